Context: an optimization exercise on an open-source flow, tuned for small area, a short achievable clock period and few clock cycles per item. The choices shown serve that exercise and are no tape-out recipe.
RTL that was checked went through simulation tests only; none was proved equivalent to the original.
Order is by start time. A run may have started before the one above it ended, and the first run may already hold edits.
Some runs may be left out. An edit can pass the tests and still lose a function that they never use.
No functional check of the RTL was part of runs 2, 4 to 6, 13 and 15 to 17.

**design/flow/config.mk**
```make
export PLATFORM = sky130hd
export DESIGN_NAME = invsqrt
export DESIGN_NICKNAME = invsqrt
export VERILOG_FILES = /design/flow/design.v
export SDC_FILE = /design/flow/constraint.sdc
export NUM_CORES = 4
export LEC_CHECK = 0
export CAP_MARGIN = 20
export CORE_MARGIN = 2
export CORE_UTILIZATION = 40
export SLEW_MARGIN = 20
```
**design/flow/constraint.sdc**
```tcl
create_clock -name core_clock -period 11.0 [get_ports {clk}]
set_input_delay 2.2000 -clock core_clock [delete_from_list [all_inputs] [get_ports {clk}]]
set_output_delay 2.2000 -clock core_clock [all_outputs]
set_load 0.01 [all_outputs]
```
**design/flow/design.v**
```verilog
`timescale 1ns / 1ps
module float_sq_mul (clk, rst, start, float_in_sq, float_in_mul, float_out, ready);
input wire start;
input wire clk;
input wire rst;
input wire [31:0] float_in_sq;
input wire [31:0] float_in_mul;
output reg [31:0] float_out;
output reg ready;
wire signed [7:0] E_sq, E_mul;
wire signed [7:0] E_sq2;
reg signed [7:0] E;
wire [22:0] M_in_sq, M_in_mul, M_sq_trunc, M_mul_trunc;
reg [22:0] M_sq_done, M;
reg [47:0] M_mul, M_sq, M_sq_of;
reg [2:0] state;
localparam IDLE_SQ = 3'b000,
           OVERLOWSQ = 3'b001,
           ROUNDSQ = 3'b010,
           MUL = 3'b011,
           OVERFLOWMUL = 3'b100,
           ROUNDMUL = 3'b101,
           FINISH = 3'b110;
assign E_sq = float_in_sq[30:23] - 127;
assign E_mul = float_in_mul[30:23] - 127;
assign E_sq2 = E_sq << 1;
assign M_in_sq = float_in_sq[22:0];
assign M_in_mul = float_in_mul[22:0];
assign M_sq_trunc = M_sq[22:0];
assign M_mul_trunc = M_mul[22:0];
always @(posedge clk)
    if(rst == 1'b1) begin
        float_out <= 32'b0;
        E <= 8'b0;
        M_sq_done <= 23'b0;
        M <= 23'b0;
        M_mul <= 48'b0;
        M_sq <= 48'b0;
        M_sq_of <= 48'b0;
        ready <= 1'b0;
        state <= IDLE_SQ;
    end else begin
        case(state)
            IDLE_SQ: begin
                ready <= 1'b0;
                if (start == 1'b1) begin
                    M_sq <= ({1'b1, M_in_sq} * {1'b1, M_in_sq});
                    state <= OVERLOWSQ;
                end else
                    state <= IDLE_SQ;
            end
            OVERLOWSQ: begin
                if (M_sq[47] == 1'b1) begin
                    M_sq_of <= (M_sq >> 1);
                    E <= E_sq2 + E_mul + 1;
                end else begin
                    M_sq_of <= M_sq;
                    E <= E_sq2 + E_mul;
                end
                state <= ROUNDSQ;
            end
            ROUNDSQ: begin
                if(M_sq_trunc[22] == 1'b1)
                    M_sq_done <= M_sq_of[45:23] + 1;
                else
                    M_sq_done <= M_sq_of[45:23];
                state <= MUL;
            end
            MUL: begin
                M_mul <= ({1'b1, M_sq_done} * {1'b1, M_in_mul});
                state <= OVERFLOWMUL;
            end
            OVERFLOWMUL: begin
                if (M_mul[47] == 1'b1) begin
                    M_mul <= (M_mul >> 1);
                    E <= E + 1;
                end else begin
                    M_mul <= M_mul;
                    E <= E;
                end
                state <= ROUNDMUL;
            end
            ROUNDMUL: begin
                if(M_mul_trunc[22] == 1'b1)
                    M <= M_mul[45:23] + 1;
                else
                    M <= M_mul[45:23];
                state <= FINISH;
            end
            FINISH: begin
                float_out[30:0] <= {(E + 127), M};
                float_out[31] <= 0;
                ready <= 1'b1;
                state <= IDLE_SQ;
            end
        endcase
    end
endmodule
`timescale 1ns / 1ps
module float_sub_1d5 (clk, rst, start, float_in, float_out, ready);
input wire start;
input wire clk;
input wire rst;
input wire [31:0] float_in;
output reg [31:0] float_out;
output reg ready;
wire [1:0] E_in;
wire [7:0] E;
reg [23 +3:0] M_in, M_sub, M_ov;
reg [23:0] M_rd;
wire E_ov;
reg [2:0] state;
wire [22:0] M;
localparam IDLE = 3'b000,
           SUBTRACTION = 3'b001,
           OVERFLOW = 3'b010,
           ROUNDING = 3'b011,
           FINISH = 3'b100;
assign E_in = float_in[24:23];
assign M = float_in[22:0];
assign E_ov = (M_sub[23+3] == 1'b0) ? 1'b0 : 1'b1;
assign E = {7'b011_1111, E_ov};
always @(posedge clk)
    if(rst == 1'b1) begin
        float_out <= 32'b0;
        M_in <= 27'b0;
        M_sub <= 27'b0;
        M_ov <= 27'b0;
        M_rd <= 24'b0;
        ready <= 1'b0;
        state <= IDLE;
    end else begin
        case(state)
            IDLE: begin
                ready <= 0;
                if (start == 1'b1) begin
                    if (E_in == 2'b10)
                        M_in <= (({1'b1, M, 3'b000}) >> 1);
                    else if (E_in == 2'b01)
                        M_in <= (({1'b1, M, 3'b000}) >> 2);
                    else
                        M_in <= {1'b1, M, 3'b000};
                    state <= SUBTRACTION;
                end else begin
                    state <= IDLE;
                end
            end
            SUBTRACTION: begin
                M_sub <= ({1'b1, 23'h40_0000, 3'b000}) - M_in;
                state <= OVERFLOW;
            end
            OVERFLOW: begin
                if (M_sub[23+3] == 1'b0)
                    M_ov <= M_sub << 1;
                else
                    M_ov <= M_sub;
                state <= ROUNDING;
            end
            ROUNDING: begin
                if (M_ov[3-1] == 1'b1)
                    M_rd <= M_ov[23+3:3] + 1;
                else
                    M_rd <= M_ov[23+3:3];
                state <= FINISH;
            end
            FINISH: begin
                float_out[30:0] <= {E, M_rd[22:0]};
                float_out[31] <= 0;
                ready <= 1'b1;
                state <= IDLE;
            end
        endcase
    end
endmodule
`timescale 1ns / 1ps
module float_mul (clk, rst, start, float_in_1, float_in_2, float_out, ready);
input wire start;
input wire clk;
input wire rst;
input wire [31:0] float_in_1;
input wire [31:0] float_in_2;
output reg [31:0] float_out;
output reg ready;
wire signed [7:0] E1, E2;
reg signed [7:0] E;
wire [22:0] M1, M2, M_trunc;
reg [22:0] M;
reg [47:0] M_mul;
reg [1:0] state;
localparam IDLE_MUL = 2'b00,
           OVERFLOW = 2'b01,
           ROUNDING = 2'b10,
           FINISH = 2'b11;
assign E1 = float_in_1[30:23] - 127;
assign E2 = float_in_2[30:23] - 127;
assign M1 = float_in_1[22:0];
assign M2 = float_in_2[22:0];
assign M_trunc = M_mul[22:0];
always @ (posedge clk)
    if(rst == 1'b1) begin
        float_out <= 32'b0;
        ready <= 1'b0;
        state <= IDLE_MUL;
        E <= 8'b0;
        M <= 23'b0;
        M_mul <= 48'b0;
    end else begin
        case(state)
            IDLE_MUL: begin
                E <= E1 + E2;
                ready <= 1'b0;
                if (start == 1'b1) begin
                    M_mul <= ({1'b1, M1} * {1'b1, M2});
                    state <= OVERFLOW;
                end else begin
                    state <= IDLE_MUL;
                end
            end
            OVERFLOW: begin
                if (M_mul[47] == 1) begin
                    M_mul <= M_mul >> 1;
                    E <= E + 1;
                end else begin
                    M_mul <= M_mul;
                    E <= E;
                end
                state <= ROUNDING;
            end
            ROUNDING: begin
                if(M_trunc[22] == 1) begin
                    M <= M_mul[45:23] + 1;
                end else begin
                    M <= M_mul[45:23];
                end
                state <= FINISH;
            end
            FINISH: begin
                float_out[30:0] <= {(E + 127), M};
                float_out[31] <= 0;
                ready <= 1'b1;
                state <= IDLE_MUL;
            end
        endcase
    end
endmodule
`timescale 1ns / 1ps
module invsqrt (clk, rst, start, float_in, float_out, ready);
input wire start;
input wire clk;
input wire rst;
input wire [31:0] float_in;
output wire [31:0] float_out;
output reg ready;
wire [31:0] x2, y, mul_yyx2, sub_1d5_yyx2, fp;
wire [22:0] M_in;
wire [7:0] E_in_x2;
wire rdy_1, rdy_2, rdy_3;
wire [31:0] float_out_invsq;
wire error;
assign M_in = float_in[22:0];
assign E_in_x2 = float_in[30:23] - 1;
assign x2 = {1'b0, E_in_x2, M_in};
assign y = 32'h5f3759df - (float_in >> 1);
assign error = ((float_in == 32'b0) || (float_in[30:23] == 8'hFF) || (float_in[31] == 1'b1)) ? 1'b1 : 1'b0;
assign float_out = (error == 1'b0) ? float_out_invsq : 32'h7FFFFFFF;
float_sq_mul  multiply_yyx2     (clk, rst, start, y,        x2, mul_yyx2,                  rdy_1);
float_sub_1d5 subtract_1d5_yyx2 (clk, rst, rdy_1, mul_yyx2, sub_1d5_yyx2,                  rdy_2);
float_mul     multiply_y_sub    (clk, rst, rdy_2, y,        sub_1d5_yyx2, float_out_invsq, rdy_3);
always @(posedge clk)
    if(rst == 1'b1) begin
        ready <= 0;
    end else begin
        if (start == 1'b1) begin
            ready <= 0;
        end else if (rdy_3 == 1'b1) begin
            ready <= 1;
        end else begin
            ready <= ready;
        end
    end
endmodule
```
**design/flow/run.sh**
```bash
#!/bin/bash
# synth_recipe.tcl (not shown) runs the flow's synth.tcl, then flattens the netlist and writes it again
# the make line also repeats each setting of config.mk as NAME=value (left out here)
make -C /OpenROAD-flow-scripts/flow DESIGN_CONFIG=/design/flow/config.mk WORK_HOME=/design/flow/orfs CLKGATE_MAP_FILE= SYNTH_SCRIPT=/design/flow/synth_recipe.tcl finish
```
==> flow_summary.yaml, run 1 <==
floorplan:
  dieArea_um2: 173000
  row_count: 151
  fp.dieW_um: 415
  design.portCount: 68
  coreArea_um2: 169000
  start_util_pct: 40.1
  die_h_um: 415
clock_network:
  cts_sinks: 372
  clockBufferDepth: 3
  clk_pin_slew_ns: 0.06
  hold_buffers: 0
  insertion_delay_ns: 0.62
  clockRootBuffer: "clkbuf_16"
  cts_made_buffers: 44
  cts_setup_buffers: 0
  htreeDepth: 2
  cts_repair_resize_count: 0
  cts_tree: "built"
detailed_routing:
  vias: 51600
  drt_iter0_drc: 3001
  viasPerCell: 5.09
  drtAntennaViolNets: 0
  dr.pass1.iters: 5
  wl_per_cell_um: 18.5
  wl_um: 187000
  drc: 0
finish:
  multi_input_area_um2: 52900
  nFillCells: 16500
  final_area_um2: 74900
  nets: 9837
  final_util_pct: 44.4
  finalNonFillerCells: 10100
  seqCellArea_um2: 7450
  area_growth_syn_to_layout_pct: 10.6
  drive_gt1_share_pct: 7.93
worst_setup_path:
  crit_required_ns: 11.44
  arrival_ns: 11.09
  crit_path_max_incr_delay_ns: 0.55
  cp_slowest_cell: "clkdlybuf4s50_1"
  cp_max_fo: 6
  end_kind: "register"
  critPathLaunchType: "input port"
  worst-setup-path-type: "in -> reg"
grt:
  grt_max_degree: 129
  grt_pass1_vias: 55400
  overflow: 0
  antenna_found_initial: 6
  grt_use_total_pct: 22.4
  grt.busiest_layer: "met2"
  grt_pass1_wl_um: 307000
  grt_use_met3_pct: 3.10
  grt_util_met1_pct: 29.6
  grt_use_met2_pct: 37.7
timing:
  hold_viol_final: 0
  period_needed_ns: 10.65
  skew_ns: 0.0724
  slew_violations: 0
  worst_slew_pin_slew_ns: 1.14
  slew_headroom_pct: 23.7
  rsz0062_at_grt: "no"
  max_freq_ghz: 0.0939
  min_period_over_period_pct: 96.8
  setup_viol: 0
synthesis:
  yosysTopAreaCell: "fa_1"
  async_flop_share_pct: 0
  synth_cells: 7726
  synth_warnings: 4
  synth_edf_count: 0
  synth-main-ff-cell: "dfxtp_1"
  seq_area_frac_synth_pct: 11.0
  synth.avg_cell_area_um2: 8.76
  netlist_area_um2: 67700
  synth_top_area_share_pct: 41.0
  yosysUniqueCellTypes: 75
  ys_ff_latch: 372
  synth_commonest_cells: "inv_1 (1597), fa_1 (1386), nand2_1 (1154)"
  synthTopCellsByArea: "fa_1 (41%), dfxtp_1 (11%), ha_1 (9.8%)"
  yosysMostFrequentCell: "inv_1"
run:
  drv_cap: 0
placement:
  placed_cell_area_um2: 73500
  hpwl_um: 151000
  dp.cells: 10100
  numPortBuffers: 66
  gp_congestion: 0.931
min_path:
  hold_path.class: "reg -> reg"
run_status:
  outcome: "timing/DRC/antenna clean"
## per-stage QoR
| step | setup TNS, ns | worst slack, ns | hold WS (ns) |
|---|---|---|---|
| 6_report | 0 | 0.347 | 0.409 |
| 5_1_grt | 0 | 0.00196 | 0.443 |
| 4_1_cts | 0 | 0.466 | 0.418 |
| 3_5_place_dp | -0.0887 | -0.0887 | 0.445 |
| 3_3_place_gp | -0.00135 | -0.00135 | 0.441 |
| 2_1_floorplan | 0 | 0.687 | 0.432 |
## final cells by class
cell class,instances,share of cell area (%)
sequential,372,9.94
inverter,1600,8.02
clock inverter,14,0.227
clock buffer,61,1.62
timing repair buffer,532,5.78
multi-input combinational,5338,70.7
tap,2218,3.71
antenna,4,0.0134
## metal layers
layer | share of wire (%) | routed length [um]
met1 | 43 | 79900
met2 | 48 | 90100
met3 | 5.8 | 10800
met4 | 3.6 | 6690
met5 | 0.0085 | 16
## cell usage in the layout, fill, tap and decap left out, drive strengths merged, types with 57 or more instances in the layout
master / n
a211oi: 155
a21o: 58
a21oi: 243
and2: 312
buf: 473
clkbuf: 61
clkdlybuf4s50: 59
dfxtp: 372
fa: 1386
ha: 528
inv: 1600
mux2i: 105
nand2: 1154
nand2b: 65
nand3: 66
nor2: 477
nor2b: 57
o21ai: 140
xnor2: 92
xor2: 114
## worst max-delay path: cells and delay by family
kind,cells,cell delay (ns)
fa+ha+maj,8,3.75
buf+inv,13,2.06
compound gates,8,1.48
simple gates,8,1.30
xor+xnor,1,0.29
## flip-flops by register name, indices dropped and copies added, names as in the netlist, 2 cells and up
| signal | cells |
|---|---|
| multiply_y_sub.E | 8 |
| multiply_y_sub.M | 23 |
| multiply_y_sub.M_mul | 26 |
| multiply_y_sub.float_out | 31 |
| multiply_y_sub.state | 2 |
| multiply_yyx2.E | 2 |
| multiply_yyx2.M | 23 |
| multiply_yyx2.M_mul | 26 |
| multiply_yyx2.M_sq | 26 |
| multiply_yyx2.M_sq_done | 23 |
| multiply_yyx2.M_sq_of | 23 |
| multiply_yyx2.float_out | 25 |
| multiply_yyx2.state | 3 |
| subtract_1d5_yyx2.M_in | 26 |
| subtract_1d5_yyx2.M_ov | 24 |
| subtract_1d5_yyx2.M_rd | 23 |
| subtract_1d5_yyx2.M_sub | 26 |
| subtract_1d5_yyx2.float_out | 25 |
| subtract_1d5_yyx2.state | 3 |
## cell families after synthesis
kind of cell | synth area share [%]
AO/OA/AOI/OAI | 7.02
XOR/XNOR | 2.66
adder cells (fa/ha/maj) | 50.7
buffers and inverters | 11.2
flip-flops | 11.0
multiplexers | 1.60
other | 0.00554
AND/OR/NAND/NOR | 15.8
## worst paths after layout
path / slack, ns / cells past startpoint / from / to
setup / recovery: 0.35 / 38 / float_in[11] / multiply_yyx2.M_sq[47]
hold / removal: 0.41 / 2 / subtract_1d5_yyx2.M_rd[20] / subtract_1d5_yyx2.float_out[20]
setup reg to reg: 2.76 / 23 / multiply_yyx2.M_sq_done[17] / multiply_yyx2.M_mul[34]
hold reg to reg: 0.41 / 2 / subtract_1d5_yyx2.M_rd[20] / subtract_1d5_yyx2.float_out[20]
Testbench counts, summed over its fixed seeds: cycles 57,600, items 3,200.
Power of run 1 is not shown: the default activity estimate is doubtful for this run.
==> run 2: changes to the inputs <==
==> design/flow/design.v (replaced) <==
`timescale 1ns / 1ps
module invsqrt (clk, rst, start, float_in, float_out, ready);
input wire start;
input wire clk;
input wire rst;
input wire [31:0] float_in;
output wire [31:0] float_out;
output wire ready;
localparam IDLE = 2'd0,
           S1   = 2'd1,
           S2   = 2'd2,
           DONE = 2'd3;
reg  [1:0]  state;
reg  [47:22] P;
reg         n1;        
reg         e_ov;      
wire [31:0] y  = 32'h5f3759df - (float_in >> 1);
wire [7:0]  ye = y[30:23];
wire [7:0]  xe = float_in[30:23];
wire [22:0] sq_done = (P[47] ? P[46:24] : P[45:23]) + {22'd0, P[22]};
wire [22:0] m_rnd   = (P[47] ? P[46:24] : P[45:23]) + {22'd0, (P[47] ? P[23] : P[22])};
wire [7:0]  te = {ye - 8'd127, 1'b0} + (xe - 8'd128) + {7'd0, n1} + {7'd0, P[47]} + 8'd127;
wire [26:0] m_t = {1'b1, m_rnd, 3'b000};
wire [26:0] m_in = (te[1:0] == 2'b10) ? (m_t >> 1) :
                   (te[1:0] == 2'b01) ? (m_t >> 2) : m_t;
wire [26:0] m_sub = 27'h6000000 - m_in;
wire [26:0] m_ov  = m_sub[26] ? m_sub : (m_sub << 1);
wire [22:0] rd    = m_ov[25:3] + {22'd0, m_ov[2]};
wire [23:0] opa = (state == S1) ? {1'b1, sq_done} : {1'b1, y[22:0]};
wire [23:0] opb = (state == S1) ? {1'b1, float_in[22:0]} :
                  (state == S2) ? {1'b1, rd} : {1'b1, y[22:0]};
wire [47:0] prod = opa * opb;
always @(posedge clk) begin
    if (rst) begin
        state <= IDLE;
    end else if (start) begin
        state <= S1;
    end else begin
        case (state)
            S1:      state <= S2;
            S2:      state <= DONE;
            default: state <= state;
        endcase
    end
end
always @(posedge clk) begin
    if (start || state == S1 || state == S2)
        P <= prod[47:22];
    if (state == S1)
        n1 <= P[47];
    if (state == S2)
        e_ov <= m_sub[26];
end
assign ready = (state == DONE);
wire [7:0] oe = ye + {7'd0, e_ov} - 8'd1 + {7'd0, P[47]};
wire error = (float_in == 32'b0) || (float_in[30:23] == 8'hFF) || float_in[31];
assign float_out = error ? 32'h7FFFFFFF : {1'b0, oe, m_rnd};
endmodule
==> run 2 against run 1 <==
  * Now fails the layout checks on negative setup slack
  * Synthesized cell count shrank 62%
  * Utilization grew 8.5 points
  * Flip-flop and latch count shrank 342
  * Wire length shrank 55%
  * Final cell count shrank 58%
  * First-iteration DRC count shrank 43%
  * Non-clock buffer count grew 159
  * Register-to-register slack lost 4.2 ns
==> flow_summary.yaml, run 2 <==
placement:
  dp.cells: 4182
  numPortBuffers: 66
  hpwl_um: 72200
  pre_cts_slack_ns: -4.41
  gp_congestion: 0.958
worst_setup_path:
  r2r_slack_ns: -1.47
  path_common_cell: "fa_1"
  cp_max_fo: 6
  end_kind: "register"
  critPathLaunchType: "input port"
  reg2regPathDepth: 52
  worst-setup-path-type: "in -> reg"
  r2r-end: "P[47]"
  crit_path_max_incr_delay_ns: 0.56
  arrival_ns: 14.28
  crit_required_ns: 11.05
  regToRegStartpoint: "P[47]"
  cp_slowest_cell: "fa_2"
floorplan:
  row_count: 89
  die_h_um: 249
  start_util_pct: 40.6
  design.portCount: 68
  dieArea_um2: 62100
  coreArea_um2: 59200
  fp.dieW_um: 249
timing:
  setup_viol: 26
  worst_slack_ns: -3.23
  min_period_over_period_pct: 129
  max_freq_ghz: 0.0703
  worst_slew_pin_slew_ns: 0.869
  hold_ws_ns: 0.511
  skew_ns: 0.0112
  hold_viol_final: 0
  period_needed_ns: 14.23
  rsz0062_at_grt: "yes"
  slew_violations: 0
  slew_headroom_pct: 42.0
clock_network:
  htreeDepth: 2
  cts_made_buffers: 5
  clockBufferDepth: 2
  clockRootBuffer: "clkbuf_16"
  clk_pin_slew_ns: 0.07
  insertion_delay_ns: 0.30
  cts_tree: "built"
  cts_sinks: 30
synthesis:
  synth_cells: 2904
  synth_edf_count: 28
  synth.avg_cell_area_um2: 8.29
  async_flop_share_pct: 0
  seq_area_frac_synth_pct: 3.66
  synth_top_area_share_pct: 40.1
  yosysMostFrequentCell: "inv_1"
  ys_ff_latch: 30
  netlist_area_um2: 24100
  synth_warnings: 1
  synth_commonest_cells: "inv_1 (573), fa_1 (482), nand2_1 (455)"
  synth-main-ff-cell: "edfxtp_1"
  yosysTopAreaCell: "fa_1"
  synthTopCellsByArea: "fa_1 (40%), ha_1 (10%), inv_1 (8.9%)"
  yosysUniqueCellTypes: 103
grt:
  overflow: 0
  grt_pass1_wl_um: 133000
  grt_pass1_vias: 24100
  grt_use_total_pct: 27.5
  grt_max_degree: 72
  antenna_found_initial: 0
min_path:
  hold_depth: 2
  hp-start: "state[0]"
  hold_path.class: "reg -> reg"
  min_to: "state[0]"
finish:
  largest_register_ffs: 26
  nFillCells: 5479
  final_util_pct: 52.9
  area_growth_syn_to_layout_pct: 30.3
  drive_gt1_share_pct: 25.1
  multi_input_area_um2: 21500
  nets: 4181
  layout_common_cells: "buf_4 (584), inv_1 (564), fa_1 (467), nand2_1 (441), nor2_1 (223)"
  largest-register: "P"
  seqCellArea_um2: 881
  antenna_cells: 0
  final_common_cell: "buf_4"
  finalNonFillerCells: 4245
  top_regs: "P x26, state x2"
detailed_routing:
  vias: 22600
  viasPerCell: 5.33
  drc: 0
  drtAntennaViolNets: 0
  drt_iter0_drc: 1705
  dr.pass1.iters: 5
  wl_per_cell_um: 19.8
  wl_um: 84200
run_status:
  failed_checks: "negative setup slack"
  outcome: "complete, but fails checks"
run:
  drv_cap: 0
==> run 2: layer usage <==
layer	vias up	GRT usage (%)	wire, um
met3	183	4.40	6190
met1	11300	36.2	35000
met2	914	46.1	39500
met5	-	0	0
met4	0	9.14	3550
li1	10200	-	-
==> run 2: how the worst max path moves through the flow <==
stage | from | endpoint | slack (ns) | cells after the start
2_1_floorplan | float_in[6] | P[47] | -3.69 | 64
3_3_place_gp | float_in[6] | P[47] | -4.16 | 62
3_5_place_dp | float_in[6] | P[47] | -4.41 | 62
4_1_cts | float_in[6] | P[40] | -3.24 | 63
5_1_grt | float_in[7] | P[40] | -3.75 | 62
6_report | float_in[6] | P[47] | -3.23 | 60
==> run 2: area by class of cell <==
| cell class | instances | area share [%] |
|---|---|---|
| multi-input combinational | 2156 | 68.4 |
| timing repair buffer | 691 | 18.2 |
| inverter | 587 | 7.07 |
| tap | 773 | 3.08 |
| sequential | 30 | 2.81 |
| clock buffer | 5 | 0.399 |
| clock inverter | 3 | 0.0519 |
==> run 2: stage by stage <==
step,TNS [ns],cell area [um2]
after global routing,-86.85,31400
after floorplan,-78.91,24500
after CTS,-74.14,30800
final,-75.38,31400
after global placement,-96.00,30000
after detailed placement,-102.45,30000
==> run 2: cells by family (layout without fill, tap and decap cells) <==
| logic type | count (synthesis) | in the layout | share of synthesized area, % |
|---|---|---|---|
| adders and majority gates | 675 | 675 | 50.1 |
| and+or+nand+nor | 983 | 983 | 18.6 |
| buffers and inverters | 718 | 1286 | 11.6 |
| muxes | 45 | 45 | 2.08 |
| other | 1 | 1 | 0.0156 |
| DFF | 30 | 30 | 3.66 |
| xor gates and xnor gates | 121 | 121 | 4.47 |
| AOI/OAI and AO/OA | 331 | 331 | 9.49 |
==> run 2: critical path: cells and delay by family <==
kind            cells  cell delay (ns)
fa+ha+maj          11             4.29
simple gates       18             3.16
compound gates     15             2.80
buf+inv            12             1.10
xor+xnor            3             0.46
mux                 1             0.25
==> run 2: timing repair <==
item                                    CTS  global route
pin swaps                                65            60
endpoints found under the setup margin   26            26
gates resized for setup                  94           101
buffers inserted                         36            27
hold buffers                              0             0
Power of run 2 is not shown: default switching activity piles up to over one toggle a cycle in this logic, so the estimate is an artifact.
==> run 3: changes to the inputs <==
==> design/flow/design.v (replaced) <==
`timescale 1ns / 1ps
module booth_mul (a, b, cin, p);
input  wire [23:0] a;
input  wire [23:0] b;
input  wire        cin;
output wire [47:0] p;
wire one0 = b[0] ^ cin;
wire two0 = (b[1] & ~b[0] & ~cin) | (~b[1] & b[0] & cin);
wire neg0 = b[1];
wire pp0_0 = ((one0 & a[0])) ^ neg0;
wire pp0_1 = ((one0 & a[1]) | (two0 & a[0])) ^ neg0;
wire pp0_2 = ((one0 & a[2]) | (two0 & a[1])) ^ neg0;
wire pp0_3 = ((one0 & a[3]) | (two0 & a[2])) ^ neg0;
wire pp0_4 = ((one0 & a[4]) | (two0 & a[3])) ^ neg0;
wire pp0_5 = ((one0 & a[5]) | (two0 & a[4])) ^ neg0;
wire pp0_6 = ((one0 & a[6]) | (two0 & a[5])) ^ neg0;
wire pp0_7 = ((one0 & a[7]) | (two0 & a[6])) ^ neg0;
wire pp0_8 = ((one0 & a[8]) | (two0 & a[7])) ^ neg0;
wire pp0_9 = ((one0 & a[9]) | (two0 & a[8])) ^ neg0;
wire pp0_10 = ((one0 & a[10]) | (two0 & a[9])) ^ neg0;
wire pp0_11 = ((one0 & a[11]) | (two0 & a[10])) ^ neg0;
wire pp0_12 = ((one0 & a[12]) | (two0 & a[11])) ^ neg0;
wire pp0_13 = ((one0 & a[13]) | (two0 & a[12])) ^ neg0;
wire pp0_14 = ((one0 & a[14]) | (two0 & a[13])) ^ neg0;
wire pp0_15 = ((one0 & a[15]) | (two0 & a[14])) ^ neg0;
wire pp0_16 = ((one0 & a[16]) | (two0 & a[15])) ^ neg0;
wire pp0_17 = ((one0 & a[17]) | (two0 & a[16])) ^ neg0;
wire pp0_18 = ((one0 & a[18]) | (two0 & a[17])) ^ neg0;
wire pp0_19 = ((one0 & a[19]) | (two0 & a[18])) ^ neg0;
wire pp0_20 = ((one0 & a[20]) | (two0 & a[19])) ^ neg0;
wire pp0_21 = ((one0 & a[21]) | (two0 & a[20])) ^ neg0;
wire pp0_22 = ((one0 & a[22]) | (two0 & a[21])) ^ neg0;
wire pp0_23 = ((one0 & a[23]) | (two0 & a[22])) ^ neg0;
wire pp0_24 = ((two0 & a[23])) ^ neg0;
wire nn0 = ~neg0;
wire one1 = b[2] ^ b[1];
wire two1 = (b[3] & ~b[2] & ~b[1]) | (~b[3] & b[2] & b[1]);
wire neg1 = b[3];
wire pp1_0 = ((one1 & a[0])) ^ neg1;
wire pp1_1 = ((one1 & a[1]) | (two1 & a[0])) ^ neg1;
wire pp1_2 = ((one1 & a[2]) | (two1 & a[1])) ^ neg1;
wire pp1_3 = ((one1 & a[3]) | (two1 & a[2])) ^ neg1;
wire pp1_4 = ((one1 & a[4]) | (two1 & a[3])) ^ neg1;
wire pp1_5 = ((one1 & a[5]) | (two1 & a[4])) ^ neg1;
wire pp1_6 = ((one1 & a[6]) | (two1 & a[5])) ^ neg1;
wire pp1_7 = ((one1 & a[7]) | (two1 & a[6])) ^ neg1;
wire pp1_8 = ((one1 & a[8]) | (two1 & a[7])) ^ neg1;
wire pp1_9 = ((one1 & a[9]) | (two1 & a[8])) ^ neg1;
wire pp1_10 = ((one1 & a[10]) | (two1 & a[9])) ^ neg1;
wire pp1_11 = ((one1 & a[11]) | (two1 & a[10])) ^ neg1;
wire pp1_12 = ((one1 & a[12]) | (two1 & a[11])) ^ neg1;
wire pp1_13 = ((one1 & a[13]) | (two1 & a[12])) ^ neg1;
wire pp1_14 = ((one1 & a[14]) | (two1 & a[13])) ^ neg1;
wire pp1_15 = ((one1 & a[15]) | (two1 & a[14])) ^ neg1;
wire pp1_16 = ((one1 & a[16]) | (two1 & a[15])) ^ neg1;
wire pp1_17 = ((one1 & a[17]) | (two1 & a[16])) ^ neg1;
wire pp1_18 = ((one1 & a[18]) | (two1 & a[17])) ^ neg1;
wire pp1_19 = ((one1 & a[19]) | (two1 & a[18])) ^ neg1;
wire pp1_20 = ((one1 & a[20]) | (two1 & a[19])) ^ neg1;
wire pp1_21 = ((one1 & a[21]) | (two1 & a[20])) ^ neg1;
wire pp1_22 = ((one1 & a[22]) | (two1 & a[21])) ^ neg1;
wire pp1_23 = ((one1 & a[23]) | (two1 & a[22])) ^ neg1;
wire pp1_24 = ((two1 & a[23])) ^ neg1;
wire nn1 = ~neg1;
wire one2 = b[4] ^ b[3];
wire two2 = (b[5] & ~b[4] & ~b[3]) | (~b[5] & b[4] & b[3]);
wire neg2 = b[5];
wire pp2_0 = ((one2 & a[0])) ^ neg2;
wire pp2_1 = ((one2 & a[1]) | (two2 & a[0])) ^ neg2;
wire pp2_2 = ((one2 & a[2]) | (two2 & a[1])) ^ neg2;
wire pp2_3 = ((one2 & a[3]) | (two2 & a[2])) ^ neg2;
wire pp2_4 = ((one2 & a[4]) | (two2 & a[3])) ^ neg2;
wire pp2_5 = ((one2 & a[5]) | (two2 & a[4])) ^ neg2;
wire pp2_6 = ((one2 & a[6]) | (two2 & a[5])) ^ neg2;
wire pp2_7 = ((one2 & a[7]) | (two2 & a[6])) ^ neg2;
wire pp2_8 = ((one2 & a[8]) | (two2 & a[7])) ^ neg2;
wire pp2_9 = ((one2 & a[9]) | (two2 & a[8])) ^ neg2;
wire pp2_10 = ((one2 & a[10]) | (two2 & a[9])) ^ neg2;
wire pp2_11 = ((one2 & a[11]) | (two2 & a[10])) ^ neg2;
wire pp2_12 = ((one2 & a[12]) | (two2 & a[11])) ^ neg2;
wire pp2_13 = ((one2 & a[13]) | (two2 & a[12])) ^ neg2;
wire pp2_14 = ((one2 & a[14]) | (two2 & a[13])) ^ neg2;
wire pp2_15 = ((one2 & a[15]) | (two2 & a[14])) ^ neg2;
wire pp2_16 = ((one2 & a[16]) | (two2 & a[15])) ^ neg2;
wire pp2_17 = ((one2 & a[17]) | (two2 & a[16])) ^ neg2;
wire pp2_18 = ((one2 & a[18]) | (two2 & a[17])) ^ neg2;
wire pp2_19 = ((one2 & a[19]) | (two2 & a[18])) ^ neg2;
wire pp2_20 = ((one2 & a[20]) | (two2 & a[19])) ^ neg2;
wire pp2_21 = ((one2 & a[21]) | (two2 & a[20])) ^ neg2;
wire pp2_22 = ((one2 & a[22]) | (two2 & a[21])) ^ neg2;
wire pp2_23 = ((one2 & a[23]) | (two2 & a[22])) ^ neg2;
wire pp2_24 = ((two2 & a[23])) ^ neg2;
wire nn2 = ~neg2;
wire one3 = b[6] ^ b[5];
wire two3 = (b[7] & ~b[6] & ~b[5]) | (~b[7] & b[6] & b[5]);
wire neg3 = b[7];
wire pp3_0 = ((one3 & a[0])) ^ neg3;
wire pp3_1 = ((one3 & a[1]) | (two3 & a[0])) ^ neg3;
wire pp3_2 = ((one3 & a[2]) | (two3 & a[1])) ^ neg3;
wire pp3_3 = ((one3 & a[3]) | (two3 & a[2])) ^ neg3;
wire pp3_4 = ((one3 & a[4]) | (two3 & a[3])) ^ neg3;
wire pp3_5 = ((one3 & a[5]) | (two3 & a[4])) ^ neg3;
wire pp3_6 = ((one3 & a[6]) | (two3 & a[5])) ^ neg3;
wire pp3_7 = ((one3 & a[7]) | (two3 & a[6])) ^ neg3;
wire pp3_8 = ((one3 & a[8]) | (two3 & a[7])) ^ neg3;
wire pp3_9 = ((one3 & a[9]) | (two3 & a[8])) ^ neg3;
wire pp3_10 = ((one3 & a[10]) | (two3 & a[9])) ^ neg3;
wire pp3_11 = ((one3 & a[11]) | (two3 & a[10])) ^ neg3;
wire pp3_12 = ((one3 & a[12]) | (two3 & a[11])) ^ neg3;
wire pp3_13 = ((one3 & a[13]) | (two3 & a[12])) ^ neg3;
wire pp3_14 = ((one3 & a[14]) | (two3 & a[13])) ^ neg3;
wire pp3_15 = ((one3 & a[15]) | (two3 & a[14])) ^ neg3;
wire pp3_16 = ((one3 & a[16]) | (two3 & a[15])) ^ neg3;
wire pp3_17 = ((one3 & a[17]) | (two3 & a[16])) ^ neg3;
wire pp3_18 = ((one3 & a[18]) | (two3 & a[17])) ^ neg3;
wire pp3_19 = ((one3 & a[19]) | (two3 & a[18])) ^ neg3;
wire pp3_20 = ((one3 & a[20]) | (two3 & a[19])) ^ neg3;
wire pp3_21 = ((one3 & a[21]) | (two3 & a[20])) ^ neg3;
wire pp3_22 = ((one3 & a[22]) | (two3 & a[21])) ^ neg3;
wire pp3_23 = ((one3 & a[23]) | (two3 & a[22])) ^ neg3;
wire pp3_24 = ((two3 & a[23])) ^ neg3;
wire nn3 = ~neg3;
wire one4 = b[8] ^ b[7];
wire two4 = (b[9] & ~b[8] & ~b[7]) | (~b[9] & b[8] & b[7]);
wire neg4 = b[9];
wire pp4_0 = ((one4 & a[0])) ^ neg4;
wire pp4_1 = ((one4 & a[1]) | (two4 & a[0])) ^ neg4;
wire pp4_2 = ((one4 & a[2]) | (two4 & a[1])) ^ neg4;
wire pp4_3 = ((one4 & a[3]) | (two4 & a[2])) ^ neg4;
wire pp4_4 = ((one4 & a[4]) | (two4 & a[3])) ^ neg4;
wire pp4_5 = ((one4 & a[5]) | (two4 & a[4])) ^ neg4;
wire pp4_6 = ((one4 & a[6]) | (two4 & a[5])) ^ neg4;
wire pp4_7 = ((one4 & a[7]) | (two4 & a[6])) ^ neg4;
wire pp4_8 = ((one4 & a[8]) | (two4 & a[7])) ^ neg4;
wire pp4_9 = ((one4 & a[9]) | (two4 & a[8])) ^ neg4;
wire pp4_10 = ((one4 & a[10]) | (two4 & a[9])) ^ neg4;
wire pp4_11 = ((one4 & a[11]) | (two4 & a[10])) ^ neg4;
wire pp4_12 = ((one4 & a[12]) | (two4 & a[11])) ^ neg4;
wire pp4_13 = ((one4 & a[13]) | (two4 & a[12])) ^ neg4;
wire pp4_14 = ((one4 & a[14]) | (two4 & a[13])) ^ neg4;
wire pp4_15 = ((one4 & a[15]) | (two4 & a[14])) ^ neg4;
wire pp4_16 = ((one4 & a[16]) | (two4 & a[15])) ^ neg4;
wire pp4_17 = ((one4 & a[17]) | (two4 & a[16])) ^ neg4;
wire pp4_18 = ((one4 & a[18]) | (two4 & a[17])) ^ neg4;
wire pp4_19 = ((one4 & a[19]) | (two4 & a[18])) ^ neg4;
wire pp4_20 = ((one4 & a[20]) | (two4 & a[19])) ^ neg4;
wire pp4_21 = ((one4 & a[21]) | (two4 & a[20])) ^ neg4;
wire pp4_22 = ((one4 & a[22]) | (two4 & a[21])) ^ neg4;
wire pp4_23 = ((one4 & a[23]) | (two4 & a[22])) ^ neg4;
wire pp4_24 = ((two4 & a[23])) ^ neg4;
wire nn4 = ~neg4;
wire one5 = b[10] ^ b[9];
wire two5 = (b[11] & ~b[10] & ~b[9]) | (~b[11] & b[10] & b[9]);
wire neg5 = b[11];
wire pp5_0 = ((one5 & a[0])) ^ neg5;
wire pp5_1 = ((one5 & a[1]) | (two5 & a[0])) ^ neg5;
wire pp5_2 = ((one5 & a[2]) | (two5 & a[1])) ^ neg5;
wire pp5_3 = ((one5 & a[3]) | (two5 & a[2])) ^ neg5;
wire pp5_4 = ((one5 & a[4]) | (two5 & a[3])) ^ neg5;
wire pp5_5 = ((one5 & a[5]) | (two5 & a[4])) ^ neg5;
wire pp5_6 = ((one5 & a[6]) | (two5 & a[5])) ^ neg5;
wire pp5_7 = ((one5 & a[7]) | (two5 & a[6])) ^ neg5;
wire pp5_8 = ((one5 & a[8]) | (two5 & a[7])) ^ neg5;
wire pp5_9 = ((one5 & a[9]) | (two5 & a[8])) ^ neg5;
wire pp5_10 = ((one5 & a[10]) | (two5 & a[9])) ^ neg5;
wire pp5_11 = ((one5 & a[11]) | (two5 & a[10])) ^ neg5;
wire pp5_12 = ((one5 & a[12]) | (two5 & a[11])) ^ neg5;
wire pp5_13 = ((one5 & a[13]) | (two5 & a[12])) ^ neg5;
wire pp5_14 = ((one5 & a[14]) | (two5 & a[13])) ^ neg5;
wire pp5_15 = ((one5 & a[15]) | (two5 & a[14])) ^ neg5;
wire pp5_16 = ((one5 & a[16]) | (two5 & a[15])) ^ neg5;
wire pp5_17 = ((one5 & a[17]) | (two5 & a[16])) ^ neg5;
wire pp5_18 = ((one5 & a[18]) | (two5 & a[17])) ^ neg5;
wire pp5_19 = ((one5 & a[19]) | (two5 & a[18])) ^ neg5;
wire pp5_20 = ((one5 & a[20]) | (two5 & a[19])) ^ neg5;
wire pp5_21 = ((one5 & a[21]) | (two5 & a[20])) ^ neg5;
wire pp5_22 = ((one5 & a[22]) | (two5 & a[21])) ^ neg5;
wire pp5_23 = ((one5 & a[23]) | (two5 & a[22])) ^ neg5;
wire pp5_24 = ((two5 & a[23])) ^ neg5;
wire nn5 = ~neg5;
wire one6 = b[12] ^ b[11];
wire two6 = (b[13] & ~b[12] & ~b[11]) | (~b[13] & b[12] & b[11]);
wire neg6 = b[13];
wire pp6_0 = ((one6 & a[0])) ^ neg6;
wire pp6_1 = ((one6 & a[1]) | (two6 & a[0])) ^ neg6;
wire pp6_2 = ((one6 & a[2]) | (two6 & a[1])) ^ neg6;
wire pp6_3 = ((one6 & a[3]) | (two6 & a[2])) ^ neg6;
wire pp6_4 = ((one6 & a[4]) | (two6 & a[3])) ^ neg6;
wire pp6_5 = ((one6 & a[5]) | (two6 & a[4])) ^ neg6;
wire pp6_6 = ((one6 & a[6]) | (two6 & a[5])) ^ neg6;
wire pp6_7 = ((one6 & a[7]) | (two6 & a[6])) ^ neg6;
wire pp6_8 = ((one6 & a[8]) | (two6 & a[7])) ^ neg6;
wire pp6_9 = ((one6 & a[9]) | (two6 & a[8])) ^ neg6;
wire pp6_10 = ((one6 & a[10]) | (two6 & a[9])) ^ neg6;
wire pp6_11 = ((one6 & a[11]) | (two6 & a[10])) ^ neg6;
wire pp6_12 = ((one6 & a[12]) | (two6 & a[11])) ^ neg6;
wire pp6_13 = ((one6 & a[13]) | (two6 & a[12])) ^ neg6;
wire pp6_14 = ((one6 & a[14]) | (two6 & a[13])) ^ neg6;
wire pp6_15 = ((one6 & a[15]) | (two6 & a[14])) ^ neg6;
wire pp6_16 = ((one6 & a[16]) | (two6 & a[15])) ^ neg6;
wire pp6_17 = ((one6 & a[17]) | (two6 & a[16])) ^ neg6;
wire pp6_18 = ((one6 & a[18]) | (two6 & a[17])) ^ neg6;
wire pp6_19 = ((one6 & a[19]) | (two6 & a[18])) ^ neg6;
wire pp6_20 = ((one6 & a[20]) | (two6 & a[19])) ^ neg6;
wire pp6_21 = ((one6 & a[21]) | (two6 & a[20])) ^ neg6;
wire pp6_22 = ((one6 & a[22]) | (two6 & a[21])) ^ neg6;
wire pp6_23 = ((one6 & a[23]) | (two6 & a[22])) ^ neg6;
wire pp6_24 = ((two6 & a[23])) ^ neg6;
wire nn6 = ~neg6;
wire one7 = b[14] ^ b[13];
wire two7 = (b[15] & ~b[14] & ~b[13]) | (~b[15] & b[14] & b[13]);
wire neg7 = b[15];
wire pp7_0 = ((one7 & a[0])) ^ neg7;
wire pp7_1 = ((one7 & a[1]) | (two7 & a[0])) ^ neg7;
wire pp7_2 = ((one7 & a[2]) | (two7 & a[1])) ^ neg7;
wire pp7_3 = ((one7 & a[3]) | (two7 & a[2])) ^ neg7;
wire pp7_4 = ((one7 & a[4]) | (two7 & a[3])) ^ neg7;
wire pp7_5 = ((one7 & a[5]) | (two7 & a[4])) ^ neg7;
wire pp7_6 = ((one7 & a[6]) | (two7 & a[5])) ^ neg7;
wire pp7_7 = ((one7 & a[7]) | (two7 & a[6])) ^ neg7;
wire pp7_8 = ((one7 & a[8]) | (two7 & a[7])) ^ neg7;
wire pp7_9 = ((one7 & a[9]) | (two7 & a[8])) ^ neg7;
wire pp7_10 = ((one7 & a[10]) | (two7 & a[9])) ^ neg7;
wire pp7_11 = ((one7 & a[11]) | (two7 & a[10])) ^ neg7;
wire pp7_12 = ((one7 & a[12]) | (two7 & a[11])) ^ neg7;
wire pp7_13 = ((one7 & a[13]) | (two7 & a[12])) ^ neg7;
wire pp7_14 = ((one7 & a[14]) | (two7 & a[13])) ^ neg7;
wire pp7_15 = ((one7 & a[15]) | (two7 & a[14])) ^ neg7;
wire pp7_16 = ((one7 & a[16]) | (two7 & a[15])) ^ neg7;
wire pp7_17 = ((one7 & a[17]) | (two7 & a[16])) ^ neg7;
wire pp7_18 = ((one7 & a[18]) | (two7 & a[17])) ^ neg7;
wire pp7_19 = ((one7 & a[19]) | (two7 & a[18])) ^ neg7;
wire pp7_20 = ((one7 & a[20]) | (two7 & a[19])) ^ neg7;
wire pp7_21 = ((one7 & a[21]) | (two7 & a[20])) ^ neg7;
wire pp7_22 = ((one7 & a[22]) | (two7 & a[21])) ^ neg7;
wire pp7_23 = ((one7 & a[23]) | (two7 & a[22])) ^ neg7;
wire pp7_24 = ((two7 & a[23])) ^ neg7;
wire nn7 = ~neg7;
wire one8 = b[16] ^ b[15];
wire two8 = (b[17] & ~b[16] & ~b[15]) | (~b[17] & b[16] & b[15]);
wire neg8 = b[17];
wire pp8_0 = ((one8 & a[0])) ^ neg8;
wire pp8_1 = ((one8 & a[1]) | (two8 & a[0])) ^ neg8;
wire pp8_2 = ((one8 & a[2]) | (two8 & a[1])) ^ neg8;
wire pp8_3 = ((one8 & a[3]) | (two8 & a[2])) ^ neg8;
wire pp8_4 = ((one8 & a[4]) | (two8 & a[3])) ^ neg8;
wire pp8_5 = ((one8 & a[5]) | (two8 & a[4])) ^ neg8;
wire pp8_6 = ((one8 & a[6]) | (two8 & a[5])) ^ neg8;
wire pp8_7 = ((one8 & a[7]) | (two8 & a[6])) ^ neg8;
wire pp8_8 = ((one8 & a[8]) | (two8 & a[7])) ^ neg8;
wire pp8_9 = ((one8 & a[9]) | (two8 & a[8])) ^ neg8;
wire pp8_10 = ((one8 & a[10]) | (two8 & a[9])) ^ neg8;
wire pp8_11 = ((one8 & a[11]) | (two8 & a[10])) ^ neg8;
wire pp8_12 = ((one8 & a[12]) | (two8 & a[11])) ^ neg8;
wire pp8_13 = ((one8 & a[13]) | (two8 & a[12])) ^ neg8;
wire pp8_14 = ((one8 & a[14]) | (two8 & a[13])) ^ neg8;
wire pp8_15 = ((one8 & a[15]) | (two8 & a[14])) ^ neg8;
wire pp8_16 = ((one8 & a[16]) | (two8 & a[15])) ^ neg8;
wire pp8_17 = ((one8 & a[17]) | (two8 & a[16])) ^ neg8;
wire pp8_18 = ((one8 & a[18]) | (two8 & a[17])) ^ neg8;
wire pp8_19 = ((one8 & a[19]) | (two8 & a[18])) ^ neg8;
wire pp8_20 = ((one8 & a[20]) | (two8 & a[19])) ^ neg8;
wire pp8_21 = ((one8 & a[21]) | (two8 & a[20])) ^ neg8;
wire pp8_22 = ((one8 & a[22]) | (two8 & a[21])) ^ neg8;
wire pp8_23 = ((one8 & a[23]) | (two8 & a[22])) ^ neg8;
wire pp8_24 = ((two8 & a[23])) ^ neg8;
wire nn8 = ~neg8;
wire one9 = b[18] ^ b[17];
wire two9 = (b[19] & ~b[18] & ~b[17]) | (~b[19] & b[18] & b[17]);
wire neg9 = b[19];
wire pp9_0 = ((one9 & a[0])) ^ neg9;
wire pp9_1 = ((one9 & a[1]) | (two9 & a[0])) ^ neg9;
wire pp9_2 = ((one9 & a[2]) | (two9 & a[1])) ^ neg9;
wire pp9_3 = ((one9 & a[3]) | (two9 & a[2])) ^ neg9;
wire pp9_4 = ((one9 & a[4]) | (two9 & a[3])) ^ neg9;
wire pp9_5 = ((one9 & a[5]) | (two9 & a[4])) ^ neg9;
wire pp9_6 = ((one9 & a[6]) | (two9 & a[5])) ^ neg9;
wire pp9_7 = ((one9 & a[7]) | (two9 & a[6])) ^ neg9;
wire pp9_8 = ((one9 & a[8]) | (two9 & a[7])) ^ neg9;
wire pp9_9 = ((one9 & a[9]) | (two9 & a[8])) ^ neg9;
wire pp9_10 = ((one9 & a[10]) | (two9 & a[9])) ^ neg9;
wire pp9_11 = ((one9 & a[11]) | (two9 & a[10])) ^ neg9;
wire pp9_12 = ((one9 & a[12]) | (two9 & a[11])) ^ neg9;
wire pp9_13 = ((one9 & a[13]) | (two9 & a[12])) ^ neg9;
wire pp9_14 = ((one9 & a[14]) | (two9 & a[13])) ^ neg9;
wire pp9_15 = ((one9 & a[15]) | (two9 & a[14])) ^ neg9;
wire pp9_16 = ((one9 & a[16]) | (two9 & a[15])) ^ neg9;
wire pp9_17 = ((one9 & a[17]) | (two9 & a[16])) ^ neg9;
wire pp9_18 = ((one9 & a[18]) | (two9 & a[17])) ^ neg9;
wire pp9_19 = ((one9 & a[19]) | (two9 & a[18])) ^ neg9;
wire pp9_20 = ((one9 & a[20]) | (two9 & a[19])) ^ neg9;
wire pp9_21 = ((one9 & a[21]) | (two9 & a[20])) ^ neg9;
wire pp9_22 = ((one9 & a[22]) | (two9 & a[21])) ^ neg9;
wire pp9_23 = ((one9 & a[23]) | (two9 & a[22])) ^ neg9;
wire pp9_24 = ((two9 & a[23])) ^ neg9;
wire nn9 = ~neg9;
wire one10 = b[20] ^ b[19];
wire two10 = (b[21] & ~b[20] & ~b[19]) | (~b[21] & b[20] & b[19]);
wire neg10 = b[21];
wire pp10_0 = ((one10 & a[0])) ^ neg10;
wire pp10_1 = ((one10 & a[1]) | (two10 & a[0])) ^ neg10;
wire pp10_2 = ((one10 & a[2]) | (two10 & a[1])) ^ neg10;
wire pp10_3 = ((one10 & a[3]) | (two10 & a[2])) ^ neg10;
wire pp10_4 = ((one10 & a[4]) | (two10 & a[3])) ^ neg10;
wire pp10_5 = ((one10 & a[5]) | (two10 & a[4])) ^ neg10;
wire pp10_6 = ((one10 & a[6]) | (two10 & a[5])) ^ neg10;
wire pp10_7 = ((one10 & a[7]) | (two10 & a[6])) ^ neg10;
wire pp10_8 = ((one10 & a[8]) | (two10 & a[7])) ^ neg10;
wire pp10_9 = ((one10 & a[9]) | (two10 & a[8])) ^ neg10;
wire pp10_10 = ((one10 & a[10]) | (two10 & a[9])) ^ neg10;
wire pp10_11 = ((one10 & a[11]) | (two10 & a[10])) ^ neg10;
wire pp10_12 = ((one10 & a[12]) | (two10 & a[11])) ^ neg10;
wire pp10_13 = ((one10 & a[13]) | (two10 & a[12])) ^ neg10;
wire pp10_14 = ((one10 & a[14]) | (two10 & a[13])) ^ neg10;
wire pp10_15 = ((one10 & a[15]) | (two10 & a[14])) ^ neg10;
wire pp10_16 = ((one10 & a[16]) | (two10 & a[15])) ^ neg10;
wire pp10_17 = ((one10 & a[17]) | (two10 & a[16])) ^ neg10;
wire pp10_18 = ((one10 & a[18]) | (two10 & a[17])) ^ neg10;
wire pp10_19 = ((one10 & a[19]) | (two10 & a[18])) ^ neg10;
wire pp10_20 = ((one10 & a[20]) | (two10 & a[19])) ^ neg10;
wire pp10_21 = ((one10 & a[21]) | (two10 & a[20])) ^ neg10;
wire pp10_22 = ((one10 & a[22]) | (two10 & a[21])) ^ neg10;
wire pp10_23 = ((one10 & a[23]) | (two10 & a[22])) ^ neg10;
wire pp10_24 = ((two10 & a[23])) ^ neg10;
wire nn10 = ~neg10;
wire one11 = b[22] ^ b[21];
wire two11 = (b[23] & ~b[22] & ~b[21]) | (~b[23] & b[22] & b[21]);
wire neg11 = b[23];
wire pp11_0 = ((one11 & a[0])) ^ neg11;
wire pp11_1 = ((one11 & a[1]) | (two11 & a[0])) ^ neg11;
wire pp11_2 = ((one11 & a[2]) | (two11 & a[1])) ^ neg11;
wire pp11_3 = ((one11 & a[3]) | (two11 & a[2])) ^ neg11;
wire pp11_4 = ((one11 & a[4]) | (two11 & a[3])) ^ neg11;
wire pp11_5 = ((one11 & a[5]) | (two11 & a[4])) ^ neg11;
wire pp11_6 = ((one11 & a[6]) | (two11 & a[5])) ^ neg11;
wire pp11_7 = ((one11 & a[7]) | (two11 & a[6])) ^ neg11;
wire pp11_8 = ((one11 & a[8]) | (two11 & a[7])) ^ neg11;
wire pp11_9 = ((one11 & a[9]) | (two11 & a[8])) ^ neg11;
wire pp11_10 = ((one11 & a[10]) | (two11 & a[9])) ^ neg11;
wire pp11_11 = ((one11 & a[11]) | (two11 & a[10])) ^ neg11;
wire pp11_12 = ((one11 & a[12]) | (two11 & a[11])) ^ neg11;
wire pp11_13 = ((one11 & a[13]) | (two11 & a[12])) ^ neg11;
wire pp11_14 = ((one11 & a[14]) | (two11 & a[13])) ^ neg11;
wire pp11_15 = ((one11 & a[15]) | (two11 & a[14])) ^ neg11;
wire pp11_16 = ((one11 & a[16]) | (two11 & a[15])) ^ neg11;
wire pp11_17 = ((one11 & a[17]) | (two11 & a[16])) ^ neg11;
wire pp11_18 = ((one11 & a[18]) | (two11 & a[17])) ^ neg11;
wire pp11_19 = ((one11 & a[19]) | (two11 & a[18])) ^ neg11;
wire pp11_20 = ((one11 & a[20]) | (two11 & a[19])) ^ neg11;
wire pp11_21 = ((one11 & a[21]) | (two11 & a[20])) ^ neg11;
wire pp11_22 = ((one11 & a[22]) | (two11 & a[21])) ^ neg11;
wire pp11_23 = ((one11 & a[23]) | (two11 & a[22])) ^ neg11;
wire pp11_24 = ((two11 & a[23])) ^ neg11;
wire nn11 = ~neg11;
wire s1 = pp0_2 ^ pp1_0;
wire c2 = pp0_2 & pp1_0;
wire s3 = pp0_3 ^ pp1_1;
wire c4 = pp0_3 & pp1_1;
wire s5 = pp0_4 ^ pp1_2 ^ pp2_0;
wire c6 = (pp0_4 & pp1_2) | (pp0_4 & pp2_0) | (pp1_2 & pp2_0);
wire s7 = neg2 ^ c4;
wire c8 = neg2 & c4;
wire s9 = pp0_5 ^ pp1_3 ^ pp2_1;
wire c10 = (pp0_5 & pp1_3) | (pp0_5 & pp2_1) | (pp1_3 & pp2_1);
wire s11 = c6 ^ c8;
wire c12 = c6 & c8;
wire s13 = pp0_6 ^ pp1_4 ^ pp2_2;
wire c14 = (pp0_6 & pp1_4) | (pp0_6 & pp2_2) | (pp1_4 & pp2_2);
wire s15 = pp3_0 ^ neg3 ^ c10;
wire c16 = (pp3_0 & neg3) | (pp3_0 & c10) | (neg3 & c10);
wire s17 = s13 ^ c12;
wire c18 = s13 & c12;
wire s19 = pp0_7 ^ pp1_5 ^ pp2_3;
wire c20 = (pp0_7 & pp1_5) | (pp0_7 & pp2_3) | (pp1_5 & pp2_3);
wire s21 = pp3_1 ^ c14 ^ s19;
wire c22 = (pp3_1 & c14) | (pp3_1 & s19) | (c14 & s19);
wire s23 = c16 ^ c18;
wire c24 = c16 & c18;
wire s25 = pp0_8 ^ pp1_6 ^ pp2_4;
wire c26 = (pp0_8 & pp1_6) | (pp0_8 & pp2_4) | (pp1_6 & pp2_4);
wire s27 = pp3_2 ^ pp4_0 ^ neg4;
wire c28 = (pp3_2 & pp4_0) | (pp3_2 & neg4) | (pp4_0 & neg4);
wire s29 = c20 ^ s25 ^ s27;
wire c30 = (c20 & s25) | (c20 & s27) | (s25 & s27);
wire s31 = c22 ^ s29;
wire c32 = c22 & s29;
wire s33 = pp0_9 ^ pp1_7 ^ pp2_5;
wire c34 = (pp0_9 & pp1_7) | (pp0_9 & pp2_5) | (pp1_7 & pp2_5);
wire s35 = pp3_3 ^ pp4_1 ^ c26;
wire c36 = (pp3_3 & pp4_1) | (pp3_3 & c26) | (pp4_1 & c26);
wire s37 = c28 ^ s33 ^ c30;
wire c38 = (c28 & s33) | (c28 & c30) | (s33 & c30);
wire s39 = s35 ^ c32;
wire c40 = s35 & c32;
wire s41 = pp0_10 ^ pp1_8 ^ pp2_6;
wire c42 = (pp0_10 & pp1_8) | (pp0_10 & pp2_6) | (pp1_8 & pp2_6);
wire s43 = pp3_4 ^ pp4_2 ^ pp5_0;
wire c44 = (pp3_4 & pp4_2) | (pp3_4 & pp5_0) | (pp4_2 & pp5_0);
wire s45 = neg5 ^ c34 ^ s41;
wire c46 = (neg5 & c34) | (neg5 & s41) | (c34 & s41);
wire s47 = s43 ^ c36 ^ s45;
wire c48 = (s43 & c36) | (s43 & s45) | (c36 & s45);
wire s49 = c38 ^ c40;
wire c50 = c38 & c40;
wire s51 = pp0_11 ^ pp1_9 ^ pp2_7;
wire c52 = (pp0_11 & pp1_9) | (pp0_11 & pp2_7) | (pp1_9 & pp2_7);
wire s53 = pp3_5 ^ pp4_3 ^ pp5_1;
wire c54 = (pp3_5 & pp4_3) | (pp3_5 & pp5_1) | (pp4_3 & pp5_1);
wire s55 = c42 ^ c44 ^ s51;
wire c56 = (c42 & c44) | (c42 & s51) | (c44 & s51);
wire s57 = s53 ^ c46 ^ s55;
wire c58 = (s53 & c46) | (s53 & s55) | (c46 & s55);
wire s59 = c48 ^ s57;
wire c60 = c48 & s57;
wire s61 = pp0_12 ^ pp1_10 ^ pp2_8;
wire c62 = (pp0_12 & pp1_10) | (pp0_12 & pp2_8) | (pp1_10 & pp2_8);
wire s63 = pp3_6 ^ pp4_4 ^ pp5_2;
wire c64 = (pp3_6 & pp4_4) | (pp3_6 & pp5_2) | (pp4_4 & pp5_2);
wire s65 = pp6_0 ^ neg6 ^ c52;
wire c66 = (pp6_0 & neg6) | (pp6_0 & c52) | (neg6 & c52);
wire s67 = c54 ^ s61 ^ s63;
wire c68 = (c54 & s61) | (c54 & s63) | (s61 & s63);
wire s69 = c56 ^ s65 ^ s67;
wire c70 = (c56 & s65) | (c56 & s67) | (s65 & s67);
wire s71 = c58 ^ s69;
wire c72 = c58 & s69;
wire s73 = pp0_13 ^ pp1_11 ^ pp2_9;
wire c74 = (pp0_13 & pp1_11) | (pp0_13 & pp2_9) | (pp1_11 & pp2_9);
wire s75 = pp3_7 ^ pp4_5 ^ pp5_3;
wire c76 = (pp3_7 & pp4_5) | (pp3_7 & pp5_3) | (pp4_5 & pp5_3);
wire s77 = pp6_1 ^ c62 ^ c64;
wire c78 = (pp6_1 & c62) | (pp6_1 & c64) | (c62 & c64);
wire s79 = s73 ^ s75 ^ c66;
wire c80 = (s73 & s75) | (s73 & c66) | (s75 & c66);
wire s81 = c68 ^ s77 ^ s79;
wire c82 = (c68 & s77) | (c68 & s79) | (s77 & s79);
wire s83 = c70 ^ c72;
wire c84 = c70 & c72;
wire s85 = pp0_14 ^ pp1_12 ^ pp2_10;
wire c86 = (pp0_14 & pp1_12) | (pp0_14 & pp2_10) | (pp1_12 & pp2_10);
wire s87 = pp3_8 ^ pp4_6 ^ pp5_4;
wire c88 = (pp3_8 & pp4_6) | (pp3_8 & pp5_4) | (pp4_6 & pp5_4);
wire s89 = pp6_2 ^ pp7_0 ^ neg7;
wire c90 = (pp6_2 & pp7_0) | (pp6_2 & neg7) | (pp7_0 & neg7);
wire s91 = c74 ^ c76 ^ s85;
wire c92 = (c74 & c76) | (c74 & s85) | (c76 & s85);
wire s93 = s87 ^ s89 ^ c78;
wire c94 = (s87 & s89) | (s87 & c78) | (s89 & c78);
wire s95 = s91 ^ c80 ^ s93;
wire c96 = (s91 & c80) | (s91 & s93) | (c80 & s93);
wire s97 = c82 ^ s95;
wire c98 = c82 & s95;
wire s99 = pp0_15 ^ pp1_13 ^ pp2_11;
wire c100 = (pp0_15 & pp1_13) | (pp0_15 & pp2_11) | (pp1_13 & pp2_11);
wire s101 = pp3_9 ^ pp4_7 ^ pp5_5;
wire c102 = (pp3_9 & pp4_7) | (pp3_9 & pp5_5) | (pp4_7 & pp5_5);
wire s103 = pp6_3 ^ pp7_1 ^ c86;
wire c104 = (pp6_3 & pp7_1) | (pp6_3 & c86) | (pp7_1 & c86);
wire s105 = c88 ^ c90 ^ s99;
wire c106 = (c88 & c90) | (c88 & s99) | (c90 & s99);
wire s107 = s101 ^ c92 ^ s103;
wire c108 = (s101 & c92) | (s101 & s103) | (c92 & s103);
wire s109 = s105 ^ c94 ^ s107;
wire c110 = (s105 & c94) | (s105 & s107) | (c94 & s107);
wire s111 = c96 ^ s109;
wire c112 = c96 & s109;
wire s113 = pp0_16 ^ pp1_14 ^ pp2_12;
wire c114 = (pp0_16 & pp1_14) | (pp0_16 & pp2_12) | (pp1_14 & pp2_12);
wire s115 = pp3_10 ^ pp4_8 ^ pp5_6;
wire c116 = (pp3_10 & pp4_8) | (pp3_10 & pp5_6) | (pp4_8 & pp5_6);
wire s117 = pp6_4 ^ pp7_2 ^ pp8_0;
wire c118 = (pp6_4 & pp7_2) | (pp6_4 & pp8_0) | (pp7_2 & pp8_0);
wire s119 = neg8 ^ c100 ^ c102;
wire c120 = (neg8 & c100) | (neg8 & c102) | (c100 & c102);
wire s121 = s113 ^ s115 ^ s117;
wire c122 = (s113 & s115) | (s113 & s117) | (s115 & s117);
wire s123 = c104 ^ c106 ^ s119;
wire c124 = (c104 & c106) | (c104 & s119) | (c106 & s119);
wire s125 = s121 ^ c108 ^ s123;
wire c126 = (s121 & c108) | (s121 & s123) | (c108 & s123);
wire s127 = c110 ^ s125;
wire c128 = c110 & s125;
wire s129 = pp0_17 ^ pp1_15 ^ pp2_13;
wire c130 = (pp0_17 & pp1_15) | (pp0_17 & pp2_13) | (pp1_15 & pp2_13);
wire s131 = pp3_11 ^ pp4_9 ^ pp5_7;
wire c132 = (pp3_11 & pp4_9) | (pp3_11 & pp5_7) | (pp4_9 & pp5_7);
wire s133 = pp6_5 ^ pp7_3 ^ pp8_1;
wire c134 = (pp6_5 & pp7_3) | (pp6_5 & pp8_1) | (pp7_3 & pp8_1);
wire s135 = c114 ^ c116 ^ c118;
wire c136 = (c114 & c116) | (c114 & c118) | (c116 & c118);
wire s137 = s129 ^ s131 ^ s133;
wire c138 = (s129 & s131) | (s129 & s133) | (s131 & s133);
wire s139 = c120 ^ c122 ^ s135;
wire c140 = (c120 & c122) | (c120 & s135) | (c122 & s135);
wire s141 = s137 ^ c124 ^ s139;
wire c142 = (s137 & c124) | (s137 & s139) | (c124 & s139);
wire s143 = c126 ^ s141;
wire c144 = c126 & s141;
wire s145 = pp0_18 ^ pp1_16 ^ pp2_14;
wire c146 = (pp0_18 & pp1_16) | (pp0_18 & pp2_14) | (pp1_16 & pp2_14);
wire s147 = pp3_12 ^ pp4_10 ^ pp5_8;
wire c148 = (pp3_12 & pp4_10) | (pp3_12 & pp5_8) | (pp4_10 & pp5_8);
wire s149 = pp6_6 ^ pp7_4 ^ pp8_2;
wire c150 = (pp6_6 & pp7_4) | (pp6_6 & pp8_2) | (pp7_4 & pp8_2);
wire s151 = pp9_0 ^ neg9 ^ c130;
wire c152 = (pp9_0 & neg9) | (pp9_0 & c130) | (neg9 & c130);
wire s153 = c132 ^ c134 ^ s145;
wire c154 = (c132 & c134) | (c132 & s145) | (c134 & s145);
wire s155 = s147 ^ s149 ^ c136;
wire c156 = (s147 & s149) | (s147 & c136) | (s149 & c136);
wire s157 = c138 ^ s151 ^ s153;
wire c158 = (c138 & s151) | (c138 & s153) | (s151 & s153);
wire s159 = c140 ^ s155 ^ s157;
wire c160 = (c140 & s155) | (c140 & s157) | (s155 & s157);
wire s161 = c142 ^ s159;
wire c162 = c142 & s159;
wire s163 = pp0_19 ^ pp1_17 ^ pp2_15;
wire c164 = (pp0_19 & pp1_17) | (pp0_19 & pp2_15) | (pp1_17 & pp2_15);
wire s165 = pp3_13 ^ pp4_11 ^ pp5_9;
wire c166 = (pp3_13 & pp4_11) | (pp3_13 & pp5_9) | (pp4_11 & pp5_9);
wire s167 = pp6_7 ^ pp7_5 ^ pp8_3;
wire c168 = (pp6_7 & pp7_5) | (pp6_7 & pp8_3) | (pp7_5 & pp8_3);
wire s169 = pp9_1 ^ c146 ^ c148;
wire c170 = (pp9_1 & c146) | (pp9_1 & c148) | (c146 & c148);
wire s171 = c150 ^ s163 ^ s165;
wire c172 = (c150 & s163) | (c150 & s165) | (s163 & s165);
wire s173 = s167 ^ c152 ^ c154;
wire c174 = (s167 & c152) | (s167 & c154) | (c152 & c154);
wire s175 = s169 ^ s171 ^ c156;
wire c176 = (s169 & s171) | (s169 & c156) | (s171 & c156);
wire s177 = c158 ^ s173 ^ s175;
wire c178 = (c158 & s173) | (c158 & s175) | (s173 & s175);
wire s179 = c160 ^ s177;
wire c180 = c160 & s177;
wire s181 = pp0_20 ^ pp1_18 ^ pp2_16;
wire c182 = (pp0_20 & pp1_18) | (pp0_20 & pp2_16) | (pp1_18 & pp2_16);
wire s183 = pp3_14 ^ pp4_12 ^ pp5_10;
wire c184 = (pp3_14 & pp4_12) | (pp3_14 & pp5_10) | (pp4_12 & pp5_10);
wire s185 = pp6_8 ^ pp7_6 ^ pp8_4;
wire c186 = (pp6_8 & pp7_6) | (pp6_8 & pp8_4) | (pp7_6 & pp8_4);
wire s187 = pp9_2 ^ pp10_0 ^ neg10;
wire c188 = (pp9_2 & pp10_0) | (pp9_2 & neg10) | (pp10_0 & neg10);
wire s189 = c164 ^ c166 ^ c168;
wire c190 = (c164 & c166) | (c164 & c168) | (c166 & c168);
wire s191 = s181 ^ s183 ^ s185;
wire c192 = (s181 & s183) | (s181 & s185) | (s183 & s185);
wire s193 = s187 ^ c170 ^ c172;
wire c194 = (s187 & c170) | (s187 & c172) | (c170 & c172);
wire s195 = s189 ^ s191 ^ c174;
wire c196 = (s189 & s191) | (s189 & c174) | (s191 & c174);
wire s197 = s193 ^ c176 ^ s195;
wire c198 = (s193 & c176) | (s193 & s195) | (c176 & s195);
wire s199 = c178 ^ s197;
wire c200 = c178 & s197;
wire s201 = pp0_21 ^ pp1_19 ^ pp2_17;
wire c202 = (pp0_21 & pp1_19) | (pp0_21 & pp2_17) | (pp1_19 & pp2_17);
wire s203 = pp3_15 ^ pp4_13 ^ pp5_11;
wire c204 = (pp3_15 & pp4_13) | (pp3_15 & pp5_11) | (pp4_13 & pp5_11);
wire s205 = pp6_9 ^ pp7_7 ^ pp8_5;
wire c206 = (pp6_9 & pp7_7) | (pp6_9 & pp8_5) | (pp7_7 & pp8_5);
wire s207 = pp9_3 ^ pp10_1 ^ c182;
wire c208 = (pp9_3 & pp10_1) | (pp9_3 & c182) | (pp10_1 & c182);
wire s209 = c184 ^ c186 ^ c188;
wire c210 = (c184 & c186) | (c184 & c188) | (c186 & c188);
wire s211 = s201 ^ s203 ^ s205;
wire c212 = (s201 & s203) | (s201 & s205) | (s203 & s205);
wire s213 = c190 ^ c192 ^ s207;
wire c214 = (c190 & c192) | (c190 & s207) | (c192 & s207);
wire s215 = s209 ^ s211 ^ c194;
wire c216 = (s209 & s211) | (s209 & c194) | (s211 & c194);
wire s217 = s213 ^ c196 ^ s215;
wire c218 = (s213 & c196) | (s213 & s215) | (c196 & s215);
wire s219 = c198 ^ s217;
wire c220 = c198 & s217;
wire s221 = pp0_22 ^ pp1_20 ^ pp2_18;
wire c222 = (pp0_22 & pp1_20) | (pp0_22 & pp2_18) | (pp1_20 & pp2_18);
wire s223 = pp3_16 ^ pp4_14 ^ pp5_12;
wire c224 = (pp3_16 & pp4_14) | (pp3_16 & pp5_12) | (pp4_14 & pp5_12);
wire s225 = pp6_10 ^ pp7_8 ^ pp8_6;
wire c226 = (pp6_10 & pp7_8) | (pp6_10 & pp8_6) | (pp7_8 & pp8_6);
wire s227 = pp9_4 ^ pp10_2 ^ pp11_0;
wire c228 = (pp9_4 & pp10_2) | (pp9_4 & pp11_0) | (pp10_2 & pp11_0);
wire s229 = neg11 ^ c202 ^ c204;
wire c230 = (neg11 & c202) | (neg11 & c204) | (c202 & c204);
wire s231 = c206 ^ s221 ^ s223;
wire c232 = (c206 & s221) | (c206 & s223) | (s221 & s223);
wire s233 = s225 ^ s227 ^ c208;
wire c234 = (s225 & s227) | (s225 & c208) | (s227 & c208);
wire s235 = c210 ^ c212 ^ s229;
wire c236 = (c210 & c212) | (c210 & s229) | (c212 & s229);
wire s237 = s231 ^ c214 ^ s233;
wire c238 = (s231 & c214) | (s231 & s233) | (c214 & s233);
wire s239 = s235 ^ c216 ^ s237;
wire c240 = (s235 & c216) | (s235 & s237) | (c216 & s237);
wire s241 = c218 ^ s239;
wire c242 = c218 & s239;
wire s243 = pp0_23 ^ pp1_21 ^ pp2_19;
wire c244 = (pp0_23 & pp1_21) | (pp0_23 & pp2_19) | (pp1_21 & pp2_19);
wire s245 = pp3_17 ^ pp4_15 ^ pp5_13;
wire c246 = (pp3_17 & pp4_15) | (pp3_17 & pp5_13) | (pp4_15 & pp5_13);
wire s247 = pp6_11 ^ pp7_9 ^ pp8_7;
wire c248 = (pp6_11 & pp7_9) | (pp6_11 & pp8_7) | (pp7_9 & pp8_7);
wire s249 = pp9_5 ^ pp10_3 ^ pp11_1;
wire c250 = (pp9_5 & pp10_3) | (pp9_5 & pp11_1) | (pp10_3 & pp11_1);
wire s251 = c222 ^ c224 ^ c226;
wire c252 = (c222 & c224) | (c222 & c226) | (c224 & c226);
wire s253 = c228 ^ s243 ^ s245;
wire c254 = (c228 & s243) | (c228 & s245) | (s243 & s245);
wire s255 = s247 ^ s249 ^ c230;
wire c256 = (s247 & s249) | (s247 & c230) | (s249 & c230);
wire s257 = c232 ^ s251 ^ s253;
wire c258 = (c232 & s251) | (c232 & s253) | (s251 & s253);
wire s259 = c234 ^ c236 ^ s255;
wire c260 = (c234 & c236) | (c234 & s255) | (c236 & s255);
wire s261 = s257 ^ c238 ^ s259;
wire c262 = (s257 & c238) | (s257 & s259) | (c238 & s259);
wire s263 = c240 ^ s261;
wire c264 = c240 & s261;
wire s265 = pp0_24 ^ pp1_22 ^ pp2_20;
wire c266 = (pp0_24 & pp1_22) | (pp0_24 & pp2_20) | (pp1_22 & pp2_20);
wire s267 = pp3_18 ^ pp4_16 ^ pp5_14;
wire c268 = (pp3_18 & pp4_16) | (pp3_18 & pp5_14) | (pp4_16 & pp5_14);
wire s269 = pp6_12 ^ pp7_10 ^ pp8_8;
wire c270 = (pp6_12 & pp7_10) | (pp6_12 & pp8_8) | (pp7_10 & pp8_8);
wire s271 = pp9_6 ^ pp10_4 ^ pp11_2;
wire c272 = (pp9_6 & pp10_4) | (pp9_6 & pp11_2) | (pp10_4 & pp11_2);
wire s273 = a[0] ^ c244 ^ c246;
wire c274 = (a[0] & c244) | (a[0] & c246) | (c244 & c246);
wire s275 = c248 ^ c250 ^ s265;
wire c276 = (c248 & c250) | (c248 & s265) | (c250 & s265);
wire s277 = s267 ^ s269 ^ s271;
wire c278 = (s267 & s269) | (s267 & s271) | (s269 & s271);
wire s279 = c252 ^ c254 ^ s273;
wire c280 = (c252 & c254) | (c252 & s273) | (c254 & s273);
wire s281 = s275 ^ s277 ^ c256;
wire c282 = (s275 & s277) | (s275 & c256) | (s277 & c256);
wire s283 = c258 ^ s279 ^ s281;
wire c284 = (c258 & s279) | (c258 & s281) | (s279 & s281);
wire s285 = c260 ^ c262 ^ s283;
wire c286 = (c260 & c262) | (c260 & s283) | (c262 & s283);
wire s287 = nn0 ^ pp1_23 ^ pp2_21;
wire c288 = (nn0 & pp1_23) | (nn0 & pp2_21) | (pp1_23 & pp2_21);
wire s289 = pp3_19 ^ pp4_17 ^ pp5_15;
wire c290 = (pp3_19 & pp4_17) | (pp3_19 & pp5_15) | (pp4_17 & pp5_15);
wire s291 = pp6_13 ^ pp7_11 ^ pp8_9;
wire c292 = (pp6_13 & pp7_11) | (pp6_13 & pp8_9) | (pp7_11 & pp8_9);
wire s293 = pp9_7 ^ pp10_5 ^ pp11_3;
wire c294 = (pp9_7 & pp10_5) | (pp9_7 & pp11_3) | (pp10_5 & pp11_3);
wire s295 = a[1] ^ 1'b1 ^ c266;
wire c296 = (a[1] & 1'b1) | (a[1] & c266) | (1'b1 & c266);
wire s297 = c268 ^ c270 ^ c272;
wire c298 = (c268 & c270) | (c268 & c272) | (c270 & c272);
wire s299 = s287 ^ s289 ^ s291;
wire c300 = (s287 & s289) | (s287 & s291) | (s289 & s291);
wire s301 = s293 ^ c274 ^ c276;
wire c302 = (s293 & c274) | (s293 & c276) | (c274 & c276);
wire s303 = c278 ^ s295 ^ s297;
wire c304 = (c278 & s295) | (c278 & s297) | (s295 & s297);
wire s305 = s299 ^ c280 ^ s301;
wire c306 = (s299 & c280) | (s299 & s301) | (c280 & s301);
wire s307 = s303 ^ c282 ^ s305;
wire c308 = (s303 & c282) | (s303 & s305) | (c282 & s305);
wire s309 = c284 ^ s307;
wire c310 = c284 & s307;
wire s311 = pp1_24 ^ pp2_22 ^ pp3_20;
wire c312 = (pp1_24 & pp2_22) | (pp1_24 & pp3_20) | (pp2_22 & pp3_20);
wire s313 = pp4_18 ^ pp5_16 ^ pp6_14;
wire c314 = (pp4_18 & pp5_16) | (pp4_18 & pp6_14) | (pp5_16 & pp6_14);
wire s315 = pp7_12 ^ pp8_10 ^ pp9_8;
wire c316 = (pp7_12 & pp8_10) | (pp7_12 & pp9_8) | (pp8_10 & pp9_8);
wire s317 = pp10_6 ^ pp11_4 ^ a[2];
wire c318 = (pp10_6 & pp11_4) | (pp10_6 & a[2]) | (pp11_4 & a[2]);
wire s319 = 1'b1 ^ c288 ^ c290;
wire c320 = (1'b1 & c288) | (1'b1 & c290) | (c288 & c290);
wire s321 = c292 ^ c294 ^ s311;
wire c322 = (c292 & c294) | (c292 & s311) | (c294 & s311);
wire s323 = s313 ^ s315 ^ s317;
wire c324 = (s313 & s315) | (s313 & s317) | (s315 & s317);
wire s325 = c296 ^ c298 ^ c300;
wire c326 = (c296 & c298) | (c296 & c300) | (c298 & c300);
wire s327 = s319 ^ s321 ^ s323;
wire c328 = (s319 & s321) | (s319 & s323) | (s321 & s323);
wire s329 = c302 ^ c304 ^ s325;
wire c330 = (c302 & c304) | (c302 & s325) | (c304 & s325);
wire s331 = s327 ^ c306 ^ s329;
wire c332 = (s327 & c306) | (s327 & s329) | (c306 & s329);
wire s333 = c308 ^ s331;
wire c334 = c308 & s331;
wire s335 = nn1 ^ pp2_23 ^ pp3_21;
wire c336 = (nn1 & pp2_23) | (nn1 & pp3_21) | (pp2_23 & pp3_21);
wire s337 = pp4_19 ^ pp5_17 ^ pp6_15;
wire c338 = (pp4_19 & pp5_17) | (pp4_19 & pp6_15) | (pp5_17 & pp6_15);
wire s339 = pp7_13 ^ pp8_11 ^ pp9_9;
wire c340 = (pp7_13 & pp8_11) | (pp7_13 & pp9_9) | (pp8_11 & pp9_9);
wire s341 = pp10_7 ^ pp11_5 ^ a[3];
wire c342 = (pp10_7 & pp11_5) | (pp10_7 & a[3]) | (pp11_5 & a[3]);
wire s343 = c312 ^ c314 ^ c316;
wire c344 = (c312 & c314) | (c312 & c316) | (c314 & c316);
wire s345 = c318 ^ s335 ^ s337;
wire c346 = (c318 & s335) | (c318 & s337) | (s335 & s337);
wire s347 = s339 ^ s341 ^ c320;
wire c348 = (s339 & s341) | (s339 & c320) | (s341 & c320);
wire s349 = c322 ^ c324 ^ s343;
wire c350 = (c322 & c324) | (c322 & s343) | (c324 & s343);
wire s351 = s345 ^ c326 ^ s347;
wire c352 = (s345 & c326) | (s345 & s347) | (c326 & s347);
wire s353 = c328 ^ s349 ^ s351;
wire c354 = (c328 & s349) | (c328 & s351) | (s349 & s351);
wire s355 = c330 ^ c332 ^ s353;
wire c356 = (c330 & c332) | (c330 & s353) | (c332 & s353);
wire s357 = pp2_24 ^ pp3_22 ^ pp4_20;
wire c358 = (pp2_24 & pp3_22) | (pp2_24 & pp4_20) | (pp3_22 & pp4_20);
wire s359 = pp5_18 ^ pp6_16 ^ pp7_14;
wire c360 = (pp5_18 & pp6_16) | (pp5_18 & pp7_14) | (pp6_16 & pp7_14);
wire s361 = pp8_12 ^ pp9_10 ^ pp10_8;
wire c362 = (pp8_12 & pp9_10) | (pp8_12 & pp10_8) | (pp9_10 & pp10_8);
wire s363 = pp11_6 ^ a[4] ^ 1'b1;
wire c364 = (pp11_6 & a[4]) | (pp11_6 & 1'b1) | (a[4] & 1'b1);
wire s365 = c336 ^ c338 ^ c340;
wire c366 = (c336 & c338) | (c336 & c340) | (c338 & c340);
wire s367 = c342 ^ s357 ^ s359;
wire c368 = (c342 & s357) | (c342 & s359) | (s357 & s359);
wire s369 = s361 ^ s363 ^ c344;
wire c370 = (s361 & s363) | (s361 & c344) | (s363 & c344);
wire s371 = c346 ^ s365 ^ s367;
wire c372 = (c346 & s365) | (c346 & s367) | (s365 & s367);
wire s373 = c348 ^ c350 ^ s369;
wire c374 = (c348 & c350) | (c348 & s369) | (c350 & s369);
wire s375 = s371 ^ c352 ^ s373;
wire c376 = (s371 & c352) | (s371 & s373) | (c352 & s373);
wire s377 = c354 ^ s375;
wire c378 = c354 & s375;
wire s379 = nn2 ^ pp3_23 ^ pp4_21;
wire c380 = (nn2 & pp3_23) | (nn2 & pp4_21) | (pp3_23 & pp4_21);
wire s381 = pp5_19 ^ pp6_17 ^ pp7_15;
wire c382 = (pp5_19 & pp6_17) | (pp5_19 & pp7_15) | (pp6_17 & pp7_15);
wire s383 = pp8_13 ^ pp9_11 ^ pp10_9;
wire c384 = (pp8_13 & pp9_11) | (pp8_13 & pp10_9) | (pp9_11 & pp10_9);
wire s385 = pp11_7 ^ a[5] ^ c358;
wire c386 = (pp11_7 & a[5]) | (pp11_7 & c358) | (a[5] & c358);
wire s387 = c360 ^ c362 ^ c364;
wire c388 = (c360 & c362) | (c360 & c364) | (c362 & c364);
wire s389 = s379 ^ s381 ^ s383;
wire c390 = (s379 & s381) | (s379 & s383) | (s381 & s383);
wire s391 = c366 ^ c368 ^ s385;
wire c392 = (c366 & c368) | (c366 & s385) | (c368 & s385);
wire s393 = s387 ^ s389 ^ c370;
wire c394 = (s387 & s389) | (s387 & c370) | (s389 & c370);
wire s395 = c372 ^ s391 ^ s393;
wire c396 = (c372 & s391) | (c372 & s393) | (s391 & s393);
wire s397 = c374 ^ c376 ^ s395;
wire c398 = (c374 & c376) | (c374 & s395) | (c376 & s395);
wire s399 = pp3_24 ^ pp4_22 ^ pp5_20;
wire c400 = (pp3_24 & pp4_22) | (pp3_24 & pp5_20) | (pp4_22 & pp5_20);
wire s401 = pp6_18 ^ pp7_16 ^ pp8_14;
wire c402 = (pp6_18 & pp7_16) | (pp6_18 & pp8_14) | (pp7_16 & pp8_14);
wire s403 = pp9_12 ^ pp10_10 ^ pp11_8;
wire c404 = (pp9_12 & pp10_10) | (pp9_12 & pp11_8) | (pp10_10 & pp11_8);
wire s405 = a[6] ^ 1'b1 ^ c380;
wire c406 = (a[6] & 1'b1) | (a[6] & c380) | (1'b1 & c380);
wire s407 = c382 ^ c384 ^ s399;
wire c408 = (c382 & c384) | (c382 & s399) | (c384 & s399);
wire s409 = s401 ^ s403 ^ c386;
wire c410 = (s401 & s403) | (s401 & c386) | (s403 & c386);
wire s411 = c388 ^ c390 ^ s405;
wire c412 = (c388 & c390) | (c388 & s405) | (c390 & s405);
wire s413 = s407 ^ c392 ^ s409;
wire c414 = (s407 & c392) | (s407 & s409) | (c392 & s409);
wire s415 = s411 ^ c394 ^ s413;
wire c416 = (s411 & c394) | (s411 & s413) | (c394 & s413);
wire s417 = c396 ^ s415;
wire c418 = c396 & s415;
wire s419 = nn3 ^ pp4_23 ^ pp5_21;
wire c420 = (nn3 & pp4_23) | (nn3 & pp5_21) | (pp4_23 & pp5_21);
wire s421 = pp6_19 ^ pp7_17 ^ pp8_15;
wire c422 = (pp6_19 & pp7_17) | (pp6_19 & pp8_15) | (pp7_17 & pp8_15);
wire s423 = pp9_13 ^ pp10_11 ^ pp11_9;
wire c424 = (pp9_13 & pp10_11) | (pp9_13 & pp11_9) | (pp10_11 & pp11_9);
wire s425 = a[7] ^ c400 ^ c402;
wire c426 = (a[7] & c400) | (a[7] & c402) | (c400 & c402);
wire s427 = c404 ^ s419 ^ s421;
wire c428 = (c404 & s419) | (c404 & s421) | (s419 & s421);
wire s429 = s423 ^ c406 ^ c408;
wire c430 = (s423 & c406) | (s423 & c408) | (c406 & c408);
wire s431 = s425 ^ s427 ^ c410;
wire c432 = (s425 & s427) | (s425 & c410) | (s427 & c410);
wire s433 = c412 ^ s429 ^ s431;
wire c434 = (c412 & s429) | (c412 & s431) | (s429 & s431);
wire s435 = c414 ^ c416 ^ s433;
wire c436 = (c414 & c416) | (c414 & s433) | (c416 & s433);
wire s437 = pp4_24 ^ pp5_22 ^ pp6_20;
wire c438 = (pp4_24 & pp5_22) | (pp4_24 & pp6_20) | (pp5_22 & pp6_20);
wire s439 = pp7_18 ^ pp8_16 ^ pp9_14;
wire c440 = (pp7_18 & pp8_16) | (pp7_18 & pp9_14) | (pp8_16 & pp9_14);
wire s441 = pp10_12 ^ pp11_10 ^ a[8];
wire c442 = (pp10_12 & pp11_10) | (pp10_12 & a[8]) | (pp11_10 & a[8]);
wire s443 = 1'b1 ^ c420 ^ c422;
wire c444 = (1'b1 & c420) | (1'b1 & c422) | (c420 & c422);
wire s445 = c424 ^ s437 ^ s439;
wire c446 = (c424 & s437) | (c424 & s439) | (s437 & s439);
wire s447 = s441 ^ c426 ^ c428;
wire c448 = (s441 & c426) | (s441 & c428) | (c426 & c428);
wire s449 = s443 ^ s445 ^ c430;
wire c450 = (s443 & s445) | (s443 & c430) | (s445 & c430);
wire s451 = s447 ^ c432 ^ s449;
wire c452 = (s447 & c432) | (s447 & s449) | (c432 & s449);
wire s453 = c434 ^ s451;
wire c454 = c434 & s451;
wire s455 = nn4 ^ pp5_23 ^ pp6_21;
wire c456 = (nn4 & pp5_23) | (nn4 & pp6_21) | (pp5_23 & pp6_21);
wire s457 = pp7_19 ^ pp8_17 ^ pp9_15;
wire c458 = (pp7_19 & pp8_17) | (pp7_19 & pp9_15) | (pp8_17 & pp9_15);
wire s459 = pp10_13 ^ pp11_11 ^ a[9];
wire c460 = (pp10_13 & pp11_11) | (pp10_13 & a[9]) | (pp11_11 & a[9]);
wire s461 = c438 ^ c440 ^ c442;
wire c462 = (c438 & c440) | (c438 & c442) | (c440 & c442);
wire s463 = s455 ^ s457 ^ s459;
wire c464 = (s455 & s457) | (s455 & s459) | (s457 & s459);
wire s465 = c444 ^ c446 ^ s461;
wire c466 = (c444 & c446) | (c444 & s461) | (c446 & s461);
wire s467 = s463 ^ c448 ^ s465;
wire c468 = (s463 & c448) | (s463 & s465) | (c448 & s465);
wire s469 = c450 ^ s467 ^ c452;
wire c470 = (c450 & s467) | (c450 & c452) | (s467 & c452);
wire s471 = pp5_24 ^ pp6_22 ^ pp7_20;
wire c472 = (pp5_24 & pp6_22) | (pp5_24 & pp7_20) | (pp6_22 & pp7_20);
wire s473 = pp8_18 ^ pp9_16 ^ pp10_14;
wire c474 = (pp8_18 & pp9_16) | (pp8_18 & pp10_14) | (pp9_16 & pp10_14);
wire s475 = pp11_12 ^ a[10] ^ 1'b1;
wire c476 = (pp11_12 & a[10]) | (pp11_12 & 1'b1) | (a[10] & 1'b1);
wire s477 = c456 ^ c458 ^ c460;
wire c478 = (c456 & c458) | (c456 & c460) | (c458 & c460);
wire s479 = s471 ^ s473 ^ s475;
wire c480 = (s471 & s473) | (s471 & s475) | (s473 & s475);
wire s481 = c462 ^ c464 ^ s477;
wire c482 = (c462 & c464) | (c462 & s477) | (c464 & s477);
wire s483 = s479 ^ c466 ^ s481;
wire c484 = (s479 & c466) | (s479 & s481) | (c466 & s481);
wire s485 = c468 ^ s483;
wire c486 = c468 & s483;
wire s487 = nn5 ^ pp6_23 ^ pp7_21;
wire c488 = (nn5 & pp6_23) | (nn5 & pp7_21) | (pp6_23 & pp7_21);
wire s489 = pp8_19 ^ pp9_17 ^ pp10_15;
wire c490 = (pp8_19 & pp9_17) | (pp8_19 & pp10_15) | (pp9_17 & pp10_15);
wire s491 = pp11_13 ^ a[11] ^ c472;
wire c492 = (pp11_13 & a[11]) | (pp11_13 & c472) | (a[11] & c472);
wire s493 = c474 ^ c476 ^ s487;
wire c494 = (c474 & c476) | (c474 & s487) | (c476 & s487);
wire s495 = s489 ^ c478 ^ c480;
wire c496 = (s489 & c478) | (s489 & c480) | (c478 & c480);
wire s497 = s491 ^ s493 ^ c482;
wire c498 = (s491 & s493) | (s491 & c482) | (s493 & c482);
wire s499 = s495 ^ s497 ^ c484;
wire c500 = (s495 & s497) | (s495 & c484) | (s497 & c484);
wire s501 = pp6_24 ^ pp7_22 ^ pp8_20;
wire c502 = (pp6_24 & pp7_22) | (pp6_24 & pp8_20) | (pp7_22 & pp8_20);
wire s503 = pp9_18 ^ pp10_16 ^ pp11_14;
wire c504 = (pp9_18 & pp10_16) | (pp9_18 & pp11_14) | (pp10_16 & pp11_14);
wire s505 = a[12] ^ 1'b1 ^ c488;
wire c506 = (a[12] & 1'b1) | (a[12] & c488) | (1'b1 & c488);
wire s507 = c490 ^ s501 ^ s503;
wire c508 = (c490 & s501) | (c490 & s503) | (s501 & s503);
wire s509 = c492 ^ c494 ^ s505;
wire c510 = (c492 & c494) | (c492 & s505) | (c494 & s505);
wire s511 = s507 ^ c496 ^ s509;
wire c512 = (s507 & c496) | (s507 & s509) | (c496 & s509);
wire s513 = c498 ^ s511;
wire c514 = c498 & s511;
wire s515 = nn6 ^ pp7_23 ^ pp8_21;
wire c516 = (nn6 & pp7_23) | (nn6 & pp8_21) | (pp7_23 & pp8_21);
wire s517 = pp9_19 ^ pp10_17 ^ pp11_15;
wire c518 = (pp9_19 & pp10_17) | (pp9_19 & pp11_15) | (pp10_17 & pp11_15);
wire s519 = a[13] ^ c502 ^ c504;
wire c520 = (a[13] & c502) | (a[13] & c504) | (c502 & c504);
wire s521 = s515 ^ s517 ^ c506;
wire c522 = (s515 & s517) | (s515 & c506) | (s517 & c506);
wire s523 = c508 ^ s519 ^ c510;
wire c524 = (c508 & s519) | (c508 & c510) | (s519 & c510);
wire s525 = s521 ^ s523 ^ c512;
wire c526 = (s521 & s523) | (s521 & c512) | (s523 & c512);
wire s527 = pp7_24 ^ pp8_22 ^ pp9_20;
wire c528 = (pp7_24 & pp8_22) | (pp7_24 & pp9_20) | (pp8_22 & pp9_20);
wire s529 = pp10_18 ^ pp11_16 ^ a[14];
wire c530 = (pp10_18 & pp11_16) | (pp10_18 & a[14]) | (pp11_16 & a[14]);
wire s531 = 1'b1 ^ c516 ^ c518;
wire c532 = (1'b1 & c516) | (1'b1 & c518) | (c516 & c518);
wire s533 = s527 ^ s529 ^ c520;
wire c534 = (s527 & s529) | (s527 & c520) | (s529 & c520);
wire s535 = s531 ^ c522 ^ s533;
wire c536 = (s531 & c522) | (s531 & s533) | (c522 & s533);
wire s537 = c524 ^ s535;
wire c538 = c524 & s535;
wire s539 = nn7 ^ pp8_23 ^ pp9_21;
wire c540 = (nn7 & pp8_23) | (nn7 & pp9_21) | (pp8_23 & pp9_21);
wire s541 = pp10_19 ^ pp11_17 ^ a[15];
wire c542 = (pp10_19 & pp11_17) | (pp10_19 & a[15]) | (pp11_17 & a[15]);
wire s543 = c528 ^ c530 ^ s539;
wire c544 = (c528 & c530) | (c528 & s539) | (c530 & s539);
wire s545 = s541 ^ c532 ^ s543;
wire c546 = (s541 & c532) | (s541 & s543) | (c532 & s543);
wire s547 = c534 ^ s545 ^ c536;
wire c548 = (c534 & s545) | (c534 & c536) | (s545 & c536);
wire s549 = pp8_24 ^ pp9_22 ^ pp10_20;
wire c550 = (pp8_24 & pp9_22) | (pp8_24 & pp10_20) | (pp9_22 & pp10_20);
wire s551 = pp11_18 ^ a[16] ^ 1'b1;
wire c552 = (pp11_18 & a[16]) | (pp11_18 & 1'b1) | (a[16] & 1'b1);
wire s553 = c540 ^ c542 ^ s549;
wire c554 = (c540 & c542) | (c540 & s549) | (c542 & s549);
wire s555 = s551 ^ c544 ^ s553;
wire c556 = (s551 & c544) | (s551 & s553) | (c544 & s553);
wire s557 = c546 ^ s555;
wire c558 = c546 & s555;
wire s559 = nn8 ^ pp9_23 ^ pp10_21;
wire c560 = (nn8 & pp9_23) | (nn8 & pp10_21) | (pp9_23 & pp10_21);
wire s561 = pp11_19 ^ a[17] ^ c550;
wire c562 = (pp11_19 & a[17]) | (pp11_19 & c550) | (a[17] & c550);
wire s563 = c552 ^ s559 ^ c554;
wire c564 = (c552 & s559) | (c552 & c554) | (s559 & c554);
wire s565 = s561 ^ c556 ^ s563;
wire c566 = (s561 & c556) | (s561 & s563) | (c556 & s563);
wire s567 = pp9_24 ^ pp10_22 ^ pp11_20;
wire c568 = (pp9_24 & pp10_22) | (pp9_24 & pp11_20) | (pp10_22 & pp11_20);
wire s569 = a[18] ^ 1'b1 ^ c560;
wire c570 = (a[18] & 1'b1) | (a[18] & c560) | (1'b1 & c560);
wire s571 = s567 ^ c562 ^ s569;
wire c572 = (s567 & c562) | (s567 & s569) | (c562 & s569);
wire s573 = c564 ^ s571;
wire c574 = c564 & s571;
wire s575 = nn9 ^ pp10_23 ^ pp11_21;
wire c576 = (nn9 & pp10_23) | (nn9 & pp11_21) | (pp10_23 & pp11_21);
wire s577 = a[19] ^ c568 ^ s575;
wire c578 = (a[19] & c568) | (a[19] & s575) | (c568 & s575);
wire s579 = c570 ^ s577 ^ c572;
wire c580 = (c570 & s577) | (c570 & c572) | (s577 & c572);
wire s581 = pp10_24 ^ pp11_22 ^ a[20];
wire c582 = (pp10_24 & pp11_22) | (pp10_24 & a[20]) | (pp11_22 & a[20]);
wire s583 = 1'b1 ^ c576 ^ s581;
wire c584 = (1'b1 & c576) | (1'b1 & s581) | (c576 & s581);
wire s585 = c578 ^ s583;
wire c586 = c578 & s583;
wire s587 = nn10 ^ pp11_23 ^ a[21];
wire c588 = (nn10 & pp11_23) | (nn10 & a[21]) | (pp11_23 & a[21]);
wire s589 = c582 ^ s587 ^ c584;
wire c590 = (c582 & s587) | (c582 & c584) | (s587 & c584);
wire s591 = pp11_24 ^ a[22] ^ 1'b1;
wire c592 = (pp11_24 & a[22]) | (pp11_24 & 1'b1) | (a[22] & 1'b1);
wire s593 = c588 ^ s591;
wire c594 = c588 & s591;
wire s595 = nn11 ^ a[23] ^ c592;
wire c596 = (nn11 & a[23]) | (nn11 & c592) | (a[23] & c592);
wire [47:0] ps = {c594, s593, c586, s585, c574, s573, c558, s557, c538, s537, c514, c500, c486, s485, c454, c436, c418, c398, c378, s377, c334, c310, c286, c264, c242, c220, c200, c180, c162, c144, c128, c112, c98, c84, s81, c60, c50, s47, s37, c24, s21, s15, s9, s5, c2, neg1, pp0_1, neg0};
wire [47:0] pc = {s595, c590, s589, c580, s579, c566, s565, c548, s547, c526, s525, s513, s499, c470, s469, s453, s435, s417, s397, c356, s355, s333, s309, s285, s263, s241, s219, s199, s179, s161, s143, s127, s111, s97, s83, s71, s59, s49, s39, s31, s23, s17, s11, s7, s3, s1, 1'b0, pp0_0};
assign p = ps + pc;
endmodule
`timescale 1ns / 1ps
module invsqrt (clk, rst, start, float_in, float_out, ready);
input wire start;
input wire clk;
input wire rst;
input wire [31:0] float_in;
output wire [31:0] float_out;
output wire ready;
localparam IDLE = 2'd0,
           S1   = 2'd1,
           S2   = 2'd2,
           DONE = 2'd3;
reg  [1:0]   state;
reg  [47:22] R;
reg  [1:0]   K;       
reg          wrap1;   
reg          wrap3;   
reg          e_ov;    
wire [31:0] y  = 32'h5f3759df - (float_in >> 1);
wire [7:0]  ye = y[30:23];
wire [7:0]  xe = float_in[30:23];
wire [22:0] xm = float_in[22:0];
wire in_s1 = (state == S1);
wire in_s2 = (state == S2);
wire [22:0] hi1 = R[47] ? R[46:24] : R[45:23];
wire        r1  = R[22];
wire        n2   = R[47] & ~wrap1;
wire [22:0] hi2  = R[47] ? R[46:24] : R[45:23];
wire        r2   = R[47] ? R[23] : R[22];
wire [1:0]  te   = K + {1'b0, n2};
wire [1:0]  s    = (te == 2'b10) ? 2'd1 : (te == 2'b01) ? 2'd2 : 2'd0;
wire [25:0] ds   = (s == 2'd1) ? 26'h1800000 : (s == 2'd2) ? 26'h3000000 : 26'h0C00000;
wire        wrap2 = r2 & (&hi2);
wire [25:0] w    = wrap2 ? (ds - 26'h0800000) : (ds + {3'b110, ~hi2} + {25'd0, ~r2});
wire [26:0] m_sub = (s == 2'd1) ? {w[24:0], 2'b00} : (s == 2'd2) ? {w, 1'b0} : {w[23:0], 3'b000};
wire [26:0] m_ov  = m_sub[26] ? m_sub : (m_sub << 1);
wire [22:0] a3   = m_ov[25:3];
wire        r3   = m_ov[2];
wire [23:0] opa = in_s1 ? {1'b1, xm} : {1'b1, y[22:0]};
wire [23:0] opb = in_s1 ? {1'b1, hi1} : in_s2 ? {1'b1, a3} : {1'b1, y[22:0]};
wire        cin = in_s1 ? r1 : in_s2 ? r3 : 1'b0;
wire [47:0] P;
booth_mul mul (.a(opa), .b(opb), .cin(cin), .p(P));
wire        n3  = R[47] & ~wrap3;
wire [22:0] m3  = R[47] ? R[46:24] + {22'd0, R[23]} : R[45:23] + {22'd0, R[22]};
wire [7:0]  oe  = ye + {7'd0, e_ov} - 8'd1 + {7'd0, n3};
wire error = (float_in == 32'b0) || (float_in[30:23] == 8'hFF) || float_in[31];
assign float_out = error ? 32'h7FFFFFFF : {1'b0, oe, m3};
assign ready = (state == DONE);
always @(posedge clk) begin
    if (rst)
        state <= IDLE;
    else if (start)
        state <= S1;
    else if (in_s1)
        state <= S2;
    else if (in_s2)
        state <= DONE;
end
always @(posedge clk) begin
    if (start || in_s1 || in_s2)
        R <= P[47:22];
    if (start)
        K <= {ye[0], 1'b0} + xe[1:0] + 2'd1;
    if (in_s1) begin
        K <= K + {1'b0, R[47]};
        wrap1 <= r1 & (&hi1);
    end
    if (in_s2) begin
        e_ov <= m_sub[26];
        wrap3 <= r3 & (&a3);
    end
end
endmodule
==> run 3 against run 2 <==
  * Utilization down 7.7 points
  * First-iteration DRC count up 130%
  * Clock-buffer cell count unchanged
  * Final cell count down 5.4%
  * Clock skew down 0.0080 ns
  * Now clean on timing, DRC and antenna
  * Worst setup slack better by 3.6 ns
  * Wire length up 31%
  * Fmax up 34%
==> flow_summary.yaml, run 3 <==
clock_network:
  clockBufferDepth: 2
  insertion_delay_ns: 0.29
  cts_tree: "built"
  clk_pin_slew_ns: 0.06
  htreeDepth: 2
  cts_sinks: 33
  cts_made_buffers: 5
  clockRootBuffer: "clkbuf_16"
floorplan:
  row_count: 88
  design.portCount: 68
  dieArea_um2: 59700
  fp.dieW_um: 244
  coreArea_um2: 57400
  die_h_um: 244
  start_util_pct: 40.2
synthesis:
  seq_area_frac_synth_pct: 4.21
  yosysMostFrequentCell: "a21oi_1"
  yosysTopAreaCell: "fa_1"
  async_flop_share_pct: 0
  synth_cells: 3246
  synth-main-ff-cell: "edfxtp_1"
  netlist_area_um2: 23100
  synth_edf_count: 31
  synth.avg_cell_area_um2: 7.11
  ys_ff_latch: 33
  synth_warnings: 1
  synthTopCellsByArea: "fa_1 (21%), a21oi_1 (9.3%), o21ai_0 (8.0%)"
  yosysUniqueCellTypes: 101
  synth_commonest_cells: "a21oi_1 (428), o21ai_0 (370), inv_1 (322)"
  synth_top_area_share_pct: 20.7
finish:
  nets: 3642
  top_regs: "R x26, K x2, state x2"
  antenna_cells: 0
  final_area_um2: 25900
  layout_common_cells: "a21oi_1 (424), o21ai_0 (366), inv_1 (322), buf_4 (254), fa_1 (239)"
  finalNonFillerCells: 4014
  final_common_cell: "a21oi_1"
  drive_gt1_share_pct: 12.0
  area_growth_syn_to_layout_pct: 12.4
  final_util_pct: 45.2
  nFillCells: 5935
  largest_register_ffs: 26
  largest-register: "R"
detailed_routing:
  wl_um: 110000
  wl_per_cell_um: 27.5
  dr.pass1.iters: 8
  drc: 0
  drtAntennaViolNets: 0
  vias: 26700
  drt_iter0_drc: 3856
  viasPerCell: 6.64
worst_setup_path:
  crit_path_max_incr_delay_ns: 0.54
  critPathLaunchType: "register"
  setup.worst_path.start: "R[47]"
  cp_slowest_cell: "a222oi_1"
  end_kind: "register"
  arrival_ns: 10.63
  regToRegStartpoint: "R[47]"
  path_common_cell: "fa_1"
  cp_max_fo: 43
  crit_required_ns: 11.04
  reg2regPathDepth: 42
  worst-setup-path-type: "reg -> reg"
timing:
  slew_violations: 0
  max_freq_ghz: 0.0944
  hold_viol_final: 0
  slew_headroom_pct: 30.9
  skew_ns: 0.00318
  period_needed_ns: 10.59
  worst_slack_ns: 0.407
  worst_slew_pin_slew_ns: 1.04
  min_period_over_period_pct: 96.3
  setup_viol: 0
placement:
  gp_congestion: 0.973
  numPortBuffers: 66
  placed_cell_area_um2: 25600
  pre_cts_slack_ns: -0.0293
  hpwl_um: 85300
  dp.cells: 4003
run_status:
  outcome: "timing/DRC/antenna clean"
grt:
  grt_use_total_pct: 35.7
  antenna_found_initial: 1
  overflow: 0
  grt_pass1_vias: 24900
  grt_max_degree: 78
  grt_pass1_wl_um: 162000
min_path:
  hold_path.class: "reg -> reg"
  hp-start: "state[1]"
  hold_depth: 2
run:
  drv_cap: 0
## run 3: cell types whose count changed after synthesis, sizes merged, moves of 28 or more
cell / before / now
a21oi: 87 / 429
o21ai: 52 / 378
nand2: 455 / 189
inv: 577 / 325
fa: 482 / 239
clkbuf: 87 / 260
o22ai: 5 / 118
nor2: 243 / 159
ha: 193 / 120
o221ai: 2 / 71
a22oi: 5 / 65
buf: 44 / 80
a222oi: 1 / 30
a221oi: 6 / 34
## run 3: path summary, 6_finish.rpt
path | endpoint | slack, ns
setup / recovery | R[44] | 0.41
hold / removal | state[1] | 0.53
setup reg to reg | R[44] | 0.41
hold reg to reg | state[1] | 0.53
## run 3: routing by layer
metal | wire length, um | track usage (%) | part of all wire [%]
met2 | 47600 | 54.7 | 43
met3 | 12900 | 7.33 | 12
met1 | 44300 | 48.9 | 40
met4 | 5480 | 14.6 | 5.0
met5 | 0 | 0 | 0
## run 3: critical path, delay by kind of cell, from the launching register on
kind,cells,cell delay [ns]
flip-flops,1,0.36
adder cells (fa/ha/maj),10,3.75
XOR/XNOR,2,0.34
AO/OA/AOI/OAI,12,2.77
buffers and inverters,9,1.25
AND/OR/NAND/NOR,9,1.86
## run 3: stage by stage
step           setup TNS [ns]  hold slack, ns
6_report                    0           0.528
5_1_grt               -0.0254           0.541
4_1_cts                     0           0.522
3_5_place_dp          -0.0329           0.511
3_3_place_gp                0           0.490
2_1_floorplan               0           0.470
## run 3: area by class of cell
| class | instances | area [um2] | area share [%] |
|---|---|---|---|
| Sequential cell | 33 | 971 | 3.74 |
| Multi-Input combinational cell | 2542 | 19800 | 76.3 |
| Timing Repair Buffer | 335 | 2810 | 10.8 |
| Tap cell | 765 | 957 | 3.69 |
| Clock buffer | 5 | 125 | 0.482 |
| Inverter | 331 | 1240 | 4.79 |
| Clock inverter | 3 | 46.3 | 0.178 |
## run 3: logic make-up (layout without fill, tap and decap cells)
group	count (synthesis)	in the layout	share of synthesized area, %
buffers and inverters	671	674	11.3
AOI/OAI and AO/OA	1346	1346	36.4
DFF	33	33	4.21
and+or+nand+nor	669	669	14.2
muxes	38	38	1.70
adders and majority gates	370	370	27.7
other	1	1	0.0162
xor gates and xnor gates	118	118	4.48
## run 3: timing repair
action | CTS | global route
hold endpoints to repair | 0 | 0
setup buffers | 0 | 3
endpoints found under the setup margin | 0 | 16
hold buffers | 0 | 0
resized for setup | 0 | 47
Testbench counts for the RTL of run 3, summed over its fixed seeds: cycles 12,800, items 3,200.
Power of run 3 is left out for the same reason.
==> run 4: changes to the inputs <==
--- a/design/flow/design.v
+++ b/design/flow/design.v
@@ -1,2 +1,20 @@
 `timescale 1ns / 1ps
+module sub_1d5 (K, n, hi, r, m_ov, e_ov);
+input  wire [1:0]  K;
+input  wire        n;
+input  wire [22:0] hi;
+input  wire        r;
+output wire [23:0] m_ov;    
+output wire        e_ov;
+wire [1:0]  te = K + {1'b0, n};
+wire [1:0]  s  = (te == 2'b10) ? 2'd1 : (te == 2'b01) ? 2'd2 : 2'd0;
+wire [25:0] ds   = (s == 2'd1) ? 26'h1800000 : (s == 2'd2) ? 26'h3000000 : 26'h0C00000;
+wire        wrap = r & (&hi);
+wire [25:0] w    = wrap ? (ds - 26'h0800000) : (ds + {3'b110, ~hi} + {25'd0, ~r});
+wire [26:0] m_sub = (s == 2'd1) ? {w[24:0], 2'b00} : (s == 2'd2) ? {w, 1'b0} : {w[23:0], 3'b000};
+wire [26:0] mo    = m_sub[26] ? m_sub : (m_sub << 1);
+assign m_ov = mo[25:2];
+assign e_ov = m_sub[26];
+endmodule
+`timescale 1ns / 1ps
 module booth_mul (a, b, cin, p);
@@ -980,14 +998,9 @@
 wire        r1  = R[22];
-wire        n2   = R[47] & ~wrap1;
-wire [22:0] hi2  = R[47] ? R[46:24] : R[45:23];
-wire        r2   = R[47] ? R[23] : R[22];
-wire [1:0]  te   = K + {1'b0, n2};
-wire [1:0]  s    = (te == 2'b10) ? 2'd1 : (te == 2'b01) ? 2'd2 : 2'd0;
-wire [25:0] ds   = (s == 2'd1) ? 26'h1800000 : (s == 2'd2) ? 26'h3000000 : 26'h0C00000;
-wire        wrap2 = r2 & (&hi2);
-wire [25:0] w    = wrap2 ? (ds - 26'h0800000) : (ds + {3'b110, ~hi2} + {25'd0, ~r2});
-wire [26:0] m_sub = (s == 2'd1) ? {w[24:0], 2'b00} : (s == 2'd2) ? {w, 1'b0} : {w[23:0], 3'b000};
-wire [26:0] m_ov  = m_sub[26] ? m_sub : (m_sub << 1);
-wire [22:0] a3   = m_ov[25:3];
-wire        r3   = m_ov[2];
+wire [23:0] sub_lo, sub_hi;    
+wire        ov_lo, ov_hi;      
+sub_1d5 sub_n0 (.K(K), .n(1'b0),   .hi(R[45:23]), .r(R[22]), .m_ov(sub_lo), .e_ov(ov_lo));
+sub_1d5 sub_n1 (.K(K), .n(~wrap1), .hi(R[46:24]), .r(R[23]), .m_ov(sub_hi), .e_ov(ov_hi));
+wire [22:0] a3   = R[47] ? sub_hi[23:1] : sub_lo[23:1];
+wire        r3   = R[47] ? sub_hi[0] : sub_lo[0];
+wire        ov2  = R[47] ? ov_hi : ov_lo;
 wire [23:0] opa = in_s1 ? {1'b1, xm} : {1'b1, y[22:0]};
@@ -1023,3 +1036,3 @@
     if (in_s2) begin
-        e_ov <= m_sub[26];
+        e_ov <= ov2;
         wrap3 <= r3 & (&a3);
--- a/design/flow/config.mk
+++ b/design/flow/config.mk
@@ -7,2 +7,3 @@
 export LEC_CHECK = 0
+export ABC_AREA = 1
 export CAP_MARGIN = 20
==> run 4 against run 3 <==
  * Clock skew up 0.013 ns
  * Utilization decreased by 1.6 points
  * Synthesized area down 0.93%
  * Non-clock buffer count down 166
  * Wire length shrank 14%
  * Fmax is 1.8% higher
  * Critical endpoint is now R[37]
  * Highest routed layer unchanged
==> flow_summary.yaml, run 4 <==
finish:
  nets: 3930
  largest-register: "R"
  final_common_cell: "nand2_1"
  top_regs: "R x26, K x2, state x2"
  antenna_cells: 0
  largest_register_ffs: 26
  layout_common_cells: "nand2_1 (771), inv_1 (565), xor2_1 (281), nor2_1 (279), fa_1 (239)"
  final_util_pct: 43.6
  finalNonFillerCells: 4287
  drive_gt1_share_pct: 5.55
  area_growth_syn_to_layout_pct: 7.66
synthesis:
  seq_area_frac_synth_pct: 4.25
  synth_top_area_share_pct: 20.9
  synth.avg_cell_area_um2: 6.47
  ys_ff_latch: 33
  yosysTopAreaCell: "fa_1"
  synthTopCellsByArea: "fa_1 (21%), nand2_1 (13%), xor2_1 (11%)"
  yosysUniqueCellTypes: 60
  synth-main-ff-cell: "edfxtp_1"
  synth_edf_count: 31
  yosysMostFrequentCell: "nand2_1"
  synth_commonest_cells: "nand2_1 (771), inv_1 (565), xor2_1 (281)"
  netlist_area_um2: 22900
  synth_cells: 3536
  synth_warnings: 1
  async_flop_share_pct: 0
worst_setup_path:
  crit_path_max_incr_delay_ns: 0.65
  cp_max_fo: 10
  crit_required_ns: 11.05
  r2r_slack_ns: 0.78
  worst-setup-path-type: "in -> reg"
  critPathLaunchType: "input port"
  cp_slowest_cell: "clkdlybuf4s50_1"
  r2r-end: "R[37]"
  reg2regPathDepth: 39
  path_buf_inv: 6
  regToRegStartpoint: "K[0]"
  arrival_ns: 10.45
  end_kind: "register"
  path_common_cell: "nand2_1"
  crit_family: "adder cells"
floorplan:
  die_h_um: 243
  design.portCount: 68
  dieArea_um2: 59100
  row_count: 87
  coreArea_um2: 56500
  start_util_pct: 40.5
  fp.dieW_um: 243
run_status:
  outcome: "timing/DRC/antenna clean"
min_path:
  hold_path.class: "reg -> reg"
  min_to: "state[1]"
  hp-start: "state[1]"
  hold_depth: 2
detailed_routing:
  drc: 0
  drtAntennaViolNets: 0
  wl_um: 95400
  vias: 24900
  drt_iter0_drc: 2641
  dr.pass1.iters: 5
  wl_per_cell_um: 22.2
  viasPerCell: 5.81
grt:
  grt_pass1_wl_um: 143000
  overflow: 0
  antenna_found_initial: 0
  grt_max_degree: 78
  grt_pass1_vias: 23300
  grt_use_total_pct: 31.6
timing:
  slew_violations: 0
  skew_ns: 0.0160
  worst_slew_pin_slew_ns: 1.05
  max_freq_ghz: 0.0961
  rsz0062_at_grt: "no"
  period_needed_ns: 10.41
  slew_headroom_pct: 29.0
  hold_viol_final: 0
  setup_tns_ns: 0
  min_period_over_period_pct: 94.6
  setup_viol: 0
clock_network:
  cts_repair_resize_count: 0
  clockRootBuffer: "clkbuf_16"
  cts_made_buffers: 5
  cts_setup_buffers: 0
  cts_tree: "built"
  insertion_delay_ns: 0.30
  htreeDepth: 2
  cts_sinks: 33
  hold_buffers: 0
  clk_pin_slew_ns: 0.07
  clockBufferDepth: 2
placement:
  dp.cells: 4279
  hpwl_um: 78200
  numPortBuffers: 66
  gp_congestion: 0.990
run:
  drv_cap: 0
run 4: cell count changes after synthesis, sizes merged, moves of 161 or more:
cell,previous run,this run
a21oi,429,132
o21ai,378,217
xor2,42,281
clkbuf,260,84
nand2,189,785
inv,325,581
run 4: worst max path at each step:
stage | start | end | slack, ns | cells after the start
2_1_floorplan | float_in[6] | R[37] | 1.58 | 41
3_3_place_gp | float_in[6] | R[37] | 0.45 | 31
3_5_place_dp | float_in[6] | R[37] | 0.43 | 37
4_1_cts | float_in[6] | R[37] | 0.73 | 37
5_1_grt | float_in[6] | R[37] | 0.01 | 44
6_report | float_in[6] | R[37] | 0.59 | 37
run 4: worst register-to-register path: cells and delay by family (launching register included):
family | cells | cell delay [ns]
compound gates | 9 | 2.21
xor+xnor | 3 | 0.61
fa+ha+maj | 10 | 4.12
buf+inv | 3 | 0.36
flops | 1 | 0.56
simple gates | 14 | 2.11
run 4: cell type report:
cell class	instances	area, um2
multi-input combinational	2731	18900
clock inverter	3	46.3
tap	756	946
fill	6076	31900
clock buffer	5	125
inverter	590	2210
sequential	33	971
timing repair buffer	169	1430
run 4: cell families after synthesis:
group	share of synthesized area, %
AOI/OAI and AO/OA	17.9
xor gates and xnor gates	11.2
adders and majority gates	27.9
buffers and inverters	13.5
DFF	4.25
other	0.0164
and+or+nand+nor	25.4
run 4: layer usage:
metal	track usage [%]	share of wire (%)
met5	0	0
met4	13.2	4.7
met3	3.77	8.5
met1	42.5	41
met2	51.2	46
run 4: through the flow:
stage	setup slack (ns)	area [um2]	hold slack (ns)
CTS	0.735	24600	0.526
finish	0.592	24600	0.530
floorplan	1.58	22900	0.470
global route	0.0132	24600	0.568
global placement	0.452	24500	0.515
detailed placement	0.431	24500	0.517
Power of run 4 is left out for the same reason.
==> run 5: changes to the inputs <==
==> design/flow/design.v (replaced) <==
`timescale 1ns / 1ps
module booth_mul (a, b, cin, p);
input  wire [23:0] a;
input  wire [23:0] b;
input  wire        cin;
output wire [47:0] p;
wire one0 = b[0] ^ cin;
wire two0 = (b[1] & ~b[0] & ~cin) | (~b[1] & b[0] & cin);
wire neg0 = b[1];
wire pp0_0 = ((one0 & a[0])) ^ neg0;
wire pp0_1 = ((one0 & a[1]) | (two0 & a[0])) ^ neg0;
wire pp0_2 = ((one0 & a[2]) | (two0 & a[1])) ^ neg0;
wire pp0_3 = ((one0 & a[3]) | (two0 & a[2])) ^ neg0;
wire pp0_4 = ((one0 & a[4]) | (two0 & a[3])) ^ neg0;
wire pp0_5 = ((one0 & a[5]) | (two0 & a[4])) ^ neg0;
wire pp0_6 = ((one0 & a[6]) | (two0 & a[5])) ^ neg0;
wire pp0_7 = ((one0 & a[7]) | (two0 & a[6])) ^ neg0;
wire pp0_8 = ((one0 & a[8]) | (two0 & a[7])) ^ neg0;
wire pp0_9 = ((one0 & a[9]) | (two0 & a[8])) ^ neg0;
wire pp0_10 = ((one0 & a[10]) | (two0 & a[9])) ^ neg0;
wire pp0_11 = ((one0 & a[11]) | (two0 & a[10])) ^ neg0;
wire pp0_12 = ((one0 & a[12]) | (two0 & a[11])) ^ neg0;
wire pp0_13 = ((one0 & a[13]) | (two0 & a[12])) ^ neg0;
wire pp0_14 = ((one0 & a[14]) | (two0 & a[13])) ^ neg0;
wire pp0_15 = ((one0 & a[15]) | (two0 & a[14])) ^ neg0;
wire pp0_16 = ((one0 & a[16]) | (two0 & a[15])) ^ neg0;
wire pp0_17 = ((one0 & a[17]) | (two0 & a[16])) ^ neg0;
wire pp0_18 = ((one0 & a[18]) | (two0 & a[17])) ^ neg0;
wire pp0_19 = ((one0 & a[19]) | (two0 & a[18])) ^ neg0;
wire pp0_20 = ((one0 & a[20]) | (two0 & a[19])) ^ neg0;
wire pp0_21 = ((one0 & a[21]) | (two0 & a[20])) ^ neg0;
wire pp0_22 = ((one0 & a[22]) | (two0 & a[21])) ^ neg0;
wire pp0_23 = ((one0 & a[23]) | (two0 & a[22])) ^ neg0;
wire pp0_24 = ((two0 & a[23])) ^ neg0;
wire nn0 = ~neg0;
wire one1 = b[2] ^ b[1];
wire two1 = (b[3] & ~b[2] & ~b[1]) | (~b[3] & b[2] & b[1]);
wire neg1 = b[3];
wire pp1_0 = ((one1 & a[0])) ^ neg1;
wire pp1_1 = ((one1 & a[1]) | (two1 & a[0])) ^ neg1;
wire pp1_2 = ((one1 & a[2]) | (two1 & a[1])) ^ neg1;
wire pp1_3 = ((one1 & a[3]) | (two1 & a[2])) ^ neg1;
wire pp1_4 = ((one1 & a[4]) | (two1 & a[3])) ^ neg1;
wire pp1_5 = ((one1 & a[5]) | (two1 & a[4])) ^ neg1;
wire pp1_6 = ((one1 & a[6]) | (two1 & a[5])) ^ neg1;
wire pp1_7 = ((one1 & a[7]) | (two1 & a[6])) ^ neg1;
wire pp1_8 = ((one1 & a[8]) | (two1 & a[7])) ^ neg1;
wire pp1_9 = ((one1 & a[9]) | (two1 & a[8])) ^ neg1;
wire pp1_10 = ((one1 & a[10]) | (two1 & a[9])) ^ neg1;
wire pp1_11 = ((one1 & a[11]) | (two1 & a[10])) ^ neg1;
wire pp1_12 = ((one1 & a[12]) | (two1 & a[11])) ^ neg1;
wire pp1_13 = ((one1 & a[13]) | (two1 & a[12])) ^ neg1;
wire pp1_14 = ((one1 & a[14]) | (two1 & a[13])) ^ neg1;
wire pp1_15 = ((one1 & a[15]) | (two1 & a[14])) ^ neg1;
wire pp1_16 = ((one1 & a[16]) | (two1 & a[15])) ^ neg1;
wire pp1_17 = ((one1 & a[17]) | (two1 & a[16])) ^ neg1;
wire pp1_18 = ((one1 & a[18]) | (two1 & a[17])) ^ neg1;
wire pp1_19 = ((one1 & a[19]) | (two1 & a[18])) ^ neg1;
wire pp1_20 = ((one1 & a[20]) | (two1 & a[19])) ^ neg1;
wire pp1_21 = ((one1 & a[21]) | (two1 & a[20])) ^ neg1;
wire pp1_22 = ((one1 & a[22]) | (two1 & a[21])) ^ neg1;
wire pp1_23 = ((one1 & a[23]) | (two1 & a[22])) ^ neg1;
wire pp1_24 = ((two1 & a[23])) ^ neg1;
wire nn1 = ~neg1;
wire one2 = b[4] ^ b[3];
wire two2 = (b[5] & ~b[4] & ~b[3]) | (~b[5] & b[4] & b[3]);
wire neg2 = b[5];
wire pp2_0 = ((one2 & a[0])) ^ neg2;
wire pp2_1 = ((one2 & a[1]) | (two2 & a[0])) ^ neg2;
wire pp2_2 = ((one2 & a[2]) | (two2 & a[1])) ^ neg2;
wire pp2_3 = ((one2 & a[3]) | (two2 & a[2])) ^ neg2;
wire pp2_4 = ((one2 & a[4]) | (two2 & a[3])) ^ neg2;
wire pp2_5 = ((one2 & a[5]) | (two2 & a[4])) ^ neg2;
wire pp2_6 = ((one2 & a[6]) | (two2 & a[5])) ^ neg2;
wire pp2_7 = ((one2 & a[7]) | (two2 & a[6])) ^ neg2;
wire pp2_8 = ((one2 & a[8]) | (two2 & a[7])) ^ neg2;
wire pp2_9 = ((one2 & a[9]) | (two2 & a[8])) ^ neg2;
wire pp2_10 = ((one2 & a[10]) | (two2 & a[9])) ^ neg2;
wire pp2_11 = ((one2 & a[11]) | (two2 & a[10])) ^ neg2;
wire pp2_12 = ((one2 & a[12]) | (two2 & a[11])) ^ neg2;
wire pp2_13 = ((one2 & a[13]) | (two2 & a[12])) ^ neg2;
wire pp2_14 = ((one2 & a[14]) | (two2 & a[13])) ^ neg2;
wire pp2_15 = ((one2 & a[15]) | (two2 & a[14])) ^ neg2;
wire pp2_16 = ((one2 & a[16]) | (two2 & a[15])) ^ neg2;
wire pp2_17 = ((one2 & a[17]) | (two2 & a[16])) ^ neg2;
wire pp2_18 = ((one2 & a[18]) | (two2 & a[17])) ^ neg2;
wire pp2_19 = ((one2 & a[19]) | (two2 & a[18])) ^ neg2;
wire pp2_20 = ((one2 & a[20]) | (two2 & a[19])) ^ neg2;
wire pp2_21 = ((one2 & a[21]) | (two2 & a[20])) ^ neg2;
wire pp2_22 = ((one2 & a[22]) | (two2 & a[21])) ^ neg2;
wire pp2_23 = ((one2 & a[23]) | (two2 & a[22])) ^ neg2;
wire pp2_24 = ((two2 & a[23])) ^ neg2;
wire nn2 = ~neg2;
wire one3 = b[6] ^ b[5];
wire two3 = (b[7] & ~b[6] & ~b[5]) | (~b[7] & b[6] & b[5]);
wire neg3 = b[7];
wire pp3_0 = ((one3 & a[0])) ^ neg3;
wire pp3_1 = ((one3 & a[1]) | (two3 & a[0])) ^ neg3;
wire pp3_2 = ((one3 & a[2]) | (two3 & a[1])) ^ neg3;
wire pp3_3 = ((one3 & a[3]) | (two3 & a[2])) ^ neg3;
wire pp3_4 = ((one3 & a[4]) | (two3 & a[3])) ^ neg3;
wire pp3_5 = ((one3 & a[5]) | (two3 & a[4])) ^ neg3;
wire pp3_6 = ((one3 & a[6]) | (two3 & a[5])) ^ neg3;
wire pp3_7 = ((one3 & a[7]) | (two3 & a[6])) ^ neg3;
wire pp3_8 = ((one3 & a[8]) | (two3 & a[7])) ^ neg3;
wire pp3_9 = ((one3 & a[9]) | (two3 & a[8])) ^ neg3;
wire pp3_10 = ((one3 & a[10]) | (two3 & a[9])) ^ neg3;
wire pp3_11 = ((one3 & a[11]) | (two3 & a[10])) ^ neg3;
wire pp3_12 = ((one3 & a[12]) | (two3 & a[11])) ^ neg3;
wire pp3_13 = ((one3 & a[13]) | (two3 & a[12])) ^ neg3;
wire pp3_14 = ((one3 & a[14]) | (two3 & a[13])) ^ neg3;
wire pp3_15 = ((one3 & a[15]) | (two3 & a[14])) ^ neg3;
wire pp3_16 = ((one3 & a[16]) | (two3 & a[15])) ^ neg3;
wire pp3_17 = ((one3 & a[17]) | (two3 & a[16])) ^ neg3;
wire pp3_18 = ((one3 & a[18]) | (two3 & a[17])) ^ neg3;
wire pp3_19 = ((one3 & a[19]) | (two3 & a[18])) ^ neg3;
wire pp3_20 = ((one3 & a[20]) | (two3 & a[19])) ^ neg3;
wire pp3_21 = ((one3 & a[21]) | (two3 & a[20])) ^ neg3;
wire pp3_22 = ((one3 & a[22]) | (two3 & a[21])) ^ neg3;
wire pp3_23 = ((one3 & a[23]) | (two3 & a[22])) ^ neg3;
wire pp3_24 = ((two3 & a[23])) ^ neg3;
wire nn3 = ~neg3;
wire one4 = b[8] ^ b[7];
wire two4 = (b[9] & ~b[8] & ~b[7]) | (~b[9] & b[8] & b[7]);
wire neg4 = b[9];
wire pp4_0 = ((one4 & a[0])) ^ neg4;
wire pp4_1 = ((one4 & a[1]) | (two4 & a[0])) ^ neg4;
wire pp4_2 = ((one4 & a[2]) | (two4 & a[1])) ^ neg4;
wire pp4_3 = ((one4 & a[3]) | (two4 & a[2])) ^ neg4;
wire pp4_4 = ((one4 & a[4]) | (two4 & a[3])) ^ neg4;
wire pp4_5 = ((one4 & a[5]) | (two4 & a[4])) ^ neg4;
wire pp4_6 = ((one4 & a[6]) | (two4 & a[5])) ^ neg4;
wire pp4_7 = ((one4 & a[7]) | (two4 & a[6])) ^ neg4;
wire pp4_8 = ((one4 & a[8]) | (two4 & a[7])) ^ neg4;
wire pp4_9 = ((one4 & a[9]) | (two4 & a[8])) ^ neg4;
wire pp4_10 = ((one4 & a[10]) | (two4 & a[9])) ^ neg4;
wire pp4_11 = ((one4 & a[11]) | (two4 & a[10])) ^ neg4;
wire pp4_12 = ((one4 & a[12]) | (two4 & a[11])) ^ neg4;
wire pp4_13 = ((one4 & a[13]) | (two4 & a[12])) ^ neg4;
wire pp4_14 = ((one4 & a[14]) | (two4 & a[13])) ^ neg4;
wire pp4_15 = ((one4 & a[15]) | (two4 & a[14])) ^ neg4;
wire pp4_16 = ((one4 & a[16]) | (two4 & a[15])) ^ neg4;
wire pp4_17 = ((one4 & a[17]) | (two4 & a[16])) ^ neg4;
wire pp4_18 = ((one4 & a[18]) | (two4 & a[17])) ^ neg4;
wire pp4_19 = ((one4 & a[19]) | (two4 & a[18])) ^ neg4;
wire pp4_20 = ((one4 & a[20]) | (two4 & a[19])) ^ neg4;
wire pp4_21 = ((one4 & a[21]) | (two4 & a[20])) ^ neg4;
wire pp4_22 = ((one4 & a[22]) | (two4 & a[21])) ^ neg4;
wire pp4_23 = ((one4 & a[23]) | (two4 & a[22])) ^ neg4;
wire pp4_24 = ((two4 & a[23])) ^ neg4;
wire nn4 = ~neg4;
wire one5 = b[10] ^ b[9];
wire two5 = (b[11] & ~b[10] & ~b[9]) | (~b[11] & b[10] & b[9]);
wire neg5 = b[11];
wire pp5_0 = ((one5 & a[0])) ^ neg5;
wire pp5_1 = ((one5 & a[1]) | (two5 & a[0])) ^ neg5;
wire pp5_2 = ((one5 & a[2]) | (two5 & a[1])) ^ neg5;
wire pp5_3 = ((one5 & a[3]) | (two5 & a[2])) ^ neg5;
wire pp5_4 = ((one5 & a[4]) | (two5 & a[3])) ^ neg5;
wire pp5_5 = ((one5 & a[5]) | (two5 & a[4])) ^ neg5;
wire pp5_6 = ((one5 & a[6]) | (two5 & a[5])) ^ neg5;
wire pp5_7 = ((one5 & a[7]) | (two5 & a[6])) ^ neg5;
wire pp5_8 = ((one5 & a[8]) | (two5 & a[7])) ^ neg5;
wire pp5_9 = ((one5 & a[9]) | (two5 & a[8])) ^ neg5;
wire pp5_10 = ((one5 & a[10]) | (two5 & a[9])) ^ neg5;
wire pp5_11 = ((one5 & a[11]) | (two5 & a[10])) ^ neg5;
wire pp5_12 = ((one5 & a[12]) | (two5 & a[11])) ^ neg5;
wire pp5_13 = ((one5 & a[13]) | (two5 & a[12])) ^ neg5;
wire pp5_14 = ((one5 & a[14]) | (two5 & a[13])) ^ neg5;
wire pp5_15 = ((one5 & a[15]) | (two5 & a[14])) ^ neg5;
wire pp5_16 = ((one5 & a[16]) | (two5 & a[15])) ^ neg5;
wire pp5_17 = ((one5 & a[17]) | (two5 & a[16])) ^ neg5;
wire pp5_18 = ((one5 & a[18]) | (two5 & a[17])) ^ neg5;
wire pp5_19 = ((one5 & a[19]) | (two5 & a[18])) ^ neg5;
wire pp5_20 = ((one5 & a[20]) | (two5 & a[19])) ^ neg5;
wire pp5_21 = ((one5 & a[21]) | (two5 & a[20])) ^ neg5;
wire pp5_22 = ((one5 & a[22]) | (two5 & a[21])) ^ neg5;
wire pp5_23 = ((one5 & a[23]) | (two5 & a[22])) ^ neg5;
wire pp5_24 = ((two5 & a[23])) ^ neg5;
wire nn5 = ~neg5;
wire one6 = b[12] ^ b[11];
wire two6 = (b[13] & ~b[12] & ~b[11]) | (~b[13] & b[12] & b[11]);
wire neg6 = b[13];
wire pp6_0 = ((one6 & a[0])) ^ neg6;
wire pp6_1 = ((one6 & a[1]) | (two6 & a[0])) ^ neg6;
wire pp6_2 = ((one6 & a[2]) | (two6 & a[1])) ^ neg6;
wire pp6_3 = ((one6 & a[3]) | (two6 & a[2])) ^ neg6;
wire pp6_4 = ((one6 & a[4]) | (two6 & a[3])) ^ neg6;
wire pp6_5 = ((one6 & a[5]) | (two6 & a[4])) ^ neg6;
wire pp6_6 = ((one6 & a[6]) | (two6 & a[5])) ^ neg6;
wire pp6_7 = ((one6 & a[7]) | (two6 & a[6])) ^ neg6;
wire pp6_8 = ((one6 & a[8]) | (two6 & a[7])) ^ neg6;
wire pp6_9 = ((one6 & a[9]) | (two6 & a[8])) ^ neg6;
wire pp6_10 = ((one6 & a[10]) | (two6 & a[9])) ^ neg6;
wire pp6_11 = ((one6 & a[11]) | (two6 & a[10])) ^ neg6;
wire pp6_12 = ((one6 & a[12]) | (two6 & a[11])) ^ neg6;
wire pp6_13 = ((one6 & a[13]) | (two6 & a[12])) ^ neg6;
wire pp6_14 = ((one6 & a[14]) | (two6 & a[13])) ^ neg6;
wire pp6_15 = ((one6 & a[15]) | (two6 & a[14])) ^ neg6;
wire pp6_16 = ((one6 & a[16]) | (two6 & a[15])) ^ neg6;
wire pp6_17 = ((one6 & a[17]) | (two6 & a[16])) ^ neg6;
wire pp6_18 = ((one6 & a[18]) | (two6 & a[17])) ^ neg6;
wire pp6_19 = ((one6 & a[19]) | (two6 & a[18])) ^ neg6;
wire pp6_20 = ((one6 & a[20]) | (two6 & a[19])) ^ neg6;
wire pp6_21 = ((one6 & a[21]) | (two6 & a[20])) ^ neg6;
wire pp6_22 = ((one6 & a[22]) | (two6 & a[21])) ^ neg6;
wire pp6_23 = ((one6 & a[23]) | (two6 & a[22])) ^ neg6;
wire pp6_24 = ((two6 & a[23])) ^ neg6;
wire nn6 = ~neg6;
wire one7 = b[14] ^ b[13];
wire two7 = (b[15] & ~b[14] & ~b[13]) | (~b[15] & b[14] & b[13]);
wire neg7 = b[15];
wire pp7_0 = ((one7 & a[0])) ^ neg7;
wire pp7_1 = ((one7 & a[1]) | (two7 & a[0])) ^ neg7;
wire pp7_2 = ((one7 & a[2]) | (two7 & a[1])) ^ neg7;
wire pp7_3 = ((one7 & a[3]) | (two7 & a[2])) ^ neg7;
wire pp7_4 = ((one7 & a[4]) | (two7 & a[3])) ^ neg7;
wire pp7_5 = ((one7 & a[5]) | (two7 & a[4])) ^ neg7;
wire pp7_6 = ((one7 & a[6]) | (two7 & a[5])) ^ neg7;
wire pp7_7 = ((one7 & a[7]) | (two7 & a[6])) ^ neg7;
wire pp7_8 = ((one7 & a[8]) | (two7 & a[7])) ^ neg7;
wire pp7_9 = ((one7 & a[9]) | (two7 & a[8])) ^ neg7;
wire pp7_10 = ((one7 & a[10]) | (two7 & a[9])) ^ neg7;
wire pp7_11 = ((one7 & a[11]) | (two7 & a[10])) ^ neg7;
wire pp7_12 = ((one7 & a[12]) | (two7 & a[11])) ^ neg7;
wire pp7_13 = ((one7 & a[13]) | (two7 & a[12])) ^ neg7;
wire pp7_14 = ((one7 & a[14]) | (two7 & a[13])) ^ neg7;
wire pp7_15 = ((one7 & a[15]) | (two7 & a[14])) ^ neg7;
wire pp7_16 = ((one7 & a[16]) | (two7 & a[15])) ^ neg7;
wire pp7_17 = ((one7 & a[17]) | (two7 & a[16])) ^ neg7;
wire pp7_18 = ((one7 & a[18]) | (two7 & a[17])) ^ neg7;
wire pp7_19 = ((one7 & a[19]) | (two7 & a[18])) ^ neg7;
wire pp7_20 = ((one7 & a[20]) | (two7 & a[19])) ^ neg7;
wire pp7_21 = ((one7 & a[21]) | (two7 & a[20])) ^ neg7;
wire pp7_22 = ((one7 & a[22]) | (two7 & a[21])) ^ neg7;
wire pp7_23 = ((one7 & a[23]) | (two7 & a[22])) ^ neg7;
wire pp7_24 = ((two7 & a[23])) ^ neg7;
wire nn7 = ~neg7;
wire one8 = b[16] ^ b[15];
wire two8 = (b[17] & ~b[16] & ~b[15]) | (~b[17] & b[16] & b[15]);
wire neg8 = b[17];
wire pp8_0 = ((one8 & a[0])) ^ neg8;
wire pp8_1 = ((one8 & a[1]) | (two8 & a[0])) ^ neg8;
wire pp8_2 = ((one8 & a[2]) | (two8 & a[1])) ^ neg8;
wire pp8_3 = ((one8 & a[3]) | (two8 & a[2])) ^ neg8;
wire pp8_4 = ((one8 & a[4]) | (two8 & a[3])) ^ neg8;
wire pp8_5 = ((one8 & a[5]) | (two8 & a[4])) ^ neg8;
wire pp8_6 = ((one8 & a[6]) | (two8 & a[5])) ^ neg8;
wire pp8_7 = ((one8 & a[7]) | (two8 & a[6])) ^ neg8;
wire pp8_8 = ((one8 & a[8]) | (two8 & a[7])) ^ neg8;
wire pp8_9 = ((one8 & a[9]) | (two8 & a[8])) ^ neg8;
wire pp8_10 = ((one8 & a[10]) | (two8 & a[9])) ^ neg8;
wire pp8_11 = ((one8 & a[11]) | (two8 & a[10])) ^ neg8;
wire pp8_12 = ((one8 & a[12]) | (two8 & a[11])) ^ neg8;
wire pp8_13 = ((one8 & a[13]) | (two8 & a[12])) ^ neg8;
wire pp8_14 = ((one8 & a[14]) | (two8 & a[13])) ^ neg8;
wire pp8_15 = ((one8 & a[15]) | (two8 & a[14])) ^ neg8;
wire pp8_16 = ((one8 & a[16]) | (two8 & a[15])) ^ neg8;
wire pp8_17 = ((one8 & a[17]) | (two8 & a[16])) ^ neg8;
wire pp8_18 = ((one8 & a[18]) | (two8 & a[17])) ^ neg8;
wire pp8_19 = ((one8 & a[19]) | (two8 & a[18])) ^ neg8;
wire pp8_20 = ((one8 & a[20]) | (two8 & a[19])) ^ neg8;
wire pp8_21 = ((one8 & a[21]) | (two8 & a[20])) ^ neg8;
wire pp8_22 = ((one8 & a[22]) | (two8 & a[21])) ^ neg8;
wire pp8_23 = ((one8 & a[23]) | (two8 & a[22])) ^ neg8;
wire pp8_24 = ((two8 & a[23])) ^ neg8;
wire nn8 = ~neg8;
wire one9 = b[18] ^ b[17];
wire two9 = (b[19] & ~b[18] & ~b[17]) | (~b[19] & b[18] & b[17]);
wire neg9 = b[19];
wire pp9_0 = ((one9 & a[0])) ^ neg9;
wire pp9_1 = ((one9 & a[1]) | (two9 & a[0])) ^ neg9;
wire pp9_2 = ((one9 & a[2]) | (two9 & a[1])) ^ neg9;
wire pp9_3 = ((one9 & a[3]) | (two9 & a[2])) ^ neg9;
wire pp9_4 = ((one9 & a[4]) | (two9 & a[3])) ^ neg9;
wire pp9_5 = ((one9 & a[5]) | (two9 & a[4])) ^ neg9;
wire pp9_6 = ((one9 & a[6]) | (two9 & a[5])) ^ neg9;
wire pp9_7 = ((one9 & a[7]) | (two9 & a[6])) ^ neg9;
wire pp9_8 = ((one9 & a[8]) | (two9 & a[7])) ^ neg9;
wire pp9_9 = ((one9 & a[9]) | (two9 & a[8])) ^ neg9;
wire pp9_10 = ((one9 & a[10]) | (two9 & a[9])) ^ neg9;
wire pp9_11 = ((one9 & a[11]) | (two9 & a[10])) ^ neg9;
wire pp9_12 = ((one9 & a[12]) | (two9 & a[11])) ^ neg9;
wire pp9_13 = ((one9 & a[13]) | (two9 & a[12])) ^ neg9;
wire pp9_14 = ((one9 & a[14]) | (two9 & a[13])) ^ neg9;
wire pp9_15 = ((one9 & a[15]) | (two9 & a[14])) ^ neg9;
wire pp9_16 = ((one9 & a[16]) | (two9 & a[15])) ^ neg9;
wire pp9_17 = ((one9 & a[17]) | (two9 & a[16])) ^ neg9;
wire pp9_18 = ((one9 & a[18]) | (two9 & a[17])) ^ neg9;
wire pp9_19 = ((one9 & a[19]) | (two9 & a[18])) ^ neg9;
wire pp9_20 = ((one9 & a[20]) | (two9 & a[19])) ^ neg9;
wire pp9_21 = ((one9 & a[21]) | (two9 & a[20])) ^ neg9;
wire pp9_22 = ((one9 & a[22]) | (two9 & a[21])) ^ neg9;
wire pp9_23 = ((one9 & a[23]) | (two9 & a[22])) ^ neg9;
wire pp9_24 = ((two9 & a[23])) ^ neg9;
wire nn9 = ~neg9;
wire one10 = b[20] ^ b[19];
wire two10 = (b[21] & ~b[20] & ~b[19]) | (~b[21] & b[20] & b[19]);
wire neg10 = b[21];
wire pp10_0 = ((one10 & a[0])) ^ neg10;
wire pp10_1 = ((one10 & a[1]) | (two10 & a[0])) ^ neg10;
wire pp10_2 = ((one10 & a[2]) | (two10 & a[1])) ^ neg10;
wire pp10_3 = ((one10 & a[3]) | (two10 & a[2])) ^ neg10;
wire pp10_4 = ((one10 & a[4]) | (two10 & a[3])) ^ neg10;
wire pp10_5 = ((one10 & a[5]) | (two10 & a[4])) ^ neg10;
wire pp10_6 = ((one10 & a[6]) | (two10 & a[5])) ^ neg10;
wire pp10_7 = ((one10 & a[7]) | (two10 & a[6])) ^ neg10;
wire pp10_8 = ((one10 & a[8]) | (two10 & a[7])) ^ neg10;
wire pp10_9 = ((one10 & a[9]) | (two10 & a[8])) ^ neg10;
wire pp10_10 = ((one10 & a[10]) | (two10 & a[9])) ^ neg10;
wire pp10_11 = ((one10 & a[11]) | (two10 & a[10])) ^ neg10;
wire pp10_12 = ((one10 & a[12]) | (two10 & a[11])) ^ neg10;
wire pp10_13 = ((one10 & a[13]) | (two10 & a[12])) ^ neg10;
wire pp10_14 = ((one10 & a[14]) | (two10 & a[13])) ^ neg10;
wire pp10_15 = ((one10 & a[15]) | (two10 & a[14])) ^ neg10;
wire pp10_16 = ((one10 & a[16]) | (two10 & a[15])) ^ neg10;
wire pp10_17 = ((one10 & a[17]) | (two10 & a[16])) ^ neg10;
wire pp10_18 = ((one10 & a[18]) | (two10 & a[17])) ^ neg10;
wire pp10_19 = ((one10 & a[19]) | (two10 & a[18])) ^ neg10;
wire pp10_20 = ((one10 & a[20]) | (two10 & a[19])) ^ neg10;
wire pp10_21 = ((one10 & a[21]) | (two10 & a[20])) ^ neg10;
wire pp10_22 = ((one10 & a[22]) | (two10 & a[21])) ^ neg10;
wire pp10_23 = ((one10 & a[23]) | (two10 & a[22])) ^ neg10;
wire pp10_24 = ((two10 & a[23])) ^ neg10;
wire nn10 = ~neg10;
wire one11 = b[22] ^ b[21];
wire two11 = (b[23] & ~b[22] & ~b[21]) | (~b[23] & b[22] & b[21]);
wire neg11 = b[23];
wire pp11_0 = ((one11 & a[0])) ^ neg11;
wire pp11_1 = ((one11 & a[1]) | (two11 & a[0])) ^ neg11;
wire pp11_2 = ((one11 & a[2]) | (two11 & a[1])) ^ neg11;
wire pp11_3 = ((one11 & a[3]) | (two11 & a[2])) ^ neg11;
wire pp11_4 = ((one11 & a[4]) | (two11 & a[3])) ^ neg11;
wire pp11_5 = ((one11 & a[5]) | (two11 & a[4])) ^ neg11;
wire pp11_6 = ((one11 & a[6]) | (two11 & a[5])) ^ neg11;
wire pp11_7 = ((one11 & a[7]) | (two11 & a[6])) ^ neg11;
wire pp11_8 = ((one11 & a[8]) | (two11 & a[7])) ^ neg11;
wire pp11_9 = ((one11 & a[9]) | (two11 & a[8])) ^ neg11;
wire pp11_10 = ((one11 & a[10]) | (two11 & a[9])) ^ neg11;
wire pp11_11 = ((one11 & a[11]) | (two11 & a[10])) ^ neg11;
wire pp11_12 = ((one11 & a[12]) | (two11 & a[11])) ^ neg11;
wire pp11_13 = ((one11 & a[13]) | (two11 & a[12])) ^ neg11;
wire pp11_14 = ((one11 & a[14]) | (two11 & a[13])) ^ neg11;
wire pp11_15 = ((one11 & a[15]) | (two11 & a[14])) ^ neg11;
wire pp11_16 = ((one11 & a[16]) | (two11 & a[15])) ^ neg11;
wire pp11_17 = ((one11 & a[17]) | (two11 & a[16])) ^ neg11;
wire pp11_18 = ((one11 & a[18]) | (two11 & a[17])) ^ neg11;
wire pp11_19 = ((one11 & a[19]) | (two11 & a[18])) ^ neg11;
wire pp11_20 = ((one11 & a[20]) | (two11 & a[19])) ^ neg11;
wire pp11_21 = ((one11 & a[21]) | (two11 & a[20])) ^ neg11;
wire pp11_22 = ((one11 & a[22]) | (two11 & a[21])) ^ neg11;
wire pp11_23 = ((one11 & a[23]) | (two11 & a[22])) ^ neg11;
wire pp11_24 = ((two11 & a[23])) ^ neg11;
wire nn11 = ~neg11;
wire s1, c2;
mul_ha us1 (.a(pp0_2), .b(pp1_0), .s(s1), .co(c2));
wire s3, c4;
mul_ha us3 (.a(pp0_3), .b(pp1_1), .s(s3), .co(c4));
wire s5, c6;
mul_fa us5 (.a(pp0_4), .b(pp1_2), .c(pp2_0), .s(s5), .co(c6));
wire s7, c8;
mul_ha us7 (.a(neg2), .b(c4), .s(s7), .co(c8));
wire s9, c10;
mul_fa us9 (.a(pp0_5), .b(pp1_3), .c(pp2_1), .s(s9), .co(c10));
wire s11, c12;
mul_ha us11 (.a(c6), .b(c8), .s(s11), .co(c12));
wire s13, c14;
mul_fa us13 (.a(pp0_6), .b(pp1_4), .c(pp2_2), .s(s13), .co(c14));
wire s15, c16;
mul_fa us15 (.a(pp3_0), .b(neg3), .c(c10), .s(s15), .co(c16));
wire s17, c18;
mul_ha us17 (.a(s13), .b(c12), .s(s17), .co(c18));
wire s19, c20;
mul_fa us19 (.a(pp0_7), .b(pp1_5), .c(pp2_3), .s(s19), .co(c20));
wire s21, c22;
mul_fa us21 (.a(pp3_1), .b(c14), .c(s19), .s(s21), .co(c22));
wire s23, c24;
mul_ha us23 (.a(c16), .b(c18), .s(s23), .co(c24));
wire s25, c26;
mul_fa us25 (.a(pp0_8), .b(pp1_6), .c(pp2_4), .s(s25), .co(c26));
wire s27, c28;
mul_fa us27 (.a(pp3_2), .b(pp4_0), .c(neg4), .s(s27), .co(c28));
wire s29, c30;
mul_fa us29 (.a(c20), .b(s25), .c(s27), .s(s29), .co(c30));
wire s31, c32;
mul_ha us31 (.a(c22), .b(s29), .s(s31), .co(c32));
wire s33, c34;
mul_fa us33 (.a(pp0_9), .b(pp1_7), .c(pp2_5), .s(s33), .co(c34));
wire s35, c36;
mul_fa us35 (.a(pp3_3), .b(pp4_1), .c(c26), .s(s35), .co(c36));
wire s37, c38;
mul_fa us37 (.a(c28), .b(s33), .c(c30), .s(s37), .co(c38));
wire s39, c40;
mul_ha us39 (.a(s35), .b(c32), .s(s39), .co(c40));
wire s41, c42;
mul_fa us41 (.a(pp0_10), .b(pp1_8), .c(pp2_6), .s(s41), .co(c42));
wire s43, c44;
mul_fa us43 (.a(pp3_4), .b(pp4_2), .c(pp5_0), .s(s43), .co(c44));
wire s45, c46;
mul_fa us45 (.a(neg5), .b(c34), .c(s41), .s(s45), .co(c46));
wire s47, c48;
mul_fa us47 (.a(s43), .b(c36), .c(s45), .s(s47), .co(c48));
wire s49, c50;
mul_ha us49 (.a(c38), .b(c40), .s(s49), .co(c50));
wire s51, c52;
mul_fa us51 (.a(pp0_11), .b(pp1_9), .c(pp2_7), .s(s51), .co(c52));
wire s53, c54;
mul_fa us53 (.a(pp3_5), .b(pp4_3), .c(pp5_1), .s(s53), .co(c54));
wire s55, c56;
mul_fa us55 (.a(c42), .b(c44), .c(s51), .s(s55), .co(c56));
wire s57, c58;
mul_fa us57 (.a(s53), .b(c46), .c(s55), .s(s57), .co(c58));
wire s59, c60;
mul_ha us59 (.a(c48), .b(s57), .s(s59), .co(c60));
wire s61, c62;
mul_fa us61 (.a(pp0_12), .b(pp1_10), .c(pp2_8), .s(s61), .co(c62));
wire s63, c64;
mul_fa us63 (.a(pp3_6), .b(pp4_4), .c(pp5_2), .s(s63), .co(c64));
wire s65, c66;
mul_fa us65 (.a(pp6_0), .b(neg6), .c(c52), .s(s65), .co(c66));
wire s67, c68;
mul_fa us67 (.a(c54), .b(s61), .c(s63), .s(s67), .co(c68));
wire s69, c70;
mul_fa us69 (.a(c56), .b(s65), .c(s67), .s(s69), .co(c70));
wire s71, c72;
mul_ha us71 (.a(c58), .b(s69), .s(s71), .co(c72));
wire s73, c74;
mul_fa us73 (.a(pp0_13), .b(pp1_11), .c(pp2_9), .s(s73), .co(c74));
wire s75, c76;
mul_fa us75 (.a(pp3_7), .b(pp4_5), .c(pp5_3), .s(s75), .co(c76));
wire s77, c78;
mul_fa us77 (.a(pp6_1), .b(c62), .c(c64), .s(s77), .co(c78));
wire s79, c80;
mul_fa us79 (.a(s73), .b(s75), .c(c66), .s(s79), .co(c80));
wire s81, c82;
mul_fa us81 (.a(c68), .b(s77), .c(s79), .s(s81), .co(c82));
wire s83, c84;
mul_ha us83 (.a(c70), .b(c72), .s(s83), .co(c84));
wire s85, c86;
mul_fa us85 (.a(pp0_14), .b(pp1_12), .c(pp2_10), .s(s85), .co(c86));
wire s87, c88;
mul_fa us87 (.a(pp3_8), .b(pp4_6), .c(pp5_4), .s(s87), .co(c88));
wire s89, c90;
mul_fa us89 (.a(pp6_2), .b(pp7_0), .c(neg7), .s(s89), .co(c90));
wire s91, c92;
mul_fa us91 (.a(c74), .b(c76), .c(s85), .s(s91), .co(c92));
wire s93, c94;
mul_fa us93 (.a(s87), .b(s89), .c(c78), .s(s93), .co(c94));
wire s95, c96;
mul_fa us95 (.a(s91), .b(c80), .c(s93), .s(s95), .co(c96));
wire s97, c98;
mul_ha us97 (.a(c82), .b(s95), .s(s97), .co(c98));
wire s99, c100;
mul_fa us99 (.a(pp0_15), .b(pp1_13), .c(pp2_11), .s(s99), .co(c100));
wire s101, c102;
mul_fa us101 (.a(pp3_9), .b(pp4_7), .c(pp5_5), .s(s101), .co(c102));
wire s103, c104;
mul_fa us103 (.a(pp6_3), .b(pp7_1), .c(c86), .s(s103), .co(c104));
wire s105, c106;
mul_fa us105 (.a(c88), .b(c90), .c(s99), .s(s105), .co(c106));
wire s107, c108;
mul_fa us107 (.a(s101), .b(c92), .c(s103), .s(s107), .co(c108));
wire s109, c110;
mul_fa us109 (.a(s105), .b(c94), .c(s107), .s(s109), .co(c110));
wire s111, c112;
mul_ha us111 (.a(c96), .b(s109), .s(s111), .co(c112));
wire s113, c114;
mul_fa us113 (.a(pp0_16), .b(pp1_14), .c(pp2_12), .s(s113), .co(c114));
wire s115, c116;
mul_fa us115 (.a(pp3_10), .b(pp4_8), .c(pp5_6), .s(s115), .co(c116));
wire s117, c118;
mul_fa us117 (.a(pp6_4), .b(pp7_2), .c(pp8_0), .s(s117), .co(c118));
wire s119, c120;
mul_fa us119 (.a(neg8), .b(c100), .c(c102), .s(s119), .co(c120));
wire s121, c122;
mul_fa us121 (.a(s113), .b(s115), .c(s117), .s(s121), .co(c122));
wire s123, c124;
mul_fa us123 (.a(c104), .b(c106), .c(s119), .s(s123), .co(c124));
wire s125, c126;
mul_fa us125 (.a(s121), .b(c108), .c(s123), .s(s125), .co(c126));
wire s127, c128;
mul_ha us127 (.a(c110), .b(s125), .s(s127), .co(c128));
wire s129, c130;
mul_fa us129 (.a(pp0_17), .b(pp1_15), .c(pp2_13), .s(s129), .co(c130));
wire s131, c132;
mul_fa us131 (.a(pp3_11), .b(pp4_9), .c(pp5_7), .s(s131), .co(c132));
wire s133, c134;
mul_fa us133 (.a(pp6_5), .b(pp7_3), .c(pp8_1), .s(s133), .co(c134));
wire s135, c136;
mul_fa us135 (.a(c114), .b(c116), .c(c118), .s(s135), .co(c136));
wire s137, c138;
mul_fa us137 (.a(s129), .b(s131), .c(s133), .s(s137), .co(c138));
wire s139, c140;
mul_fa us139 (.a(c120), .b(c122), .c(s135), .s(s139), .co(c140));
wire s141, c142;
mul_fa us141 (.a(s137), .b(c124), .c(s139), .s(s141), .co(c142));
wire s143, c144;
mul_ha us143 (.a(c126), .b(s141), .s(s143), .co(c144));
wire s145, c146;
mul_fa us145 (.a(pp0_18), .b(pp1_16), .c(pp2_14), .s(s145), .co(c146));
wire s147, c148;
mul_fa us147 (.a(pp3_12), .b(pp4_10), .c(pp5_8), .s(s147), .co(c148));
wire s149, c150;
mul_fa us149 (.a(pp6_6), .b(pp7_4), .c(pp8_2), .s(s149), .co(c150));
wire s151, c152;
mul_fa us151 (.a(pp9_0), .b(neg9), .c(c130), .s(s151), .co(c152));
wire s153, c154;
mul_fa us153 (.a(c132), .b(c134), .c(s145), .s(s153), .co(c154));
wire s155, c156;
mul_fa us155 (.a(s147), .b(s149), .c(c136), .s(s155), .co(c156));
wire s157, c158;
mul_fa us157 (.a(c138), .b(s151), .c(s153), .s(s157), .co(c158));
wire s159, c160;
mul_fa us159 (.a(c140), .b(s155), .c(s157), .s(s159), .co(c160));
wire s161, c162;
mul_ha us161 (.a(c142), .b(s159), .s(s161), .co(c162));
wire s163, c164;
mul_fa us163 (.a(pp0_19), .b(pp1_17), .c(pp2_15), .s(s163), .co(c164));
wire s165, c166;
mul_fa us165 (.a(pp3_13), .b(pp4_11), .c(pp5_9), .s(s165), .co(c166));
wire s167, c168;
mul_fa us167 (.a(pp6_7), .b(pp7_5), .c(pp8_3), .s(s167), .co(c168));
wire s169, c170;
mul_fa us169 (.a(pp9_1), .b(c146), .c(c148), .s(s169), .co(c170));
wire s171, c172;
mul_fa us171 (.a(c150), .b(s163), .c(s165), .s(s171), .co(c172));
wire s173, c174;
mul_fa us173 (.a(s167), .b(c152), .c(c154), .s(s173), .co(c174));
wire s175, c176;
mul_fa us175 (.a(s169), .b(s171), .c(c156), .s(s175), .co(c176));
wire s177, c178;
mul_fa us177 (.a(c158), .b(s173), .c(s175), .s(s177), .co(c178));
wire s179, c180;
mul_ha us179 (.a(c160), .b(s177), .s(s179), .co(c180));
wire s181, c182;
mul_fa us181 (.a(pp0_20), .b(pp1_18), .c(pp2_16), .s(s181), .co(c182));
wire s183, c184;
mul_fa us183 (.a(pp3_14), .b(pp4_12), .c(pp5_10), .s(s183), .co(c184));
wire s185, c186;
mul_fa us185 (.a(pp6_8), .b(pp7_6), .c(pp8_4), .s(s185), .co(c186));
wire s187, c188;
mul_fa us187 (.a(pp9_2), .b(pp10_0), .c(neg10), .s(s187), .co(c188));
wire s189, c190;
mul_fa us189 (.a(c164), .b(c166), .c(c168), .s(s189), .co(c190));
wire s191, c192;
mul_fa us191 (.a(s181), .b(s183), .c(s185), .s(s191), .co(c192));
wire s193, c194;
mul_fa us193 (.a(s187), .b(c170), .c(c172), .s(s193), .co(c194));
wire s195, c196;
mul_fa us195 (.a(s189), .b(s191), .c(c174), .s(s195), .co(c196));
wire s197, c198;
mul_fa us197 (.a(s193), .b(c176), .c(s195), .s(s197), .co(c198));
wire s199, c200;
mul_ha us199 (.a(c178), .b(s197), .s(s199), .co(c200));
wire s201, c202;
mul_fa us201 (.a(pp0_21), .b(pp1_19), .c(pp2_17), .s(s201), .co(c202));
wire s203, c204;
mul_fa us203 (.a(pp3_15), .b(pp4_13), .c(pp5_11), .s(s203), .co(c204));
wire s205, c206;
mul_fa us205 (.a(pp6_9), .b(pp7_7), .c(pp8_5), .s(s205), .co(c206));
wire s207, c208;
mul_fa us207 (.a(pp9_3), .b(pp10_1), .c(c182), .s(s207), .co(c208));
wire s209, c210;
mul_fa us209 (.a(c184), .b(c186), .c(c188), .s(s209), .co(c210));
wire s211, c212;
mul_fa us211 (.a(s201), .b(s203), .c(s205), .s(s211), .co(c212));
wire s213, c214;
mul_fa us213 (.a(c190), .b(c192), .c(s207), .s(s213), .co(c214));
wire s215, c216;
mul_fa us215 (.a(s209), .b(s211), .c(c194), .s(s215), .co(c216));
wire s217, c218;
mul_fa us217 (.a(s213), .b(c196), .c(s215), .s(s217), .co(c218));
wire s219, c220;
mul_ha us219 (.a(c198), .b(s217), .s(s219), .co(c220));
wire s221, c222;
mul_fa us221 (.a(pp0_22), .b(pp1_20), .c(pp2_18), .s(s221), .co(c222));
wire s223, c224;
mul_fa us223 (.a(pp3_16), .b(pp4_14), .c(pp5_12), .s(s223), .co(c224));
wire s225, c226;
mul_fa us225 (.a(pp6_10), .b(pp7_8), .c(pp8_6), .s(s225), .co(c226));
wire s227, c228;
mul_fa us227 (.a(pp9_4), .b(pp10_2), .c(pp11_0), .s(s227), .co(c228));
wire s229, c230;
mul_fa us229 (.a(neg11), .b(c202), .c(c204), .s(s229), .co(c230));
wire s231, c232;
mul_fa us231 (.a(c206), .b(s221), .c(s223), .s(s231), .co(c232));
wire s233, c234;
mul_fa us233 (.a(s225), .b(s227), .c(c208), .s(s233), .co(c234));
wire s235, c236;
mul_fa us235 (.a(c210), .b(c212), .c(s229), .s(s235), .co(c236));
wire s237, c238;
mul_fa us237 (.a(s231), .b(c214), .c(s233), .s(s237), .co(c238));
wire s239, c240;
mul_fa us239 (.a(s235), .b(c216), .c(s237), .s(s239), .co(c240));
wire s241, c242;
mul_ha us241 (.a(c218), .b(s239), .s(s241), .co(c242));
wire s243, c244;
mul_fa us243 (.a(pp0_23), .b(pp1_21), .c(pp2_19), .s(s243), .co(c244));
wire s245, c246;
mul_fa us245 (.a(pp3_17), .b(pp4_15), .c(pp5_13), .s(s245), .co(c246));
wire s247, c248;
mul_fa us247 (.a(pp6_11), .b(pp7_9), .c(pp8_7), .s(s247), .co(c248));
wire s249, c250;
mul_fa us249 (.a(pp9_5), .b(pp10_3), .c(pp11_1), .s(s249), .co(c250));
wire s251, c252;
mul_fa us251 (.a(c222), .b(c224), .c(c226), .s(s251), .co(c252));
wire s253, c254;
mul_fa us253 (.a(c228), .b(s243), .c(s245), .s(s253), .co(c254));
wire s255, c256;
mul_fa us255 (.a(s247), .b(s249), .c(c230), .s(s255), .co(c256));
wire s257, c258;
mul_fa us257 (.a(c232), .b(s251), .c(s253), .s(s257), .co(c258));
wire s259, c260;
mul_fa us259 (.a(c234), .b(c236), .c(s255), .s(s259), .co(c260));
wire s261, c262;
mul_fa us261 (.a(s257), .b(c238), .c(s259), .s(s261), .co(c262));
wire s263, c264;
mul_ha us263 (.a(c240), .b(s261), .s(s263), .co(c264));
wire s265, c266;
mul_fa us265 (.a(pp0_24), .b(pp1_22), .c(pp2_20), .s(s265), .co(c266));
wire s267, c268;
mul_fa us267 (.a(pp3_18), .b(pp4_16), .c(pp5_14), .s(s267), .co(c268));
wire s269, c270;
mul_fa us269 (.a(pp6_12), .b(pp7_10), .c(pp8_8), .s(s269), .co(c270));
wire s271, c272;
mul_fa us271 (.a(pp9_6), .b(pp10_4), .c(pp11_2), .s(s271), .co(c272));
wire s273, c274;
mul_fa us273 (.a(a[0]), .b(c244), .c(c246), .s(s273), .co(c274));
wire s275, c276;
mul_fa us275 (.a(c248), .b(c250), .c(s265), .s(s275), .co(c276));
wire s277, c278;
mul_fa us277 (.a(s267), .b(s269), .c(s271), .s(s277), .co(c278));
wire s279, c280;
mul_fa us279 (.a(c252), .b(c254), .c(s273), .s(s279), .co(c280));
wire s281, c282;
mul_fa us281 (.a(s275), .b(s277), .c(c256), .s(s281), .co(c282));
wire s283, c284;
mul_fa us283 (.a(c258), .b(s279), .c(s281), .s(s283), .co(c284));
wire s285, c286;
mul_fa us285 (.a(c260), .b(c262), .c(s283), .s(s285), .co(c286));
wire s287, c288;
mul_fa us287 (.a(neg0), .b(pp1_23), .c(pp2_21), .s(s287), .co(c288));
wire s289, c290;
mul_fa us289 (.a(pp3_19), .b(pp4_17), .c(pp5_15), .s(s289), .co(c290));
wire s291, c292;
mul_fa us291 (.a(pp6_13), .b(pp7_11), .c(pp8_9), .s(s291), .co(c292));
wire s293, c294;
mul_fa us293 (.a(pp9_7), .b(pp10_5), .c(pp11_3), .s(s293), .co(c294));
wire s295, c296;
mul_fa us295 (.a(a[1]), .b(c266), .c(c268), .s(s295), .co(c296));
wire s297, c298;
mul_fa us297 (.a(c270), .b(c272), .c(s287), .s(s297), .co(c298));
wire s299, c300;
mul_fa us299 (.a(s289), .b(s291), .c(s293), .s(s299), .co(c300));
wire s301, c302;
mul_fa us301 (.a(c274), .b(c276), .c(c278), .s(s301), .co(c302));
wire s303, c304;
mul_fa us303 (.a(s295), .b(s297), .c(s299), .s(s303), .co(c304));
wire s305, c306;
mul_fa us305 (.a(c280), .b(s301), .c(s303), .s(s305), .co(c306));
wire s307, c308;
mul_fa us307 (.a(c282), .b(s305), .c(c284), .s(s307), .co(c308));
wire s309, c310;
mul_fa us309 (.a(neg0), .b(pp1_24), .c(pp2_22), .s(s309), .co(c310));
wire s311, c312;
mul_fa us311 (.a(pp3_20), .b(pp4_18), .c(pp5_16), .s(s311), .co(c312));
wire s313, c314;
mul_fa us313 (.a(pp6_14), .b(pp7_12), .c(pp8_10), .s(s313), .co(c314));
wire s315, c316;
mul_fa us315 (.a(pp9_8), .b(pp10_6), .c(pp11_4), .s(s315), .co(c316));
wire s317, c318;
mul_fa us317 (.a(a[2]), .b(c288), .c(c290), .s(s317), .co(c318));
wire s319, c320;
mul_fa us319 (.a(c292), .b(c294), .c(s309), .s(s319), .co(c320));
wire s321, c322;
mul_fa us321 (.a(s311), .b(s313), .c(s315), .s(s321), .co(c322));
wire s323, c324;
mul_fa us323 (.a(c296), .b(c298), .c(c300), .s(s323), .co(c324));
wire s325, c326;
mul_fa us325 (.a(s317), .b(s319), .c(s321), .s(s325), .co(c326));
wire s327, c328;
mul_fa us327 (.a(c302), .b(c304), .c(s323), .s(s327), .co(c328));
wire s329, c330;
mul_fa us329 (.a(s325), .b(s327), .c(c306), .s(s329), .co(c330));
wire s331, c332;
mul_fa us331 (.a(nn0), .b(nn1), .c(pp2_23), .s(s331), .co(c332));
wire s333, c334;
mul_fa us333 (.a(pp3_21), .b(pp4_19), .c(pp5_17), .s(s333), .co(c334));
wire s335, c336;
mul_fa us335 (.a(pp6_15), .b(pp7_13), .c(pp8_11), .s(s335), .co(c336));
wire s337, c338;
mul_fa us337 (.a(pp9_9), .b(pp10_7), .c(pp11_5), .s(s337), .co(c338));
wire s339, c340;
mul_fa us339 (.a(a[3]), .b(c310), .c(c312), .s(s339), .co(c340));
wire s341, c342;
mul_fa us341 (.a(c314), .b(c316), .c(s331), .s(s341), .co(c342));
wire s343, c344;
mul_fa us343 (.a(s333), .b(s335), .c(s337), .s(s343), .co(c344));
wire s345, c346;
mul_fa us345 (.a(c318), .b(c320), .c(c322), .s(s345), .co(c346));
wire s347, c348;
mul_fa us347 (.a(s339), .b(s341), .c(s343), .s(s347), .co(c348));
wire s349, c350;
mul_fa us349 (.a(c324), .b(c326), .c(s345), .s(s349), .co(c350));
wire s351, c352;
mul_fa us351 (.a(s347), .b(c328), .c(s349), .s(s351), .co(c352));
wire s353, c354;
mul_fa us353 (.a(pp2_24), .b(pp3_22), .c(pp4_20), .s(s353), .co(c354));
wire s355, c356;
mul_fa us355 (.a(pp5_18), .b(pp6_16), .c(pp7_14), .s(s355), .co(c356));
wire s357, c358;
mul_fa us357 (.a(pp8_12), .b(pp9_10), .c(pp10_8), .s(s357), .co(c358));
wire s359, c360;
mul_fa us359 (.a(pp11_6), .b(a[4]), .c(1'b1), .s(s359), .co(c360));
wire s361, c362;
mul_fa us361 (.a(c332), .b(c334), .c(c336), .s(s361), .co(c362));
wire s363, c364;
mul_fa us363 (.a(c338), .b(s353), .c(s355), .s(s363), .co(c364));
wire s365, c366;
mul_fa us365 (.a(s357), .b(s359), .c(c340), .s(s365), .co(c366));
wire s367, c368;
mul_fa us367 (.a(c342), .b(c344), .c(s361), .s(s367), .co(c368));
wire s369, c370;
mul_fa us369 (.a(s363), .b(c346), .c(s365), .s(s369), .co(c370));
wire s371, c372;
mul_fa us371 (.a(c348), .b(s367), .c(s369), .s(s371), .co(c372));
wire s373, c374;
mul_ha us373 (.a(c350), .b(c352), .s(s373), .co(c374));
wire s375, c376;
mul_fa us375 (.a(nn2), .b(pp3_23), .c(pp4_21), .s(s375), .co(c376));
wire s377, c378;
mul_fa us377 (.a(pp5_19), .b(pp6_17), .c(pp7_15), .s(s377), .co(c378));
wire s379, c380;
mul_fa us379 (.a(pp8_13), .b(pp9_11), .c(pp10_9), .s(s379), .co(c380));
wire s381, c382;
mul_fa us381 (.a(pp11_7), .b(a[5]), .c(c354), .s(s381), .co(c382));
wire s383, c384;
mul_fa us383 (.a(c356), .b(c358), .c(c360), .s(s383), .co(c384));
wire s385, c386;
mul_fa us385 (.a(s375), .b(s377), .c(s379), .s(s385), .co(c386));
wire s387, c388;
mul_fa us387 (.a(c362), .b(c364), .c(s381), .s(s387), .co(c388));
wire s389, c390;
mul_fa us389 (.a(s383), .b(s385), .c(c366), .s(s389), .co(c390));
wire s391, c392;
mul_fa us391 (.a(c368), .b(s387), .c(s389), .s(s391), .co(c392));
wire s393, c394;
mul_fa us393 (.a(c370), .b(c372), .c(s391), .s(s393), .co(c394));
wire s395, c396;
mul_fa us395 (.a(pp3_24), .b(pp4_22), .c(pp5_20), .s(s395), .co(c396));
wire s397, c398;
mul_fa us397 (.a(pp6_18), .b(pp7_16), .c(pp8_14), .s(s397), .co(c398));
wire s399, c400;
mul_fa us399 (.a(pp9_12), .b(pp10_10), .c(pp11_8), .s(s399), .co(c400));
wire s401, c402;
mul_fa us401 (.a(a[6]), .b(1'b1), .c(c376), .s(s401), .co(c402));
wire s403, c404;
mul_fa us403 (.a(c378), .b(c380), .c(s395), .s(s403), .co(c404));
wire s405, c406;
mul_fa us405 (.a(s397), .b(s399), .c(c382), .s(s405), .co(c406));
wire s407, c408;
mul_fa us407 (.a(c384), .b(c386), .c(s401), .s(s407), .co(c408));
wire s409, c410;
mul_fa us409 (.a(s403), .b(c388), .c(s405), .s(s409), .co(c410));
wire s411, c412;
mul_fa us411 (.a(s407), .b(c390), .c(s409), .s(s411), .co(c412));
wire s413, c414;
mul_ha us413 (.a(c392), .b(s411), .s(s413), .co(c414));
wire s415, c416;
mul_fa us415 (.a(nn3), .b(pp4_23), .c(pp5_21), .s(s415), .co(c416));
wire s417, c418;
mul_fa us417 (.a(pp6_19), .b(pp7_17), .c(pp8_15), .s(s417), .co(c418));
wire s419, c420;
mul_fa us419 (.a(pp9_13), .b(pp10_11), .c(pp11_9), .s(s419), .co(c420));
wire s421, c422;
mul_fa us421 (.a(a[7]), .b(c396), .c(c398), .s(s421), .co(c422));
wire s423, c424;
mul_fa us423 (.a(c400), .b(s415), .c(s417), .s(s423), .co(c424));
wire s425, c426;
mul_fa us425 (.a(s419), .b(c402), .c(c404), .s(s425), .co(c426));
wire s427, c428;
mul_fa us427 (.a(s421), .b(s423), .c(c406), .s(s427), .co(c428));
wire s429, c430;
mul_fa us429 (.a(c408), .b(s425), .c(s427), .s(s429), .co(c430));
wire s431, c432;
mul_fa us431 (.a(c410), .b(c412), .c(s429), .s(s431), .co(c432));
wire s433, c434;
mul_fa us433 (.a(pp4_24), .b(pp5_22), .c(pp6_20), .s(s433), .co(c434));
wire s435, c436;
mul_fa us435 (.a(pp7_18), .b(pp8_16), .c(pp9_14), .s(s435), .co(c436));
wire s437, c438;
mul_fa us437 (.a(pp10_12), .b(pp11_10), .c(a[8]), .s(s437), .co(c438));
wire s439, c440;
mul_fa us439 (.a(1'b1), .b(c416), .c(c418), .s(s439), .co(c440));
wire s441, c442;
mul_fa us441 (.a(c420), .b(s433), .c(s435), .s(s441), .co(c442));
wire s443, c444;
mul_fa us443 (.a(s437), .b(c422), .c(c424), .s(s443), .co(c444));
wire s445, c446;
mul_fa us445 (.a(s439), .b(s441), .c(c426), .s(s445), .co(c446));
wire s447, c448;
mul_fa us447 (.a(s443), .b(c428), .c(s445), .s(s447), .co(c448));
wire s449, c450;
mul_ha us449 (.a(c430), .b(s447), .s(s449), .co(c450));
wire s451, c452;
mul_fa us451 (.a(nn4), .b(pp5_23), .c(pp6_21), .s(s451), .co(c452));
wire s453, c454;
mul_fa us453 (.a(pp7_19), .b(pp8_17), .c(pp9_15), .s(s453), .co(c454));
wire s455, c456;
mul_fa us455 (.a(pp10_13), .b(pp11_11), .c(a[9]), .s(s455), .co(c456));
wire s457, c458;
mul_fa us457 (.a(c434), .b(c436), .c(c438), .s(s457), .co(c458));
wire s459, c460;
mul_fa us459 (.a(s451), .b(s453), .c(s455), .s(s459), .co(c460));
wire s461, c462;
mul_fa us461 (.a(c440), .b(c442), .c(s457), .s(s461), .co(c462));
wire s463, c464;
mul_fa us463 (.a(s459), .b(c444), .c(s461), .s(s463), .co(c464));
wire s465, c466;
mul_fa us465 (.a(c446), .b(s463), .c(c448), .s(s465), .co(c466));
wire s467, c468;
mul_fa us467 (.a(pp5_24), .b(pp6_22), .c(pp7_20), .s(s467), .co(c468));
wire s469, c470;
mul_fa us469 (.a(pp8_18), .b(pp9_16), .c(pp10_14), .s(s469), .co(c470));
wire s471, c472;
mul_fa us471 (.a(pp11_12), .b(a[10]), .c(1'b1), .s(s471), .co(c472));
wire s473, c474;
mul_fa us473 (.a(c452), .b(c454), .c(c456), .s(s473), .co(c474));
wire s475, c476;
mul_fa us475 (.a(s467), .b(s469), .c(s471), .s(s475), .co(c476));
wire s477, c478;
mul_fa us477 (.a(c458), .b(c460), .c(s473), .s(s477), .co(c478));
wire s479, c480;
mul_fa us479 (.a(s475), .b(c462), .c(s477), .s(s479), .co(c480));
wire s481, c482;
mul_ha us481 (.a(c464), .b(s479), .s(s481), .co(c482));
wire s483, c484;
mul_fa us483 (.a(nn5), .b(pp6_23), .c(pp7_21), .s(s483), .co(c484));
wire s485, c486;
mul_fa us485 (.a(pp8_19), .b(pp9_17), .c(pp10_15), .s(s485), .co(c486));
wire s487, c488;
mul_fa us487 (.a(pp11_13), .b(a[11]), .c(c468), .s(s487), .co(c488));
wire s489, c490;
mul_fa us489 (.a(c470), .b(c472), .c(s483), .s(s489), .co(c490));
wire s491, c492;
mul_fa us491 (.a(s485), .b(c474), .c(c476), .s(s491), .co(c492));
wire s493, c494;
mul_fa us493 (.a(s487), .b(s489), .c(c478), .s(s493), .co(c494));
wire s495, c496;
mul_fa us495 (.a(s491), .b(s493), .c(c480), .s(s495), .co(c496));
wire s497, c498;
mul_fa us497 (.a(pp6_24), .b(pp7_22), .c(pp8_20), .s(s497), .co(c498));
wire s499, c500;
mul_fa us499 (.a(pp9_18), .b(pp10_16), .c(pp11_14), .s(s499), .co(c500));
wire s501, c502;
mul_fa us501 (.a(a[12]), .b(1'b1), .c(c484), .s(s501), .co(c502));
wire s503, c504;
mul_fa us503 (.a(c486), .b(s497), .c(s499), .s(s503), .co(c504));
wire s505, c506;
mul_fa us505 (.a(c488), .b(c490), .c(s501), .s(s505), .co(c506));
wire s507, c508;
mul_fa us507 (.a(s503), .b(c492), .c(s505), .s(s507), .co(c508));
wire s509, c510;
mul_ha us509 (.a(c494), .b(s507), .s(s509), .co(c510));
wire s511, c512;
mul_fa us511 (.a(nn6), .b(pp7_23), .c(pp8_21), .s(s511), .co(c512));
wire s513, c514;
mul_fa us513 (.a(pp9_19), .b(pp10_17), .c(pp11_15), .s(s513), .co(c514));
wire s515, c516;
mul_fa us515 (.a(a[13]), .b(c498), .c(c500), .s(s515), .co(c516));
wire s517, c518;
mul_fa us517 (.a(s511), .b(s513), .c(c502), .s(s517), .co(c518));
wire s519, c520;
mul_fa us519 (.a(c504), .b(s515), .c(c506), .s(s519), .co(c520));
wire s521, c522;
mul_fa us521 (.a(s517), .b(s519), .c(c508), .s(s521), .co(c522));
wire s523, c524;
mul_fa us523 (.a(pp7_24), .b(pp8_22), .c(pp9_20), .s(s523), .co(c524));
wire s525, c526;
mul_fa us525 (.a(pp10_18), .b(pp11_16), .c(a[14]), .s(s525), .co(c526));
wire s527, c528;
mul_fa us527 (.a(1'b1), .b(c512), .c(c514), .s(s527), .co(c528));
wire s529, c530;
mul_fa us529 (.a(s523), .b(s525), .c(c516), .s(s529), .co(c530));
wire s531, c532;
mul_fa us531 (.a(s527), .b(c518), .c(s529), .s(s531), .co(c532));
wire s533, c534;
mul_ha us533 (.a(c520), .b(s531), .s(s533), .co(c534));
wire s535, c536;
mul_fa us535 (.a(nn7), .b(pp8_23), .c(pp9_21), .s(s535), .co(c536));
wire s537, c538;
mul_fa us537 (.a(pp10_19), .b(pp11_17), .c(a[15]), .s(s537), .co(c538));
wire s539, c540;
mul_fa us539 (.a(c524), .b(c526), .c(s535), .s(s539), .co(c540));
wire s541, c542;
mul_fa us541 (.a(s537), .b(c528), .c(s539), .s(s541), .co(c542));
wire s543, c544;
mul_fa us543 (.a(c530), .b(s541), .c(c532), .s(s543), .co(c544));
wire s545, c546;
mul_fa us545 (.a(pp8_24), .b(pp9_22), .c(pp10_20), .s(s545), .co(c546));
wire s547, c548;
mul_fa us547 (.a(pp11_18), .b(a[16]), .c(1'b1), .s(s547), .co(c548));
wire s549, c550;
mul_fa us549 (.a(c536), .b(c538), .c(s545), .s(s549), .co(c550));
wire s551, c552;
mul_fa us551 (.a(s547), .b(c540), .c(s549), .s(s551), .co(c552));
wire s553, c554;
mul_ha us553 (.a(c542), .b(s551), .s(s553), .co(c554));
wire s555, c556;
mul_fa us555 (.a(nn8), .b(pp9_23), .c(pp10_21), .s(s555), .co(c556));
wire s557, c558;
mul_fa us557 (.a(pp11_19), .b(a[17]), .c(c546), .s(s557), .co(c558));
wire s559, c560;
mul_fa us559 (.a(c548), .b(s555), .c(c550), .s(s559), .co(c560));
wire s561, c562;
mul_fa us561 (.a(s557), .b(c552), .c(s559), .s(s561), .co(c562));
wire s563, c564;
mul_fa us563 (.a(pp9_24), .b(pp10_22), .c(pp11_20), .s(s563), .co(c564));
wire s565, c566;
mul_fa us565 (.a(a[18]), .b(1'b1), .c(c556), .s(s565), .co(c566));
wire s567, c568;
mul_fa us567 (.a(s563), .b(c558), .c(s565), .s(s567), .co(c568));
wire s569, c570;
mul_ha us569 (.a(c560), .b(s567), .s(s569), .co(c570));
wire s571, c572;
mul_fa us571 (.a(nn9), .b(pp10_23), .c(pp11_21), .s(s571), .co(c572));
wire s573, c574;
mul_fa us573 (.a(a[19]), .b(c564), .c(s571), .s(s573), .co(c574));
wire s575, c576;
mul_fa us575 (.a(c566), .b(s573), .c(c568), .s(s575), .co(c576));
wire s577, c578;
mul_fa us577 (.a(pp10_24), .b(pp11_22), .c(a[20]), .s(s577), .co(c578));
wire s579, c580;
mul_fa us579 (.a(1'b1), .b(c572), .c(s577), .s(s579), .co(c580));
wire s581, c582;
mul_ha us581 (.a(c574), .b(s579), .s(s581), .co(c582));
wire s583, c584;
mul_fa us583 (.a(nn10), .b(pp11_23), .c(a[21]), .s(s583), .co(c584));
wire s585, c586;
mul_fa us585 (.a(c578), .b(s583), .c(c580), .s(s585), .co(c586));
wire s587, c588;
mul_fa us587 (.a(pp11_24), .b(a[22]), .c(1'b1), .s(s587), .co(c588));
wire s589, c590;
mul_ha us589 (.a(c584), .b(s587), .s(s589), .co(c590));
wire s591, c592;
mul_fa us591 (.a(nn11), .b(a[23]), .c(c588), .s(s591), .co(c592));
wire [47:0] ps = {c590, s589, c582, s581, c570, s569, c554, s553, c534, s533, c510, c496, c482, s481, c450, c432, c414, c394, c374, s371, c330, s329, c286, c264, c242, c220, c200, c180, c162, c144, c128, c112, c98, c84, s81, c60, c50, s47, s37, c24, s21, s15, s9, s5, c2, neg1, pp0_1, neg0};
wire [47:0] pc = {s591, c586, s585, c576, s575, c562, s561, c544, s543, c522, s521, s509, s495, c466, s465, s449, s431, s413, s393, s373, s351, c308, s307, s285, s263, s241, s219, s199, s179, s161, s143, s127, s111, s97, s83, s71, s59, s49, s39, s31, s23, s17, s11, s7, s3, s1, 1'b0, pp0_0};
assign p = ps + pc;
endmodule
module mul_fa (a, b, c, s, co);
input wire a, b, c;
output wire s, co;
assign s = a ^ b ^ c;
assign co = (a & b) | (a & c) | (b & c);
endmodule
module mul_ha (a, b, s, co);
input wire a, b;
output wire s, co;
assign s = a ^ b;
assign co = a & b;
endmodule
`timescale 1ns / 1ps
module invsqrt (clk, rst, start, float_in, float_out, ready);
input wire start;
input wire clk;
input wire rst;
input wire [31:0] float_in;
output wire [31:0] float_out;
output wire ready;
localparam IDLE = 2'd0,
           S1   = 2'd1,
           S2   = 2'd2,
           DONE = 2'd3;
reg  [1:0]   state;
reg  [47:22] R;
reg  [1:0]   K;       
reg          wrap1;   
reg          wrap3;   
reg          e_ov;    
wire [31:0] y  = 32'h5f3759df - (float_in >> 1);
wire [7:0]  ye = y[30:23];
wire [7:0]  xe = float_in[30:23];
wire [22:0] xm = float_in[22:0];
wire in_s1 = (state == S1);
wire in_s2 = (state == S2);
wire [22:0] hi1 = R[47] ? R[46:24] : R[45:23];
wire        r1  = R[22];
function [24:0] sub_1d5;
    input [1:0]  te;
    input [22:0] hi;
    input        r;
    reg   [1:0]  s;
    reg   [25:0] ds, w;
    reg   [26:0] m_sub, mo;
    begin
        s = (te == 2'b10) ? 2'd1 : (te == 2'b01) ? 2'd2 : 2'd0;
        ds = (s == 2'd1) ? 26'h1800000 : (s == 2'd2) ? 26'h3000000 : 26'h0C00000;
        w = (r & (&hi)) ? (ds - 26'h0800000) : (ds + {3'b110, ~hi} + {25'd0, ~r});
        m_sub = (s == 2'd1) ? {w[24:0], 2'b00} : (s == 2'd2) ? {w, 1'b0} : {w[23:0], 3'b000};
        mo = m_sub[26] ? m_sub : (m_sub << 1);
        sub_1d5 = {m_sub[26], mo[25:2]};
    end
endfunction
wire [24:0] sub_lo = sub_1d5(K, R[45:23], R[22]);
wire [24:0] sub_hi = sub_1d5(K + {1'b0, ~wrap1}, R[46:24], R[23]);
wire [22:0] a3   = R[47] ? sub_hi[23:1] : sub_lo[23:1];
wire        r3   = R[47] ? sub_hi[0] : sub_lo[0];
wire        ov2  = R[47] ? sub_hi[24] : sub_lo[24];
wire [23:0] opa = in_s1 ? {1'b1, xm} : {1'b1, y[22:0]};
wire [23:0] opb = in_s1 ? {1'b1, hi1} : in_s2 ? {1'b1, a3} : {1'b1, y[22:0]};
wire        cin = in_s1 ? r1 : in_s2 ? r3 : 1'b0;
wire [47:0] P;
booth_mul mul (.a(opa), .b(opb), .cin(cin), .p(P));
wire        n3  = R[47] & ~wrap3;
wire [22:0] m3  = R[47] ? R[46:24] + {22'd0, R[23]} : R[45:23] + {22'd0, R[22]};
wire [7:0]  oe  = ye + {7'd0, e_ov} - 8'd1 + {7'd0, n3};
wire error = (float_in == 32'b0) || (float_in[30:23] == 8'hFF) || float_in[31];
assign float_out = error ? 32'h7FFFFFFF : {1'b0, oe, m3};
assign ready = (state == DONE);
always @(posedge clk) begin
    if (rst)
        state <= IDLE;
    else if (start)
        state <= S1;
    else if (in_s1)
        state <= S2;
    else if (in_s2)
        state <= DONE;
end
always @(posedge clk) begin
    if (start || in_s1 || in_s2)
        R <= P[47:22];
    if (start)
        K <= {ye[0], 1'b0} + xe[1:0] + 2'd1;
    if (in_s1) begin
        K <= K + {1'b0, R[47]};
        wrap1 <= r1 & (&hi1);
    end
    if (in_s2) begin
        e_ov <= ov2;
        wrap3 <= r3 & (&a3);
    end
end
endmodule
--- a/design/flow/config.mk
+++ b/design/flow/config.mk
@@ -12 +12,3 @@
 export SLEW_MARGIN = 20
+export SYNTH_HIERARCHICAL = 1
+export SYNTH_MINIMUM_KEEP_SIZE = 0
==> run 5 against run 4 <==
  * Still clean on timing, DRC and antenna
  * Global-route usage fell by 1.0 points
  * Design area down 3.3%
  * Flip-flop and latch count unchanged
  * Utilization fell by 0.36 points
  * Register-to-register slack better by 0.33 ns
  * Synthesized cell count is 9.4% lower
  * Synthesized area is 2.4% lower
  * Wire length shrank 7.1%
  * Via count fell by 8.8%
  * Sequential share of layout area up 0.13 points
  * Worst setup slack improved by 0.24 ns
==> flow_summary.yaml, run 5 <==
min_path:
  min_to: "state[1]"
  hold_path.class: "reg -> reg"
  hold_depth: 2
  hp-start: "state[1]"
synthesis:
  synth.avg_cell_area_um2: 6.97
  netlist_area_um2: 22300
  synth_cells: 3203
  synth_warnings: 7
grt:
  antenna_found_initial: 0
  grt_pass1_vias: 22000
  overflow: 0
  grt_max_degree: 104
  grt_pass1_wl_um: 134000
  grt_use_total_pct: 30.5
finish:
  area_growth_syn_to_layout_pct: 6.71
  seqCellArea_um2: 971
  largest_register_ffs: 26
  final_area_um2: 23800
  layout_common_cells: "nand2_1 (678), xor2_1 (342), inv_1 (299), o22ai_1 (287), nor2_1 (268)"
  largest-register: "R"
  antenna_cells: 0
  top_regs: "R x26, K x2, state x2"
  final_common_cell: "nand2_1"
  multi_input_area_um2: 19400
  nets: 3558
  nFillCells: 5944
  drive_gt1_share_pct: 6.13
clock_network:
  htreeDepth: 2
  cts_repair_resize_count: 0
  clockBufferDepth: 2
  clockRootBuffer: "clkbuf_16"
  clk_pin_slew_ns: 0.06
  cts_tree: "built"
  cts_made_buffers: 5
  cts_setup_buffers: 0
  cts_sinks: 33
  hold_buffers: 0
  insertion_delay_ns: 0.30
worst_setup_path:
  arrival_ns: 10.19
  crit_family: "adder cells"
  cp_slowest_cell: "inv_1"
  path_buf_inv: 3
  crit_path_max_incr_delay_ns: 0.63
  critPathLaunchType: "input port"
  worst-setup-path-type: "in -> reg"
  regToRegStartpoint: "K[0]"
  reg2regPathDepth: 37
  crit_required_ns: 11.03
  cp_max_fo: 23
  r2r-end: "R[47]"
  path_common_cell: "fa_1"
  end_kind: "register"
  r2r_slack_ns: 1.11
timing:
  worst_slack_ns: 0.835
  hold_ws_ns: 0.506
  slew_violations: 0
  slew_headroom_pct: 27.3
  rsz0062_at_grt: "no"
  setup_viol: 0
  hold_viol_final: 0
  period_needed_ns: 10.16
  min_period_over_period_pct: 92.4
  max_freq_ghz: 0.0984
  setup_tns_ns: 0
  skew_ns: 0.0134
  worst_slew_pin_slew_ns: 1.09
run:
  drv_cap: 0
placement:
  pre_cts_slack_ns: 0.679
  gp_congestion: 0.986
  hpwl_um: 70400
  numPortBuffers: 66
  placed_cell_area_um2: 23600
floorplan:
  fp.dieW_um: 240
  coreArea_um2: 55100
  start_util_pct: 40.5
  design.portCount: 68
  row_count: 86
  die_h_um: 240
  dieArea_um2: 57700
detailed_routing:
  wl_met2_um: 39600
  drc: 0
  drt_iter0_drc: 2405
  wl_per_cell_um: 22.7
  vias: 22700
  dr.pass1.iters: 6
  viasPerCell: 5.83
  wl_met3_um: 7730
  wl_um: 88600
  dr.max_layer_used: "met4"
  drt-met1-wl_um: 36300
  drtAntennaViolNets: 0
run_status:
  outcome: "timing/DRC/antenna clean"
-- run 5: metal layers --
layer  GRT usage [%]  up-vias
li1                -    10500
met1            40.6    10800
met2            48.0     1190
met3            4.74      215
met4            15.7        0
met5               0        -
-- run 5: worst min-delay path: cells and delay by family, from the launching register on --
family | cells | cell delay [ns]
AO/OA/AOI/OAI | 1 | 0.06
buffers and inverters | 1 | 0.07
flip-flops | 1 | 0.32
-- run 5: final cells by class --
cell class / count / area share [%]
timing repair buffer: 125 / 4.63
multi-input combinational: 2668 / 81.7
clock inverter: 3 / 0.194
clock buffer: 5 / 0.525
tap: 748 / 3.93
inverter: 315 / 4.98
sequential: 33 / 4.08
-- run 5: how the worst max path moves through the flow --
stage                        to   startpoint  depth (start not counted)
after CTS                 R[36]  float_in[8]                         32
after floorplan           R[47]  float_in[6]                         32
after detailed placement  R[36]  float_in[8]                         32
after global placement    R[36]  float_in[8]                         32
final                     R[36]  float_in[8]                         30
after global routing      R[33]  float_in[7]                         32
-- run 5: stage by stage --
step                      std cells  util, %
after detailed placement       3889     42.9
after global placement         3889     42.9
final                          3897     43.2
after global routing           3897     43.2
after CTS                      3897     43.2
after floorplan                3217        -
Power of run 5 is left out for the same reason.
==> run 6: changes to the inputs <==
--- a/design/flow/design.v
+++ b/design/flow/design.v
@@ -975,3 +975,3 @@
 reg  [1:0]   state;
-reg  [47:22] R;
+reg  [24:0]  R;       
 reg  [1:0]   K;       
@@ -986,4 +986,5 @@
 wire in_s2 = (state == S2);
-wire [22:0] hi1 = R[47] ? R[46:24] : R[45:23];
-wire        r1  = R[22];
+wire        Rn  = R[24];
+wire [22:0] Rhi = R[23:1];
+wire        Rr  = R[0];
 function [24:0] sub_1d5;
@@ -1004,14 +1005,13 @@
 endfunction
-wire [24:0] sub_lo = sub_1d5(K, R[45:23], R[22]);
-wire [24:0] sub_hi = sub_1d5(K + {1'b0, ~wrap1}, R[46:24], R[23]);
-wire [22:0] a3   = R[47] ? sub_hi[23:1] : sub_lo[23:1];
-wire        r3   = R[47] ? sub_hi[0] : sub_lo[0];
-wire        ov2  = R[47] ? sub_hi[24] : sub_lo[24];
+wire [24:0] sub = sub_1d5(K + {1'b0, Rn & ~wrap1}, Rhi, Rr);
+wire [22:0] a3   = sub[23:1];
+wire        r3   = sub[0];
+wire        ov2  = sub[24];
 wire [23:0] opa = in_s1 ? {1'b1, xm} : {1'b1, y[22:0]};
-wire [23:0] opb = in_s1 ? {1'b1, hi1} : in_s2 ? {1'b1, a3} : {1'b1, y[22:0]};
-wire        cin = in_s1 ? r1 : in_s2 ? r3 : 1'b0;
+wire [23:0] opb = in_s1 ? {1'b1, Rhi} : in_s2 ? {1'b1, a3} : {1'b1, y[22:0]};
+wire        cin = in_s1 ? Rr : in_s2 ? r3 : 1'b0;
 wire [47:0] P;
 booth_mul mul (.a(opa), .b(opb), .cin(cin), .p(P));
-wire        n3  = R[47] & ~wrap3;
-wire [22:0] m3  = R[47] ? R[46:24] + {22'd0, R[23]} : R[45:23] + {22'd0, R[22]};
+wire        n3  = Rn & ~wrap3;
+wire [22:0] m3  = Rhi + {22'd0, Rr};
 wire [7:0]  oe  = ye + {7'd0, e_ov} - 8'd1 + {7'd0, n3};
@@ -1032,3 +1032,3 @@
     if (start || in_s1 || in_s2)
-        R <= P[47:22];
+        R <= {P[47], P[47] ? P[46:24] : P[45:23], (P[47] & ~start) ? P[23] : P[22]};
     if (start)
@@ -1036,4 +1036,4 @@
     if (in_s1) begin
-        K <= K + {1'b0, R[47]};
-        wrap1 <= r1 & (&hi1);
+        K <= K + {1'b0, Rn};
+        wrap1 <= Rr & (&Rhi);
     end
--- a/design/flow/config.mk
+++ b/design/flow/config.mk
@@ -11,2 +11,3 @@
 export CORE_UTILIZATION = 40
+export SETUP_SLACK_MARGIN = 2
 export SLEW_MARGIN = 20
==> run 6 against run 5 <==
  * Non-clock buffer count rose by 136
  * Die area fell by 11%
  * First-iteration DRC count down 3.2%
  * Still clean on timing, DRC and antenna
  * Largest cell class unchanged
  * Global-route usage increased by 1.6 points
  * Synthesized area shrank 11%
  * Clock-buffer cell count unchanged
  * Hold slack gained 0.022 ns
  * Clock skew shrank 0.0076 ns
  * Final cell count is 10% lower
  * Critical endpoint is now R[0]
  * Worst setup slack improved by 1.2 ns
==> flow_summary.yaml, run 6 <==
worst_setup_path:
  cp_max_fo: 14
  cp_slowest_cell: "fa_2"
  reg2regPathDepth: 48
  r2r-end: "R[0]"
  crit_required_ns: 11.03
  path_buf_inv: 5
  cp.depth: 36
  crit_end: "R[0]"
  critPathLaunchType: "input port"
  crit_path_max_incr_delay_ns: 0.58
  crit_family: "adder cells"
  end_kind: "register"
  setup.worst_path.start: "float_in[8]"
  r2r_slack_ns: 2.19
  path_common_cell: "nand2_2"
  worst-setup-path-type: "in -> reg"
  arrival_ns: 8.95
  regToRegStartpoint: "R[24]"
finish:
  area_growth_syn_to_layout_pct: 24.7
  final_util_pct: 50.6
  layout_common_cells: "nand2_1 (461), xor2_1 (305), o22ai_1 (243), inv_1 (235), fa_1 (202)"
  multi_input_area_um2: 19100
  nets: 3243
  final_common_cell: "nand2_1"
  drive_gt1_share_pct: 23.0
  nFillCells: 4773
  largest-register: "R"
  largest_register_ffs: 25
  seqCellArea_um2: 941
  top_regs: "R x25, K x2, state x2"
  finalNonFillerCells: 3505
  antenna_cells: 0
  final_area_um2: 24700
floorplan:
  dieArea_um2: 51400
  die_h_um: 227
  coreArea_um2: 49000
  fp.dieW_um: 227
  row_count: 81
  design.portCount: 68
  start_util_pct: 40.5
timing:
  slew_headroom_pct: 23.1
  rsz0062_at_grt: "yes"
  min_period_over_period_pct: 81.1
  slew_violations: 0
  setup_viol: 0
  worst_slew_pin_slew_ns: 1.15
  hold_viol_final: 0
  setup_tns_ns: 0
  skew_ns: 0.00578
  max_freq_ghz: 0.112
  period_needed_ns: 8.92
clock_network:
  clk_pin_slew_ns: 0.06
  clockBufferDepth: 2
  cts_sinks: 32
  htreeDepth: 2
  cts_made_buffers: 5
  insertion_delay_ns: 0.29
  cts_tree: "built"
  clockRootBuffer: "clkbuf_16"
detailed_routing:
  drtAntennaViolNets: 0
  viasPerCell: 5.97
  dr.pass1.iters: 6
  wl_um: 84900
  drc: 0
  vias: 20900
  wl_per_cell_um: 24.2
  drt_iter0_drc: 2327
grt:
  overflow: 0
  antenna_found_initial: 1
  grt_pass1_vias: 20700
  grt_max_degree: 39
  grt_use_total_pct: 32.1
  grt_pass1_wl_um: 125000
placement:
  dp.cells: 3368
  hpwl_um: 63800
  placed_cell_area_um2: 21400
  numPortBuffers: 66
  gp_congestion: 0.998
synthesis:
  synth_warnings: 7
  synth_cells: 2721
  synth.avg_cell_area_um2: 7.29
  netlist_area_um2: 19800
run_status:
  outcome: "timing/DRC/antenna clean"
run:
  drv_cap: 0
min_path:
  hold_path.class: "reg -> reg"
-- run 6: metrics by stage --
step,worst slack [ns],hold slack (ns)
after floorplan,2.00,0.470
after global placement,0.607,0.490
after detailed placement,0.535,0.512
after CTS,2.00,0.521
after global routing,1.83,0.563
final,2.08,0.528
-- run 6: worst min-delay path by stage --
| stage | start | to | slack, ns | depth (start not counted) |
|---|---|---|---|---|
| after global placement | state[1] | state[1] | 0.49 | 2 |
| after detailed placement | state[1] | state[1] | 0.51 | 2 |
| after floorplan | state[1] | state[1] | 0.47 | 2 |
| final | state[1] | state[1] | 0.53 | 2 |
| after CTS | state[1] | state[1] | 0.52 | 2 |
| after global routing | state[1] | state[1] | 0.56 | 2 |
-- run 6: final cells by class --
| type | instances | share of cell area [%] |
|---|---|---|
| clock inverter | 3 | 0.172 |
| clock buffer | 5 | 0.506 |
| timing repair buffer | 261 | 10.5 |
| sequential | 32 | 3.80 |
| inverter | 275 | 4.35 |
| timing repair inverter | 2 | 0.0607 |
| multi-input combinational | 2263 | 77.3 |
| tap | 664 | 3.36 |
-- run 6: per-layer routing --
layer  share of wire, %  vias to the layer above  track usage, %  routed length, um
met1                 39                    10100            41.4              33300
met3                9.4                      295            5.46               7990
met4                6.4                        0            18.3               5400
li1                   -                     9232               -                  -
met2                 45                     1263            50.8              38200
met5                  0                        -               0                  0
-- run 6: timing repair --
action | 4_1_cts | 5_1_grt
setup buffers | 63 | 52
pin swaps | 37 | 136
resized for setup | 220 | 350
endpoints found under the setup margin | 25 | 25
cloned | 9 | 5
hold buffers | 0 | 0
-- run 6: worst register-to-register path, delay by kind of cell (launching register included) --
family | cells | cell delay, ns
XOR/XNOR | 1 | 0.19
adder cells (fa/ha/maj) | 10 | 3.85
flip-flops | 1 | 0.47
AO/OA/AOI/OAI | 8 | 1.02
AND/OR/NAND/NOR | 22 | 2.07
buffers and inverters | 7 | 0.93
Power of run 6 is left out for the same reason.
==> run 7: changes to the inputs <==
--- a/design/flow/design.v
+++ b/design/flow/design.v
@@ -994,3 +994,4 @@
     reg   [1:0]  s;
-    reg   [25:0] ds, w;
+    reg   [25:0] negu, w;
+    reg   [3:0]  ds;
     reg   [26:0] m_sub, mo;
@@ -998,4 +999,5 @@
         s = (te == 2'b10) ? 2'd1 : (te == 2'b01) ? 2'd2 : 2'd0;
-        ds = (s == 2'd1) ? 26'h1800000 : (s == 2'd2) ? 26'h3000000 : 26'h0C00000;
-        w = (r & (&hi)) ? (ds - 26'h0800000) : (ds + {3'b110, ~hi} + {25'd0, ~r});
+        negu = (r & (&hi)) ? 26'h3800000 : ({3'b110, ~hi} + {25'd0, ~r});
+        ds = (s == 2'd1) ? 4'h6 : (s == 2'd2) ? 4'hC : 4'h3;
+        w = {negu[25:22] + ds, negu[21:0]};
         m_sub = (s == 2'd1) ? {w[24:0], 2'b00} : (s == 2'd2) ? {w, 1'b0} : {w[23:0], 3'b000};
--- a/design/flow/config.mk
+++ b/design/flow/config.mk
@@ -10,3 +10,3 @@
 export CORE_MARGIN = 2
-export CORE_UTILIZATION = 40
+export CORE_UTILIZATION = 70
 export SETUP_SLACK_MARGIN = 2
==> run 7 against run 6 <==
  * The flow now stops in 5_1_grt
  * Synthesized area shrank 0.38%
  * Synthesized cell count is 1.4% lower
==> flow_summary.yaml, run 7 <==
timing:
  postGrtWorstEndpoint: "R[17]$_DFFE_PP_/D"
  endpoint_type: "register input"
placement:
  gp_congestion: 1.15
  numPortBuffers: 66
  hpwl_um: 59600
floorplan:
  die_h_um: 172
  row_count: 61
  design.portCount: 68
  start_util_pct: 71.1
  fp.dieW_um: 172
synthesis:
  netlist_area_um2: 19800
  synth_warnings: 7
  synth.avg_cell_area_um2: 7.37
  synth_cells: 2682
run_status:
  outcome: "did not finish"
  lastStage: "5_1_grt"
  stop_error: "[ERROR GRT-0232] Routing congestion too high. Check the congestion heatmap in the GUI."
grt:
  overflow: 314
  grt_use_total_pct: 90.1
  grt_max_degree: 49
clock_network:
  htreeDepth: 2
  cts_made_buffers: 5
  clockBufferDepth: 2
  clockRootBuffer: "clkbuf_16"
==> run 7: stage by stage <==
step	hold WS (ns)	util (%)	instances	setup WS, ns	cell area (um2)
2_1_floorplan	0.470	-	2696	2.00	20000
3_3_place_gp	0.488	75.8	3049	0.659	21100
3_5_place_dp	0.518	75.8	3049	0.444	21100
4_1_cts	0.529	83.9	3185	2.00	23300
==> run 7: worst max-delay path by stage <==
stage	depth (start not counted)	to	from	slack [ns]
detailed placement	37	R[0]	float_in[6]	0.44
floorplan	41	R[7]	float_in[6]	2.00
global placement	38	R[0]	float_in[6]	0.66
CTS	46	R[18]	R[0]	2.00
==> run 7: what timing repair did <==
action,4_1_cts
gates cloned,8
hold buffers,0
setup buffers,120
pin swaps,68
gates resized for setup,321
setup endpoints to repair,25
==> run 7: routing by layer <==
| metal | global-route usage [%] | GRT overflow |
|---|---|---|
| met5 | 73.0 | 10 |
| met4 | 91.1 | 108 |
| met3 | 82.7 | 29 |
| met2 | 99.8 | 144 |
| met1 | 87.6 | 23 |
Testbench counts for the RTL of run 7, summed over its fixed seeds: cycles 12,800, items 3,200.
==> run 8: changes to the inputs <==
--- a/design/flow/design.v
+++ b/design/flow/design.v
@@ -948,3 +948,261 @@
 wire [47:0] pc = {s591, c586, s585, c576, s575, c562, s561, c544, s543, c522, s521, s509, s495, c466, s465, s449, s431, s413, s393, s373, s351, c308, s307, s285, s263, s241, s219, s199, s179, s161, s143, s127, s111, s97, s83, s71, s59, s49, s39, s31, s23, s17, s11, s7, s3, s1, 1'b0, pp0_0};
-assign p = ps + pc;
+wire [47:0] g0 = ps & pc;
+wire [47:0] p0 = ps ^ pc;
+wire G1_1 = g0[1] | (p0[1] & g0[0]);
+wire P1_1 = p0[1] & p0[0];
+wire G1_3 = g0[3] | (p0[3] & g0[2]);
+wire P1_3 = p0[3] & p0[2];
+wire G1_5 = g0[5] | (p0[5] & g0[4]);
+wire P1_5 = p0[5] & p0[4];
+wire G1_7 = g0[7] | (p0[7] & g0[6]);
+wire P1_7 = p0[7] & p0[6];
+wire G1_9 = g0[9] | (p0[9] & g0[8]);
+wire P1_9 = p0[9] & p0[8];
+wire G1_11 = g0[11] | (p0[11] & g0[10]);
+wire P1_11 = p0[11] & p0[10];
+wire G1_13 = g0[13] | (p0[13] & g0[12]);
+wire P1_13 = p0[13] & p0[12];
+wire G1_15 = g0[15] | (p0[15] & g0[14]);
+wire P1_15 = p0[15] & p0[14];
+wire G1_17 = g0[17] | (p0[17] & g0[16]);
+wire P1_17 = p0[17] & p0[16];
+wire G1_19 = g0[19] | (p0[19] & g0[18]);
+wire P1_19 = p0[19] & p0[18];
+wire G1_21 = g0[21] | (p0[21] & g0[20]);
+wire P1_21 = p0[21] & p0[20];
+wire G1_23 = g0[23] | (p0[23] & g0[22]);
+wire P1_23 = p0[23] & p0[22];
+wire G1_25 = g0[25] | (p0[25] & g0[24]);
+wire P1_25 = p0[25] & p0[24];
+wire G1_27 = g0[27] | (p0[27] & g0[26]);
+wire P1_27 = p0[27] & p0[26];
+wire G1_29 = g0[29] | (p0[29] & g0[28]);
+wire P1_29 = p0[29] & p0[28];
+wire G1_31 = g0[31] | (p0[31] & g0[30]);
+wire P1_31 = p0[31] & p0[30];
+wire G1_33 = g0[33] | (p0[33] & g0[32]);
+wire P1_33 = p0[33] & p0[32];
+wire G1_35 = g0[35] | (p0[35] & g0[34]);
+wire P1_35 = p0[35] & p0[34];
+wire G1_37 = g0[37] | (p0[37] & g0[36]);
+wire P1_37 = p0[37] & p0[36];
+wire G1_39 = g0[39] | (p0[39] & g0[38]);
+wire P1_39 = p0[39] & p0[38];
+wire G1_41 = g0[41] | (p0[41] & g0[40]);
+wire P1_41 = p0[41] & p0[40];
+wire G1_43 = g0[43] | (p0[43] & g0[42]);
+wire P1_43 = p0[43] & p0[42];
+wire G1_45 = g0[45] | (p0[45] & g0[44]);
+wire P1_45 = p0[45] & p0[44];
+wire G1_47 = g0[47] | (p0[47] & g0[46]);
+wire P1_47 = p0[47] & p0[46];
+wire G2_2 = g0[2] | (p0[2] & G1_1);
+wire P2_2 = p0[2] & P1_1;
+wire G2_3 = G1_3 | (P1_3 & G1_1);
+wire P2_3 = P1_3 & P1_1;
+wire G2_6 = g0[6] | (p0[6] & G1_5);
+wire P2_6 = p0[6] & P1_5;
+wire G2_7 = G1_7 | (P1_7 & G1_5);
+wire P2_7 = P1_7 & P1_5;
+wire G2_10 = g0[10] | (p0[10] & G1_9);
+wire P2_10 = p0[10] & P1_9;
+wire G2_11 = G1_11 | (P1_11 & G1_9);
+wire P2_11 = P1_11 & P1_9;
+wire G2_14 = g0[14] | (p0[14] & G1_13);
+wire P2_14 = p0[14] & P1_13;
+wire G2_15 = G1_15 | (P1_15 & G1_13);
+wire P2_15 = P1_15 & P1_13;
+wire G2_18 = g0[18] | (p0[18] & G1_17);
+wire P2_18 = p0[18] & P1_17;
+wire G2_19 = G1_19 | (P1_19 & G1_17);
+wire P2_19 = P1_19 & P1_17;
+wire G2_22 = g0[22] | (p0[22] & G1_21);
+wire P2_22 = p0[22] & P1_21;
+wire G2_23 = G1_23 | (P1_23 & G1_21);
+wire P2_23 = P1_23 & P1_21;
+wire G2_26 = g0[26] | (p0[26] & G1_25);
+wire P2_26 = p0[26] & P1_25;
+wire G2_27 = G1_27 | (P1_27 & G1_25);
+wire P2_27 = P1_27 & P1_25;
+wire G2_30 = g0[30] | (p0[30] & G1_29);
+wire P2_30 = p0[30] & P1_29;
+wire G2_31 = G1_31 | (P1_31 & G1_29);
+wire P2_31 = P1_31 & P1_29;
+wire G2_34 = g0[34] | (p0[34] & G1_33);
+wire P2_34 = p0[34] & P1_33;
+wire G2_35 = G1_35 | (P1_35 & G1_33);
+wire P2_35 = P1_35 & P1_33;
+wire G2_38 = g0[38] | (p0[38] & G1_37);
+wire P2_38 = p0[38] & P1_37;
+wire G2_39 = G1_39 | (P1_39 & G1_37);
+wire P2_39 = P1_39 & P1_37;
+wire G2_42 = g0[42] | (p0[42] & G1_41);
+wire P2_42 = p0[42] & P1_41;
+wire G2_43 = G1_43 | (P1_43 & G1_41);
+wire P2_43 = P1_43 & P1_41;
+wire G2_46 = g0[46] | (p0[46] & G1_45);
+wire P2_46 = p0[46] & P1_45;
+wire G2_47 = G1_47 | (P1_47 & G1_45);
+wire P2_47 = P1_47 & P1_45;
+wire G3_4 = g0[4] | (p0[4] & G2_3);
+wire P3_4 = p0[4] & P2_3;
+wire G3_5 = G1_5 | (P1_5 & G2_3);
+wire P3_5 = P1_5 & P2_3;
+wire G3_6 = G2_6 | (P2_6 & G2_3);
+wire P3_6 = P2_6 & P2_3;
+wire G3_7 = G2_7 | (P2_7 & G2_3);
+wire P3_7 = P2_7 & P2_3;
+wire G3_12 = g0[12] | (p0[12] & G2_11);
+wire P3_12 = p0[12] & P2_11;
+wire G3_13 = G1_13 | (P1_13 & G2_11);
+wire P3_13 = P1_13 & P2_11;
+wire G3_14 = G2_14 | (P2_14 & G2_11);
+wire P3_14 = P2_14 & P2_11;
+wire G3_15 = G2_15 | (P2_15 & G2_11);
+wire P3_15 = P2_15 & P2_11;
+wire G3_20 = g0[20] | (p0[20] & G2_19);
+wire P3_20 = p0[20] & P2_19;
+wire G3_21 = G1_21 | (P1_21 & G2_19);
+wire P3_21 = P1_21 & P2_19;
+wire G3_22 = G2_22 | (P2_22 & G2_19);
+wire P3_22 = P2_22 & P2_19;
+wire G3_23 = G2_23 | (P2_23 & G2_19);
+wire P3_23 = P2_23 & P2_19;
+wire G3_28 = g0[28] | (p0[28] & G2_27);
+wire P3_28 = p0[28] & P2_27;
+wire G3_29 = G1_29 | (P1_29 & G2_27);
+wire P3_29 = P1_29 & P2_27;
+wire G3_30 = G2_30 | (P2_30 & G2_27);
+wire P3_30 = P2_30 & P2_27;
+wire G3_31 = G2_31 | (P2_31 & G2_27);
+wire P3_31 = P2_31 & P2_27;
+wire G3_36 = g0[36] | (p0[36] & G2_35);
+wire P3_36 = p0[36] & P2_35;
+wire G3_37 = G1_37 | (P1_37 & G2_35);
+wire P3_37 = P1_37 & P2_35;
+wire G3_38 = G2_38 | (P2_38 & G2_35);
+wire P3_38 = P2_38 & P2_35;
+wire G3_39 = G2_39 | (P2_39 & G2_35);
+wire P3_39 = P2_39 & P2_35;
+wire G3_44 = g0[44] | (p0[44] & G2_43);
+wire P3_44 = p0[44] & P2_43;
+wire G3_45 = G1_45 | (P1_45 & G2_43);
+wire P3_45 = P1_45 & P2_43;
+wire G3_46 = G2_46 | (P2_46 & G2_43);
+wire P3_46 = P2_46 & P2_43;
+wire G3_47 = G2_47 | (P2_47 & G2_43);
+wire P3_47 = P2_47 & P2_43;
+wire G4_8 = g0[8] | (p0[8] & G3_7);
+wire P4_8 = p0[8] & P3_7;
+wire G4_9 = G1_9 | (P1_9 & G3_7);
+wire P4_9 = P1_9 & P3_7;
+wire G4_10 = G2_10 | (P2_10 & G3_7);
+wire P4_10 = P2_10 & P3_7;
+wire G4_11 = G2_11 | (P2_11 & G3_7);
+wire P4_11 = P2_11 & P3_7;
+wire G4_12 = G3_12 | (P3_12 & G3_7);
+wire P4_12 = P3_12 & P3_7;
+wire G4_13 = G3_13 | (P3_13 & G3_7);
+wire P4_13 = P3_13 & P3_7;
+wire G4_14 = G3_14 | (P3_14 & G3_7);
+wire P4_14 = P3_14 & P3_7;
+wire G4_15 = G3_15 | (P3_15 & G3_7);
+wire P4_15 = P3_15 & P3_7;
+wire G4_24 = g0[24] | (p0[24] & G3_23);
+wire P4_24 = p0[24] & P3_23;
+wire G4_25 = G1_25 | (P1_25 & G3_23);
+wire P4_25 = P1_25 & P3_23;
+wire G4_26 = G2_26 | (P2_26 & G3_23);
+wire P4_26 = P2_26 & P3_23;
+wire G4_27 = G2_27 | (P2_27 & G3_23);
+wire P4_27 = P2_27 & P3_23;
+wire G4_28 = G3_28 | (P3_28 & G3_23);
+wire P4_28 = P3_28 & P3_23;
+wire G4_29 = G3_29 | (P3_29 & G3_23);
+wire P4_29 = P3_29 & P3_23;
+wire G4_30 = G3_30 | (P3_30 & G3_23);
+wire P4_30 = P3_30 & P3_23;
+wire G4_31 = G3_31 | (P3_31 & G3_23);
+wire P4_31 = P3_31 & P3_23;
+wire G4_40 = g0[40] | (p0[40] & G3_39);
+wire P4_40 = p0[40] & P3_39;
+wire G4_41 = G1_41 | (P1_41 & G3_39);
+wire P4_41 = P1_41 & P3_39;
+wire G4_42 = G2_42 | (P2_42 & G3_39);
+wire P4_42 = P2_42 & P3_39;
+wire G4_43 = G2_43 | (P2_43 & G3_39);
+wire P4_43 = P2_43 & P3_39;
+wire G4_44 = G3_44 | (P3_44 & G3_39);
+wire P4_44 = P3_44 & P3_39;
+wire G4_45 = G3_45 | (P3_45 & G3_39);
+wire P4_45 = P3_45 & P3_39;
+wire G4_46 = G3_46 | (P3_46 & G3_39);
+wire P4_46 = P3_46 & P3_39;
+wire G4_47 = G3_47 | (P3_47 & G3_39);
+wire P4_47 = P3_47 & P3_39;
+wire G5_16 = g0[16] | (p0[16] & G4_15);
+wire P5_16 = p0[16] & P4_15;
+wire G5_17 = G1_17 | (P1_17 & G4_15);
+wire P5_17 = P1_17 & P4_15;
+wire G5_18 = G2_18 | (P2_18 & G4_15);
+wire P5_18 = P2_18 & P4_15;
+wire G5_19 = G2_19 | (P2_19 & G4_15);
+wire P5_19 = P2_19 & P4_15;
+wire G5_20 = G3_20 | (P3_20 & G4_15);
+wire P5_20 = P3_20 & P4_15;
+wire G5_21 = G3_21 | (P3_21 & G4_15);
+wire P5_21 = P3_21 & P4_15;
+wire G5_22 = G3_22 | (P3_22 & G4_15);
+wire P5_22 = P3_22 & P4_15;
+wire G5_23 = G3_23 | (P3_23 & G4_15);
+wire P5_23 = P3_23 & P4_15;
+wire G5_24 = G4_24 | (P4_24 & G4_15);
+wire P5_24 = P4_24 & P4_15;
+wire G5_25 = G4_25 | (P4_25 & G4_15);
+wire P5_25 = P4_25 & P4_15;
+wire G5_26 = G4_26 | (P4_26 & G4_15);
+wire P5_26 = P4_26 & P4_15;
+wire G5_27 = G4_27 | (P4_27 & G4_15);
+wire P5_27 = P4_27 & P4_15;
+wire G5_28 = G4_28 | (P4_28 & G4_15);
+wire P5_28 = P4_28 & P4_15;
+wire G5_29 = G4_29 | (P4_29 & G4_15);
+wire P5_29 = P4_29 & P4_15;
+wire G5_30 = G4_30 | (P4_30 & G4_15);
+wire P5_30 = P4_30 & P4_15;
+wire G5_31 = G4_31 | (P4_31 & G4_15);
+wire P5_31 = P4_31 & P4_15;
+wire G6_32 = g0[32] | (p0[32] & G5_31);
+wire P6_32 = p0[32] & P5_31;
+wire G6_33 = G1_33 | (P1_33 & G5_31);
+wire P6_33 = P1_33 & P5_31;
+wire G6_34 = G2_34 | (P2_34 & G5_31);
+wire P6_34 = P2_34 & P5_31;
+wire G6_35 = G2_35 | (P2_35 & G5_31);
+wire P6_35 = P2_35 & P5_31;
+wire G6_36 = G3_36 | (P3_36 & G5_31);
+wire P6_36 = P3_36 & P5_31;
+wire G6_37 = G3_37 | (P3_37 & G5_31);
+wire P6_37 = P3_37 & P5_31;
+wire G6_38 = G3_38 | (P3_38 & G5_31);
+wire P6_38 = P3_38 & P5_31;
+wire G6_39 = G3_39 | (P3_39 & G5_31);
+wire P6_39 = P3_39 & P5_31;
+wire G6_40 = G4_40 | (P4_40 & G5_31);
+wire P6_40 = P4_40 & P5_31;
+wire G6_41 = G4_41 | (P4_41 & G5_31);
+wire P6_41 = P4_41 & P5_31;
+wire G6_42 = G4_42 | (P4_42 & G5_31);
+wire P6_42 = P4_42 & P5_31;
+wire G6_43 = G4_43 | (P4_43 & G5_31);
+wire P6_43 = P4_43 & P5_31;
+wire G6_44 = G4_44 | (P4_44 & G5_31);
+wire P6_44 = P4_44 & P5_31;
+wire G6_45 = G4_45 | (P4_45 & G5_31);
+wire P6_45 = P4_45 & P5_31;
+wire G6_46 = G4_46 | (P4_46 & G5_31);
+wire P6_46 = P4_46 & P5_31;
+wire G6_47 = G4_47 | (P4_47 & G5_31);
+wire P6_47 = P4_47 & P5_31;
+assign p = p0 ^ {G6_46, G6_45, G6_44, G6_43, G6_42, G6_41, G6_40, G6_39, G6_38, G6_37, G6_36, G6_35, G6_34, G6_33, G6_32, G5_31, G5_30, G5_29, G5_28, G5_27, G5_26, G5_25, G5_24, G5_23, G5_22, G5_21, G5_20, G5_19, G5_18, G5_17, G5_16, G4_15, G4_14, G4_13, G4_12, G4_11, G4_10, G4_9, G4_8, G3_7, G3_6, G3_5, G3_4, G2_3, G2_2, G1_1, g0[0], 1'b0};
 endmodule
--- a/design/flow/config.mk
+++ b/design/flow/config.mk
@@ -10,4 +10,4 @@
 export CORE_MARGIN = 2
-export CORE_UTILIZATION = 70
-export SETUP_SLACK_MARGIN = 2
+export CORE_UTILIZATION = 55
+export SETUP_SLACK_MARGIN = 3
 export SLEW_MARGIN = 20
@@ -15 +15,2 @@
 export SYNTH_MINIMUM_KEEP_SIZE = 0
+export TNS_END_PERCENT = 0
==> run 8 against run 7 <==
  * Now clean on timing, DRC and antenna
  * Synthesized area is 5.2% lower
  * Synthesized cell count is 9.4% lower
==> flow_summary.yaml, run 8 <==
placement:
  hpwl_um: 51500
  gp_congestion: 0.986
  dp.cells: 2859
  numPortBuffers: 66
floorplan:
  design.portCount: 68
  row_count: 67
  fp.dieW_um: 189
  die_h_um: 189
  coreArea_um2: 33500
  start_util_pct: 55.9
  dieArea_um2: 35600
finish:
  largest_register_ffs: 25
  area_growth_syn_to_layout_pct: 25.9
  drive_gt1_share_pct: 26.0
  largest-register: "R"
  final_common_cell: "nand2_1"
  antenna_cells: 0
  top_regs: "R x25, K x2, state x2"
  layout_common_cells: "nand2_1 (403), xor2_1 (316), o22ai_1 (259), fa_1 (214), buf_4 (213)"
  finalNonFillerCells: 3078
  nets: 3032
worst_setup_path:
  crit_path_max_incr_delay_ns: 0.55
  cp_slowest_cell: "fa_2"
  r2r_slack_ns: 1.95
  arrival_ns: 9.09
  end_kind: "register"
  cp_max_fo: 12
  crit_required_ns: 11.04
  critPathLaunchType: "register"
  worst-setup-path-type: "reg -> reg"
timing:
  worst_slew_pin_slew_ns: 1.10
  period_needed_ns: 9.05
  setup_tns_ns: 0
  min_period_over_period_pct: 82.3
  skew_ns: 0.00619
  hold_viol_final: 0
  slew_headroom_pct: 25.9
  slew_violations: 0
  max_freq_ghz: 0.110
  setup_viol: 0
  rsz0062_at_grt: "yes"
grt:
  overflow: 0
  grt_pass1_vias: 19500
  grt_max_degree: 58
  antenna_found_initial: 0
  grt_pass1_wl_um: 113000
  grt_use_total_pct: 41.5
detailed_routing:
  drc: 0
  drtAntennaViolNets: 0
  dr.pass1.iters: 12
  wl_um: 74500
  wl_per_cell_um: 24.2
  drt_iter0_drc: 2449
  vias: 19800
  viasPerCell: 6.42
synthesis:
  netlist_area_um2: 18700
  synth_warnings: 7
  synth.avg_cell_area_um2: 7.71
  synth_cells: 2431
clock_network:
  htreeDepth: 2
  cts_tree: "built"
  cts_made_buffers: 5
  cts_sinks: 32
  clockBufferDepth: 2
  clk_pin_slew_ns: 0.06
  insertion_delay_ns: 0.29
  clockRootBuffer: "clkbuf_16"
min_path:
  hold_path.class: "reg -> reg"
run_status:
  outcome: "timing/DRC/antenna clean"
run:
  drv_cap: 0
## run 8: repair_timing
action                                  in CTS  in global routing
endpoints found under the setup margin      31                 28
hold buffers                                 0                  0
cloned                                      21                  6
gates resized for setup                    337                 78
pin swaps                                  115                 64
buffers inserted                           157                 27
## run 8: worst paths after layout
check,startpoint,end,cells past startpoint
worst max-delay path,R[14],R[8],40
worst min-delay path,state[1],state[1],2
worst max register to register,R[14],R[8],40
worst min register to register,state[1],state[1],2
## run 8: cell type report
type,count,area [um2]
fill,2681,9930
inverter,229,960
sequential,32,941
tap,448,561
timing repair buffer,334,3220
clock buffer,5,125
clock inverter,3,42.5
timing repair inverter,9,55.1
multi-input combinational,2018,17700
## run 8: metrics by stage
step | worst slack (ns) | util [%] | hold WS, ns | instance area, um2
2_1_floorplan | 2.37 | - | 0.470 | 19300
3_3_place_gp | 0.815 | 60.4 | 0.493 | 20200
3_5_place_dp | 0.731 | 60.4 | 0.516 | 20200
4_1_cts | 2.29 | 68.5 | 0.525 | 23000
5_1_grt | 1.62 | 70.4 | 0.559 | 23600
6_report | 1.95 | 70.4 | 0.525 | 23600
## run 8: critical path: cells and delay by family (launching register included)
| family | cells | cell delay [ns] |
|---|---|---|
| and+or+nand+nor | 18 | 2.63 |
| xor gates and xnor gates | 1 | 0.26 |
| DFF | 1 | 0.45 |
| AOI/OAI and AO/OA | 7 | 1.11 |
| buffers and inverters | 6 | 0.84 |
| adders and majority gates | 8 | 3.50 |
## run 8: per-layer routing
layer | routed length (um) | vias to the layer above | GRT usage [%]
met2 | 31500 | 1438 | 62.0
li1 | - | 8503 | -
met3 | 9850 | 335 | 11.6
met4 | 4520 | 0 | 18.8
met1 | 28600 | 9493 | 56.2
met5 | 0 | - | 0
Testbench counts for the RTL of run 8, summed over its fixed seeds: cycles 12,800, items 3,200.
Power of run 8 is left out for the same reason.
==> run 9: changes to the inputs <==
--- a/design/flow/config.mk
+++ b/design/flow/config.mk
@@ -10,4 +10,4 @@
 export CORE_MARGIN = 2
-export CORE_UTILIZATION = 55
-export SETUP_SLACK_MARGIN = 3
+export CORE_UTILIZATION = 62
+export SETUP_SLACK_MARGIN = 2
 export SLEW_MARGIN = 20
==> run 9 against run 8 <==
  * Wire length shrank 1.8%
  * Still clean on timing, DRC and antenna
  * Critical endpoint is now R[10]
  * Sequential share of layout area up 0.072 points
  * Non-clock buffer count is 32 lower
  * Highest routed layer is now met5
  * Synthesized cell count is the same
  * Utilization increased by 7.6 points
  * Final cell count decreased by 3.2%
  * Die area down 11%
==> flow_summary.yaml, run 9 <==
worst_setup_path:
  worst-setup-path-type: "reg -> reg"
  cp_slowest_cell: "edfxtp_1"
  end_kind: "register"
  crit_end: "R[10]"
  regToRegStartpoint: "R[11]"
  cp_max_fo: 16
  crit_required_ns: 11.04
  crit_path_max_incr_delay_ns: 0.57
  reg2regPathDepth: 38
  r2r-end: "R[10]"
  critPathLaunchType: "register"
  path_common_cell: "fa_1"
  r2r_slack_ns: 1.91
  arrival_ns: 9.13
  setup.worst_path.start: "R[11]"
grt:
  antenna_found_initial: 1
  overflow: 0
  grt_pass1_vias: 19100
  grt_pass1_wl_um: 107000
  grt_max_degree: 55
  grt_use_total_pct: 44.3
floorplan:
  dieArea_um2: 31600
  start_util_pct: 63.1
  die_h_um: 178
  design.portCount: 68
  fp.dieW_um: 178
  coreArea_um2: 29700
  row_count: 63
finish:
  nFillCells: 2092
  largest-register: "R"
  drive_gt1_share_pct: 25.1
  top_regs: "R x25, K x2, state x2"
  largest_register_ffs: 25
  final_common_cell: "nand2_1"
  layout_common_cells: "nand2_1 (393), xor2_1 (311), o22ai_1 (257), fa_1 (206), buf_4 (190)"
  area_growth_syn_to_layout_pct: 23.7
  nets: 2992
detailed_routing:
  dr.pass1.iters: 8
  vias: 19900
  wl_per_cell_um: 24.5
  viasPerCell: 6.66
  drc: 0
  wl_um: 73100
  drt_iter0_drc: 2881
  drtAntennaViolNets: 0
synthesis:
  synth_cells: 2431
  synth.avg_cell_area_um2: 7.71
  netlist_area_um2: 18700
  synth_warnings: 7
timing:
  skew_ns: 0.00912
  period_needed_ns: 9.09
  min_period_over_period_pct: 82.6
  setup_viol: 0
  worst_slack_ns: 1.91
  slew_violations: 0
  slew_headroom_pct: 17.3
  setup_tns_ns: 0
  worst_slew_pin_slew_ns: 1.23
  hold_viol_final: 0
  rsz0062_at_grt: "yes"
  max_freq_ghz: 0.110
clock_network:
  hold_buffers: 0
  clk_pin_slew_ns: 0.06
  clockRootBuffer: "clkbuf_16"
  clockBufferDepth: 2
  insertion_delay_ns: 0.29
  htreeDepth: 2
  cts_tree: "built"
  cts_sinks: 32
  cts_made_buffers: 5
placement:
  gp_congestion: 0.998
  hpwl_um: 49400
  numPortBuffers: 66
  pre_cts_slack_ns: 0.560
run_status:
  outcome: "timing/DRC/antenna clean"
min_path:
  hold_path.class: "reg -> reg"
run:
  drv_cap: 0
-- run 9: cell count changes in the layout (fill, tap and decap cells not counted), moves of 5 or more --
cell / before / now
buf_4: 213 / 190
nand2_1: 403 / 393
a21oi_4: 17 / 8
fa_1: 214 / 206
fa_2: 53 / 61
nand2_4: 10 / 17
nor2_4: 35 / 28
inv_1: 167 / 173
buf_8: 8 / 3
nor2_1: 84 / 89
xor2_1: 316 / 311
-- run 9: worst min path at each step --
| stage | from | to | slack [ns] | cells after the start |
|---|---|---|---|---|
| after floorplan | state[1] | state[1] | 0.47 | 2 |
| after global placement | state[1] | state[1] | 0.50 | 2 |
| after detailed placement | state[1] | state[1] | 0.52 | 2 |
| after CTS | state[1] | state[1] | 0.53 | 2 |
| after global routing | state[1] | state[1] | 0.56 | 2 |
| final | state[1] | state[1] | 0.54 | 2 |
-- run 9: layer usage --
| layer | GRT usage, % | up-vias | share of wire (%) |
|---|---|---|---|
| li1 | - | 8428 | - |
| met1 | 58.2 | 9389 | 36 |
| met2 | 65.7 | 1656 | 43 |
| met3 | 14.9 | 387 | 15 |
| met4 | 21.2 | 2 | 6.8 |
| met5 | 0 | - | 0.019 |
-- run 9: per-stage QoR --
stage | utilization (%) | cells | hold slack, ns | instance area, um2
global route | 78.0 | 2980 | 0.564 | 23200
CTS | 72.7 | 2892 | 0.533 | 21600
floorplan | - | 2446 | 0.470 | 18800
detailed placement | 66.3 | 2785 | 0.522 | 19700
finish | 78.0 | 2981 | 0.542 | 23200
global placement | 66.3 | 2785 | 0.496 | 19700
-- run 9: worst max-delay path: cells and delay by family (launching register included) --
| kind | cells | cell delay, ns |
|---|---|---|
| compound gates | 6 | 1.40 |
| xor+xnor | 1 | 0.29 |
| fa+ha+maj | 9 | 3.82 |
| buf+inv | 8 | 0.90 |
| flops | 1 | 0.57 |
| simple gates | 14 | 1.84 |
-- run 9: layout make-up --
class | count | area [um2] | area share [%]
Antenna cell | 1 | 2.50 | 0.0108
Clock buffer | 6 | 129 | 0.556
Clock inverter | 2 | 35.0 | 0.151
Inverter | 229 | 952 | 4.11
Multi-Input combinational cell | 2014 | 17700 | 76.3
Sequential cell | 32 | 941 | 4.06
Tap cell | 390 | 488 | 2.11
Timing Repair Buffer | 302 | 2920 | 12.6
Timing Repair inverter | 5 | 30.0 | 0.130
-- run 9: repair_timing --
action                     in CTS  in global routing
resized for setup             252                238
setup endpoints to repair      25                 25
gates cloned                   11                  6
buffers inserted               88                 82
pin swaps                      59                121
Power of run 9 is left out for the same reason.
==> run 10: changes to the inputs <==
--- a/design/flow/design.v
+++ b/design/flow/design.v
@@ -1252,2 +1252,3 @@
     reg   [1:0]  s;
+    reg          ov;
     reg   [25:0] negu, w;
@@ -1261,4 +1262,6 @@
         m_sub = (s == 2'd1) ? {w[24:0], 2'b00} : (s == 2'd2) ? {w, 1'b0} : {w[23:0], 3'b000};
-        mo = m_sub[26] ? m_sub : (m_sub << 1);
-        sub_1d5 = {m_sub[26], mo[25:2]};
+        ov = (s == 2'd0) ? (hi[22] & ((|hi[21:0]) | r) & ~(r & (&hi))) :
+             (s == 2'd1) ? ((~(|hi) & ~r) | (r & (&hi))) : 1'b1;
+        mo = ov ? m_sub : (m_sub << 1);
+        sub_1d5 = {ov, mo[25:2]};
     end
==> run 10 against run 9 <==
  * Design area fell by 3.5%
  * Worst setup slack improved by 0.14 ns
  * Critical path depth fell by 4
  * Non-clock buffer count fell by 63
  * Synthesized area rose by 1.8%
  * Via count rose by 2.4%
  * Critical endpoint is now R[9]
==> flow_summary.yaml, run 10 <==
floorplan:
  fp.dieW_um: 179
  start_util_pct: 62.7
  design.portCount: 68
  row_count: 64
  die_h_um: 179
  dieArea_um2: 32200
  coreArea_um2: 30400
timing:
  slew_violations: 0
  rsz0062_at_grt: "yes"
  skew_ns: 0.00491
  worst_slew_pin_slew_ns: 1.07
  period_needed_ns: 8.95
  setup_tns_ns: 0
  max_freq_ghz: 0.112
  hold_viol_final: 0
  min_period_over_period_pct: 81.4
  slew_headroom_pct: 28.6
  setup_viol: 0
finish:
  layout_common_cells: "nand2_1 (480), xor2_1 (318), o22ai_1 (271), fa_1 (247), inv_1 (208)"
  final_util_pct: 73.5
  drive_gt1_share_pct: 17.8
  top_regs: "R x25, K x2, state x2"
  nets: 3048
  nFillCells: 2412
  area_growth_syn_to_layout_pct: 17.3
  final_common_cell: "nand2_1"
  finalNonFillerCells: 3049
  largest_register_ffs: 25
  largest-register: "R"
clock_network:
  cts_made_buffers: 5
  insertion_delay_ns: 0.29
  clockRootBuffer: "clkbuf_16"
  hold_buffers: 0
  clk_pin_slew_ns: 0.06
  cts_sinks: 32
  cts_tree: "built"
  htreeDepth: 2
  clockBufferDepth: 2
detailed_routing:
  drt_iter0_drc: 3222
  dr.pass1.iters: 8
  wl_per_cell_um: 24.5
  vias: 20300
  drtAntennaViolNets: 0
  drc: 0
  viasPerCell: 6.67
  wl_um: 74600
grt:
  grt_pass1_vias: 19700
  grt_max_degree: 35
  grt_util_met1_pct: 60.7
  grt_use_total_pct: 44.2
  grt_use_met3_pct: 14.9
  grt_use_met2_pct: 64.1
  overflow: 0
  antenna_found_initial: 1
  grt.busiest_layer: "met2"
  grt_pass1_wl_um: 112000
worst_setup_path:
  setup.worst_path.start: "float_in[8]"
  crit_path_max_incr_delay_ns: 0.54
  arrival_ns: 8.98
  cp_slowest_cell: "fa_1"
  end_kind: "register"
  cp_max_fo: 12
  critPathLaunchType: "input port"
  crit_required_ns: 11.02
  regToRegStartpoint: "R[0]"
  worst-setup-path-type: "in -> reg"
synthesis:
  synth.avg_cell_area_um2: 7.49
  synth_cells: 2548
  netlist_area_um2: 19100
  synth_warnings: 7
min_path:
  hp-start: "state[1]"
  hold_path.class: "reg -> reg"
placement:
  hpwl_um: 54000
  gp_congestion: 1.02
  dp.cells: 2921
  numPortBuffers: 66
run_status:
  outcome: "timing/DRC/antenna clean"
run:
  drv_cap: 0
run 10: worst paths after layout:
check	end	slack, ns	cells past startpoint
max	R[9]	2.05	34
min	state[1]	0.53	2
max reg2reg	R[9]	2.20	39
min reg2reg	state[1]	0.53	2
run 10: routing by layer:
metal	up-vias	share of wire, %
met3	419	16
met1	9552	37
met5	-	0.091
li1	8587	-
met2	1773	41
met4	2	6.0
run 10: metrics by stage:
stage	area (um2)	setup slack (ns)	hold slack [ns]
4_1_cts	21300	2.00	0.536
2_1_floorplan	19100	2.08	0.470
6_report	22400	2.05	0.531
3_3_place_gp	20100	0.693	0.499
3_5_place_dp	20100	0.625	0.527
5_1_grt	22400	1.84	0.570
run 10: critical path: cells and delay by family:
family,cells,cell delay (ns)
fa+ha+maj,7,3.29
simple gates,14,1.45
compound gates,5,0.84
buf+inv,6,0.76
xor+xnor,2,0.42
run 10: repair_timing:
item,CTS,global route
endpoints found under the setup margin,25,25
resized for setup,150,191
setup buffers,61,41
cloned,4,10
pin swaps,30,57
run 10: cell type report:
type	instances	area, um2	area share (%)
antenna	4	10.0	0.0447
clock buffer	5	125	0.559
clock inverter	3	42.5	0.190
inverter	248	1020	4.58
multi-input combinational	2116	17500	78.1
sequential	32	941	4.21
tap	396	495	2.21
timing repair buffer	239	2230	9.95
timing repair inverter	6	40.0	0.179
Testbench counts for the RTL of run 10, summed over its fixed seeds: cycles 12,800, items 3,200.
Power of run 10 is left out for the same reason.
==> run 11: changes to the inputs <==
--- a/design/flow/design.v
+++ b/design/flow/design.v
@@ -1233,3 +1233,3 @@
 reg  [1:0]   state;
-reg  [24:0]  R;       
+reg  [47:22] R;       
 reg  [1:0]   K;       
@@ -1244,5 +1244,6 @@
 wire in_s2 = (state == S2);
-wire        Rn  = R[24];
-wire [22:0] Rhi = R[23:1];
-wire        Rr  = R[0];
+wire        Rn    = R[47];
+wire [22:0] Rhi   = Rn ? R[46:24] : R[45:23];
+wire        Rr    = Rn ? R[23] : R[22];
+wire        Rr_sq = R[22];
 function [24:0] sub_1d5;
@@ -1274,3 +1275,3 @@
 wire [23:0] opb = in_s1 ? {1'b1, Rhi} : in_s2 ? {1'b1, a3} : {1'b1, y[22:0]};
-wire        cin = in_s1 ? Rr : in_s2 ? r3 : 1'b0;
+wire        cin = in_s1 ? Rr_sq : in_s2 ? r3 : 1'b0;
 wire [47:0] P;
@@ -1295,3 +1296,3 @@
     if (start || in_s1 || in_s2)
-        R <= {P[47], P[47] ? P[46:24] : P[45:23], (P[47] & ~start) ? P[23] : P[22]};
+        R <= P[47:22];
     if (start)
@@ -1300,3 +1301,3 @@
         K <= K + {1'b0, Rn};
-        wrap1 <= Rr & (&Rhi);
+        wrap1 <= Rr_sq & (&Rhi);
     end
==> run 11 against run 10 <==
  * Still clean on timing, DRC and antenna
  * Wire length hardly changed
  * Hold slack better by 0.0026 ns
  * Utilization is 0.64 points higher
  * Synthesized cell count is 3.2% lower
  * Non-clock buffer count is 14 lower
  * Clock-buffer cell count stayed put
  * Worst setup slack better by 0.057 ns
  * Flip-flop and latch count is 1 higher
  * Critical path type unchanged
==> flow_summary.yaml, run 11 <==
run_status:
  outcome: "timing/DRC/antenna clean"
timing:
  slew_headroom_pct: 12.9
  skew_ns: 0.00822
  rsz0062_at_grt: "no"
  hold_ws_ns: 0.534
  setup_viol: 0
  period_needed_ns: 8.89
  setup_tns_ns: 0
  max_freq_ghz: 0.112
  worst_slew_pin_slew_ns: 1.29
  min_period_over_period_pct: 80.9
  slew_violations: 0
  hold_viol_final: 0
synthesis:
  synth.avg_cell_area_um2: 7.67
  synth_warnings: 7
  netlist_area_um2: 18900
  synth_cells: 2466
detailed_routing:
  vias: 19600
  wl_um: 74700
  drt_iter0_drc: 2696
  viasPerCell: 6.67
  drc: 0
  drtAntennaViolNets: 0
  dr.pass1.iters: 6
  wl_per_cell_um: 25.4
finish:
  final_common_cell: "nand2_1"
  largest_register_ffs: 26
  nFillCells: 2327
  drive_gt1_share_pct: 18.7
  largest-register: "R"
  layout_common_cells: "nand2_1 (482), xor2_1 (309), o22ai_1 (266), fa_1 (251), inv_1 (196)"
  final_util_pct: 74.2
  top_regs: "R x26, K x2, state x2"
  area_growth_syn_to_layout_pct: 16.9
  antenna_cells: 0
  nets: 2954
placement:
  gp_congestion: 1.08
  hpwl_um: 53900
  numPortBuffers: 66
grt:
  grt_max_degree: 49
  grt_pass1_vias: 18700
  overflow: 0
  grt_use_total_pct: 45.8
  antenna_found_initial: 0
  grt_pass1_wl_um: 109000
worst_setup_path:
  crit_path_max_incr_delay_ns: 0.66
  path_common_cell: "fa_1"
  worst-setup-path-type: "in -> reg"
  regToRegStartpoint: "R[47]"
  reg2regPathDepth: 47
  critPathLaunchType: "input port"
  r2r_slack_ns: 2.12
  arrival_ns: 8.93
  cp_slowest_cell: "clkdlybuf4s50_1"
  setup.worst_path.start: "float_in[18]"
  cp_max_fo: 7
  crit_required_ns: 11.04
  r2r-end: "R[33]"
  end_kind: "register"
floorplan:
  die_h_um: 179
  dieArea_um2: 31900
  design.portCount: 68
  row_count: 63
  coreArea_um2: 29800
  fp.dieW_um: 179
  start_util_pct: 63.4
clock_network:
  cts_made_buffers: 5
  cts_sinks: 33
  insertion_delay_ns: 0.29
  cts_tree: "built"
  hold_buffers: 0
  htreeDepth: 2
  clockBufferDepth: 2
  clk_pin_slew_ns: 0.06
  clockRootBuffer: "clkbuf_16"
min_path:
  hold_path.class: "reg -> reg"
  hp-start: "state[1]"
  hold_depth: 2
  min_to: "state[1]"
run:
  drv_cap: 0
==> run 11: repair_timing <==
action | 4_1_cts | 5_1_grt
resized for setup | 114 | 170
cloned | 3 | 5
pin swaps | 27 | 59
setup buffers | 35 | 59
endpoints found under the setup margin | 29 | 28
==> run 11: area by class of cell <==
type,instances,area (um2),share of cell area (%)
clock inverter,3,46.3,0.209
timing repair buffer,225,2170,9.83
clock buffer,5,125,0.566
multi-input combinational,2046,17300,78.3
timing repair inverter,2,16.3,0.0736
sequential,33,971,4.39
inverter,238,978,4.43
tap,390,488,2.21
==> run 11: worst max-delay path by stage <==
| stage | end | slack [ns] |
|---|---|---|
| 2_1_floorplan | R[32] | 2.03 |
| 3_3_place_gp | R[32] | 0.68 |
| 3_5_place_dp | R[33] | 0.44 |
| 4_1_cts | R[33] | 1.96 |
| 5_1_grt | R[32] | 1.83 |
| 6_report | R[33] | 2.11 |
==> run 11: per-stage QoR <==
| stage | cells | instance area, um2 | setup WS [ns] |
|---|---|---|---|
| after floorplan | 2481 | 19000 | 2.03 |
| after global placement | 2832 | 19900 | 0.683 |
| final | 2942 | 22100 | 2.11 |
| after global routing | 2942 | 22100 | 1.83 |
| after CTS | 2878 | 20900 | 1.96 |
| after detailed placement | 2832 | 19900 | 0.445 |
==> run 11: critical path, delay by kind of cell <==
family | cells | cell delay [ns]
AOI/OAI and AO/OA | 5 | 0.61
buffers and inverters | 6 | 1.08
and+or+nand+nor | 12 | 1.52
xor gates and xnor gates | 2 | 0.25
adders and majority gates | 7 | 3.23
==> run 11: per-layer routing <==
layer	global-route usage, %	up-vias	part of all wire [%]
met5	0	-	0
met4	21.9	0	6.3
met3	16.1	348	16
met2	66.4	1648	41
met1	61.0	9313	36
li1	-	8301	-
Testbench counts for the RTL of run 11, summed over its fixed seeds: cycles 12,800, items 3,200.
Power of run 11 is left out for the same reason.
==> run 12: changes to the inputs <==
==> design/flow/flow/run.sh (new file) <==
#!/bin/bash
# The standard layout, with the port buffers made of plain buffers
# (sky130_fd_sc_hd__buf_2) instead of the default delay-cell buffers.
set -euo pipefail
export BUFFER_PORTS_ARGS="-buffer_cell sky130_fd_sc_hd__buf_2"
bash standard.sh > standard_flow.log 2>&1
==> design/flow/standard.sh (new file) <==
#!/bin/bash
# synth_recipe.tcl (not shown) runs the flow's synth.tcl, then flattens the netlist and writes it again
# the make line also repeats each setting of config.mk as NAME=value (left out here)
make -C /OpenROAD-flow-scripts/flow DESIGN_CONFIG=/design/flow/config.mk WORK_HOME=/design/flow/orfs CLKGATE_MAP_FILE= SYNTH_SCRIPT=/design/flow/synth_recipe.tcl "${@:-finish}"
removed: design/flow/run.sh
==> run 12 against run 11 <==
  * Critical path depth up 3
  * Clock skew up 0.0023 ns
  * Final cell count up 0.51%
  * Non-clock buffer count up 13
  * Flip-flop and latch count unchanged
  * Die area unchanged
  * Critical path type unchanged
==> flow_summary.yaml, run 12 <==
min_path:
  hp-start: "state[1]"
  hold_path.class: "reg -> reg"
  hold_depth: 2
  min_to: "state[1]"
clock_network:
  hold_buffers: 0
  cts_sinks: 33
  clockBufferDepth: 2
  clockRootBuffer: "clkbuf_16"
  htreeDepth: 2
  cts_made_buffers: 5
  cts_tree: "built"
  clk_pin_slew_ns: 0.06
  insertion_delay_ns: 0.32
synthesis:
  synth_warnings: 7
  synth_cells: 2466
  netlist_area_um2: 18900
  synth.avg_cell_area_um2: 7.67
worst_setup_path:
  cp_max_fo: 6
  path_common_cell: "nand2_4"
  end_kind: "register"
  crit_required_ns: 11.08
  critPathLaunchType: "input port"
  cp_slowest_cell: "fa_1"
  reg2regPathDepth: 28
  r2r_slack_ns: 2.14
  arrival_ns: 8.97
  regToRegStartpoint: "state[1]"
  crit_path_max_incr_delay_ns: 0.56
  r2r-end: "R[32]"
  worst-setup-path-type: "in -> reg"
finish:
  nFillCells: 2321
  drive_gt1_share_pct: 21.0
  top_regs: "R x26, K x2, state x2"
  area_growth_syn_to_layout_pct: 15.5
  final_common_cell: "nand2_1"
  seqCellArea_um2: 971
  final_area_um2: 21800
  multi_input_area_um2: 17300
  layout_common_cells: "nand2_1 (480), xor2_1 (310), o22ai_1 (269), fa_1 (250), inv_1 (202)"
  largest-register: "R"
  nets: 2969
  antenna_cells: 0
  largest_register_ffs: 26
timing:
  slew_violations: 0
  max_freq_ghz: 0.112
  skew_ns: 0.0105
  hold_viol_final: 0
  setup_tns_ns: 0
  rsz0062_at_grt: "no"
  slew_headroom_pct: 19.8
  min_period_over_period_pct: 80.9
  worst_slack_ns: 2.10
  worst_slew_pin_slew_ns: 1.19
  setup_viol: 0
  period_needed_ns: 8.90
grt:
  overflow: 0
  grt_use_met2_pct: 64.7
  grt_max_degree: 49
  grt_pass1_vias: 18400
  grt_util_met1_pct: 60.8
  grt_use_met3_pct: 15.5
  grt.busiest_layer: "met2"
  grt_use_total_pct: 44.8
  grt_pass1_wl_um: 107000
  antenna_found_initial: 0
detailed_routing:
  dr.pass1.iters: 7
  drc: 0
  drt_iter0_drc: 3144
  wl_per_cell_um: 24.9
  viasPerCell: 6.66
  drtAntennaViolNets: 0
  vias: 19700
  wl_um: 73800
placement:
  gp_congestion: 1.04
  numPortBuffers: 66
  pre_cts_slack_ns: 0.897
  hpwl_um: 52200
  placed_cell_area_um2: 19600
run_status:
  outcome: "timing/DRC/antenna clean"
floorplan:
  coreArea_um2: 29800
  design.portCount: 68
  dieArea_um2: 31900
  start_util_pct: 63.4
  row_count: 63
  fp.dieW_um: 179
  die_h_um: 179
run:
  drv_cap: 0
## run 12: what timing repair did
item / CTS / global route
setup buffers: 33 / 77
resized for setup: 69 / 209
setup endpoints to repair: 24 / 26
pin swaps: 13 / 84
cloned: 2 / 5
## run 12: cell type report
| type | count | share of cell area (%) |
|---|---|---|
| Inverter | 238 | 4.37 |
| Timing Repair Buffer | 238 | 8.64 |
| Clock buffer | 5 | 0.573 |
| Clock inverter | 3 | 0.212 |
| Tap cell | 390 | 2.24 |
| Multi-Input combinational cell | 2046 | 79.4 |
| Sequential cell | 33 | 4.45 |
| Timing Repair inverter | 4 | 0.132 |
## run 12: worst max-delay path by stage
stage | startpoint | endpoint | slack [ns] | depth (start not counted)
4_1_cts | float_in[6] | R[43] | 1.97 | 35
6_report | float_in[7] | R[32] | 2.10 | 35
2_1_floorplan | float_in[6] | R[32] | 2.03 | 34
3_5_place_dp | float_in[6] | R[33] | 0.90 | 33
5_1_grt | float_in[7] | R[32] | 1.88 | 34
3_3_place_gp | float_in[6] | R[32] | 0.99 | 33
## run 12: worst max-delay path: cells and delay by family
family	cells	cell delay (ns)
adders and majority gates	8	3.41
and+or+nand+nor	15	1.51
AOI/OAI and AO/OA	4	0.83
buffers and inverters	6	0.64
xor gates and xnor gates	2	0.41
## run 12: per-stage QoR
| stage | std cells | utilization [%] | hold WS, ns |
|---|---|---|---|
| after floorplan | 2481 | - | 0.470 |
| after global placement | 2832 | 65.7 | 0.490 |
| after detailed placement | 2832 | 65.7 | 0.504 |
| after CTS | 2875 | 67.9 | 0.512 |
| after global routing | 2957 | 73.3 | 0.567 |
| final | 2957 | 73.3 | 0.512 |
## run 12: layer usage
| metal | vias up | share of wire [%] |
|---|---|---|
| met4 | 0 | 5.7 |
| li1 | 8316 | - |
| met2 | 1717 | 41 |
| met1 | 9304 | 36 |
| met5 | - | 0 |
| met3 | 362 | 16 |
Power of run 12 is left out for the same reason.
==> run 13: changes to the inputs <==
--- a/design/flow/design.v
+++ b/design/flow/design.v
@@ -1206,3 +1206,50 @@
 wire P6_47 = P4_47 & P5_31;
-assign p = p0 ^ {G6_46, G6_45, G6_44, G6_43, G6_42, G6_41, G6_40, G6_39, G6_38, G6_37, G6_36, G6_35, G6_34, G6_33, G6_32, G5_31, G5_30, G5_29, G5_28, G5_27, G5_26, G5_25, G5_24, G5_23, G5_22, G5_21, G5_20, G5_19, G5_18, G5_17, G5_16, G4_15, G4_14, G4_13, G4_12, G4_11, G4_10, G4_9, G4_8, G3_7, G3_6, G3_5, G3_4, G2_3, G2_2, G1_1, g0[0], 1'b0};
+mul_xor ux0 (.a(p0[0]), .b(1'b0), .y(p[0]));
+mul_xor ux1 (.a(p0[1]), .b(g0[0]), .y(p[1]));
+mul_xor ux2 (.a(p0[2]), .b(G1_1), .y(p[2]));
+mul_xor ux3 (.a(p0[3]), .b(G2_2), .y(p[3]));
+mul_xor ux4 (.a(p0[4]), .b(G2_3), .y(p[4]));
+mul_xor ux5 (.a(p0[5]), .b(G3_4), .y(p[5]));
+mul_xor ux6 (.a(p0[6]), .b(G3_5), .y(p[6]));
+mul_xor ux7 (.a(p0[7]), .b(G3_6), .y(p[7]));
+mul_xor ux8 (.a(p0[8]), .b(G3_7), .y(p[8]));
+mul_xor ux9 (.a(p0[9]), .b(G4_8), .y(p[9]));
+mul_xor ux10 (.a(p0[10]), .b(G4_9), .y(p[10]));
+mul_xor ux11 (.a(p0[11]), .b(G4_10), .y(p[11]));
+mul_xor ux12 (.a(p0[12]), .b(G4_11), .y(p[12]));
+mul_xor ux13 (.a(p0[13]), .b(G4_12), .y(p[13]));
+mul_xor ux14 (.a(p0[14]), .b(G4_13), .y(p[14]));
+mul_xor ux15 (.a(p0[15]), .b(G4_14), .y(p[15]));
+mul_xor ux16 (.a(p0[16]), .b(G4_15), .y(p[16]));
+mul_xor ux17 (.a(p0[17]), .b(G5_16), .y(p[17]));
+mul_xor ux18 (.a(p0[18]), .b(G5_17), .y(p[18]));
+mul_xor ux19 (.a(p0[19]), .b(G5_18), .y(p[19]));
+mul_xor ux20 (.a(p0[20]), .b(G5_19), .y(p[20]));
+mul_xor ux21 (.a(p0[21]), .b(G5_20), .y(p[21]));
+mul_xor ux22 (.a(p0[22]), .b(G5_21), .y(p[22]));
+mul_xor ux23 (.a(p0[23]), .b(G5_22), .y(p[23]));
+mul_xor ux24 (.a(p0[24]), .b(G5_23), .y(p[24]));
+mul_xor ux25 (.a(p0[25]), .b(G5_24), .y(p[25]));
+mul_xor ux26 (.a(p0[26]), .b(G5_25), .y(p[26]));
+mul_xor ux27 (.a(p0[27]), .b(G5_26), .y(p[27]));
+mul_xor ux28 (.a(p0[28]), .b(G5_27), .y(p[28]));
+mul_xor ux29 (.a(p0[29]), .b(G5_28), .y(p[29]));
+mul_xor ux30 (.a(p0[30]), .b(G5_29), .y(p[30]));
+mul_xor ux31 (.a(p0[31]), .b(G5_30), .y(p[31]));
+mul_xor ux32 (.a(p0[32]), .b(G5_31), .y(p[32]));
+mul_xor ux33 (.a(p0[33]), .b(G6_32), .y(p[33]));
+mul_xor ux34 (.a(p0[34]), .b(G6_33), .y(p[34]));
+mul_xor ux35 (.a(p0[35]), .b(G6_34), .y(p[35]));
+mul_xor ux36 (.a(p0[36]), .b(G6_35), .y(p[36]));
+mul_xor ux37 (.a(p0[37]), .b(G6_36), .y(p[37]));
+mul_xor ux38 (.a(p0[38]), .b(G6_37), .y(p[38]));
+mul_xor ux39 (.a(p0[39]), .b(G6_38), .y(p[39]));
+mul_xor ux40 (.a(p0[40]), .b(G6_39), .y(p[40]));
+mul_xor ux41 (.a(p0[41]), .b(G6_40), .y(p[41]));
+mul_xor ux42 (.a(p0[42]), .b(G6_41), .y(p[42]));
+mul_xor ux43 (.a(p0[43]), .b(G6_42), .y(p[43]));
+mul_xor ux44 (.a(p0[44]), .b(G6_43), .y(p[44]));
+mul_xor ux45 (.a(p0[45]), .b(G6_44), .y(p[45]));
+mul_xor ux46 (.a(p0[46]), .b(G6_45), .y(p[46]));
+mul_xor ux47 (.a(p0[47]), .b(G6_46), .y(p[47]));
 endmodule
@@ -1214,2 +1261,7 @@
 endmodule
+module mul_xor (a, b, y);
+input wire a, b;
+output wire y;
+assign y = a ^ b;
+endmodule
 module mul_ha (a, b, s, co);
==> run 13 against run 12 <==
  * The layout now fails its checks (max-capacitance violations, max-slew violations)
  * Fmax is 3.3% lower
  * First-iteration DRC count is 3.5% lower
  * Utilization is 1.7 points lower
  * Clock skew is 0.0030 ns lower
  * Hold slack better by 0.019 ns
  * Critical endpoint is now R[47]
==> flow_summary.yaml, run 13 <==
placement:
  placed_cell_area_um2: 19500
  numPortBuffers: 66
  hpwl_um: 51500
  gp_congestion: 1.04
  dp.cells: 2863
timing:
  setup_viol: 0
  min_period_over_period_pct: 83.6
  period_needed_ns: 9.20
  setup_tns_ns: 0
  max_freq_ghz: 0.109
  skew_ns: 0.00752
  hold_viol_final: 0
  slew_violations: 4
  slew_headroom_pct: -14.1
  rsz0062_at_grt: "yes"
  worst_slew_pin_slew_ns: 1.69
worst_setup_path:
  path_common_cell: "nand2_1"
  end_kind: "register"
  cp_max_fo: 24
  crit_required_ns: 11.05
  arrival_ns: 9.25
  critPathLaunchType: "input port"
  crit_path_max_incr_delay_ns: 0.79
  cp_slowest_cell: "o21ai_0"
  worst-setup-path-type: "in -> reg"
finish:
  antenna_cells: 0
  largest_register_ffs: 26
  final_area_um2: 21200
  nFillCells: 2456
  drive_gt1_share_pct: 18.1
  largest-register: "R"
  layout_common_cells: "nand2_1 (531), xor2_1 (308), o22ai_1 (272), fa_1 (252), inv_1 (243)"
  final_common_cell: "nand2_1"
  top_regs: "R x26, K x2, state x2"
  finalNonFillerCells: 2980
  area_growth_syn_to_layout_pct: 13.8
  nets: 2990
run_status:
  failed_checks: "max-capacitance violations, max-slew violations"
  outcome: "complete, but fails checks"
synthesis:
  netlist_area_um2: 18600
  synth_cells: 2492
  synth_warnings: 7
  synth.avg_cell_area_um2: 7.48
clock_network:
  clockRootBuffer: "clkbuf_16"
  cts_tree: "built"
  insertion_delay_ns: 0.30
  htreeDepth: 2
  cts_sinks: 33
  cts_made_buffers: 5
  clockBufferDepth: 2
  clk_pin_slew_ns: 0.06
  hold_buffers: 0
grt:
  grt_pass1_vias: 18400
  antenna_found_initial: 0
  grt_pass1_wl_um: 107000
  grt_max_degree: 29
  overflow: 0
  grt_use_total_pct: 44.8
floorplan:
  dieArea_um2: 31500
  row_count: 63
  start_util_pct: 62.9
  design.portCount: 68
  fp.dieW_um: 177
  die_h_um: 177
  coreArea_um2: 29600
detailed_routing:
  wl_per_cell_um: 23.8
  drt_iter0_drc: 3034
  wl_um: 71000
  vias: 19400
  viasPerCell: 6.51
  dr.pass1.iters: 8
  drtAntennaViolNets: 0
  drc: 0
min_path:
  hold_path.class: "reg -> reg"
run:
  drv_cap: 1
run 13: changes by cell type in the layout (fill, tap and decap cells not counted), sizes merged, moves of 5 or more:
cell / previous run / this run
nand2: 556 / 581
nand3: 100 / 81
clkinvlp: 7 / 24
inv: 233 / 262
a21oi: 68 / 57
xor2: 316 / 310
buf: 236 / 228
o21ai: 79 / 84
nor2: 155 / 160
run 13: layout make-up:
class	count	area [um2]	area share, %
well taps	390	488	2.30
multi-input cells	2033	16700	78.7
flip-flops and latches	33	971	4.58
clock buffers	5	125	0.590
repair buffers	230	1760	8.29
inverters	277	1110	5.22
repair inverters	9	56.3	0.265
clock inverters	3	12.5	0.0590
run 13: final timing paths:
path | slack [ns] | depth (start not counted) | start | end
worst max-delay path | 1.80 | 27 | float_in[6] | R[47]
worst min-delay path | 0.53 | 2 | state[1] | state[1]
worst max register to register | 2.07 | 43 | R[47] | R[47]
worst min register to register | 0.53 | 2 | state[1] | state[1]
run 13: timing repair:
action	4_1_cts	5_1_grt
gates cloned	10	1
pin swaps	9	34
endpoints found under the setup margin	26	24
buffers inserted	50	47
resized for setup	90	100
run 13: critical path, delay by kind of cell:
| family | cells | cell delay [ns] |
|---|---|---|
| fa+ha+maj | 8 | 3.24 |
| compound gates | 3 | 1.32 |
| buf+inv | 4 | 1.20 |
| simple gates | 10 | 0.85 |
| xor+xnor | 2 | 0.41 |
run 13: layer usage:
metal / global-route usage [%] / routed length (um) / vias up
met1: 61.6 / 26500 / 9146
met5: 0 / 91 / -
met2: 65.4 / 29700 / 1596
met4: 16.8 / 3680 / 2
met3: 15.0 / 11100 / 324
li1: - / - / 8342
run 13: per-stage QoR:
| stage | util, % | hold WS (ns) | setup slack (ns) |
|---|---|---|---|
| after global routing | 71.6 | 0.567 | 1.64 |
| after CTS | 68.9 | 0.532 | 2.00 |
| after floorplan | - | 0.470 | 2.04 |
| after global placement | 65.7 | 0.492 | 0.686 |
| final | 71.6 | 0.531 | 1.80 |
| after detailed placement | 65.7 | 0.521 | 0.699 |
Power of run 13 is left out for the same reason.
==> run 14: changes to the inputs <==
==> design/flow/design.v: back to that of run 11 <==
--- a/design/flow/config.mk
+++ b/design/flow/config.mk
@@ -11,3 +11,3 @@
 export CORE_UTILIZATION = 62
-export SETUP_SLACK_MARGIN = 2
+export SETUP_SLACK_MARGIN = 2.5
 export SLEW_MARGIN = 20
==> run 14 against run 13 <==
  * The run now finishes clean
  * Synthesized area rose by 1.4%
  * Design area rose by 4.7%
  * Non-clock buffer count rose by 32
  * Synthesized cell count fell by 1.0%
  * Final cell count rose by 0.27%
  * Flip-flop and latch count did not move
  * Via count rose by 1.9%
  * Critical path depth fell by 4
  * Critical endpoint is now R[32]
==> flow_summary.yaml, run 14 <==
clock_network:
  cts_made_buffers: 5
  cts_tree: "built"
  clk_pin_slew_ns: 0.06
  htreeDepth: 2
  clockRootBuffer: "clkbuf_16"
  clockBufferDepth: 2
  hold_buffers: 0
  cts_sinks: 33
  insertion_delay_ns: 0.29
worst_setup_path:
  worst-setup-path-type: "in -> reg"
  cp_max_fo: 12
  crit_required_ns: 11.06
  arrival_ns: 8.76
  end_kind: "register"
  critPathLaunchType: "input port"
placement:
  hpwl_um: 52800
  numPortBuffers: 66
  gp_congestion: 0.986
grt:
  grt_use_total_pct: 45.3
  grt_pass1_wl_um: 108000
  grt_max_degree: 49
  antenna_found_initial: 0
  grt_pass1_vias: 18800
  overflow: 0
finish:
  drive_gt1_share_pct: 22.9
  nFillCells: 2338
  seqCellArea_um2: 971
  antenna_cells: 0
  largest-register: "R"
  final_common_cell: "nand2_1"
  multi_input_area_um2: 17500
  top_regs: "R x26, K x2, state x2"
  layout_common_cells: "nand2_1 (478), xor2_1 (309), o22ai_1 (264), fa_1 (242), inv_1 (195)"
  largest_register_ffs: 26
  nets: 3000
  area_growth_syn_to_layout_pct: 17.5
floorplan:
  fp.dieW_um: 179
  dieArea_um2: 31900
  design.portCount: 68
  start_util_pct: 63.4
  row_count: 63
  die_h_um: 179
  coreArea_um2: 29800
timing:
  skew_ns: 0.00490
  rsz0062_at_grt: "yes"
  max_freq_ghz: 0.115
  setup_tns_ns: 0
  slew_headroom_pct: 16.6
  worst_slew_pin_slew_ns: 1.24
  setup_viol: 0
  slew_violations: 0
  period_needed_ns: 8.70
  hold_viol_final: 0
  min_period_over_period_pct: 79.1
detailed_routing:
  drt_iter0_drc: 3147
  wl_per_cell_um: 24.7
  wl_um: 73700
  drtAntennaViolNets: 0
  drc: 0
  vias: 19800
  dr.pass1.iters: 10
  viasPerCell: 6.62
synthesis:
  synth.avg_cell_area_um2: 7.67
  synth_warnings: 7
  netlist_area_um2: 18900
  synth_cells: 2466
min_path:
  hold_path.class: "reg -> reg"
run_status:
  outcome: "timing/DRC/antenna clean"
run:
  drv_cap: 0
-- run 14: final cells by class --
class	instances	share of cell area [%]
timing repair inverter	9	0.237
timing repair buffer	262	9.16
clock inverter	3	0.208
sequential	33	4.37
clock buffer	5	0.563
inverter	238	4.50
multi-input combinational	2048	78.8
tap	390	2.20
-- run 14: repair_timing --
item,CTS,global route
gates cloned,7,7
endpoints found under the hold margin,0,0
pin swaps,22,77
setup endpoints to repair,26,26
buffers inserted,65,71
gates resized for setup,98,180
-- run 14: per-layer routing --
metal  up-vias  global-route usage (%)  wire length (um)
met1      9332                    60.5             26700
met2      1621                    64.4             30100
met3       431                    17.4             11600
met5         -                       0               107
li1       8394                       -                 -
met4         4                    21.5              5160
-- run 14: through the flow --
step / instances / hold slack (ns) / area [um2] / utilization (%) / worst slack [ns]
after CTS: 2908 / 0.516 / 20800 / 69.9 / 2.36
after global placement: 2828 / 0.491 / 19700 / 66.0 / 1.33
after floorplan: 2481 / 0.470 / 19200 / - / 2.51
final: 2988 / 0.519 / 22200 / 74.5 / 2.30
after detailed placement: 2828 / 0.506 / 19700 / 66.0 / 1.25
after global routing: 2988 / 0.546 / 22200 / 74.5 / 2.15
-- run 14: path summary, 6_finish.rpt --
kind / endpoint / cells after the start / startpoint / slack (ns)
setup / recovery: R[32] / 23 / float_in[4] / 2.30
hold / removal: state[1] / 2 / state[1] / 0.52
setup reg to reg: R[32] / 38 / R[47] / 2.41
hold reg to reg: state[1] / 2 / state[1] / 0.52
-- run 14: critical path, cell delays in order --
cell,delay [ns]
buf_2,0.16
o21ai_1,0.97
clkinvlp_4,0.78
o22ai_1,0.34
xor2_1,0.14
fa_1,0.46
fa_1,0.42
fa_1,0.40
fa_1,0.51
fa_1,0.41
ha_1,0.31
ha_1,0.30
nand2_1,0.08
inv_1,0.05
nand2_1,0.05
nand2_1,0.14
nand2_1,0.12
nand2_4,0.16
a21oi_4,0.10
nand2_8,0.10
inv_2,0.04
fa_1,0.47
inv_1,0.04
Testbench counts for the RTL of run 14, summed over its fixed seeds: cycles 12,800, items 3,200.
Power of run 14 is left out for the same reason.
==> run 15: changes to the inputs <==
--- a/design/flow/design.v
+++ b/design/flow/design.v
@@ -1,2 +1,136 @@
 `timescale 1ns / 1ps
+module y_guess (xs, ym, borrow);
+input  wire [22:0] xs;    
+output wire [22:0] ym;
+output wire        borrow;
+wire g1_1 = ~xs[0] | (xs[0] & 1'b1);
+wire p1_1 = xs[0] & 1'b0;
+wire g1_3 = ~xs[2] | (xs[2] & ~xs[1]);
+wire p1_3 = xs[2] & xs[1];
+wire g1_5 = ~xs[4] | (xs[4] & ~xs[3]);
+wire p1_5 = xs[4] & xs[3];
+wire g1_7 = ~xs[6] | (xs[6] & 1'b0);
+wire p1_7 = xs[6] & ~xs[5];
+wire g1_9 = ~xs[8] | (xs[8] & ~xs[7]);
+wire p1_9 = xs[8] & xs[7];
+wire g1_11 = 1'b0 | (~xs[10] & 1'b0);
+wire p1_11 = ~xs[10] & ~xs[9];
+wire g1_13 = ~xs[12] | (xs[12] & ~xs[11]);
+wire p1_13 = xs[12] & xs[11];
+wire g1_15 = ~xs[14] | (xs[14] & 1'b0);
+wire p1_15 = xs[14] & ~xs[13];
+wire g1_17 = ~xs[16] | (xs[16] & 1'b0);
+wire p1_17 = xs[16] & ~xs[15];
+wire g1_19 = ~xs[18] | (xs[18] & ~xs[17]);
+wire p1_19 = xs[18] & xs[17];
+wire g1_21 = ~xs[20] | (xs[20] & 1'b0);
+wire p1_21 = xs[20] & ~xs[19];
+wire g1_23 = 1'b0 | (~xs[22] & ~xs[21]);
+wire p1_23 = ~xs[22] & xs[21];
+wire g2_2 = ~xs[1] | (xs[1] & g1_1);
+wire p2_2 = xs[1] & p1_1;
+wire g2_3 = g1_3 | (p1_3 & g1_1);
+wire p2_3 = p1_3 & p1_1;
+wire g2_6 = 1'b0 | (~xs[5] & g1_5);
+wire p2_6 = ~xs[5] & p1_5;
+wire g2_7 = g1_7 | (p1_7 & g1_5);
+wire p2_7 = p1_7 & p1_5;
+wire g2_10 = 1'b0 | (~xs[9] & g1_9);
+wire p2_10 = ~xs[9] & p1_9;
+wire g2_11 = g1_11 | (p1_11 & g1_9);
+wire p2_11 = p1_11 & p1_9;
+wire g2_14 = 1'b0 | (~xs[13] & g1_13);
+wire p2_14 = ~xs[13] & p1_13;
+wire g2_15 = g1_15 | (p1_15 & g1_13);
+wire p2_15 = p1_15 & p1_13;
+wire g2_18 = ~xs[17] | (xs[17] & g1_17);
+wire p2_18 = xs[17] & p1_17;
+wire g2_19 = g1_19 | (p1_19 & g1_17);
+wire p2_19 = p1_19 & p1_17;
+wire g2_22 = ~xs[21] | (xs[21] & g1_21);
+wire p2_22 = xs[21] & p1_21;
+wire g2_23 = g1_23 | (p1_23 & g1_21);
+wire p2_23 = p1_23 & p1_21;
+wire g3_4 = ~xs[3] | (xs[3] & g2_3);
+wire p3_4 = xs[3] & p2_3;
+wire g3_5 = g1_5 | (p1_5 & g2_3);
+wire p3_5 = p1_5 & p2_3;
+wire g3_6 = g2_6 | (p2_6 & g2_3);
+wire p3_6 = p2_6 & p2_3;
+wire g3_7 = g2_7 | (p2_7 & g2_3);
+wire p3_7 = p2_7 & p2_3;
+wire g3_12 = ~xs[11] | (xs[11] & g2_11);
+wire p3_12 = xs[11] & p2_11;
+wire g3_13 = g1_13 | (p1_13 & g2_11);
+wire p3_13 = p1_13 & p2_11;
+wire g3_14 = g2_14 | (p2_14 & g2_11);
+wire p3_14 = p2_14 & p2_11;
+wire g3_15 = g2_15 | (p2_15 & g2_11);
+wire p3_15 = p2_15 & p2_11;
+wire g3_20 = 1'b0 | (~xs[19] & g2_19);
+wire p3_20 = ~xs[19] & p2_19;
+wire g3_21 = g1_21 | (p1_21 & g2_19);
+wire p3_21 = p1_21 & p2_19;
+wire g3_22 = g2_22 | (p2_22 & g2_19);
+wire p3_22 = p2_22 & p2_19;
+wire g3_23 = g2_23 | (p2_23 & g2_19);
+wire p3_23 = p2_23 & p2_19;
+wire g4_8 = ~xs[7] | (xs[7] & g3_7);
+wire p4_8 = xs[7] & p3_7;
+wire g4_9 = g1_9 | (p1_9 & g3_7);
+wire p4_9 = p1_9 & p3_7;
+wire g4_10 = g2_10 | (p2_10 & g3_7);
+wire p4_10 = p2_10 & p3_7;
+wire g4_11 = g2_11 | (p2_11 & g3_7);
+wire p4_11 = p2_11 & p3_7;
+wire g4_12 = g3_12 | (p3_12 & g3_7);
+wire p4_12 = p3_12 & p3_7;
+wire g4_13 = g3_13 | (p3_13 & g3_7);
+wire p4_13 = p3_13 & p3_7;
+wire g4_14 = g3_14 | (p3_14 & g3_7);
+wire p4_14 = p3_14 & p3_7;
+wire g4_15 = g3_15 | (p3_15 & g3_7);
+wire p4_15 = p3_15 & p3_7;
+wire g5_16 = 1'b0 | (~xs[15] & g4_15);
+wire p5_16 = ~xs[15] & p4_15;
+wire g5_17 = g1_17 | (p1_17 & g4_15);
+wire p5_17 = p1_17 & p4_15;
+wire g5_18 = g2_18 | (p2_18 & g4_15);
+wire p5_18 = p2_18 & p4_15;
+wire g5_19 = g2_19 | (p2_19 & g4_15);
+wire p5_19 = p2_19 & p4_15;
+wire g5_20 = g3_20 | (p3_20 & g4_15);
+wire p5_20 = p3_20 & p4_15;
+wire g5_21 = g3_21 | (p3_21 & g4_15);
+wire p5_21 = p3_21 & p4_15;
+wire g5_22 = g3_22 | (p3_22 & g4_15);
+wire p5_22 = p3_22 & p4_15;
+wire g5_23 = g3_23 | (p3_23 & g4_15);
+wire p5_23 = p3_23 & p4_15;
+assign ym[0] = xs[0] ^ 1'b1;
+assign ym[1] = xs[1] ^ g1_1;
+assign ym[2] = xs[2] ^ g2_2;
+assign ym[3] = xs[3] ^ g2_3;
+assign ym[4] = xs[4] ^ g3_4;
+assign ym[5] = ~xs[5] ^ g3_5;
+assign ym[6] = xs[6] ^ g3_6;
+assign ym[7] = xs[7] ^ g3_7;
+assign ym[8] = xs[8] ^ g4_8;
+assign ym[9] = ~xs[9] ^ g4_9;
+assign ym[10] = ~xs[10] ^ g4_10;
+assign ym[11] = xs[11] ^ g4_11;
+assign ym[12] = xs[12] ^ g4_12;
+assign ym[13] = ~xs[13] ^ g4_13;
+assign ym[14] = xs[14] ^ g4_14;
+assign ym[15] = ~xs[15] ^ g4_15;
+assign ym[16] = xs[16] ^ g5_16;
+assign ym[17] = xs[17] ^ g5_17;
+assign ym[18] = xs[18] ^ g5_18;
+assign ym[19] = ~xs[19] ^ g5_19;
+assign ym[20] = xs[20] ^ g5_20;
+assign ym[21] = xs[21] ^ g5_21;
+assign ym[22] = ~xs[22] ^ g5_22;
+assign borrow = ~g5_23;
+endmodule
+`timescale 1ns / 1ps
 module booth_mul (a, b, cin, p);
@@ -1238,4 +1372,7 @@
 reg          e_ov;    
-wire [31:0] y  = 32'h5f3759df - (float_in >> 1);
-wire [7:0]  ye = y[30:23];
+wire [22:0] ym;
+wire        y_borrow;
+y_guess ysub (.xs(float_in[23:1]), .ym(ym), .borrow(y_borrow));
+wire [7:0]  ye = 8'hBE - float_in[31:24] - {7'd0, y_borrow};
+wire [31:0] y  = {1'b0, ye, ym};
 wire [7:0]  xe = float_in[30:23];
==> run 15 against run 14 <==
  * Highest routed layer is now met4
  * Non-clock buffer count is 41 lower
  * Critical path type is now reg -> reg
  * Synthesized cell count is 5.3% higher
  * Utilization is 3.1 points lower
  * Global-route usage is 1.0 points higher
  * Still clean on timing, DRC and antenna
  * Clock skew is 0.0062 ns higher
  * First-iteration DRC count is 5.2% lower
  * Synthesized area is 3.6% higher
  * Register-to-register slack worse by 0.13 ns
  * Via count is 2.0% higher
  * Die area is 3.5% higher
  * Worst setup slack worse by 0.016 ns
  * Wire length is 3.5% higher
==> flow_summary.yaml, run 15 <==
grt:
  grt_pass1_wl_um: 116000
  grt_max_degree: 40
  grt_pass1_vias: 20100
  overflow: 0
  antenna_found_initial: 1
  grt_use_total_pct: 46.3
floorplan:
  coreArea_um2: 31300
  row_count: 65
  start_util_pct: 62.5
  design.portCount: 68
  fp.dieW_um: 182
  dieArea_um2: 33000
  die_h_um: 182
min_path:
  min_to: "state[1]"
  hold_path.class: "reg -> reg"
  hold_depth: 2
  hp-start: "state[1]"
synthesis:
  synth_warnings: 7
  synth.avg_cell_area_um2: 7.54
  netlist_area_um2: 19600
  synth_cells: 2596
worst_setup_path:
  worst-setup-path-type: "reg -> reg"
  crit_path_max_incr_delay_ns: 0.56
  cp_slowest_cell: "fa_1"
  cp_max_fo: 14
  crit_required_ns: 11.09
  path_common_cell: "buf_4"
  arrival_ns: 8.80
  reg2regPathDepth: 44
  critPathLaunchType: "register"
  end_kind: "register"
  regToRegStartpoint: "R[47]"
  r2r_slack_ns: 2.28
  r2r-end: "R[32]"
detailed_routing:
  drc: 0
  drtAntennaViolNets: 0
  dr.pass1.iters: 8
  vias: 20200
  wl_um: 76200
  wl_per_cell_um: 24.7
  drt_iter0_drc: 2982
  viasPerCell: 6.54
timing:
  slew_headroom_pct: 24.0
  setup_tns_ns: 0
  setup_viol: 0
  skew_ns: 0.0111
  worst_slew_pin_slew_ns: 1.14
  min_period_over_period_pct: 79.2
  hold_viol_final: 0
  slew_violations: 0
  worst_slack_ns: 2.28
  max_freq_ghz: 0.115
  rsz0062_at_grt: "yes"
  period_needed_ns: 8.72
clock_network:
  clockBufferDepth: 2
  cts_made_buffers: 5
  clk_pin_slew_ns: 0.07
  cts_sinks: 33
  hold_buffers: 0
  clockRootBuffer: "clkbuf_16"
  htreeDepth: 2
  cts_tree: "built"
  insertion_delay_ns: 0.32
finish:
  top_regs: "R x26, K x2, state x2"
  final_common_cell: "nand2_1"
  nets: 3097
  antenna_cells: 0
  layout_common_cells: "nand2_1 (533), xor2_1 (303), o22ai_1 (267), fa_1 (239), inv_1 (220)"
  largest-register: "R"
  drive_gt1_share_pct: 20.3
  largest_register_ffs: 26
  final_util_pct: 71.4
  area_growth_syn_to_layout_pct: 14.2
  finalNonFillerCells: 3083
placement:
  pre_cts_slack_ns: 0.722
  hpwl_um: 55500
  numPortBuffers: 66
  gp_congestion: 1.01
  dp.cells: 2960
run:
  drv_cap: 0
run_status:
  outcome: "timing/DRC/antenna clean"
[run 15: changes by cell type in the layout (fill, tap and decap cells not counted), moves of 7 or more]
| cell | delta |
|---|---|
| nand2_4 | -12 |
| ha_1 | +12 |
| nand2_1 | +55 |
| o21ai_2 | +9 |
| inv_1 | +25 |
| o221ai_4 | -8 |
| buf_4 | -47 |
| nand2_2 | +19 |
| nor2_1 | +23 |
| a22o_1 | +7 |
| o21ai_0 | +21 |
[run 15: layout make-up]
type | count | area [um2]
Clock buffer | 5 | 125
Clock inverter | 3 | 46.3
Fill cell | 2458 | 8940
Inverter | 257 | 1060
Multi-Input combinational cell | 2153 | 17800
Sequential cell | 33 | 971
Tap cell | 402 | 503
Timing Repair Buffer | 221 | 1830
Timing Repair inverter | 9 | 57.6
[run 15: layer usage]
metal / global-route usage, % / up-vias / routed length (um) / share of wire, %
met5: 0 / - / 0 / 0
met4: 31.8 / 0 / 7000 / 9.2
met3: 15.4 / 488 / 10600 / 14
met2: 69.6 / 1653 / 32100 / 42
met1: 56.5 / 9399 / 26500 / 35
li1: - / 8635 / - / -
[run 15: worst max-delay path by stage]
stage               cells after the start     to  startpoint  slack (ns)
finish                                 44  R[32]       R[47]        2.28
floorplan                              46  R[32]       R[47]        2.48
CTS                                    44  R[32]       R[23]        2.45
global placement                       40  R[33]       R[47]        0.88
detailed placement                     42  R[33]       R[47]        0.72
global route                           46  R[32]       R[47]        1.96
[run 15: critical path: cells and delay by family, from the launching register on]
family / cells / cell delay, ns
AND/OR/NAND/NOR: 16 / 1.70
XOR/XNOR: 1 / 0.20
AO/OA/AOI/OAI: 6 / 0.77
adder cells (fa/ha/maj): 10 / 3.96
buffers and inverters: 11 / 1.40
flip-flops: 1 / 0.44
[run 15: stage by stage]
step | instance area (um2) | hold slack, ns
2_1_floorplan | 19900 | 0.470
3_3_place_gp | 20300 | 0.485
3_5_place_dp | 20300 | 0.530
4_1_cts | 22000 | 0.546
5_1_grt | 22400 | 0.577
6_report | 22400 | 0.538
[run 15: timing repair]
action | 4_1_cts | 5_1_grt
buffers inserted | 83 | 17
setup endpoints to repair | 26 | 26
resized for setup | 174 | 41
gates cloned | 14 | 0
pin swaps | 69 | 58
Power of run 15 is left out for the same reason.
==> run 16: changes to the inputs <==
--- a/design/flow/design.v
+++ b/design/flow/design.v
@@ -1372,2 +1372,3 @@
 reg          e_ov;    
+reg          n_s2;    
 wire [22:0] ym;
@@ -1406,3 +1407,5 @@
 endfunction
-wire [24:0] sub = sub_1d5(K + {1'b0, Rn & ~wrap1}, Rhi, Rr);
+wire [22:0] Rhi2 = n_s2 ? R[46:24] : R[45:23];
+wire        Rr2  = n_s2 ? R[23] : R[22];
+wire [24:0] sub = sub_1d5(K + {1'b0, n_s2 & ~wrap1}, Rhi2, Rr2);
 wire [22:0] a3   = sub[23:1];
@@ -1437,2 +1440,3 @@
     if (in_s1) begin
+        n_s2 <= P[47];
         K <= K + {1'b0, Rn};
==> run 16 against run 15 <==
  * Critical endpoint is now n_s2
  * Sequential share of layout area grew 0.13 points
  * Synthesized area grew 1.2%
  * Wire length shrank 1.1%
  * Flip-flop and latch count grew 1
  * Clock skew grew 0.0075 ns
  * Design area is essentially flat
  * Via count grew 2.7%
  * Worst setup slack gained 0.051 ns
==> flow_summary.yaml, run 16 <==
floorplan:
  fp.dieW_um: 183
  dieArea_um2: 33400
  die_h_um: 183
  row_count: 65
  start_util_pct: 62.8
  design.portCount: 68
  coreArea_um2: 31600
placement:
  gp_congestion: 1.09
  numPortBuffers: 66
  pre_cts_slack_ns: 1.13
  hpwl_um: 55000
  placed_cell_area_um2: 20400
grt:
  grt_pass1_wl_um: 115000
  grt_use_total_pct: 45.0
  grt_pass1_vias: 20200
  grt_max_degree: 43
  overflow: 0
  antenna_found_initial: 6
finish:
  final_common_cell: "nand2_1"
  top_regs: "R x26, K x2, state x2"
  area_growth_syn_to_layout_pct: 12.9
  largest_register_ffs: 26
  drive_gt1_share_pct: 17.5
  nets: 3188
  largest-register: "R"
  final_area_um2: 22400
  layout_common_cells: "nand2_1 (587), xor2_1 (314), o22ai_1 (272), inv_1 (246), fa_1 (240)"
synthesis:
  synth_warnings: 7
  synth.avg_cell_area_um2: 7.36
  netlist_area_um2: 19800
  synth_cells: 2695
clock_network:
  cts_tree: "built"
  cts_made_buffers: 5
  insertion_delay_ns: 0.31
  clk_pin_slew_ns: 0.07
  cts_sinks: 34
  clockBufferDepth: 2
  htreeDepth: 2
  clockRootBuffer: "clkbuf_16"
detailed_routing:
  drc: 0
  wl_um: 75400
  vias: 20700
  wl_per_cell_um: 23.7
  drt_iter0_drc: 2539
  viasPerCell: 6.52
  drtAntennaViolNets: 0
  dr.pass1.iters: 7
worst_setup_path:
  end_kind: "register"
  path_common_cell: "nand2_1"
  cp_slowest_cell: "fa_2"
  worst-setup-path-type: "in -> reg"
  crit_path_max_incr_delay_ns: 0.58
  cp_max_fo: 10
  arrival_ns: 8.69
  critPathLaunchType: "input port"
  crit_required_ns: 11.03
timing:
  worst_slew_pin_slew_ns: 1.20
  setup_tns_ns: 0
  min_period_over_period_pct: 78.8
  slew_headroom_pct: 20.1
  period_needed_ns: 8.66
  skew_ns: 0.0186
  hold_viol_final: 0
  rsz0062_at_grt: "yes"
  slew_violations: 0
  worst_slack_ns: 2.34
  setup_viol: 0
  max_freq_ghz: 0.115
min_path:
  hold_path.class: "reg -> reg"
run:
  drv_cap: 0
run_status:
  outcome: "timing/DRC/antenna clean"
run 16: changes by cell type in the layout (fill, tap and decap cells not counted), moves of 9 or more:
cell	change
o21ai_1	+26
nand2_1	+54
nor2_1	+15
nand2_2	-22
xor2_1	+11
inv_1	+26
nand2_4	-9
run 16: final cells by class:
type | count | area, um2
multi-input cells | 2218 | 17700
inverters | 285 | 1170
fillers | 2600 | 9170
clock inverters | 3 | 68.8
repair buffers | 218 | 1720
diodes | 5 | 12.5
flip-flops and latches | 34 | 1000
repair inverters | 9 | 63.8
well taps | 402 | 503
clock buffers | 5 | 125
run 16: path summary, 6_finish.rpt:
| check | startpoint | endpoint | slack (ns) | depth (start not counted) |
|---|---|---|---|---|
| worst max register to register | n_s2 | n_s2 | 2.47 | 39 |
| worst max-delay path | float_in[6] | n_s2 | 2.34 | 35 |
| worst min register to register | state[1] | state[1] | 0.54 | 2 |
| worst min-delay path | state[1] | state[1] | 0.54 | 2 |
run 16: what timing repair did:
action | in CTS | in global routing
pin swaps | 48 | 24
endpoints found under the setup margin | 27 | 27
resized for setup | 156 | 51
buffers inserted | 92 | 11
cloned | 13 | 0
hold buffers | 0 | 0
run 16: worst max-delay path, delay by kind of cell:
family,cells,cell delay (ns)
compound gates,5,0.71
simple gates,13,1.15
fa+ha+maj,8,3.24
xor+xnor,2,0.45
buf+inv,7,0.89
run 16: per-layer routing:
| metal | wire length, um | vias up | track usage (%) | share of wire (%) |
|---|---|---|---|---|
| met5 | 13 | - | 0 | 0.017 |
| met1 | 28300 | 9754 | 59.3 | 37 |
| met4 | 4820 | 2 | 22.0 | 6.4 |
| li1 | - | 8939 | - | - |
| met3 | 10700 | 433 | 14.6 | 14 |
| met2 | 31600 | 1594 | 67.0 | 42 |
run 16: through the flow:
stage / hold slack [ns] / std cells / utilization [%]
finish: 0.542 / 3179 / 70.9
global route: 0.542 / 3179 / 70.9
detailed placement: 0.523 / 3050 / 64.7
global placement: 0.490 / 3050 / 64.7
CTS: 0.533 / 3163 / 70.0
floorplan: 0.470 / 2710 / -
Power of run 16 is left out for the same reason.
==> run 17: changes to the inputs <==
--- a/design/flow/config.mk
+++ b/design/flow/config.mk
@@ -11,3 +11,3 @@
 export CORE_UTILIZATION = 62
-export SETUP_SLACK_MARGIN = 2.5
+export SETUP_SLACK_MARGIN = 3
 export SLEW_MARGIN = 20
==> run 17 against run 16 <==
  * Still clean
  * Critical path depth is 5 lower
  * Register-to-register slack worse by 0.11 ns
  * Via count is 3.6% higher
  * Hold slack worse by 0.028 ns
  * Wire length is 8.0% higher
  * Non-clock buffer count is 50 higher
  * Die area stayed put
  * First-iteration DRC count is 14% higher
  * Utilization is 3.5 points higher
  * Design area is 4.9% higher
  * Flip-flop and latch count stayed put
==> flow_summary.yaml, run 17 <==
timing:
  slew_headroom_pct: 9.77
  rsz0062_at_grt: "yes"
  worst_slew_pin_slew_ns: 1.34
  setup_tns_ns: 0
  setup_viol: 0
  slew_violations: 0
  hold_viol_final: 0
  skew_ns: 0.0108
  max_freq_ghz: 0.114
  min_period_over_period_pct: 79.6
  period_needed_ns: 8.75
finish:
  largest-register: "R"
  antenna_cells: 0
  largest_register_ffs: 26
  top_regs: "R x26, K x2, state x2"
  nets: 3240
  drive_gt1_share_pct: 22.3
  layout_common_cells: "nand2_1 (554), xor2_1 (310), o22ai_1 (265), inv_1 (233), fa_1 (225)"
  area_growth_syn_to_layout_pct: 18.5
  final_common_cell: "nand2_1"
grt:
  grt.busiest_layer: "met2"
  grt_pass1_vias: 20700
  grt_use_total_pct: 47.3
  grt_use_met2_pct: 71.0
  grt_pass1_wl_um: 119000
  grt_use_met3_pct: 15.4
  overflow: 0
  grt_max_degree: 55
  grt_util_met1_pct: 59.8
  antenna_found_initial: 0
detailed_routing:
  wl_per_cell_um: 25.2
  dr.pass1.iters: 9
  drtAntennaViolNets: 0
  drt_iter0_drc: 2886
  drc: 0
  viasPerCell: 6.66
  wl_um: 81400
  vias: 21500
synthesis:
  synth.avg_cell_area_um2: 7.36
  synth_cells: 2695
  synth_warnings: 7
  netlist_area_um2: 19800
worst_setup_path:
  crit_required_ns: 11.07
  cp_max_fo: 12
  cp_slowest_cell: "fa_1"
  critPathLaunchType: "input port"
  crit_path_max_incr_delay_ns: 0.61
  arrival_ns: 8.82
  end_kind: "register"
  worst-setup-path-type: "in -> reg"
floorplan:
  die_h_um: 183
  coreArea_um2: 31600
  design.portCount: 68
  row_count: 65
  fp.dieW_um: 183
  dieArea_um2: 33400
  start_util_pct: 62.8
placement:
  hpwl_um: 56300
  numPortBuffers: 66
  gp_congestion: 1.01
clock_network:
  clockRootBuffer: "clkbuf_16"
  clk_pin_slew_ns: 0.07
  cts_tree: "built"
  cts_made_buffers: 5
  htreeDepth: 2
  insertion_delay_ns: 0.31
  cts_sinks: 34
  clockBufferDepth: 2
run:
  drv_cap: 0
run_status:
  outcome: "timing/DRC/antenna clean"
min_path:
  hold_path.class: "reg -> reg"
==> run 17: critical path: cells and delay by family <==
family | cells | cell delay [ns]
adders and majority gates | 8 | 3.64
and+or+nand+nor | 10 | 1.04
AOI/OAI and AO/OA | 5 | 0.88
xor gates and xnor gates | 2 | 0.60
buffers and inverters | 5 | 0.44
==> run 17: worst paths after layout <==
path	start	endpoint	slack (ns)	depth (start not counted)
min	state[1]	state[1]	0.51	2
max reg2reg	n_s2	R[38]	2.36	42
min reg2reg	state[1]	state[1]	0.51	2
max	float_in[7]	R[32]	2.25	30
==> run 17: per-layer routing <==
metal,vias to the layer above,part of all wire [%]
met5,-,0.11
met4,2,8.5
met3,548,14
met2,1747,42
met1,10100,35
li1,9029,-
==> run 17: through the flow <==
step / instances / setup slack (ns) / area [um2] / utilization [%] / hold slack, ns
after global routing: 3226 / 2.13 / 23500 / 74.4 / 0.574
after floorplan: 2710 / 2.63 / 20100 / - / 0.470
final: 3226 / 2.25 / 23500 / 74.4 / 0.513
after detailed placement: 3054 / 0.937 / 20500 / 65.1 / 0.508
after global placement: 3054 / 0.993 / 20500 / 65.1 / 0.484
after CTS: 3184 / 2.52 / 22700 / 71.8 / 0.518
==> run 17: timing repair <==
item	in CTS	in global routing
endpoints found under the setup margin	28	30
pin swaps	88	101
buffers inserted	107	42
gates resized for setup	232	119
gates cloned	15	0
hold buffers	0	0
==> run 17: cell type report <==
class,instances,area (um2)
Multi-Input combinational cell,2218,18200
Fill cell,2405,8070
Timing Repair Buffer,268,2300
Inverter,285,1200
Sequential cell,34,1000
Tap cell,402,503
Clock buffer,5,125
Timing Repair inverter,11,72.6
Clock inverter,3,68.8
Power of run 17 is left out for the same reason.

## port drivers added, routing unchanged
The flow's constraints put no driver on any port. The routed layouts listed below were extracted and timed again, unchanged, in two steps. Step 1 assumes that a clkbuf_16 drives the clock port and a buf_2 every other input. Step 2 times the ports against the registers' clock, not the clock port: input delays grow and output delays shrink by t, the midpoint of the rising clock arrivals with the driver on. a / b / c = no drivers / after step 1 / after step 2; a / b = the first two.
run	t, ns	setup WS [ns]	cell pins on the clock port's net
run 1	0.652	0.347 / 0.396 / -0.256	1
run 2	0.348	-3.231 / -3.227 / -3.574	1
run 3	0.331	0.407 / 0.407 / 0.152	1
run 4	0.351	0.592 / 0.612 / 0.261	1
run 5	0.351	0.835 / 0.867 / 0.516	1
run 6	0.325	2.078 / 2.074 / 1.749	1
run 8	0.328	1.946 / 1.946 / 1.798	1
run 9	0.330	1.911 / 1.911 / 1.707	1
run 10	0.330	2.049 / 2.065 / 1.735	1
run 11	0.329	2.106 / 2.115 / 1.791	1
run 12	0.354	2.105 / 2.119 / 1.765	1
run 13	0.333	1.801 / 1.802 / 1.469	1
run 14	0.332	2.301 / 2.314 / 1.983	1
run 15	0.363	2.285 / 2.285 / 1.921	1
run 16	0.350	2.335 / 2.309 / 1.959	1
run 17	0.358	2.246 / 2.283 / 1.924	1
Met with ideal ports but missed after step 2: setup timing in run 1. For run 1, which loses most, drivers alone change the setup slack by +0.049 ns; drivers and shift together by -0.603 ns.
